Background: an optimization exercise with open tools, aiming at small area. Do not read the settings as production practice. Only simulation tests tie the RTL to the original design; equivalence was not proved. The runs stand in the order in which they began. Some may have run side by side, so a run need not build on the results above it, and the first need not be the original design. Some runs may be left out. An edit can pass the tests and still lose a function that they never use.

--- flow/run.sh ---
#!/bin/bash
# synth_recipe.tcl (not shown) runs the flow's synth.tcl, then flattens the netlist and writes it again
# the make line also repeats each setting of config.mk as NAME=value (left out here)
make -C /OpenROAD-flow-scripts/flow DESIGN_CONFIG=/design/flow/config.mk WORK_HOME=/design/flow/orfs CLKGATE_MAP_FILE= SYNTH_SCRIPT=/design/flow/synth_recipe.tcl finish
--- flow/design.v ---
module nco (
    input  wire       Clock,
    input  wire       ClkEn,
    input  wire       Reset,
    input  wire [7:0] Theta,
    output reg  [9:0] Sine,
    output reg  [9:0] Cosine
);
  reg [9:0] sin_rom;
  reg [9:0] cos_rom;
  reg [9:0] sin_q;
  reg [9:0] cos_q;
  always @(*) begin
    case (Theta)
      8'd0: begin sin_rom = 10'h000; cos_rom = 10'h100; end
      8'd1: begin sin_rom = 10'h006; cos_rom = 10'h100; end
      8'd2: begin sin_rom = 10'h00d; cos_rom = 10'h100; end
      8'd3: begin sin_rom = 10'h013; cos_rom = 10'h0ff; end
      8'd4: begin sin_rom = 10'h019; cos_rom = 10'h0ff; end
      8'd5: begin sin_rom = 10'h01f; cos_rom = 10'h0fe; end
      8'd6: begin sin_rom = 10'h026; cos_rom = 10'h0fd; end
      8'd7: begin sin_rom = 10'h02c; cos_rom = 10'h0fc; end
      8'd8: begin sin_rom = 10'h032; cos_rom = 10'h0fb; end
      8'd9: begin sin_rom = 10'h038; cos_rom = 10'h0fa; end
      8'd10: begin sin_rom = 10'h03e; cos_rom = 10'h0f8; end
      8'd11: begin sin_rom = 10'h044; cos_rom = 10'h0f7; end
      8'd12: begin sin_rom = 10'h04a; cos_rom = 10'h0f5; end
      8'd13: begin sin_rom = 10'h050; cos_rom = 10'h0f3; end
      8'd14: begin sin_rom = 10'h056; cos_rom = 10'h0f1; end
      8'd15: begin sin_rom = 10'h05c; cos_rom = 10'h0ef; end
      8'd16: begin sin_rom = 10'h062; cos_rom = 10'h0ed; end
      8'd17: begin sin_rom = 10'h068; cos_rom = 10'h0ea; end
      8'd18: begin sin_rom = 10'h06d; cos_rom = 10'h0e7; end
      8'd19: begin sin_rom = 10'h073; cos_rom = 10'h0e5; end
      8'd20: begin sin_rom = 10'h079; cos_rom = 10'h0e2; end
      8'd21: begin sin_rom = 10'h07e; cos_rom = 10'h0df; end
      8'd22: begin sin_rom = 10'h084; cos_rom = 10'h0dc; end
      8'd23: begin sin_rom = 10'h089; cos_rom = 10'h0d8; end
      8'd24: begin sin_rom = 10'h08e; cos_rom = 10'h0d5; end
      8'd25: begin sin_rom = 10'h093; cos_rom = 10'h0d1; end
      8'd26: begin sin_rom = 10'h098; cos_rom = 10'h0ce; end
      8'd27: begin sin_rom = 10'h09d; cos_rom = 10'h0ca; end
      8'd28: begin sin_rom = 10'h0a2; cos_rom = 10'h0c6; end
      8'd29: begin sin_rom = 10'h0a7; cos_rom = 10'h0c2; end
      8'd30: begin sin_rom = 10'h0ac; cos_rom = 10'h0be; end
      8'd31: begin sin_rom = 10'h0b1; cos_rom = 10'h0b9; end
      8'd32: begin sin_rom = 10'h0b5; cos_rom = 10'h0b5; end
      8'd33: begin sin_rom = 10'h0b9; cos_rom = 10'h0b1; end
      8'd34: begin sin_rom = 10'h0be; cos_rom = 10'h0ac; end
      8'd35: begin sin_rom = 10'h0c2; cos_rom = 10'h0a7; end
      8'd36: begin sin_rom = 10'h0c6; cos_rom = 10'h0a2; end
      8'd37: begin sin_rom = 10'h0ca; cos_rom = 10'h09d; end
      8'd38: begin sin_rom = 10'h0ce; cos_rom = 10'h098; end
      8'd39: begin sin_rom = 10'h0d1; cos_rom = 10'h093; end
      8'd40: begin sin_rom = 10'h0d5; cos_rom = 10'h08e; end
      8'd41: begin sin_rom = 10'h0d8; cos_rom = 10'h089; end
      8'd42: begin sin_rom = 10'h0dc; cos_rom = 10'h084; end
      8'd43: begin sin_rom = 10'h0df; cos_rom = 10'h07e; end
      8'd44: begin sin_rom = 10'h0e2; cos_rom = 10'h079; end
      8'd45: begin sin_rom = 10'h0e5; cos_rom = 10'h073; end
      8'd46: begin sin_rom = 10'h0e7; cos_rom = 10'h06d; end
      8'd47: begin sin_rom = 10'h0ea; cos_rom = 10'h068; end
      8'd48: begin sin_rom = 10'h0ed; cos_rom = 10'h062; end
      8'd49: begin sin_rom = 10'h0ef; cos_rom = 10'h05c; end
      8'd50: begin sin_rom = 10'h0f1; cos_rom = 10'h056; end
      8'd51: begin sin_rom = 10'h0f3; cos_rom = 10'h050; end
      8'd52: begin sin_rom = 10'h0f5; cos_rom = 10'h04a; end
      8'd53: begin sin_rom = 10'h0f7; cos_rom = 10'h044; end
      8'd54: begin sin_rom = 10'h0f8; cos_rom = 10'h03e; end
      8'd55: begin sin_rom = 10'h0fa; cos_rom = 10'h038; end
      8'd56: begin sin_rom = 10'h0fb; cos_rom = 10'h032; end
      8'd57: begin sin_rom = 10'h0fc; cos_rom = 10'h02c; end
      8'd58: begin sin_rom = 10'h0fd; cos_rom = 10'h026; end
      8'd59: begin sin_rom = 10'h0fe; cos_rom = 10'h01f; end
      8'd60: begin sin_rom = 10'h0ff; cos_rom = 10'h019; end
      8'd61: begin sin_rom = 10'h0ff; cos_rom = 10'h013; end
      8'd62: begin sin_rom = 10'h100; cos_rom = 10'h00d; end
      8'd63: begin sin_rom = 10'h100; cos_rom = 10'h006; end
      8'd64: begin sin_rom = 10'h100; cos_rom = 10'h000; end
      8'd65: begin sin_rom = 10'h100; cos_rom = 10'h3fa; end
      8'd66: begin sin_rom = 10'h100; cos_rom = 10'h3f3; end
      8'd67: begin sin_rom = 10'h0ff; cos_rom = 10'h3ed; end
      8'd68: begin sin_rom = 10'h0ff; cos_rom = 10'h3e7; end
      8'd69: begin sin_rom = 10'h0fe; cos_rom = 10'h3e1; end
      8'd70: begin sin_rom = 10'h0fd; cos_rom = 10'h3da; end
      8'd71: begin sin_rom = 10'h0fc; cos_rom = 10'h3d4; end
      8'd72: begin sin_rom = 10'h0fb; cos_rom = 10'h3ce; end
      8'd73: begin sin_rom = 10'h0fa; cos_rom = 10'h3c8; end
      8'd74: begin sin_rom = 10'h0f8; cos_rom = 10'h3c2; end
      8'd75: begin sin_rom = 10'h0f7; cos_rom = 10'h3bc; end
      8'd76: begin sin_rom = 10'h0f5; cos_rom = 10'h3b6; end
      8'd77: begin sin_rom = 10'h0f3; cos_rom = 10'h3b0; end
      8'd78: begin sin_rom = 10'h0f1; cos_rom = 10'h3aa; end
      8'd79: begin sin_rom = 10'h0ef; cos_rom = 10'h3a4; end
      8'd80: begin sin_rom = 10'h0ed; cos_rom = 10'h39e; end
      8'd81: begin sin_rom = 10'h0ea; cos_rom = 10'h398; end
      8'd82: begin sin_rom = 10'h0e7; cos_rom = 10'h393; end
      8'd83: begin sin_rom = 10'h0e5; cos_rom = 10'h38d; end
      8'd84: begin sin_rom = 10'h0e2; cos_rom = 10'h387; end
      8'd85: begin sin_rom = 10'h0df; cos_rom = 10'h382; end
      8'd86: begin sin_rom = 10'h0dc; cos_rom = 10'h37c; end
      8'd87: begin sin_rom = 10'h0d8; cos_rom = 10'h377; end
      8'd88: begin sin_rom = 10'h0d5; cos_rom = 10'h372; end
      8'd89: begin sin_rom = 10'h0d1; cos_rom = 10'h36d; end
      8'd90: begin sin_rom = 10'h0ce; cos_rom = 10'h368; end
      8'd91: begin sin_rom = 10'h0ca; cos_rom = 10'h363; end
      8'd92: begin sin_rom = 10'h0c6; cos_rom = 10'h35e; end
      8'd93: begin sin_rom = 10'h0c2; cos_rom = 10'h359; end
      8'd94: begin sin_rom = 10'h0be; cos_rom = 10'h354; end
      8'd95: begin sin_rom = 10'h0b9; cos_rom = 10'h34f; end
      8'd96: begin sin_rom = 10'h0b5; cos_rom = 10'h34b; end
      8'd97: begin sin_rom = 10'h0b1; cos_rom = 10'h347; end
      8'd98: begin sin_rom = 10'h0ac; cos_rom = 10'h342; end
      8'd99: begin sin_rom = 10'h0a7; cos_rom = 10'h33e; end
      8'd100: begin sin_rom = 10'h0a2; cos_rom = 10'h33a; end
      8'd101: begin sin_rom = 10'h09d; cos_rom = 10'h336; end
      8'd102: begin sin_rom = 10'h098; cos_rom = 10'h332; end
      8'd103: begin sin_rom = 10'h093; cos_rom = 10'h32f; end
      8'd104: begin sin_rom = 10'h08e; cos_rom = 10'h32b; end
      8'd105: begin sin_rom = 10'h089; cos_rom = 10'h328; end
      8'd106: begin sin_rom = 10'h084; cos_rom = 10'h324; end
      8'd107: begin sin_rom = 10'h07e; cos_rom = 10'h321; end
      8'd108: begin sin_rom = 10'h079; cos_rom = 10'h31e; end
      8'd109: begin sin_rom = 10'h073; cos_rom = 10'h31b; end
      8'd110: begin sin_rom = 10'h06d; cos_rom = 10'h319; end
      8'd111: begin sin_rom = 10'h068; cos_rom = 10'h316; end
      8'd112: begin sin_rom = 10'h062; cos_rom = 10'h313; end
      8'd113: begin sin_rom = 10'h05c; cos_rom = 10'h311; end
      8'd114: begin sin_rom = 10'h056; cos_rom = 10'h30f; end
      8'd115: begin sin_rom = 10'h050; cos_rom = 10'h30d; end
      8'd116: begin sin_rom = 10'h04a; cos_rom = 10'h30b; end
      8'd117: begin sin_rom = 10'h044; cos_rom = 10'h309; end
      8'd118: begin sin_rom = 10'h03e; cos_rom = 10'h308; end
      8'd119: begin sin_rom = 10'h038; cos_rom = 10'h306; end
      8'd120: begin sin_rom = 10'h032; cos_rom = 10'h305; end
      8'd121: begin sin_rom = 10'h02c; cos_rom = 10'h304; end
      8'd122: begin sin_rom = 10'h026; cos_rom = 10'h303; end
      8'd123: begin sin_rom = 10'h01f; cos_rom = 10'h302; end
      8'd124: begin sin_rom = 10'h019; cos_rom = 10'h301; end
      8'd125: begin sin_rom = 10'h013; cos_rom = 10'h301; end
      8'd126: begin sin_rom = 10'h00d; cos_rom = 10'h300; end
      8'd127: begin sin_rom = 10'h006; cos_rom = 10'h300; end
      8'd128: begin sin_rom = 10'h000; cos_rom = 10'h300; end
      8'd129: begin sin_rom = 10'h3fa; cos_rom = 10'h300; end
      8'd130: begin sin_rom = 10'h3f3; cos_rom = 10'h300; end
      8'd131: begin sin_rom = 10'h3ed; cos_rom = 10'h301; end
      8'd132: begin sin_rom = 10'h3e7; cos_rom = 10'h301; end
      8'd133: begin sin_rom = 10'h3e1; cos_rom = 10'h302; end
      8'd134: begin sin_rom = 10'h3da; cos_rom = 10'h303; end
      8'd135: begin sin_rom = 10'h3d4; cos_rom = 10'h304; end
      8'd136: begin sin_rom = 10'h3ce; cos_rom = 10'h305; end
      8'd137: begin sin_rom = 10'h3c8; cos_rom = 10'h306; end
      8'd138: begin sin_rom = 10'h3c2; cos_rom = 10'h308; end
      8'd139: begin sin_rom = 10'h3bc; cos_rom = 10'h309; end
      8'd140: begin sin_rom = 10'h3b6; cos_rom = 10'h30b; end
      8'd141: begin sin_rom = 10'h3b0; cos_rom = 10'h30d; end
      8'd142: begin sin_rom = 10'h3aa; cos_rom = 10'h30f; end
      8'd143: begin sin_rom = 10'h3a4; cos_rom = 10'h311; end
      8'd144: begin sin_rom = 10'h39e; cos_rom = 10'h313; end
      8'd145: begin sin_rom = 10'h398; cos_rom = 10'h316; end
      8'd146: begin sin_rom = 10'h393; cos_rom = 10'h319; end
      8'd147: begin sin_rom = 10'h38d; cos_rom = 10'h31b; end
      8'd148: begin sin_rom = 10'h387; cos_rom = 10'h31e; end
      8'd149: begin sin_rom = 10'h382; cos_rom = 10'h321; end
      8'd150: begin sin_rom = 10'h37c; cos_rom = 10'h324; end
      8'd151: begin sin_rom = 10'h377; cos_rom = 10'h328; end
      8'd152: begin sin_rom = 10'h372; cos_rom = 10'h32b; end
      8'd153: begin sin_rom = 10'h36d; cos_rom = 10'h32f; end
      8'd154: begin sin_rom = 10'h368; cos_rom = 10'h332; end
      8'd155: begin sin_rom = 10'h363; cos_rom = 10'h336; end
      8'd156: begin sin_rom = 10'h35e; cos_rom = 10'h33a; end
      8'd157: begin sin_rom = 10'h359; cos_rom = 10'h33e; end
      8'd158: begin sin_rom = 10'h354; cos_rom = 10'h342; end
      8'd159: begin sin_rom = 10'h34f; cos_rom = 10'h347; end
      8'd160: begin sin_rom = 10'h34b; cos_rom = 10'h34b; end
      8'd161: begin sin_rom = 10'h347; cos_rom = 10'h34f; end
      8'd162: begin sin_rom = 10'h342; cos_rom = 10'h354; end
      8'd163: begin sin_rom = 10'h33e; cos_rom = 10'h359; end
      8'd164: begin sin_rom = 10'h33a; cos_rom = 10'h35e; end
      8'd165: begin sin_rom = 10'h336; cos_rom = 10'h363; end
      8'd166: begin sin_rom = 10'h332; cos_rom = 10'h368; end
      8'd167: begin sin_rom = 10'h32f; cos_rom = 10'h36d; end
      8'd168: begin sin_rom = 10'h32b; cos_rom = 10'h372; end
      8'd169: begin sin_rom = 10'h328; cos_rom = 10'h377; end
      8'd170: begin sin_rom = 10'h324; cos_rom = 10'h37c; end
      8'd171: begin sin_rom = 10'h321; cos_rom = 10'h382; end
      8'd172: begin sin_rom = 10'h31e; cos_rom = 10'h387; end
      8'd173: begin sin_rom = 10'h31b; cos_rom = 10'h38d; end
      8'd174: begin sin_rom = 10'h319; cos_rom = 10'h393; end
      8'd175: begin sin_rom = 10'h316; cos_rom = 10'h398; end
      8'd176: begin sin_rom = 10'h313; cos_rom = 10'h39e; end
      8'd177: begin sin_rom = 10'h311; cos_rom = 10'h3a4; end
      8'd178: begin sin_rom = 10'h30f; cos_rom = 10'h3aa; end
      8'd179: begin sin_rom = 10'h30d; cos_rom = 10'h3b0; end
      8'd180: begin sin_rom = 10'h30b; cos_rom = 10'h3b6; end
      8'd181: begin sin_rom = 10'h309; cos_rom = 10'h3bc; end
      8'd182: begin sin_rom = 10'h308; cos_rom = 10'h3c2; end
      8'd183: begin sin_rom = 10'h306; cos_rom = 10'h3c8; end
      8'd184: begin sin_rom = 10'h305; cos_rom = 10'h3ce; end
      8'd185: begin sin_rom = 10'h304; cos_rom = 10'h3d4; end
      8'd186: begin sin_rom = 10'h303; cos_rom = 10'h3da; end
      8'd187: begin sin_rom = 10'h302; cos_rom = 10'h3e1; end
      8'd188: begin sin_rom = 10'h301; cos_rom = 10'h3e7; end
      8'd189: begin sin_rom = 10'h301; cos_rom = 10'h3ed; end
      8'd190: begin sin_rom = 10'h300; cos_rom = 10'h3f3; end
      8'd191: begin sin_rom = 10'h300; cos_rom = 10'h3fa; end
      8'd192: begin sin_rom = 10'h300; cos_rom = 10'h000; end
      8'd193: begin sin_rom = 10'h300; cos_rom = 10'h006; end
      8'd194: begin sin_rom = 10'h300; cos_rom = 10'h00d; end
      8'd195: begin sin_rom = 10'h301; cos_rom = 10'h013; end
      8'd196: begin sin_rom = 10'h301; cos_rom = 10'h019; end
      8'd197: begin sin_rom = 10'h302; cos_rom = 10'h01f; end
      8'd198: begin sin_rom = 10'h303; cos_rom = 10'h026; end
      8'd199: begin sin_rom = 10'h304; cos_rom = 10'h02c; end
      8'd200: begin sin_rom = 10'h305; cos_rom = 10'h032; end
      8'd201: begin sin_rom = 10'h306; cos_rom = 10'h038; end
      8'd202: begin sin_rom = 10'h308; cos_rom = 10'h03e; end
      8'd203: begin sin_rom = 10'h309; cos_rom = 10'h044; end
      8'd204: begin sin_rom = 10'h30b; cos_rom = 10'h04a; end
      8'd205: begin sin_rom = 10'h30d; cos_rom = 10'h050; end
      8'd206: begin sin_rom = 10'h30f; cos_rom = 10'h056; end
      8'd207: begin sin_rom = 10'h311; cos_rom = 10'h05c; end
      8'd208: begin sin_rom = 10'h313; cos_rom = 10'h062; end
      8'd209: begin sin_rom = 10'h316; cos_rom = 10'h068; end
      8'd210: begin sin_rom = 10'h319; cos_rom = 10'h06d; end
      8'd211: begin sin_rom = 10'h31b; cos_rom = 10'h073; end
      8'd212: begin sin_rom = 10'h31e; cos_rom = 10'h079; end
      8'd213: begin sin_rom = 10'h321; cos_rom = 10'h07e; end
      8'd214: begin sin_rom = 10'h324; cos_rom = 10'h084; end
      8'd215: begin sin_rom = 10'h328; cos_rom = 10'h089; end
      8'd216: begin sin_rom = 10'h32b; cos_rom = 10'h08e; end
      8'd217: begin sin_rom = 10'h32f; cos_rom = 10'h093; end
      8'd218: begin sin_rom = 10'h332; cos_rom = 10'h098; end
      8'd219: begin sin_rom = 10'h336; cos_rom = 10'h09d; end
      8'd220: begin sin_rom = 10'h33a; cos_rom = 10'h0a2; end
      8'd221: begin sin_rom = 10'h33e; cos_rom = 10'h0a7; end
      8'd222: begin sin_rom = 10'h342; cos_rom = 10'h0ac; end
      8'd223: begin sin_rom = 10'h347; cos_rom = 10'h0b1; end
      8'd224: begin sin_rom = 10'h34b; cos_rom = 10'h0b5; end
      8'd225: begin sin_rom = 10'h34f; cos_rom = 10'h0b9; end
      8'd226: begin sin_rom = 10'h354; cos_rom = 10'h0be; end
      8'd227: begin sin_rom = 10'h359; cos_rom = 10'h0c2; end
      8'd228: begin sin_rom = 10'h35e; cos_rom = 10'h0c6; end
      8'd229: begin sin_rom = 10'h363; cos_rom = 10'h0ca; end
      8'd230: begin sin_rom = 10'h368; cos_rom = 10'h0ce; end
      8'd231: begin sin_rom = 10'h36d; cos_rom = 10'h0d1; end
      8'd232: begin sin_rom = 10'h372; cos_rom = 10'h0d5; end
      8'd233: begin sin_rom = 10'h377; cos_rom = 10'h0d8; end
      8'd234: begin sin_rom = 10'h37c; cos_rom = 10'h0dc; end
      8'd235: begin sin_rom = 10'h382; cos_rom = 10'h0df; end
      8'd236: begin sin_rom = 10'h387; cos_rom = 10'h0e2; end
      8'd237: begin sin_rom = 10'h38d; cos_rom = 10'h0e5; end
      8'd238: begin sin_rom = 10'h393; cos_rom = 10'h0e7; end
      8'd239: begin sin_rom = 10'h398; cos_rom = 10'h0ea; end
      8'd240: begin sin_rom = 10'h39e; cos_rom = 10'h0ed; end
      8'd241: begin sin_rom = 10'h3a4; cos_rom = 10'h0ef; end
      8'd242: begin sin_rom = 10'h3aa; cos_rom = 10'h0f1; end
      8'd243: begin sin_rom = 10'h3b0; cos_rom = 10'h0f3; end
      8'd244: begin sin_rom = 10'h3b6; cos_rom = 10'h0f5; end
      8'd245: begin sin_rom = 10'h3bc; cos_rom = 10'h0f7; end
      8'd246: begin sin_rom = 10'h3c2; cos_rom = 10'h0f8; end
      8'd247: begin sin_rom = 10'h3c8; cos_rom = 10'h0fa; end
      8'd248: begin sin_rom = 10'h3ce; cos_rom = 10'h0fb; end
      8'd249: begin sin_rom = 10'h3d4; cos_rom = 10'h0fc; end
      8'd250: begin sin_rom = 10'h3da; cos_rom = 10'h0fd; end
      8'd251: begin sin_rom = 10'h3e1; cos_rom = 10'h0fe; end
      8'd252: begin sin_rom = 10'h3e7; cos_rom = 10'h0ff; end
      8'd253: begin sin_rom = 10'h3ed; cos_rom = 10'h0ff; end
      8'd254: begin sin_rom = 10'h3f3; cos_rom = 10'h100; end
      8'd255: begin sin_rom = 10'h3fa; cos_rom = 10'h100; end
      default: begin sin_rom = 10'h000; cos_rom = 10'h000; end
    endcase
  end
  always @(posedge Clock) begin
    if (Reset) begin
      sin_q  <= 10'd0;
      cos_q  <= 10'd0;
      Sine   <= 10'd0;
      Cosine <= 10'd0;
    end else if (ClkEn) begin
      sin_q  <= sin_rom;
      cos_q  <= cos_rom;
      Sine   <= sin_q;
      Cosine <= cos_q;
    end
  end
endmodule
module multi (
    input  wire        Clock,
    input  wire        ClkEn,
    input  wire        Aclr,
    input  wire [9:0]  DataA,
    input  wire [9:0]  DataB,
    output reg  [19:0] Result
);
  reg [19:0] prod_q;
  wire signed [20:0] prod = $signed({1'b0, DataA}) * $signed(DataB);
  always @(posedge Clock) begin
    if (Aclr) begin
      prod_q <= 20'd0;
      Result <= 20'd0;
    end else if (ClkEn) begin
      prod_q <= prod[19:0];
      Result <= prod_q;
    end
  end
endmodule
module multi_12bit (
    input  wire        Clock,
    input  wire        ClkEn,
    input  wire        Aclr,
    input  wire [11:0] DataA,
    input  wire [11:0] DataB,
    output reg  [23:0] Result
);
  reg [23:0] prod_q;
  wire signed [23:0] prod = $signed(DataA) * $signed(DataB);
  always @(posedge Clock) begin
    if (Aclr) begin
      prod_q <= 24'd0;
      Result <= 24'd0;
    end else if (ClkEn) begin
      prod_q <= prod;
      Result <= prod_q;
    end
  end
endmodule
module CIC
  (input wire               clk,
   input wire               rst,
   input wire [7:0]		gain,
   input wire signed [11:0]  d_in,
   output reg signed [11:0]  d_out,
   output reg                d_valid);
  parameter width = 48;
  parameter decimation_ratio = 100;
  reg signed [width-1:0] d_tmp, d_d_tmp;
  reg signed [width-1:0] d1;
  reg signed [width-1:0] d2;
  reg signed [width-1:0] d3;
  reg signed [width-1:0] d4;
  reg signed [width-1:0] d6, d_d6;
  reg signed [width-1:0] d7, d_d7;
  reg signed [width-1:0] d8, d_d8;
  reg signed [width-1:0] d9;
  reg [15:0] count;
  reg v_comb;   
  always @(posedge clk)
    if (rst)
      begin
        d1 <= 'b0;
        d2 <= 'b0;
        d3 <= 'b0;
        d4 <= 'b0;
        count <= 16'b0;
        d_tmp <= 'b0;
        v_comb <= 1'b0;
      end
    else
    begin
      d1 <= d_in + d1;
      d2 <= d1 + d2;
      d3 <= d2 + d3;
      d4 <= d3 + d4;
      if (count == decimation_ratio - 1)
        begin
          count <= 16'b0;
          d_tmp <= d4;
          v_comb <= 1'b1;
        end else if (count == decimation_ratio >> 1)
          begin
            count <= count + 16'd1;
            v_comb <= 1'b0;
          end else
            begin
              count <= count + 16'd1;
              v_comb <= 1'b0;
            end
    end
  always @(posedge clk)   
    if (rst)
      begin
        d_valid <= 1'b0;
        d_d_tmp <= 'b0;
        d6 <= 'b0;
        d_d6 <= 'b0;
        d7 <= 'b0;
        d_d7 <= 'b0;
        d8 <= 'b0;
        d_d8 <= 'b0;
        d9 <= 'b0;
        d_out <= 12'b0;
      end
    else
    begin
      d_valid <= v_comb;
      if (v_comb)
        begin
          d_d_tmp <= d_tmp;
          d6 <= d_tmp - d_d_tmp;
          d_d6 <= d6;
          d7 <= d6 - d_d6;
          d_d7 <= d7;
          d8 <= d7 - d_d7;
          d_d8 <= d8;
          d9 <= d8 - d_d8;
		  d_out <= d9[35:24];
        end
    end
endmodule
module FM_demodule (
    input clk,
    input rst,
    input ce,
    input mult_ce,
    input signed [11:0] I_in,
    input signed [11:0] Q_in,
    output signed [11:0] Demod_out
);
reg signed [11:0] I_delay1;
reg signed [11:0] Q_delay1;
reg signed [11:0] I_delay2;
reg signed [11:0] Q_delay2;
always @(posedge clk) begin
    if (rst) begin
        I_delay1 <= 'b0;
        Q_delay1 <= 'b0;
        I_delay2 <= 'b0;
        Q_delay2 <= 'b0;
    end
    else if (ce) begin
        I_delay1 <= I_in;
        Q_delay1 <= Q_in;
        I_delay2 <= I_delay1;
        Q_delay2 <= Q_delay1;
    end
end
wire signed [23:0] I_times_Q_delay_full;
wire signed [23:0] Q_times_I_delay_full;
multi_12bit I_x_Q (.Clock(clk), .ClkEn(mult_ce), .Aclr(rst), .DataA(I_delay1), .DataB(Q_delay2),
    .Result(I_times_Q_delay_full));
multi_12bit Q_x_I (.Clock(clk), .ClkEn(mult_ce), .Aclr(rst), .DataA(Q_delay1), .DataB(I_delay2),
    .Result(Q_times_I_delay_full));
reg signed [31:0] out;
always @(posedge clk) begin
    if (rst)
        out <= 'b0;
    else if (ce)
        out <= Q_times_I_delay_full - I_times_Q_delay_full;
end
assign Demod_out = out[21:10];
endmodule
module fm_rx (
	input clk,
	input rst,
	input [9:0] adc_data,
	output [11:0] audio,
	output reg audio_valid
);
reg [7:0] t;
reg [3:0] t_cnt;
always @ (posedge clk) begin
	if (rst) begin
		t <= 0;
		t_cnt <= 0;
	end
	else if(t_cnt == 0) begin
		t <= 0;
		t_cnt <= t_cnt + 1'b1;
	end
	else if (t_cnt == 1) begin
		t <= 64;
		t_cnt <= t_cnt + 1'b1;
	end
	else if (t_cnt == 2) begin
		t<= 128;
		t_cnt <= t_cnt + 1'b1;
	end
	else if (t_cnt == 3) begin
		t <= 192;
		t_cnt <= 0;
	end
end
wire [9:0] sin;
wire [9:0] cos;
nco nco_inst (.Clock(clk), .ClkEn(1'b1), .Reset(rst), .Theta(t), .Sine(sin), .Cosine(cos));
wire signed [19:0] mix_I_FULL;
wire signed [19:0] mix_Q_FULL;
wire signed [11:0] mix_I;
wire signed [11:0] mix_Q;
assign mix_I = mix_I_FULL[19:8];
assign mix_Q = mix_Q_FULL[19:8];
multi multi_inst_I (.Clock(clk), .ClkEn(1'b1), .Aclr(rst), .DataA(adc_data), .DataB(cos), .Result(mix_I_FULL));
multi multi_inst_Q (.Clock(clk), .ClkEn(1'b1), .Aclr(rst), .DataA(adc_data), .DataB(sin), .Result(mix_Q_FULL));
wire signed [11:0] cic_out_data_I;
wire cic_out_valid_I;
CIC #(.width(36)) cic_I (
	.clk(clk),
	.rst(rst),
	.gain(8'd3),
	.d_in(mix_I),
	.d_out(cic_out_data_I),
	.d_valid(cic_out_valid_I)
);
wire signed [11:0] cic_out_data_Q;
wire cic_out_valid_Q;
CIC #(.width(36)) cic_Q (
	.clk(clk),
	.rst(rst),
	.gain(8'd3),
	.d_in(mix_Q),
	.d_out(cic_out_data_Q),
	.d_valid(cic_out_valid_Q)
);
reg demod_mult_ce;
always @ (posedge clk) begin
	if (rst) begin
		demod_mult_ce <= 1'b0;
		audio_valid <= 1'b0;
	end
	else begin
		demod_mult_ce <= cic_out_valid_I;
		audio_valid <= cic_out_valid_I;
	end
end
FM_demodule FM_inst (
    .clk(clk),
    .rst(rst),
    .ce(cic_out_valid_I),
    .mult_ce(demod_mult_ce),
    .I_in(cic_out_data_I),
    .Q_in(cic_out_data_Q),
    .Demod_out(audio)
);
endmodule
--- flow/constraint.sdc ---
create_clock -name core_clock -period 7.0 [get_ports {clk}]
set_input_delay 1.4000 -clock core_clock [delete_from_list [all_inputs] [get_ports {clk}]]
set_output_delay 1.4000 -clock core_clock [all_outputs]
set_load 0.01 [all_outputs]
--- flow/config.mk ---
export PLATFORM = sky130hd
export DESIGN_NAME = fm_rx
export DESIGN_NICKNAME = fm_rx
export VERILOG_FILES = /design/flow/design.v
export SDC_FILE = /design/flow/constraint.sdc
export NUM_CORES = 4
export LEC_CHECK = 0
export CAP_MARGIN = 20
export CORE_MARGIN = 2
export CORE_UTILIZATION = 40
export SLEW_MARGIN = 20
export SYNTH_MEMORY_MAX_BITS = 16384
==> summary.txt, run 1 <==
Setup path
  • CP startpoint kind: flop
  • Largest delay contributor family on the critical path: adder cells
  • RR Startpoint: FM_inst.Q_delay1[7]$_SDFFE_PP0P_
  • Cell repeated most along the worst path: fa_1
  • Cell depth of the worst setup path: 19
  • Critical path required time: 7660 ps
  • WP buf/inv: 2
  • Worst-case reg-to-reg path depth: 19
  • Setup CP Type: flop to flop
  • Critical-path top delay cell: dfxtp_1
  • Worst-path maximum fanout: 14
  • WP data arrival: 6570 ps
  • Setup crit start: FM_inst.Q_delay1[7]$_SDFFE_PP0P_
  • Crit-path max cell delay: 690 ps
  • Crit end category: flop
  • Crit-path cells: and2_1 -> fa_1 -> ha_1 -> fa_1 -> fa_1 -> inv_1 -> fa_1 -> inv_1 -> ha_1 -> nor2b_1 -> o21ai_0 -> a21boi_0 -> o21ai_0 -> a21oi_1 -> a211o_1 -> a21o_1 -> a31oi_1 -> or4b_2 -> o311ai_0

Logic synthesis
  • Post-Syn Instances: 8823
  • Number of synthesized flops with an enable pin: 0
  • Netlist Area Pre-Place: 76230 um2
  • Synth Warn #: 6
  • Avg Inst Size Synth: 8.640 um2
  • Library cells used by synthesis: 93
  • Post-synth top area share: 30.41%
  • Register area share after synthesis: 30.41%
  • Synth cell count leaders: dfxtp_1 (1158), nor2_1 (1130), inv_1 (799)
  • Main synth FF type: dfxtp_1
  • Largest family of logic cells by synthesized area: adder cells
  • Cell with the most instances after synthesis: dfxtp_1
  • Synth Register Bits: 1158
  • Mux contribution to synthesized area: 7.474%
  • Cell taking the most area after synthesis: dfxtp_1
  • Compound-Gate Fraction of Synth Area: 14.79%
  • Synth area leaders: dfxtp_1 (30%), ha_1 (13%), mux2i_1 (7.2%), fa_1 (7.1%), nor2_1 (5.6%)
  • Synth Area in Simple Gates: 16.70%
  • Synth Area in Adders: 19.83%
  • Synth async-reset ratio: 0%
  • Synth Net Count: 9881
  • Post-Synth XOR/XNOR Area: 5.227%

STA
  • Slew headroom: 25.60%
  • Clock Skew: 22.39 ps
  • Final setup viols: 0
  • RSZ-0062 raised after global routing: false
  • Worst slew pin tran: 1088 ps
  • Final hold violation count: 0
  • Setup ws final: 1084 ps
  • Final period util: 84.51%
  • Post-route minimum period: 5916 ps
  • Setup_tns: 0 ps
  • Max frequency: 169.0 MHz
  • Pins over their slew limit: 0

Global route
  • Vias in the first global route: 56000
  • Largest net degree at the start of global routing: 167
  • Initial antenna violation count: 0
  • Total Routing Usage GR: 16.40%
  • Global-route wire length before repair: 271.6 mm
  • Grt ovf: 0

Floorplanning
  • I/O pin cnt: 25
  • Die area: 194100 um2
  • CORE AREA: 189800 um2
  • Die Ht: 440.6 um
  • # rows: 160
  • Die width: 440.6 um
  • Initial Util: 40.17%

Route
  • Routed WL: 161.8 mm
  • DRT antenna net count: 0
  • Vias/cell: 5.116
  • Pre-antenna DRT Iters: 5
  • DRC: 0
  • First DRT Iteration DRCs: 2575
  • Vias: 57890
  • WL/cell: 14.30 um

Placed design
  • Port Buffers: 24
  • RePlAce Congestion: 0.8639
  • Setup slack at placement: 1059 ps
  • DPL Wire Length: 118.8 mm
  • Placed Cells: 11070

Clock network
  • Clk buf depth: 3
  • CTS Hold Buffers Added: 0
  • Htree depth: 4
  • Cts repair resizes: 0
  • CTS tree: yes
  • Clock transition at the registers of the reported paths: 60 ps
  • Clk latency of the worst-skew pair: 790 ps
  • Clock buffer count from CTS: 139
  • Setup bufs post-CTS: 0
  • CTS Sinks: 1158
  • Clock root cell: clkbuf_16

Job
  • Max Cap Viol: 0

Finish
  • Layout Nets: 9758
  • ANT cells: 0
  • Layout cell share with drive strength beyond 1: 4.020%
  • Syn-to-layout area delta: 9.606%
  • Fill cells: 18530
  • Post-Route Utilization: 44.03%
  • Finished Layout Cells: 11320

Worst hold path
  • Hold Path Cell Cnt: 1
  • Hold path start: multi_inst_Q.prod_q[13]$_SDFF_PP0_
  • Hold Path Class: flop to flop

Run status
  • Status: timing/DRC/antenna clean
[routing by layer]
layer	track usage [%]	up-vias	share of wire (%)
met1	21.11	26880	48
li1	-	30100	-
met3	2.389	230	2.8
met2	28.42	684	47
met4	4.558	0	2.3
met5	0	-	0
[area by class of cell]
| class | instances | area, um2 | area share, % |
|---|---|---|---|
| clock inverters | 54 | 794.5 | 0.9509 |
| repair buffers | 63 | 600.6 | 0.7188 |
| flip-flops and latches | 1158 | 23200 | 27.76 |
| inverters | 803 | 3018 | 3.612 |
| multi-input cells | 6535 | 48800 | 58.41 |
| well taps | 2511 | 3142 | 3.760 |
| clock buffers | 192 | 4001 | 4.789 |
[stage by stage]
stage               area, um2  hold WS (ps)
global route            83560         450.0
finish                  83560         432.1
global placement        78760         418.6
detailed placement      78760         422.0
floorplan               76230         413.8
CTS                     83560         433.7
[cell usage in the layout, fill, tap and decap left out, types with 23 or more instances in the layout]
| cell | count |
|---|---|
| o31ai_1 | 24 |
| fa_1 | 270 |
| clkbuf_16 | 142 |
| ha_1 | 776 |
| nor3b_1 | 23 |
| nor3_1 | 165 |
| o21ai_0 | 230 |
| nand4_1 | 43 |
| and2_1 | 149 |
| and4_1 | 25 |
| nor2b_1 | 153 |
| a31oi_1 | 64 |
| nor4_1 | 32 |
| a21oi_1 | 533 |
| mux2i_1 | 549 |
| nor2_1 | 1130 |
| nand2_1 | 614 |
| xor2_1 | 181 |
| clkbuf_1 | 24 |
| clkdlybuf4s50_1 | 23 |
| o22ai_1 | 29 |
| o21a_1 | 105 |
| a21boi_0 | 23 |
| xnor2_1 | 274 |
| a211oi_1 | 85 |
| o21bai_1 | 51 |
| or3_1 | 50 |
| a21o_1 | 248 |
| o211ai_1 | 33 |
| inv_1 | 797 |
| a311o_1 | 28 |
| nand2b_1 | 76 |
| buf_4 | 34 |
| or2_2 | 25 |
| dfxtp_1 | 1154 |
| clkbuf_8 | 26 |
| a211o_1 | 23 |
| nand3_1 | 125 |
| and3_1 | 80 |
[final timing paths]
kind | to | slack, ps
worst max-delay path | FM_inst.Q_x_I.prod_q[19]$_SDFFE_PP0P_ | 1080
worst min-delay path | multi_inst_Q.Result[13]$_SDFF_PP0_ | 430
worst max register to register | FM_inst.Q_x_I.prod_q[19]$_SDFFE_PP0P_ | 1080
worst min register to register | multi_inst_Q.Result[13]$_SDFF_PP0_ | 430
[logic make-up after synthesis]
group / count (synthesis)
fa+ha+maj: 1046
xor+xnor: 455
simple gates: 2755
mux: 567
compound gates: 1712
buf+inv: 1130
flops: 1158
Power of run 1 is not shown: the default activity estimate is doubtful for this run.
==> run 2: changes to the inputs <==
==> flow/design.v (replaced) <==
module fm_rx (
	input clk,
	input rst,
	input [9:0] adc_data,
	output [11:0] audio,
	output reg audio_valid
);
reg [6:0] cnt;        
reg       started;    
reg [2:0] pc;         
reg       rst_d;
wire first = ~started;
wire c99 = (cnt == 7'd99);
always @(posedge clk) begin
	if (rst) begin
		cnt <= 7'd0;
		started <= 1'b0;
		pc <= 3'd0;
		rst_d <= 1'b1;
	end else begin
		cnt <= c99 ? 7'd0 : cnt + 7'd1;
		started <= started | c99;
		if (c99 && pc != 3'd6) pc <= pc + 3'd1;
		rst_d <= 1'b0;
	end
end
wire clr = rst | rst_d;
reg [9:0] a1, a2, a3;
always @(posedge clk) begin
	if (rst) begin
		a1 <= 10'd0;
		a2 <= 10'd0;
		a3 <= 10'd0;
	end else begin
		a1 <= (first && cnt[6:1] == 6'd0) ? 10'd0 : adc_data;
		a2 <= a1;
		a3 <= a2;
	end
end
wire [1:0] p1 = cnt[1:0];
wire [1:0] p2 = cnt[1:0] - 2'd1;
wire [1:0] p3 = cnt[1:0] - 2'd2;
wire m1 = first && (cnt == 7'd3);
wire g1 = first && (cnt == 7'd4);
wire m2 = g1;
wire g2 = first && (cnt == 7'd5);
wire [10:0] v1 = {1'b0, a1} + (g1 ? {1'b0, a2} : 11'd0);
wire signed [11:0] s1op = m1 ? 12'sd0 : (p1[1] ? -$signed({1'b0, v1}) : $signed({1'b0, v1}));
wire [11:0] w2 = (p2[0] ? {2'b0, a2} : {1'b0, a2, 1'b0}) + (g2 ? {2'b0, a3} : 12'd0);
wire signed [12:0] inj2 = m2 ? 13'sd0 : (p2[1] ? $signed({1'b0, w2}) : -$signed({1'b0, w2}));
wire signed [11:0] inj3 = p3[0] ? 12'sd0 : (p3[1] ? -$signed({2'b0, a3}) : $signed({2'b0, a3}));
reg [32:0] A1, B1;
reg [33:0] A2, B2;
reg [35:0] A3, B3;
reg [35:0] A4, B4;
wire zfb = (cnt == 7'd98) || c99;
wire [32:0] A1n = B1 + {{21{s1op[11]}}, s1op};
wire [33:0] A2n = B2 + {A1, 1'b0} + {{21{inj2[12]}}, inj2};
wire [35:0] A3n = B3 + {A2, 2'b0} + {{24{inj3[11]}}, inj3};
wire [35:0] A4n = (zfb ? 36'd0 : B4) + A3;
always @(posedge clk) begin
	if (clr) begin
		A1 <= 33'd0;
		A2 <= 34'd0;
		A3 <= 36'd0;
		A4 <= 36'd0;
	end else begin
		A1 <= A1n;
		A2 <= A2n;
		A3 <= A3n;
		A4 <= A4n;
	end
	B1 <= A1;
	B2 <= A2;
	B3 <= A3;
	B4 <= A4;
end
wire ldQ  = (cnt == 7'd98);
wire ldI  = c99;
wire stepI = started && (cnt <= 7'd2);
wire stepQ = c99 || (started && (cnt <= 7'd1));
wire mul  = (cnt >= 7'd3) && (cnt <= 7'd14);
reg [35:0] accI, cI1, cI2, cI3;
reg [33:0] accQ, cQ1, cQ2, cQ3;
wire [35:0] subI = accI - cI1;
wire [33:0] subQ = accQ - cQ1;
always @(posedge clk) begin
	accI[23:0] <= ldI ? B4[23:0] : subI[23:0];
	accQ[21:0] <= ldQ ? B4[23:2] : subQ[21:0];
	if (ldI)       accI[35:24] <= B4[35:24];
	else if (stepI) accI[35:24] <= subI[35:24];
	else if (mul)  accI[35:24] <= {accI[24], accI[35:25]};
	if (ldQ)       accQ[33:22] <= B4[35:24];
	else if (stepQ) accQ[33:22] <= subQ[33:22];
	else if (mul)  accQ[33:22] <= {accQ[22], accQ[33:23]};
end
always @(posedge clk) begin
	if (rst) begin
		cI1 <= 36'd0; cI2 <= 36'd0; cI3 <= 36'd0;
		cQ1 <= 34'd0; cQ2 <= 34'd0; cQ3 <= 34'd0;
	end else begin
		if (stepI) begin
			cI1 <= cI2; cI2 <= cI3; cI3 <= accI;
		end
		if (stepQ) begin
			cQ1 <= cQ2; cQ2 <= cQ3; cQ3 <= accQ;
		end
	end
end
reg signed [11:0] Ip, Qp;
reg signed [14:0] R;
reg e10, e11;
wire qb = accQ[22];
wire ib = accI[24];
wire last = (cnt == 7'd14);
wire signed [12:0] ppa = (qb ? {Ip[11], Ip} : 13'sd0) - (ib ? {Qp[11], Qp} : 13'sd0);
wire signed [14:0] pp = last ? -{{2{ppa[12]}}, ppa} : {{2{ppa[12]}}, ppa};
wire signed [14:0] rsum = ((cnt == 7'd3) ? 15'sd0 : R) + pp;
always @(posedge clk) begin
	if (mul) begin
		R <= rsum >>> 1;
		if (cnt == 7'd13) e10 <= rsum[0];
		if (last) e11 <= rsum[0];
	end
end
always @(posedge clk) begin
	if (rst) begin
		Ip <= 12'sd0;
		Qp <= 12'sd0;
	end else if (started && cnt == 7'd15) begin
		Ip <= accI[35:24];
		Qp <= accQ[33:22];
	end
end
reg [11:0] F0, F1, F2, F3, F4, F5;
always @(posedge clk) begin
	if (cnt == 7'd1) begin
		F0 <= {R[9:0], e11, e10};
		F1 <= F0; F2 <= F1; F3 <= F2; F4 <= F3; F5 <= F4;
	end
end
always @(posedge clk) begin
	if (rst)
		audio_valid <= 1'b0;
	else
		audio_valid <= started && (cnt == 7'd1);
end
assign audio = (pc == 3'd6) ? F5 : 12'd0;
endmodule
==> summary.txt, run 2 <==
Run status
  • Status: timing/DRC/antenna clean

Placed design
  • DPL Wire Length: 55.86 mm
  • Placed Cells: 4999
  • Port Buffers: 24
  • Setup slack at placement: 79.76 ps
  • RePlAce Congestion: 0.8728

Floorplanning
  • I/O pin cnt: 25
  • Die Ht: 301.4 um
  • Die area: 90830 um2
  • Die width: 301.4 um
  • CORE AREA: 87970 um2
  • Initial Util: 40.21%
  • # rows: 109

Route
  • Met3 Wirelength: 3.373 mm
  • Pre-antenna DRT Iters: 5
  • Routed WL: 79.12 mm
  • First DRT Iteration DRCs: 1729
  • WL/cell: 15.35 um
  • Met2 WL: 33.76 mm
  • DRT met1 WL: 39.94 mm
  • Vias/cell: 5.149
  • Highest routed layer: met4
  • Vias: 26530
  • DRC: 0
  • DRT antenna net count: 0

Setup path
  • WP buf/inv: 1
  • RR Startpoint: cnt[5]$_SDFF_PP0_
  • Critical path required time: 7510 ps
  • Largest delay contributor family on the critical path: simple AND/OR/NAND/NOR gates
  • Setup CP Type: flop to flop
  • Crit-path max cell delay: 540 ps
  • Worst R2R Setup Slack: 300 ps
  • WP data arrival: 7210 ps
  • R2r endpoint: A2[33]$_SDFF_PP0_
  • Cell repeated most along the worst path: o21ai_2
  • Worst-case reg-to-reg path depth: 26
  • Critical-path top delay cell: or4b_4
  • Crit end category: flop
  • CP startpoint kind: flop
  • Worst-path maximum fanout: 8

Logic synthesis
  • Synth Warn #: 1
  • Cell with the most instances after synthesis: nand2_1
  • Post-Syn Instances: 3910
  • Library cells used by synthesis: 77
  • Synth area leaders: dfxtp_1 (34%), edfxtp_1 (9.5%), ha_1 (9.2%), nand2_1 (6.5%), a21oi_1 (6.4%)
  • Number of synthesized flops with an enable pin: 112
  • Synth async-reset ratio: 0%
  • Synth cell count leaders: nand2_1 (610), dfxtp_1 (601), a21oi_1 (451)
  • Netlist Area Pre-Place: 35370 um2
  • Cell taking the most area after synthesis: dfxtp_1
  • Synth Register Bits: 713
  • Post-synth top area share: 34.01%
  • Register area share after synthesis: 43.52%
  • Synth Net Count: 4257
  • Avg Inst Size Synth: 9.047 um2
  • Main synth FF type: dfxtp_1

Clock network
  • Clock root cell: clkbuf_16
  • Clock buffer count from CTS: 81
  • Clk latency of the worst-skew pair: 650 ps
  • CTS tree: yes
  • Clock transition at the registers of the reported paths: 60 ps
  • Htree depth: 3
  • Clk buf depth: 3
  • CTS Sinks: 713

Job
  • Max Cap Viol: 0

STA
  • Setup ws final: 301.4 ps
  • Hold slack: 312.4 ps
  • Max frequency: 149.3 MHz
  • Final period util: 95.69%
  • Pins over their slew limit: 0
  • Worst slew pin tran: 1017 ps
  • Post-route minimum period: 6699 ps
  • Final setup viols: 0
  • Clock Skew: 26.44 ps
  • Final hold violation count: 0
  • Slew headroom: 30.48%

Finish
  • Post-Route Utilization: 45.40%
  • ANT cells: 0
  • Highest-count cells in the layout ignoring fill and taps: nand2_1 (607), dfxtp_1 (600), a21oi_1 (448)
  • Layout cell share with drive strength beyond 1: 6.344%
  • Commonest non-fill, non-tap cell in the layout: nand2_1
  • Syn-to-layout area delta: 12.90%
  • Fill cells: 8513
  • Finished Layout Cells: 5153
  • Layout Nets: 4267

Global route
  • Grt ovf: 0
  • Total Routing Usage GR: 17.60%
  • Global-route wire length before repair: 131.1 mm
  • Initial antenna violation count: 1
  • Largest net degree at the start of global routing: 87
  • Vias in the first global route: 25340

Worst hold path
  • Hold-critical path endpoint: B4[12]$_DFF_P_
  • Hold Path Cell Cnt: 0
  • Hold path start: A4[12]$_SDFF_PP0_
  • Hold Path Class: flop to flop
-- run 2: changes by cell type after synthesis, sizes merged, moves of 96 or more --
cell and change:
nor2 -834, a21o -167, edfxtp +112, clkbuf -161, inv -643, fa -195, xnor2 -136, mux2i -546
nor3 -98, dfxtp -557, nor2b -96, ha -516
-- run 2: per-layer routing --
| metal | vias up | GRT usage (%) |
|---|---|---|
| li1 | 13560 | - |
| met5 | - | 0 |
| met3 | 124 | 2.637 |
| met1 | 12440 | 25.43 |
| met2 | 411 | 26.87 |
| met4 | 0 | 5.650 |
-- run 2: cell families (layout without fill, tap and decap cells) --
logic type / after synthesis / count (layout) / share of synthesized area (%)
buf+inv: 305 / 383 / 3.237
simple gates: 1364 / 1364 / 17.47
flops: 713 / 713 / 43.52
xor+xnor: 233 / 233 / 5.790
fa+ha+maj: 335 / 335 / 13.44
compound gates: 947 / 947 / 16.14
mux: 13 / 13 / 0.4032
-- run 2: worst register-to-register path: stages (launching register included) --
cell	delay (ps)
dfxtp_4	360
nor3_4	180
nor4bb_4	310
and3_1	230
ha_2	180
inv_1	50
fa_2	330
nor2b_1	130
o21a_2	160
o21ai_2	80
a221o_1	300
a31o_1	200
or4b_4	540
or3_4	390
o311a_4	440
fa_1	520
ha_4	290
nand4_1	150
or2_1	260
or4_4	510
a21oi_4	190
nor3b_2	80
o21ai_2	200
nor4_4	90
o41ai_4	210
xnor2_1	150
nor2_1	50
-- run 2: timing repair --
action,CTS,global route
endpoints found under the hold margin,0,0
setup buffers,0,4
setup endpoints to repair,0,18
hold buffers,0,0
gates resized for setup,0,31
-- run 2: stage by stage --
stage | TNS [ps] | cell area, um2
floorplan | -55.09 | 35410
global placement | 0 | 36960
detailed placement | 0 | 36960
CTS | 0 | 39760
global route | -12.77 | 39930
finish | 0 | 39930
-- run 2: worst max path at each step --
stage | startpoint | end | slack, ps | cells past startpoint
2_1_floorplan | cnt[4]$_SDFF_PP0_ | A2[33]$_SDFF_PP0_ | -60 | 29
3_3_place_gp | cnt[6]$_SDFF_PP0_ | A2[33]$_SDFF_PP0_ | 110 | 26
3_5_place_dp | cnt[6]$_SDFF_PP0_ | A2[33]$_SDFF_PP0_ | 80 | 26
4_1_cts | cnt[6]$_SDFF_PP0_ | A2[31]$_SDFF_PP0_ | 20 | 28
5_1_grt | cnt[5]$_SDFF_PP0_ | A2[33]$_SDFF_PP0_ | -10 | 26
6_report | cnt[5]$_SDFF_PP0_ | A2[33]$_SDFF_PP0_ | 300 | 26
-- run 2: layout make-up --
cell class	instances	area (um2)	area share, %
Multi-Input combinational cell	2892	19050	47.70
Sequential cell	713	15400	38.56
Clock buffer	110	2318	5.806
Tap cell	1165	1458	3.650
Timing Repair Buffer	75	638.1	1.598
Inverter	157	589.3	1.476
Clock inverter	41	481.7	1.206
Power of run 2 is not shown: the default activity estimate is doubtful for this run.
==> run 3: changes to the inputs <==
==> flow/design.v (replaced) <==
module CIC (
    input             clk,
    input             proc,     
    input             stst,     
    input             src,      
    input      [11:0] rd,       
    input             mask,     
    input             rot,      
    output     [11:0] y         
);
  reg [35:0] W0, W1, W2, W3;
  reg        cy;
  wire [11:0] ad = src ? rd : W0[11:0];
  wire [11:0] bd = mask ? 12'd0 : W1[11:0];
  wire [11:0] diff;
  wire        co;
  rca #(12) sub (.a(ad), .b(~bd), .ci(stst | cy), .s(diff), .co(co));
  always @(posedge clk) begin
    if (proc) begin
      W0 <= {diff, W0[35:12]};
      W1 <= {W2[11:0], W1[35:12]};
      W2 <= {W3[11:0], W2[35:12]};
      W3 <= {ad, W3[35:12]};
      cy <= co;
    end else if (rot) begin
      W0[35:24] <= {W0[24], W0[35:25]};
    end
  end
  assign y = W0[35:24];
endmodule
module rca #(parameter W = 12) (
    input  [W-1:0] a,
    input  [W-1:0] b,
    input          ci,
    output [W-1:0] s,
    output         co
);
  wire [W:0] c;
  assign c[0] = ci;
  genvar i;
  generate
    for (i = 0; i < W; i = i + 1) begin : bit_
      assign s[i]   = a[i] ^ b[i] ^ c[i];
      assign c[i+1] = (a[i] & b[i]) | (c[i] & (a[i] ^ b[i]));
    end
  endgenerate
  assign co = c[W];
endmodule
module csa_digit #(parameter W = 12) (
    input  [W-1:0] p,
    input  [W-1:0] q,
    input  [W-1:0] r,
    input          ki,
    input          ci,
    output [W-1:0] s,
    output         ko,
    output         co
);
  wire [W-1:0] x = p ^ q ^ r;
  wire [W-1:0] k = (p & q) | (p & r) | (q & r);
  rca #(W) add (.a(x), .b({k[W-2:0], ki}), .ci(ci), .s(s), .co(co));
  assign ko = k[W-1];
endmodule
module fm_rx (
	input clk,
	input rst,
	input [9:0] adc_data,
	output [11:0] audio,
	output reg audio_valid
);
reg [6:0] cnt;        
reg       started;    
reg [2:0] pc;         
reg       rst_d;
wire first = ~started;
wire c99 = (cnt == 7'd99);
always @(posedge clk) begin
	if (rst) begin
		cnt <= 7'd0;
		started <= 1'b0;
		pc <= 3'd0;
		rst_d <= 1'b1;
	end else begin
		cnt <= c99 ? 7'd0 : cnt + 7'd1;
		started <= started | c99;
		if (c99 && pc != 3'd6) pc <= pc + 3'd1;
		rst_d <= 1'b0;
	end
end
wire clr = rst | rst_d;
reg [10:0] a1;
reg [11:0] a2;
reg [9:0]  a3;
wire g0 = first && (cnt == 7'd3);
wire g1 = first && (cnt == 7'd4);
wire g2 = first && (cnt == 7'd5);
wire [11:0] a2_g = {a1, 1'b0} - a2;
wire [11:0] a3_g = a2 - {2'b0, a3};
always @(posedge clk) begin
	if (rst) begin
		a1 <= 11'd0;
		a2 <= 12'd0;
		a3 <= 10'd0;
	end else begin
		a1 <= (first && cnt[6:1] == 6'd0) ? 11'd0 : ({1'b0, adc_data} + (g0 ? a1 : 11'd0));
		a2 <= g1 ? a2_g : {1'b0, a1};
		a3 <= g2 ? a3_g[10:1] : a2[9:0];
	end
end
wire [1:0] p1 = cnt[1:0];
wire [1:0] p2 = cnt[1:0] - 2'd1;
wire [1:0] p3 = cnt[1:0] - 2'd2;
wire m1 = g0;         
wire m2 = g1;         
wire        neg1 = p1[1] & ~m1;
wire [11:0] op1  = m1 ? 12'd0 : ({1'b0, a1} ^ {12{neg1}});
wire        f2   = ~p2[0] & ~g2;                  
wire [12:0] v2   = f2 ? {a2, 1'b0} : {1'b0, a2};
wire        neg2 = ~p2[1] & ~m2;
wire [13:0] op2  = m2 ? 14'd0 : ({1'b0, v2} ^ {14{neg2}});
wire        isl3 = ~p3[0];
wire        neg3 = p3[1] & isl3;
wire [11:0] op3  = isl3 ? ({2'b0, a3} ^ {12{neg3}}) : 12'd0;
reg [32:0] X1, Y1;
reg [33:0] X2, Y2;
reg [35:0] X3, Y3, X4, Y4;
reg c01, c11, c02, k02, c12, k12, c03, k03, c13, k13, c04, c14;
reg [2:0] s1r;
reg       s1s;
reg [3:0] s2r;
reg       s2s;
reg       s3r, s3s;
wire z0 = (cnt == 7'd98) || c99;
wire z1 = c99 || (cnt == 7'd0);
wire z2 = (cnt == 7'd0) || (cnt == 7'd1);
wire [8:0]  n1d0;  wire n1c0;
wire [11:0] n1d1;  wire n1c1;
wire [11:0] n1d2;  wire n1c2;
rca #(9)  s1a (.a(Y1[8:0]),   .b(op1[8:0]),              .ci(neg1), .s(n1d0), .co(n1c0));
rca #(12) s1b (.a(X1[20:9]),  .b({{9{s1r[2]}}, s1r}),    .ci(c01),  .s(n1d1), .co(n1c1));
rca #(12) s1c (.a(Y1[32:21]), .b({12{s1s}}),             .ci(c11),  .s(n1d2), .co(n1c2));
wire [9:0]  n2d0;  wire n2k0, n2c0;
wire [11:0] n2d1;  wire n2k1, n2c1;
wire [11:0] n2d2;  wire n2k2, n2c2;
csa_digit #(10) s2a (.p(Y2[9:0]),   .q({X1[8:0], 1'b0}), .r(op2[9:0]),            .ki(neg2), .ci(1'b0), .s(n2d0), .ko(n2k0), .co(n2c0));
csa_digit #(12) s2b (.p(X2[21:10]), .q(Y1[20:9]),        .r({{8{s2r[3]}}, s2r}),  .ki(k02),  .ci(c02),  .s(n2d1), .ko(n2k1), .co(n2c1));
csa_digit #(12) s2c (.p(Y2[33:22]), .q(X1[32:21]),       .r({12{s2s}}),           .ki(k12),  .ci(c12),  .s(n2d2), .ko(n2k2), .co(n2c2));
wire [11:0] n3d0;  wire n3k0, n3c0;
wire [11:0] n3d1;  wire n3k1, n3c1;
wire [11:0] n3d2;  wire n3k2, n3c2;
csa_digit #(12) s3a (.p(Y3[11:0]),  .q({X2[9:0], 2'b00}), .r(op3),          .ki(neg3), .ci(1'b0), .s(n3d0), .ko(n3k0), .co(n3c0));
csa_digit #(12) s3b (.p(X3[23:12]), .q(Y2[21:10]),        .r({12{s3r}}),    .ki(k03),  .ci(c03),  .s(n3d1), .ko(n3k1), .co(n3c1));
csa_digit #(12) s3c (.p(Y3[35:24]), .q(X2[33:22]),        .r({12{s3s}}),    .ki(k13),  .ci(c13),  .s(n3d2), .ko(n3k2), .co(n3c2));
wire [11:0] n4d0;  wire n4c0;
wire [11:0] n4d1;  wire n4c1;
wire [11:0] n4d2;  wire n4c2;
rca #(12) s4a (.a(z0 ? 12'd0 : Y4[11:0]),  .b(X3[11:0]),  .ci(1'b0), .s(n4d0), .co(n4c0));
rca #(12) s4b (.a(z1 ? 12'd0 : X4[23:12]), .b(Y3[23:12]), .ci(c04),  .s(n4d1), .co(n4c1));
rca #(12) s4c (.a(z2 ? 12'd0 : Y4[35:24]), .b(X3[35:24]), .ci(c14),  .s(n4d2), .co(n4c2));
always @(posedge clk) begin
	if (clr) begin
		X1[8:0] <= 9'd0;    Y1[20:9] <= 12'd0;  X1[32:21] <= 12'd0;
		X2[9:0] <= 10'd0;   Y2[21:10] <= 12'd0; X2[33:22] <= 12'd0;
		X3[11:0] <= 12'd0;  Y3[23:12] <= 12'd0; X3[35:24] <= 12'd0;
		X4[11:0] <= 12'd0;  Y4[23:12] <= 12'd0; X4[35:24] <= 12'd0;
		{c01, c11, c02, k02, c12, k12, c03, k03, c13, k13, c04, c14} <= 12'd0;
		s1r <= 3'd0; s1s <= 1'b0; s2r <= 4'd0; s2s <= 1'b0; s3r <= 1'b0; s3s <= 1'b0;
	end else begin
		X1[8:0] <= n1d0;    Y1[20:9] <= n1d1;   X1[32:21] <= n1d2;
		X2[9:0] <= n2d0;    Y2[21:10] <= n2d1;  X2[33:22] <= n2d2;
		X3[11:0] <= n3d0;   Y3[23:12] <= n3d1;  X3[35:24] <= n3d2;
		X4[11:0] <= n4d0;   Y4[23:12] <= n4d1;  X4[35:24] <= n4d2;
		c01 <= n1c0;  c11 <= n1c1;
		c02 <= n2c0;  k02 <= n2k0;  c12 <= n2c1;  k12 <= n2k1;
		c03 <= n3c0;  k03 <= n3k0;  c13 <= n3c1;  k13 <= n3k1;
		c04 <= n4c0;  c14 <= n4c1;
		s1r <= op1[11:9];  s1s <= s1r[2];
		s2r <= op2[13:10]; s2s <= s2r[3];
		s3r <= op3[11];    s3s <= s3r;
	end
	X1[20:9] <= Y1[20:9];   Y1[8:0] <= X1[8:0];   Y1[32:21] <= X1[32:21];
	X2[21:10] <= Y2[21:10]; Y2[9:0] <= X2[9:0];   Y2[33:22] <= X2[33:22];
	X3[23:12] <= Y3[23:12]; Y3[11:0] <= X3[11:0]; Y3[35:24] <= X3[35:24];
	X4[23:12] <= Y4[23:12]; Y4[11:0] <= X4[11:0]; Y4[35:24] <= X4[35:24];
end
wire procI = c99 || (cnt <= 7'd7);
wire ststI = c99 || (cnt == 7'd2) || (cnt == 7'd5);
wire srcI  = c99 || (cnt <= 7'd1);
wire [11:0] rdI = c99 ? Y4[11:0] : (cnt == 7'd0) ? X4[23:12] : Y4[35:24];
wire procQ = (cnt >= 7'd98) || (cnt <= 7'd6);
wire ststQ = (cnt == 7'd98) || (cnt == 7'd1) || (cnt == 7'd4);
wire srcQ  = (cnt >= 7'd98) || (cnt == 7'd0);
wire [11:0] rdQ = (cnt == 7'd98) ? Y4[11:0] : c99 ? X4[23:12] : Y4[35:24];
wire cmask = (pc == 3'd0) || (pc == 3'd1 && cnt < 7'd50);
wire mul   = (cnt >= 7'd8) && (cnt <= 7'd19);
wire [11:0] Id, Qd;
CIC comb_I (.clk(clk), .proc(procI), .stst(ststI), .src(srcI), .rd(rdI),
            .mask(cmask), .rot(mul), .y(Id));
CIC comb_Q (.clk(clk), .proc(procQ), .stst(ststQ), .src(srcQ), .rd(rdQ),
            .mask(cmask), .rot(mul), .y(Qd));
reg signed [11:0] Ip, Qp;
reg signed [14:0] R;
reg e10, e11;
wire qb = Qd[0];
wire ib = Id[0];
wire last = (cnt == 7'd19);
wire signed [12:0] ppa = (qb ? {Ip[11], Ip} : 13'sd0) - (ib ? {Qp[11], Qp} : 13'sd0);
wire signed [14:0] pp = last ? -{{2{ppa[12]}}, ppa} : {{2{ppa[12]}}, ppa};
wire signed [14:0] rsum = ((cnt == 7'd8) ? 15'sd0 : R) + pp;
always @(posedge clk) begin
	if (mul) begin
		R <= rsum >>> 1;
		if (cnt == 7'd18) e10 <= rsum[0];
		if (last) e11 <= rsum[0];
	end
end
always @(posedge clk) begin
	if (rst) begin
		Ip <= 12'sd0;
		Qp <= 12'sd0;
	end else if (started && cnt == 7'd20) begin
		Ip <= Id;
		Qp <= Qd;
	end
end
reg [11:0] F0, F1, F2, F3, F4, F5;
always @(posedge clk) begin
	if (cnt == 7'd1) begin
		F0 <= {R[9:0], e11, e10};
		F1 <= F0; F2 <= F1; F3 <= F2; F4 <= F3; F5 <= F4;
	end
end
always @(posedge clk) begin
	if (rst)
		audio_valid <= 1'b0;
	else
		audio_valid <= started && (cnt == 7'd1);
end
assign audio = (pc == 3'd6) ? F5 : 12'd0;
endmodule
==> summary.txt, run 3 <==
Floorplanning
  • I/O pin cnt: 25
  • Initial Util: 40.25%
  • CORE AREA: 77210 um2
  • Die Ht: 282.8 um
  • Die area: 79950 um2
  • Die width: 282.8 um
  • # rows: 102

Clock network
  • CTS Sinks: 749
  • Clk latency of the worst-skew pair: 610 ps
  • Clk buf depth: 3
  • CTS tree: yes
  • CTS Hold Buffers Added: 0
  • Clock root cell: clkbuf_16
  • Clock buffer count from CTS: 77
  • Clock transition at the registers of the reported paths: 70 ps
  • Htree depth: 3

Logic synthesis
  • Synth Net Count: 2631
  • Post-synth top area share: 36.52%
  • Post-Syn Instances: 2323
  • Synth area leaders: edfxtp_1 (37%), dfxtp_1 (24%), fa_1 (15%), and2_1 (3.9%), ha_1 (2.8%)
  • Number of synthesized flops with an enable pin: 378
  • Synth async-reset ratio: 0%
  • Main synth FF type: edfxtp_1
  • Avg Inst Size Synth: 13.38 um2
  • Register area share after synthesis: 60.42%
  • Synth cell count leaders: edfxtp_1 (378), dfxtp_1 (371), fa_1 (226)
  • Synth Warn #: 2
  • Synth Register Bits: 749
  • Cell taking the most area after synthesis: edfxtp_1
  • Netlist Area Pre-Place: 31080 um2
  • Cell with the most instances after synthesis: edfxtp_1
  • Library cells used by synthesis: 69

Route
  • DRC: 0
  • Vias: 16460
  • Vias/cell: 4.711
  • Pre-antenna DRT Iters: 5
  • DRT antenna net count: 0
  • WL/cell: 16.28 um
  • First DRT Iteration DRCs: 999
  • Routed WL: 56.85 mm

Run status
  • Status: timing/DRC/antenna clean

Placed design
  • Placed Area: 32660 um2
  • Placed Cells: 3349
  • RePlAce Congestion: 0.8430
  • Port Buffers: 24
  • DPL Wire Length: 38.52 mm

Finish
  • Layout cell share with drive strength beyond 1: 8.442%
  • Fill cells: 6841
  • Final std cell area, no fill: 35270 um2
  • Commonest non-fill, non-tap cell in the layout: edfxtp_1
  • Highest-count cells in the layout ignoring fill and taps: edfxtp_1 (378), dfxtp_1 (370), fa_1 (221)
  • Layout Nets: 2700
  • Finished Layout Cells: 3493
  • Syn-to-layout area delta: 13.47%
  • Post-Route Utilization: 45.68%

Setup path
  • WP data arrival: 7110 ps
  • Worst R2R Setup Slack: 250 ps
  • CP startpoint kind: flop
  • Crit end category: flop
  • Setup CP Type: flop to flop
  • Critical path required time: 7360 ps
  • Worst-path maximum fanout: 3

STA
  • RSZ-0062 raised after global routing: false
  • Worst slew pin tran: 974.4 ps
  • Max frequency: 148.1 MHz
  • Setup_tns: 0 ps
  • Pins over their slew limit: 0
  • Final setup viols: 0
  • Clock Skew: 28.36 ps
  • Final period util: 96.44%
  • Slew headroom: 35.04%
  • Post-route minimum period: 6751 ps
  • Final hold violation count: 0

Worst hold path
  • Hold Path Class: flop to flop

Global route
  • Initial antenna violation count: 4
  • Total Routing Usage GR: 14.76%
  • Global-route wire length before repair: 92.05 mm
  • Vias in the first global route: 16920
  • Grt ovf: 0
  • Largest net degree at the start of global routing: 157

Job
  • Max Cap Viol: 0
[run 3: changes by cell type after synthesis, moves of 133 or more]
cell	change
ha_1	-190
fa_1	+151
a21oi_1	-346
edfxtp_1	+266
nand2_1	-415
and2_1	+133
nor2_1	-188
dfxtp_1	-230
[run 3: metal layers]
metal	up-vias	global-route usage (%)	share of wire, %
met2	252	23.18	46
met1	8216	20.89	48
li1	7898	-	-
met5	-	0	0
met3	91	2.791	3.8
met4	0	4.314	2.4
[run 3: critical path, cell delays in order, from the launching register on]
cell,delay [ps]
dfxtp_1,310
or3_4,410
buf_4,160
nor3_4,170
nand2_1,100
o21a_1,140
o21a_1,220
fa_1,410
fa_2,380
fa_2,400
fa_1,440
fa_1,440
fa_2,380
fa_2,370
fa_1,420
fa_1,420
fa_1,370
inv_1,90
fa_1,190
fa_1,420
mux2_2,270
[run 3: worst paths after layout]
kind | depth (start not counted) | end | from
setup / recovery | 20 | comb_Q.W0[35]$_DFFE_PP_ | cnt[3]$_SDFF_PP0_
hold / removal | 0 | X4[13]$_DFF_P_ | Y4[13]$_SDFF_PP0_
setup reg to reg | 20 | comb_Q.W0[35]$_DFFE_PP_ | cnt[3]$_SDFF_PP0_
hold reg to reg | 0 | X4[13]$_DFF_P_ | Y4[13]$_SDFF_PP0_
[run 3: area by class of cell]
| type | instances | area [um2] | share of cell area, % |
|---|---|---|---|
| antenna | 1 | 2.502 | 0.007095 |
| inverter | 176 | 660.6 | 1.873 |
| clock buffer | 101 | 2098 | 5.950 |
| sequential | 749 | 18780 | 53.25 |
| multi-input combinational | 1318 | 11380 | 32.28 |
| clock inverter | 38 | 437.9 | 1.242 |
| tap | 1040 | 1301 | 3.690 |
| timing repair buffer | 70 | 604.3 | 1.714 |
[run 3: through the flow]
step           hold slack (ps)  setup slack (ps)
4_1_cts                  318.5             7.527
5_1_grt                  325.8             35.72
3_5_place_dp             312.1             84.24
6_report                 318.5             249.1
3_3_place_gp             309.7             75.53
2_1_floorplan            309.6             22.05
[run 3: what timing repair did]
| item | in CTS | in global routing |
|---|---|---|
| resized for setup | 1 | 12 |
| setup endpoints to repair | 1 | 4 |
| buffers inserted | 0 | 4 |
| pin swaps | 0 | 1 |
[run 3: logic make-up (layout without fill, tap and decap cells)]
kind of cell / Yosys count / after routing / share of synthesized area (%)
flops: 749 / 749 / 60.42
simple gates: 667 / 667 / 10.88
fa+ha+maj: 296 / 296 / 17.37
buf+inv: 256 / 385 / 3.208
compound gates: 236 / 236 / 4.662
xor+xnor: 99 / 99 / 2.790
mux: 20 / 20 / 0.6682
other cells: 0 / 1 / 0
Power of run 3 is not shown: the default activity estimate is doubtful for this run.
==> run 4: changes to the inputs <==
==> flow/design.v (replaced) <==
module CIC (
    input             clk,
    input             proc,     
    input             stst,     
    input             src,      
    input      [8:0]  rd,       
    input             mask,     
    output     [11:0] y         
);
  reg [35:0] W0, W1, W2, W3;
  reg        cy;
  wire [8:0] ad = src ? rd : W0[8:0];
  wire [8:0] bd = mask ? 9'd0 : W1[8:0];
  wire [8:0] diff;
  wire       co;
  rca #(9) sub (.a(ad), .b(~bd), .ci(stst | cy), .s(diff), .co(co));
  always @(posedge clk) begin
    W0 <= {proc ? diff     : W0[8:0], W0[35:9]};
    W1 <= {proc ? W2[8:0]  : W1[8:0], W1[35:9]};
    W2 <= {proc ? W3[8:0]  : W2[8:0], W2[35:9]};
    W3 <= {proc ? ad       : W3[8:0], W3[35:9]};
    cy <= co;
  end
  assign y = W0[35:24];
endmodule
module rca #(parameter W = 12) (
    input  [W-1:0] a,
    input  [W-1:0] b,
    input          ci,
    output [W-1:0] s,
    output         co
);
  wire [W:0] c;
  assign c[0] = ci;
  genvar i;
  generate
    for (i = 0; i < W; i = i + 1) begin : bit_
      assign s[i]   = a[i] ^ b[i] ^ c[i];
      assign c[i+1] = (a[i] & b[i]) | (c[i] & (a[i] ^ b[i]));
    end
  endgenerate
  assign co = c[W];
endmodule
module csa_digit #(parameter W = 12) (
    input  [W-1:0] p,
    input  [W-1:0] q,
    input  [W-1:0] r,
    input          ki,
    input          ci,
    output [W-1:0] s,
    output         ko,
    output         co
);
  wire [W-1:0] x = p ^ q ^ r;
  wire [W-1:0] k = (p & q) | (p & r) | (q & r);
  rca #(W) add (.a(x), .b({k[W-2:0], ki}), .ci(ci), .s(s), .co(co));
  assign ko = k[W-1];
endmodule
module fm_rx (
	input clk,
	input rst,
	input [9:0] adc_data,
	output [11:0] audio,
	output reg audio_valid
);
reg [6:0] cnt;        
reg       started;    
reg [2:0] pc;         
reg       rst_d, rst_dd;
wire first = ~started;
wire c99 = (cnt == 7'd99);
always @(posedge clk) begin
	if (rst) begin
		cnt <= 7'd0;
		started <= 1'b0;
		pc <= 3'd0;
		rst_d <= 1'b1;
		rst_dd <= 1'b1;
	end else begin
		cnt <= c99 ? 7'd0 : cnt + 7'd1;
		started <= started | c99;
		if (c99 && pc != 3'd6) pc <= pc + 3'd1;
		rst_d <= 1'b0;
		rst_dd <= rst_d;
	end
end
wire clr = rst | rst_d | rst_dd;
reg [10:0] a1;
reg [11:0] a2;
reg [9:0]  a3;
wire g0 = first && (cnt == 7'd3);
wire g1 = first && (cnt == 7'd4);
wire g2 = first && (cnt == 7'd5);
wire [11:0] a2_g = {a1, 1'b0} - a2;
wire [11:0] a3_g = a2 - {2'b0, a3};
always @(posedge clk) begin
	if (rst) begin
		a1 <= 11'd0;
		a2 <= 12'd0;
		a3 <= 10'd0;
	end else begin
		a1 <= (first && cnt[6:1] == 6'd0) ? 11'd0 : ({1'b0, adc_data} + (g0 ? a1 : 11'd0));
		a2 <= g1 ? a2_g : {1'b0, a1};
		a3 <= g2 ? a3_g[10:1] : a2[9:0];
	end
end
wire [1:0] p1 = cnt[1:0];
wire [1:0] p2 = cnt[1:0] - 2'd1;
wire [1:0] p3 = cnt[1:0] - 2'd2;
wire m1 = g0;         
wire m2 = g1;         
wire        neg1 = p1[1] & ~m1;
wire [11:0] op1  = m1 ? 12'd0 : ({1'b0, a1} ^ {12{neg1}});
wire        f2   = ~p2[0] & ~g2;                  
wire [12:0] v2   = f2 ? {a2, 1'b0} : {1'b0, a2};
wire        neg2 = ~p2[1] & ~m2;
wire [13:0] op2  = m2 ? 14'd0 : ({1'b0, v2} ^ {14{neg2}});
wire        isl3 = ~p3[0];
wire        neg3 = p3[1] & isl3;
wire [11:0] op3  = isl3 ? ({2'b0, a3} ^ {12{neg3}}) : 12'd0;
reg [32:0] X1, Y1;
reg [33:0] X2, Y2;
reg [35:0] X3, Y3, X4, Y4;
reg [2:0] c1r, c4r;               
reg [2:0] c2r, k2r, c3r, k3r;     
reg [5:0] s1r;  reg s1b, s1c;     
reg [6:0] s2r;  reg s2b, s2c;
reg [2:0] s3r;  reg s3b, s3c;
wire z0 = clr || (cnt == 7'd98) || c99;
wire z1 = clr || c99 || (cnt == 7'd0);
wire z2 = clr || (cnt == 7'd0) || (cnt == 7'd1);
wire z3 = clr || (cnt == 7'd1) || (cnt == 7'd2);
wire [5:0] n1d0; wire [8:0] n1d1, n1d2, n1d3; wire [3:0] n1c;
rca #(6) s1a (.a(Y1[5:0]),   .b(op1[5:0]),               .ci(neg1),   .s(n1d0), .co(n1c[0]));
rca #(9) s1b_(.a(X1[14:6]),  .b({{3{s1r[5]}}, s1r}),     .ci(c1r[0]), .s(n1d1), .co(n1c[1]));
rca #(9) s1c_(.a(Y1[23:15]), .b({9{s1b}}),               .ci(c1r[1]), .s(n1d2), .co(n1c[2]));
rca #(9) s1d (.a(X1[32:24]), .b({9{s1c}}),               .ci(c1r[2]), .s(n1d3), .co(n1c[3]));
wire [6:0] n2d0; wire [8:0] n2d1, n2d2, n2d3; wire [3:0] n2c, n2k;
csa_digit #(7) s2a (.p(Y2[6:0]),   .q({X1[5:0], 1'b0}), .r(op2[6:0]),            .ki(neg2),   .ci(1'b0),   .s(n2d0), .ko(n2k[0]), .co(n2c[0]));
csa_digit #(9) s2b_(.p(X2[15:7]),  .q(Y1[14:6]),        .r({{2{s2r[6]}}, s2r}),  .ki(k2r[0]), .ci(c2r[0]), .s(n2d1), .ko(n2k[1]), .co(n2c[1]));
csa_digit #(9) s2c_(.p(Y2[24:16]), .q(X1[23:15]),       .r({9{s2b}}),            .ki(k2r[1]), .ci(c2r[1]), .s(n2d2), .ko(n2k[2]), .co(n2c[2]));
csa_digit #(9) s2d (.p(X2[33:25]), .q(Y1[32:24]),       .r({9{s2c}}),            .ki(k2r[2]), .ci(c2r[2]), .s(n2d3), .ko(n2k[3]), .co(n2c[3]));
wire [8:0] n3d0, n3d1, n3d2, n3d3; wire [3:0] n3c, n3k;
csa_digit #(9) s3a (.p(Y3[8:0]),   .q({X2[6:0], 2'b00}), .r(op3[8:0]),           .ki(neg3),   .ci(1'b0),   .s(n3d0), .ko(n3k[0]), .co(n3c[0]));
csa_digit #(9) s3b_(.p(X3[17:9]),  .q(Y2[15:7]),         .r({{6{s3r[2]}}, s3r}), .ki(k3r[0]), .ci(c3r[0]), .s(n3d1), .ko(n3k[1]), .co(n3c[1]));
csa_digit #(9) s3c_(.p(Y3[26:18]), .q(X2[24:16]),        .r({9{s3b}}),           .ki(k3r[1]), .ci(c3r[1]), .s(n3d2), .ko(n3k[2]), .co(n3c[2]));
csa_digit #(9) s3d (.p(X3[35:27]), .q(Y2[33:25]),        .r({9{s3c}}),           .ki(k3r[2]), .ci(c3r[2]), .s(n3d3), .ko(n3k[3]), .co(n3c[3]));
wire [8:0] n4d0, n4d1, n4d2, n4d3; wire [3:0] n4c;
rca #(9) s4a (.a(z0 ? 9'd0 : Y4[8:0]),   .b(X3[8:0]),   .ci(1'b0),   .s(n4d0), .co(n4c[0]));
rca #(9) s4b (.a(z1 ? 9'd0 : X4[17:9]),  .b(Y3[17:9]),  .ci(c4r[0]), .s(n4d1), .co(n4c[1]));
rca #(9) s4c (.a(z2 ? 9'd0 : Y4[26:18]), .b(X3[26:18]), .ci(c4r[1]), .s(n4d2), .co(n4c[2]));
rca #(9) s4d (.a(z3 ? 9'd0 : X4[35:27]), .b(Y3[35:27]), .ci(c4r[2]), .s(n4d3), .co(n4c[3]));
always @(posedge clk) begin
	if (clr) begin
		X1[5:0] <= 6'd0;  Y1[14:6] <= 9'd0;  X1[23:15] <= 9'd0;  Y1[32:24] <= 9'd0;
		X2[6:0] <= 7'd0;  Y2[15:7] <= 9'd0;  X2[24:16] <= 9'd0;  Y2[33:25] <= 9'd0;
		X3[8:0] <= 9'd0;  Y3[17:9] <= 9'd0;  X3[26:18] <= 9'd0;  Y3[35:27] <= 9'd0;
		c1r <= 3'd0; c2r <= 3'd0; k2r <= 3'd0; c3r <= 3'd0; k3r <= 3'd0; c4r <= 3'd0;
		s1r <= 6'd0; s1b <= 1'b0; s1c <= 1'b0;
		s2r <= 7'd0; s2b <= 1'b0; s2c <= 1'b0;
		s3r <= 3'd0; s3b <= 1'b0; s3c <= 1'b0;
	end else begin
		X1[5:0] <= n1d0;  Y1[14:6] <= n1d1;  X1[23:15] <= n1d2;  Y1[32:24] <= n1d3;
		X2[6:0] <= n2d0;  Y2[15:7] <= n2d1;  X2[24:16] <= n2d2;  Y2[33:25] <= n2d3;
		X3[8:0] <= n3d0;  Y3[17:9] <= n3d1;  X3[26:18] <= n3d2;  Y3[35:27] <= n3d3;
		c1r <= n1c[2:0];
		c2r <= n2c[2:0];  k2r <= n2k[2:0];
		c3r <= n3c[2:0];  k3r <= n3k[2:0];
		c4r <= n4c[2:0];
		s1r <= op1[11:6];  s1b <= s1r[5];  s1c <= s1b;
		s2r <= op2[13:7];  s2b <= s2r[6];  s2c <= s2b;
		s3r <= op3[11:9];  s3b <= s3r[2];  s3c <= s3b;
	end
	X4[8:0] <= n4d0;  Y4[17:9] <= n4d1;  X4[26:18] <= n4d2;  Y4[35:27] <= n4d3;
	Y1[5:0] <= X1[5:0];  X1[14:6] <= Y1[14:6];  Y1[23:15] <= X1[23:15];  X1[32:24] <= Y1[32:24];
	Y2[6:0] <= X2[6:0];  X2[15:7] <= Y2[15:7];  Y2[24:16] <= X2[24:16];  X2[33:25] <= Y2[33:25];
	Y3[8:0] <= X3[8:0];  X3[17:9] <= Y3[17:9];  Y3[26:18] <= X3[26:18];  X3[35:27] <= Y3[35:27];
	Y4[8:0] <= X4[8:0];  X4[17:9] <= Y4[17:9];  Y4[26:18] <= X4[26:18];  X4[35:27] <= Y4[35:27];
end
wire proc = (cnt >= 7'd98) || (cnt <= 7'd9);
wire stst = (cnt == 7'd98) || (cnt == 7'd2) || (cnt == 7'd6);
wire src  = (cnt >= 7'd98) || (cnt <= 7'd1);
wire [1:0] dsel = cnt[1:0];    
wire [8:0] rdI = (dsel == 2'd2) ? X4[8:0] : (dsel == 2'd3) ? Y4[17:9] : (dsel == 2'd0) ? X4[26:18] : Y4[35:27];
wire [8:0] rdQ = (dsel == 2'd2) ? Y4[8:0] : (dsel == 2'd3) ? X4[17:9] : (dsel == 2'd0) ? Y4[26:18] : X4[35:27];
wire cmask = (pc == 3'd0) || (pc == 3'd1 && cnt < 7'd50);
wire [11:0] Id, Qd;
CIC comb_I (.clk(clk), .proc(proc), .stst(stst), .src(src), .rd(rdI), .mask(cmask), .y(Id));
CIC comb_Q (.clk(clk), .proc(proc), .stst(stst), .src(src), .rd(rdQ), .mask(cmask), .y(Qd));
reg signed [11:0] Ip, Qp;
reg signed [14:0] R;
reg e10, e11;
wire mstep = (cnt[1:0] == 2'd2) && (cnt >= 7'd10) && (cnt <= 7'd54);
wire last = (cnt == 7'd54);
wire signed [12:0] ppa = (Ip[0] ? {Qd[11], Qd} : 13'sd0) - (Qp[0] ? {Id[11], Id} : 13'sd0);
wire signed [14:0] pp = last ? -{{2{ppa[12]}}, ppa} : {{2{ppa[12]}}, ppa};
wire signed [14:0] rsum = ((cnt == 7'd10) ? 15'sd0 : R) + pp;
always @(posedge clk) begin
	if (mstep) begin
		R <= rsum >>> 1;
		if (cnt == 7'd50) e10 <= rsum[0];
		if (last) e11 <= rsum[0];
	end
end
always @(posedge clk) begin
	if (rst) begin
		Ip <= 12'sd0;
		Qp <= 12'sd0;
	end else if (mstep) begin
		Ip <= {Ip[0], Ip[11:1]};
		Qp <= {Qp[0], Qp[11:1]};
	end else if (started && cnt == 7'd58) begin
		Ip <= Id;
		Qp <= Qd;
	end
end
reg [11:0] F0, F1, F2, F3, F4, F5;
always @(posedge clk) begin
	if (cnt == 7'd1) begin
		F0 <= {R[9:0], e11, e10};
		F1 <= F0; F2 <= F1; F3 <= F2; F4 <= F3; F5 <= F4;
	end
end
always @(posedge clk) begin
	if (rst)
		audio_valid <= 1'b0;
	else
		audio_valid <= started && (cnt == 7'd1);
end
assign audio = (pc == 3'd6) ? F5 : 12'd0;
endmodule
==> summary.txt, run 4 <==
Run status
  • Status: timing/DRC/antenna clean

Placed design
  • DPL Wire Length: 38.59 mm
  • RePlAce Congestion: 0.8480
  • Placed Area: 30200 um2
  • Port Buffers: 24

Clock network
  • Cts repair resizes: 0
  • Clk buf depth: 3
  • Clk latency of the worst-skew pair: 620 ps
  • Setup bufs post-CTS: 0
  • Htree depth: 3
  • CTS tree: yes
  • CTS Hold Buffers Added: 0
  • CTS Sinks: 766
  • Clock transition at the registers of the reported paths: 60 ps
  • Clock root cell: clkbuf_16
  • Clock buffer count from CTS: 78

Route
  • DRT antenna net count: 0
  • WL/cell: 15.76 um
  • Vias/cell: 4.646
  • Pre-antenna DRT Iters: 5
  • Routed WL: 55.28 mm
  • First DRT Iteration DRCs: 932
  • Vias: 16300
  • DRC: 0

STA
  • Worst slew pin tran: 918.5 ps
  • Setup_tns: 0 ps
  • Final setup viols: 0
  • Max frequency: 163.9 MHz
  • RSZ-0062 raised after global routing: false
  • Pins over their slew limit: 0
  • Slew headroom: 37.90%
  • Final hold violation count: 0
  • Final period util: 87.17%
  • Post-route minimum period: 6102 ps
  • Clock Skew: 21.12 ps

Job
  • Max Cap Viol: 0

Setup path
  • Setup CP Type: flop to flop
  • Crit-path max cell delay: 520 ps
  • Cell depth of the worst setup path: 20
  • Crit-path cells: inv_1 -> nor3_1 -> nor3b_1 -> a21oi_1 -> nor2_1 -> nor2_1 -> fa_1 -> fa_1 -> fa_1 -> fa_1 -> fa_1 -> inv_1 -> fa_1 -> inv_1 -> fa_1 -> fa_1 -> inv_1 -> fa_1 -> nand2_1 -> nand2_1
  • Worst-path maximum fanout: 10
  • Cell repeated most along the worst path: fa_1
  • Critical path required time: 7510 ps
  • CP startpoint kind: flop
  • WP data arrival: 6610 ps
  • Crit end category: flop
  • Worst R2R Setup Slack: 900 ps
  • WP buf/inv: 4
  • Worst-case reg-to-reg path depth: 20
  • Critical-path top delay cell: dfxtp_1
  • Largest delay contributor family on the critical path: adder cells

Logic synthesis
  • Synth Warn #: 2
  • Post-Syn Instances: 2459
  • Cell taking the most area after synthesis: dfxtp_1
  • Library cells used by synthesis: 70
  • Synth area leaders: dfxtp_1 (47%), fa_1 (15%), edfxtp_1 (9.1%), nand2_1 (3.5%), and2_1 (3.4%)
  • Cell with the most instances after synthesis: dfxtp_1
  • Post-synth top area share: 46.90%
  • Register area share after synthesis: 56.03%
  • Synth Register Bits: 766
  • Synth async-reset ratio: 0%
  • Number of synthesized flops with an enable pin: 88
  • Netlist Area Pre-Place: 28940 um2
  • Avg Inst Size Synth: 11.77 um2
  • Synth Net Count: 2761
  • Synth cell count leaders: dfxtp_1 (678), nand2_1 (272), fa_1 (220)
  • Main synth FF type: dfxtp_1

Finish
  • Fill cells: 6496
  • Highest-count cells in the layout ignoring fill and taps: dfxtp_1 (678), nand2_1 (272), fa_1 (220)
  • Syn-to-layout area delta: 13.18%
  • Commonest non-fill, non-tap cell in the layout: dfxtp_1
  • Layout Nets: 2797
  • Sequential cell area: 16220 um2
  • Post-Route Utilization: 45.74%
  • Layout cell share with drive strength beyond 1: 6.453%
  • Final std cell area, no fill: 32760 um2
  • Area of the multi-input gates: 11860 um2

Global route
  • Total Routing Usage GR: 15.51%
  • Initial antenna violation count: 1
  • Largest net degree at the start of global routing: 85
  • Vias in the first global route: 17160
  • Global-route wire length before repair: 92.33 mm
  • Grt ovf: 0

Floorplanning
  • I/O pin cnt: 25
  • CORE AREA: 71610 um2
  • # rows: 98
  • Initial Util: 40.42%
  • Die area: 74520 um2
  • Die Ht: 273.0 um
  • Die width: 273.0 um

Worst hold path
  • Hold Path Cell Cnt: 0
  • Hold Path Class: flop to flop
## run 4: cell types whose count changed in the layout (fill, tap and decap cells not counted), sizes merged, moves of 22 or more
cell,delta
a211oi,+22
and2,-34
buf,-28
dfxtp,+307
edfxtp,-290
inv,-23
mux2i,+31
nand2,+75
nand3,-23
nor2,+79
## run 4: worst paths after layout
kind,endpoint,start
setup reg to reg,comb_I.W0[35]$_DFF_P_,cnt[1]$_SDFF_PP0_
hold reg to reg,comb_Q.W3[5]$_DFF_P_,comb_Q.W3[14]$_DFF_P_
hold / removal,comb_Q.W3[5]$_DFF_P_,comb_Q.W3[14]$_DFF_P_
setup / recovery,comb_I.W0[35]$_DFF_P_,cnt[1]$_SDFF_PP0_
## run 4: per-layer routing
layer | track usage, % | part of all wire (%) | wire length (um) | up-vias
met4 | 5.824 | 2.7 | 1506 | 0
met5 | 0 | 0 | 0 | -
met2 | 24.82 | 46 | 25640 | 295
li1 | - | - | - | 8030
met3 | 2.531 | 4.1 | 2283 | 90
met1 | 21.21 | 47 | 25850 | 7884
## run 4: layout make-up
cell class                      instances  share of cell area, %
Sequential cell                       766                  49.50
Inverter                              150                  1.719
Multi-Input combinational cell       1457                  36.21
Clock buffer                          111                  6.833
Clock inverter                         31                 0.9626
Timing Repair Buffer                   42                  1.131
Antenna cell                            1               0.007639
Tap cell                              950                  3.629
## run 4: worst register-to-register path: stages (launching register included)
cell and delay (ps):
dfxtp_1 520, inv_1 210, nor3_1 490, nor3b_1 260
a21oi_1 60, nor2_1 190, nor2_1 90, fa_1 490
fa_1 480, fa_1 470, fa_1 460, fa_1 420
inv_1 90, fa_1 170, inv_1 60, fa_1 460
fa_1 440, inv_1 90, fa_1 430, nand2_1 80
nand2_1 60
## run 4: cells by family (layout without fill, tap and decap cells)
kind of cell	after synthesis	after routing	share of synthesized area, %
fa+ha+maj	290	290	18.24
compound gates	261	261	5.559
simple gates	762	762	12.55
mux	45	45	1.556
buf+inv	236	334	3.065
other cells	0	1	0
xor+xnor	99	99	2.996
flops	766	766	56.03
## run 4: metrics by stage
step / hold WS [ps] / instances / worst slack [ps]
global route: 313.2 / 3507 / 605.1
CTS: 309.1 / 3507 / 960.6
detailed placement: 312.1 / 3365 / 1004
finish: 312.8 / 3508 / 898.0
global placement: 309.5 / 3365 / 1113
floorplan: 309.6 / 2459 / 648.4
Power of run 4 is not shown: the default activity estimate is doubtful for this run.
==> run 5: changes to the inputs <==
--- a/flow/config.mk
+++ b/flow/config.mk
@@ -8,5 +8,6 @@
 export CAP_MARGIN = 20
 export CORE_MARGIN = 2
 export CORE_UTILIZATION = 40
+export CTS_BUF_LIST = sky130_fd_sc_hd__clkbuf_4
 export SLEW_MARGIN = 20
 export SYNTH_MEMORY_MAX_BITS = 16384
==> summary.txt, run 5 <==
Run status
  • Status: timing/DRC/antenna clean

Logic synthesis
  • Register area share after synthesis: 56.03%
  • Post-Syn Instances: 2459
  • Cell taking the most area after synthesis: dfxtp_1
  • Synth Net Count: 2761
  • Synth Warn #: 2
  • Netlist Area Pre-Place: 28940 um2
  • Synth async-reset ratio: 0%
  • Post-synth top area share: 46.90%
  • Synth cell count leaders: dfxtp_1 (678), nand2_1 (272), fa_1 (220)
  • Number of synthesized flops with an enable pin: 88
  • Synth area leaders: dfxtp_1 (47%), fa_1 (15%), edfxtp_1 (9.1%), nand2_1 (3.5%), and2_1 (3.4%)
  • Main synth FF type: dfxtp_1
  • Avg Inst Size Synth: 11.77 um2
  • Synth Register Bits: 766
  • Cell with the most instances after synthesis: dfxtp_1
  • Library cells used by synthesis: 70

STA
  • Setup ws final: 911.7 ps
  • Final hold violation count: 0
  • Final period util: 86.98%
  • Final setup viols: 0
  • RSZ-0062 raised after global routing: false
  • Hold slack: 290.7 ps
  • Slew headroom: 37.41%
  • Pins over their slew limit: 0
  • Setup_tns: 0 ps
  • Post-route minimum period: 6088 ps
  • Max frequency: 164.2 MHz
  • Worst slew pin tran: 929.0 ps
  • Clock Skew: 55.45 ps

Clock network
  • Cts repair resizes: 0
  • Clock root cell: clkbuf_4
  • Setup bufs post-CTS: 0
  • Htree depth: 4
  • CTS Sinks: 766
  • Clock transition at the registers of the reported paths: 70 ps
  • Clk buf depth: 3
  • Clk latency of the worst-skew pair: 980 ps
  • Clock buffer count from CTS: 188
  • CTS Hold Buffers Added: 0
  • CTS tree: yes

Route
  • Vias: 17030
  • DRC: 0
  • Vias/cell: 4.605
  • First DRT Iteration DRCs: 737
  • Routed WL: 56.21 mm
  • DRT antenna net count: 0
  • Pre-antenna DRT Iters: 5
  • Met3 Wirelength: 2.728 mm
  • WL/cell: 15.20 um
  • Met2 WL: 26.38 mm
  • Highest routed layer: met4
  • DRT met1 WL: 25.79 mm

Setup path
  • WP data arrival: 6960 ps
  • CP startpoint kind: flop
  • R2r endpoint: comb_I.W0[35]$_DFF_P_
  • Worst-path maximum fanout: 10
  • RR Startpoint: cnt[1]$_SDFF_PP0_
  • Critical path required time: 7870 ps
  • Worst-case reg-to-reg path depth: 20
  • Setup CP Type: flop to flop
  • Crit end category: flop
  • Worst R2R Setup Slack: 910 ps

Placed design
  • DPL Wire Length: 38.59 mm
  • Setup slack at placement: 1004 ps
  • Port Buffers: 24
  • RePlAce Congestion: 0.8480

Floorplanning
  • # rows: 98
  • Die width: 273.0 um
  • Die area: 74520 um2
  • CORE AREA: 71610 um2
  • I/O pin cnt: 25
  • Initial Util: 40.42%
  • Die Ht: 273.0 um

Finish
  • Syn-to-layout area delta: 12.91%
  • Highest-count cells in the layout ignoring fill and taps: dfxtp_1 (678), clkbuf_4 (276), nand2_1 (272)
  • Layout Nets: 2907
  • Fill cells: 6625
  • Commonest non-fill, non-tap cell in the layout: dfxtp_1
  • Layout cell share with drive strength beyond 1: 12.52%

Global route
  • Grt ovf: 0
  • Largest net degree at the start of global routing: 85
  • Total Routing Usage GR: 15.94%
  • Initial antenna violation count: 2
  • Global-route wire length before repair: 94.41 mm
  • Vias in the first global route: 18160

Worst hold path
  • Hold Path Class: flop to flop
  • Hold-critical path endpoint: comb_Q.W3[11]$_DFF_P_
  • Hold path start: comb_Q.W3[20]$_DFF_P_
  • Hold Path Cell Cnt: 0

Job
  • Max Cap Viol: 0
-- run 5: final cells by class --
class / count / area [um2] / area share (%)
diodes: 1 / 2.502 / 0.007658
clock buffers: 276 / 2072 / 6.340
clock inverters: 57 / 404.1 / 1.237
inverters: 150 / 563.0 / 1.723
multi-input cells: 1457 / 11860 / 36.30
flip-flops and latches: 766 / 16220 / 49.62
well taps: 950 / 1189 / 3.637
repair buffers: 42 / 370.4 / 1.133
-- run 5: logic make-up after synthesis --
family                     synth area share [%]
buffers and inverters                     3.065
muxes                                     1.556
adders and majority gates                 18.24
DFF                                       56.03
xor gates and xnor gates                  2.996
AOI/OAI and AO/OA                         5.559
and+or+nand+nor                           12.55
-- run 5: worst max path at each step --
stage                            from               endpoint  cells after the start
floorplan           cnt[0]$_SDFF_PP0_  comb_I.W0[35]$_DFF_P_                     25
global placement    cnt[0]$_SDFF_PP0_  comb_I.W0[35]$_DFF_P_                     21
detailed placement  cnt[1]$_SDFF_PP0_  comb_I.W0[35]$_DFF_P_                     20
CTS                 cnt[1]$_SDFF_PP0_  comb_I.W0[35]$_DFF_P_                     20
global route        cnt[1]$_SDFF_PP0_  comb_I.W0[35]$_DFF_P_                     20
finish              cnt[1]$_SDFF_PP0_  comb_I.W0[35]$_DFF_P_                     20
-- run 5: per-layer routing --
layer | GRT usage (%) | vias to the layer above
li1 | - | 8381
met2 | 25.25 | 325
met4 | 6.212 | 0
met3 | 4.481 | 97
met5 | 0 | -
met1 | 20.70 | 8231
-- run 5: worst max-delay path: stages, from the launching register on --
cell and delay (ps):
dfxtp_1 520, inv_1 210, nor3_1 480, nor3b_1 250, a21oi_1 60, nor2_1 190, nor2_1 90, fa_1 480
fa_1 480, fa_1 470, fa_1 460, fa_1 420, inv_1 90, fa_1 170, inv_1 60, fa_1 450
fa_1 430, inv_1 90, fa_1 430, nand2_1 80, nand2_1 60
-- run 5: through the flow --
stage               instances  instance area (um2)  utilization [%]
finish                   3699                32680            45.64
global route             3699                32680            45.64
CTS                      3698                32680            45.63
detailed placement       3365                30200            42.17
global placement         3365                30200            42.17
floorplan                2459                28940                -
Power of run 5 is not shown: the default activity estimate is doubtful for this run.
==> run 6: changes to the inputs <==
--- a/flow/design.v
+++ b/flow/design.v
@@ -91,15 +91,19 @@
 wire g0 = first && (cnt == 7'd3);
 wire g1 = first && (cnt == 7'd4);
 wire g2 = first && (cnt == 7'd5);
-wire [11:0] a2_g = {a1, 1'b0} - a2;
-wire [11:0] a3_g = a2 - {2'b0, a3};
+wire [10:0] a1_n;
+wire [11:0] a2_g, a3_g;
+wire        a1_c, a2_c, a3_c;
+rca #(11) add_a1 (.a({1'b0, adc_data}), .b(g0 ? a1 : 11'd0), .ci(1'b0), .s(a1_n), .co(a1_c));
+rca #(12) sub_a2 (.a({a1, 1'b0}), .b(~a2), .ci(1'b1), .s(a2_g), .co(a2_c));
+rca #(12) sub_a3 (.a(a2), .b(~{2'b0, a3}), .ci(1'b1), .s(a3_g), .co(a3_c));
 always @(posedge clk) begin
 	if (rst) begin
 		a1 <= 11'd0;
 		a2 <= 12'd0;
 		a3 <= 10'd0;
 	end else begin
-		a1 <= (first && cnt[6:1] == 6'd0) ? 11'd0 : ({1'b0, adc_data} + (g0 ? a1 : 11'd0));
+		a1 <= (first && cnt[6:1] == 6'd0) ? 11'd0 : a1_n;
 		a2 <= g1 ? a2_g : {1'b0, a1};
 		a3 <= g2 ? a3_g[10:1] : a2[9:0];
 	end
@@ -215,11 +219,16 @@
 	end
 end
 reg [11:0] F0, F1, F2, F3, F4, F5;
-always @(posedge clk) begin
-	if (cnt == 7'd1) begin
-		F0 <= {R[9:0], e11, e10};
-		F1 <= F0; F2 <= F1; F3 <= F2; F4 <= F3; F5 <= F4;
-	end
+wire [11:0] Xn = {R[9:0], e11, e10};
+wire fsh = (cnt >= 7'd98) || (cnt <= 7'd1);
+wire [2:0] xd = (dsel == 2'd2) ? Xn[2:0] : (dsel == 2'd3) ? Xn[5:3] : (dsel == 2'd0) ? Xn[8:6] : Xn[11:9];
+always @(posedge clk) begin
+	F0 <= {fsh ? xd      : F0[2:0], F0[11:3]};
+	F1 <= {fsh ? F0[2:0] : F1[2:0], F1[11:3]};
+	F2 <= {fsh ? F1[2:0] : F2[2:0], F2[11:3]};
+	F3 <= {fsh ? F2[2:0] : F3[2:0], F3[11:3]};
+	F4 <= {fsh ? F3[2:0] : F4[2:0], F4[11:3]};
+	F5 <= {fsh ? F4[2:0] : F5[2:0], F5[11:3]};
 end
 always @(posedge clk) begin
 	if (rst)
--- a/flow/config.mk
+++ b/flow/config.mk
@@ -8,6 +8,5 @@
 export CAP_MARGIN = 20
 export CORE_MARGIN = 2
 export CORE_UTILIZATION = 40
-export CTS_BUF_LIST = sky130_fd_sc_hd__clkbuf_4
 export SLEW_MARGIN = 20
 export SYNTH_MEMORY_MAX_BITS = 16384
==> summary.txt, run 6 <==
Run status
  • Status: timing/DRC/antenna clean

Route
  • Routed WL: 51.53 mm
  • Vias/cell: 4.575
  • DRT antenna net count: 0
  • First DRT Iteration DRCs: 857
  • DRC: 0
  • Pre-antenna DRT Iters: 5
  • WL/cell: 15.34 um
  • Vias: 15370

Global route
  • Largest net degree at the start of global routing: 74
  • GRT Max-Usage Layer: met2
  • GR Layer Usage met2: 23.80%
  • Met3 usage: 2.978%
  • Global-route wire length before repair: 87.00 mm
  • Met1 usage: 21.30%
  • Grt ovf: 0
  • Total Routing Usage GR: 15.24%
  • Initial antenna violation count: 0
  • Vias in the first global route: 16330

Logic synthesis
  • Synth Net Count: 2641
  • Synth Register Bits: 766
  • Cell taking the most area after synthesis: dfxtp_1
  • Synth area leaders: dfxtp_1 (54%), fa_1 (18%), and2_1 (3.8%), nand2_1 (3.2%), nor2_1 (2.6%)
  • Synth cell count leaders: dfxtp_1 (750), fa_1 (245), nand2_1 (241)
  • Avg Inst Size Synth: 11.90 um2
  • Register area share after synthesis: 55.60%
  • Netlist Area Pre-Place: 27870 um2
  • Post-Syn Instances: 2342
  • Synth Warn #: 2
  • Cell with the most instances after synthesis: dfxtp_1
  • Main synth FF type: dfxtp_1
  • Number of synthesized flops with an enable pin: 16
  • Post-synth top area share: 53.88%
  • Synth async-reset ratio: 0%
  • Library cells used by synthesis: 58

STA
  • Post-route minimum period: 6273 ps
  • Worst slew pin tran: 1018 ps
  • Max frequency: 159.4 MHz
  • Setup_tns: 0 ps
  • Pins over their slew limit: 0
  • Final setup viols: 0
  • Final period util: 89.61%
  • Slew headroom: 31.75%
  • RSZ-0062 raised after global routing: false
  • Final hold violation count: 0
  • Clock Skew: 30.38 ps

Clock network
  • CTS tree: yes
  • Clock buffer count from CTS: 76
  • Clk buf depth: 3
  • Setup bufs post-CTS: 0
  • CTS Hold Buffers Added: 0
  • Htree depth: 3
  • CTS Sinks: 766
  • Clk latency of the worst-skew pair: 640 ps
  • Clock transition at the registers of the reported paths: 60 ps
  • Clock root cell: clkbuf_16
  • Cts repair resizes: 0

Finish
  • Syn-to-layout area delta: 13.63%
  • Highest-count cells in the layout ignoring fill and taps: dfxtp_1 (750), fa_1 (245), nand2_1 (241)
  • Layout cell share with drive strength beyond 1: 7.208%
  • Layout Nets: 2669
  • ANT cells: 0
  • Commonest non-fill, non-tap cell in the layout: dfxtp_1

Setup path
  • Worst R2R Setup Slack: 730 ps
  • WP data arrival: 6780 ps
  • Setup crit start: cnt[4]$_SDFF_PP0_
  • Setup CP Type: flop to flop
  • R2r endpoint: comb_I.W0[35]$_DFF_P_
  • Worst-case reg-to-reg path depth: 18
  • RR Startpoint: cnt[4]$_SDFF_PP0_
  • Cell repeated most along the worst path: fa_1
  • Critical path required time: 7510 ps
  • Worst setup path endpoint: comb_I.W0[35]$_DFF_P_
  • Worst-path maximum fanout: 55
  • Crit end category: flop
  • Crit-path max cell delay: 510 ps
  • CP startpoint kind: flop
  • Crit-path cells: nor3_2 -> nor3b_1 -> a221o_2 -> buf_4 -> o21ai_0 -> fa_1 -> fa_1 -> fa_1 -> fa_1 -> inv_1 -> fa_1 -> inv_1 -> fa_1 -> fa_1 -> inv_1 -> fa_1 -> nand2_1 -> nand2_1
  • Critical-path top delay cell: nor3b_1

Floorplanning
  • Die width: 268.0 um
  • I/O pin cnt: 25
  • Die area: 71800 um2
  • Initial Util: 40.49%
  • # rows: 96
  • Die Ht: 268.0 um
  • CORE AREA: 68830 um2

Job
  • Max Cap Viol: 0

Placed design
  • Port Buffers: 24
  • RePlAce Congestion: 0.8588
  • DPL Wire Length: 36.15 mm

Worst hold path
  • Hold Path Class: flop to flop
run 6: cell count changes after synthesis, sizes merged, moves of 15 or more:
cell	delta
fa	+25
inv	-15
ha	-28
dfxtp	+72
mux2	+15
o21ai	-23
a211oi	+19
a21oi	-31
nand2	-31
edfxtp	-72
run 6: worst min-delay path by stage:
stage,startpoint,to,slack [ps],cells past startpoint
after floorplan,F0[3]$_DFF_P_,F0[0]$_DFF_P_,310,0
after global placement,F3[3]$_DFF_P_,F3[0]$_DFF_P_,310,0
after detailed placement,F2[6]$_DFF_P_,F2[3]$_DFF_P_,310,0
after CTS,comb_I.W3[16]$_DFF_P_,comb_I.W3[7]$_DFF_P_,320,0
after global routing,comb_I.W3[16]$_DFF_P_,comb_I.W3[7]$_DFF_P_,320,0
final,comb_I.W3[16]$_DFF_P_,comb_I.W3[7]$_DFF_P_,320,0
run 6: worst max-delay path: cells and delay by family (launching register included):
family	cells	cell delay, ps
flops	1	420
fa+ha+maj	8	3330
buf+inv	4	750
simple gates	4	1090
compound gates	2	530
run 6: logic make-up after synthesis:
kind of cell / share of synthesized area, %
multiplexers: 2.618
buffers and inverters: 3.093
AND/OR/NAND/NOR: 11.95
XOR/XNOR: 2.882
adder cells (fa/ha/maj): 19.49
AO/OA/AOI/OAI: 4.373
flip-flops: 55.60
run 6: metrics by stage:
| step | instances | area, um2 | hold slack [ps] | setup WS [ps] | utilization, % |
|---|---|---|---|---|---|
| 6_report | 3359 | 31670 | 317.9 | 727.1 | 46.01 |
| 5_1_grt | 3359 | 31670 | 323.2 | 357.6 | 46.01 |
| 4_1_cts | 3359 | 31670 | 316.3 | 749.3 | 46.01 |
| 3_5_place_dp | 3223 | 29120 | 312.1 | 828.0 | 42.31 |
| 3_3_place_gp | 3222 | 29090 | 309.9 | 910.8 | 42.27 |
| 2_1_floorplan | 2342 | 27870 | 309.6 | 723.3 | - |
run 6: per-layer routing:
metal / share of wire [%] / routed length, um
met1: 48 / 24720
met2: 45 / 23330
met3: 3.9 / 2011
met4: 2.8 / 1459
met5: 0 / 0
run 6: final cells by class:
type | instances | area [um2]
fill | 6190 | 37160
tap | 931 | 1165
clock buffer | 105 | 2142
multi-input combinational | 1349 | 11560
timing repair buffer | 42 | 390.4
sequential | 766 | 15490
clock inverter | 31 | 405.4
inverter | 135 | 506.7
Power of run 6 is not shown: the default activity estimate is doubtful for this run.
==> run 7: changes to the inputs <==
--- a/flow/config.mk
+++ b/flow/config.mk
@@ -8,5 +8,8 @@
 export CAP_MARGIN = 20
 export CORE_MARGIN = 2
 export CORE_UTILIZATION = 40
+export CTS_BUF_LIST = sky130_fd_sc_hd__clkbuf_16
+export CTS_CLUSTER_DIAMETER = 150
+export CTS_CLUSTER_SIZE = 30
 export SLEW_MARGIN = 20
 export SYNTH_MEMORY_MAX_BITS = 16384
==> summary.txt, run 7 <==
Run status
  • Status: timing/DRC/antenna clean

STA
  • Setup_tns: 0 ps
  • Final setup viols: 0
  • Clock Skew: 17.13 ps
  • Max frequency: 160.3 MHz
  • Worst slew pin tran: 1044 ps
  • Hold slack: 320.4 ps
  • Slew headroom: 29.98%
  • Final period util: 89.10%
  • Post-route minimum period: 6237 ps
  • Pins over their slew limit: 0
  • RSZ-0062 raised after global routing: false
  • Final hold violation count: 0

Logic synthesis
  • Cell with the most instances after synthesis: dfxtp_1
  • Synth Net Count: 2641
  • Library cells used by synthesis: 58
  • Number of synthesized flops with an enable pin: 16
  • Post-Syn Instances: 2342
  • Main synth FF type: dfxtp_1
  • Synth cell count leaders: dfxtp_1 (750), fa_1 (245), nand2_1 (241)
  • Cell taking the most area after synthesis: dfxtp_1
  • Post-synth top area share: 53.88%
  • Synth area leaders: dfxtp_1 (54%), fa_1 (18%), and2_1 (3.8%), nand2_1 (3.2%), nor2_1 (2.6%)
  • Synth Register Bits: 766
  • Synth Warn #: 2
  • Register area share after synthesis: 55.60%
  • Avg Inst Size Synth: 11.90 um2
  • Netlist Area Pre-Place: 27870 um2
  • Synth async-reset ratio: 0%

Route
  • First DRT Iteration DRCs: 817
  • Vias: 14940
  • DRT antenna net count: 0
  • Vias/cell: 4.586
  • Routed WL: 49.56 mm
  • DRC: 0
  • Pre-antenna DRT Iters: 5
  • WL/cell: 15.22 um

Finish
  • Layout cell share with drive strength beyond 1: 3.740%
  • Fill cells: 6354
  • Finished Layout Cells: 3257
  • Highest-count cells in the layout ignoring fill and taps: dfxtp_1 (750), fa_1 (245), nand2_1 (241)
  • Post-Route Utilization: 43.41%
  • Layout Nets: 2622
  • Commonest non-fill, non-tap cell in the layout: dfxtp_1
  • ANT cells: 0
  • Syn-to-layout area delta: 7.219%

Placed design
  • Port Buffers: 24
  • RePlAce Congestion: 0.8588
  • Placed Cells: 3223
  • DPL Wire Length: 36.15 mm

Global route
  • Global-route wire length before repair: 83.90 mm
  • Initial antenna violation count: 0
  • Total Routing Usage GR: 14.46%
  • Grt ovf: 0
  • Largest net degree at the start of global routing: 74
  • Vias in the first global route: 15740

Setup path
  • Worst-path maximum fanout: 55
  • WP data arrival: 6740 ps
  • Critical-path top delay cell: buf_4
  • Worst R2R Setup Slack: 760 ps
  • Largest delay contributor family on the critical path: adder cells
  • RR Startpoint: cnt[4]$_SDFF_PP0_
  • Crit-path max cell delay: 520 ps
  • WP buf/inv: 4
  • Setup CP Type: flop to flop
  • CP startpoint kind: flop
  • R2r endpoint: comb_I.W0[35]$_DFF_P_
  • Crit end category: flop
  • Critical path required time: 7500 ps
  • Cell repeated most along the worst path: fa_1
  • Crit-path cells: nor3_2 -> nor3b_1 -> a221o_2 -> buf_4 -> o21ai_0 -> fa_1 -> fa_1 -> fa_1 -> fa_1 -> inv_1 -> fa_1 -> inv_1 -> fa_1 -> fa_1 -> inv_1 -> fa_1 -> nand2_1 -> nand2_1
  • Worst-case reg-to-reg path depth: 18

Clock network
  • Cts repair resizes: 0
  • Clk latency of the worst-skew pair: 610 ps
  • Htree depth: 1
  • Clk buf depth: 3
  • CTS Hold Buffers Added: 0
  • Setup bufs post-CTS: 0
  • CTS Sinks: 766
  • Clock buffer count from CTS: 29
  • Clock root cell: clkbuf_16
  • Clock transition at the registers of the reported paths: 120 ps
  • CTS tree: yes

Floorplanning
  • Die width: 268.0 um
  • Initial Util: 40.49%
  • # rows: 96
  • Die area: 71800 um2
  • I/O pin cnt: 25
  • CORE AREA: 68830 um2
  • Die Ht: 268.0 um

Worst hold path
  • Hold Path Cell Cnt: 0
  • Hold path start: F0[11]$_DFF_P_
  • Hold Path Class: flop to flop
  • Hold-critical path endpoint: F0[8]$_DFF_P_

Job
  • Max Cap Viol: 0
## run 7: cell types whose count changed in the layout (fill, tap and decap cells not counted), sizes merged
cell and delta:
bufinv -4, clkbuf -76, clkinv -21, clkinvlp -3, inv +2
## run 7: per-layer routing
layer  GRT usage, %  wire (um)
met5              0          0
met1          21.09      24420
met2          23.34      22730
met4          3.020        975
met3          1.530       1436
## run 7: cell families after synthesis
group / count (synthesis) / share of synthesized area, %
simple gates: 707 / 11.95
mux: 71 / 2.618
buf+inv: 227 / 3.093
flops: 766 / 55.60
compound gates: 194 / 4.373
xor+xnor: 90 / 2.882
fa+ha+maj: 287 / 19.49
## run 7: stage by stage
step	instance area [um2]	setup slack, ps
floorplan	27870	723.3
global placement	29090	910.8
detailed placement	29120	828.0
CTS	29880	769.1
global route	29880	364.1
finish	29880	762.7
## run 7: layout make-up
| class | instances | area (um2) | area share, % |
|---|---|---|---|
| Timing Repair Buffer | 42 | 390.4 | 1.306 |
| Inverter | 135 | 506.7 | 1.696 |
| Tap cell | 931 | 1165 | 3.899 |
| Sequential cell | 766 | 15490 | 51.86 |
| Multi-Input combinational cell | 1349 | 11560 | 38.69 |
| Clock buffer | 29 | 725.7 | 2.429 |
| Clock inverter | 5 | 36.28 | 0.1214 |
## run 7: worst max path at each step
stage | to | from | depth (start not counted) | slack (ps)
finish | comb_I.W0[35]$_DFF_P_ | cnt[4]$_SDFF_PP0_ | 18 | 760
global route | comb_Q.W0[35]$_DFF_P_ | cnt[4]$_SDFF_PP0_ | 20 | 360
CTS | comb_I.W0[35]$_DFF_P_ | cnt[4]$_SDFF_PP0_ | 18 | 770
detailed placement | comb_I.W0[35]$_DFF_P_ | cnt[4]$_SDFF_PP0_ | 18 | 830
global placement | a1[10]$_SDFF_PP0_ | adc_data[0] | 15 | 910
floorplan | comb_I.W0[35]$_DFF_P_ | cnt[0]$_SDFF_PP0_ | 25 | 720
## run 7: worst register-to-register path, cell delays in order (launching register included)
cell and delay [ps]:
dfxtp_1 430, nor3_2 450, nor3b_1 490, a221o_2 280, buf_4 520, o21ai_0 250
fa_1 480, fa_1 500, fa_1 500, fa_1 450, inv_1 100, fa_1 170
inv_1 60, fa_1 440, fa_1 420, inv_1 80, fa_1 380, nand2_1 70
nand2_1 60
Power of run 7 is not shown: the default activity estimate is doubtful for this run.
==> run 8: changes to the inputs <==
--- a/flow/design.v
+++ b/flow/design.v
@@ -98,15 +98,9 @@
 rca #(12) sub_a2 (.a({a1, 1'b0}), .b(~a2), .ci(1'b1), .s(a2_g), .co(a2_c));
 rca #(12) sub_a3 (.a(a2), .b(~{2'b0, a3}), .ci(1'b1), .s(a3_g), .co(a3_c));
 always @(posedge clk) begin
-	if (rst) begin
-		a1 <= 11'd0;
-		a2 <= 12'd0;
-		a3 <= 10'd0;
-	end else begin
-		a1 <= (first && cnt[6:1] == 6'd0) ? 11'd0 : a1_n;
-		a2 <= g1 ? a2_g : {1'b0, a1};
-		a3 <= g2 ? a3_g[10:1] : a2[9:0];
-	end
+	a1 <= (rst || (first && cnt[6:1] == 6'd0)) ? 11'd0 : a1_n;
+	a2 <= g1 ? a2_g : {1'b0, a1};
+	a3 <= g2 ? a3_g[10:1] : a2[9:0];
 end
 wire [1:0] p1 = cnt[1:0];
 wire [1:0] p2 = cnt[1:0] - 2'd1;
@@ -192,16 +186,16 @@
 CIC comb_I (.clk(clk), .proc(proc), .stst(stst), .src(src), .rd(rdI), .mask(cmask), .y(Id));
 CIC comb_Q (.clk(clk), .proc(proc), .stst(stst), .src(src), .rd(rdQ), .mask(cmask), .y(Qd));
 reg signed [11:0] Ip, Qp;
-reg signed [14:0] R;
+reg [14:0] R;
 reg e10, e11;
 wire mstep = (cnt[1:0] == 2'd2) && (cnt >= 7'd10) && (cnt <= 7'd54);
 wire last = (cnt == 7'd54);
-wire signed [12:0] ppa = (Ip[0] ? {Qd[11], Qd} : 13'sd0) - (Qp[0] ? {Id[11], Id} : 13'sd0);
-wire signed [14:0] pp = last ? -{{2{ppa[12]}}, ppa} : {{2{ppa[12]}}, ppa};
-wire signed [14:0] rsum = ((cnt == 7'd10) ? 15'sd0 : R) + pp;
+wire [14:0] u = {{3{Qd[11]}}, Qd} & {15{Ip[0]}};
+wire [14:0] v = {{3{Id[11]}}, Id} & {15{Qp[0]}};
+wire [14:0] rsum = ((cnt == 7'd10) ? 15'd0 : R) + (u ^ {15{last}}) + (v ^ {15{~last}}) + 15'd1;
 always @(posedge clk) begin
 	if (mstep) begin
-		R <= rsum >>> 1;
+		R <= {rsum[14], rsum[14:1]};
 		if (cnt == 7'd50) e10 <= rsum[0];
 		if (last) e11 <= rsum[0];
 	end
--- a/flow/config.mk
+++ b/flow/config.mk
@@ -9,7 +9,7 @@
 export CORE_MARGIN = 2
 export CORE_UTILIZATION = 40
 export CTS_BUF_LIST = sky130_fd_sc_hd__clkbuf_16
-export CTS_CLUSTER_DIAMETER = 150
-export CTS_CLUSTER_SIZE = 30
+export CTS_CLUSTER_DIAMETER = 100
+export CTS_CLUSTER_SIZE = 22
 export SLEW_MARGIN = 20
 export SYNTH_MEMORY_MAX_BITS = 16384
==> summary.txt, run 8 <==
Finish
  • Final std cell area, no fill: 29970 um2
  • Finished Layout Cells: 3197
  • Highest-count cells in the layout ignoring fill and taps: dfxtp_1 (749), nand2_1 (279), fa_1 (257)
  • Layout Nets: 2556
  • Fill cells: 6261
  • Layout cell share with drive strength beyond 1: 5.033%
  • Commonest non-fill, non-tap cell in the layout: dfxtp_1
  • Syn-to-layout area delta: 8.293%

Setup path
  • Critical path required time: 7540 ps
  • WP buf/inv: 5
  • Setup CP Type: flop to flop
  • Crit end category: flop
  • Cell repeated most along the worst path: fa_1
  • CP startpoint kind: flop
  • Worst-path maximum fanout: 53
  • Crit-path max cell delay: 600 ps
  • Largest delay contributor family on the critical path: adder cells
  • WP data arrival: 6800 ps
  • Crit-path cells: inv_1 -> ha_1 -> o21ba_2 -> o32ai_4 -> buf_4 -> nand2_1 -> o21ai_0 -> fa_1 -> fa_1 -> fa_1 -> inv_1 -> fa_1 -> fa_1 -> inv_1 -> fa_1 -> inv_1 -> fa_1 -> fa_1 -> fa_1 -> nand2_1 -> nand2_1
  • Critical-path top delay cell: buf_4

STA
  • Max frequency: 159.6 MHz
  • Pins over their slew limit: 0
  • Final setup viols: 0
  • Setup_tns: 0 ps
  • Slew headroom: 35.74%
  • Clock Skew: 16.46 ps
  • RSZ-0062 raised after global routing: false
  • Worst slew pin tran: 963.9 ps
  • Post-route minimum period: 6264 ps
  • Final hold violation count: 0
  • Final period util: 89.49%

Floorplanning
  • Initial Util: 40.34%
  • # rows: 96
  • I/O pin cnt: 25
  • CORE AREA: 68590 um2
  • Die width: 267.0 um
  • Die Ht: 267.0 um
  • Die area: 71290 um2

Logic synthesis
  • Cell with the most instances after synthesis: dfxtp_1
  • Synth area leaders: dfxtp_1 (54%), fa_1 (19%), and2_1 (3.9%), nand2_1 (3.8%), mux2i_1 (1.9%)
  • Synth cell count leaders: dfxtp_1 (749), nand2_1 (279), fa_1 (257)
  • Post-Syn Instances: 2256
  • Netlist Area Pre-Place: 27670 um2
  • Synth Register Bits: 766
  • Synth Net Count: 2555
  • Number of synthesized flops with an enable pin: 17
  • Cell taking the most area after synthesis: dfxtp_1
  • Post-synth top area share: 54.19%
  • Avg Inst Size Synth: 12.27 um2
  • Main synth FF type: dfxtp_1
  • Register area share after synthesis: 56.03%
  • Synth Warn #: 2
  • Library cells used by synthesis: 60
  • Synth async-reset ratio: 0%

Clock network
  • Clock transition at the registers of the reported paths: 90 ps
  • Clock root cell: clkbuf_16
  • CTS Sinks: 766
  • Clk buf depth: 3
  • Clock buffer count from CTS: 41
  • CTS Hold Buffers Added: 0
  • Htree depth: 2
  • Cts repair resizes: 0
  • Setup bufs post-CTS: 0
  • CTS tree: yes
  • Clk latency of the worst-skew pair: 590 ps

Route
  • Vias/cell: 4.502
  • DRC: 0
  • Routed WL: 47.72 mm
  • DRT antenna net count: 0
  • First DRT Iteration DRCs: 733
  • Vias: 14390
  • Pre-antenna DRT Iters: 5
  • WL/cell: 14.93 um

Placed design
  • Placed Cells: 3145
  • Placed Area: 28840 um2
  • DPL Wire Length: 34.03 mm
  • RePlAce Congestion: 0.8373
  • Port Buffers: 24

Global route
  • Total Routing Usage GR: 14.21%
  • Largest net degree at the start of global routing: 108
  • Grt ovf: 0
  • Vias in the first global route: 15380
  • Global-route wire length before repair: 80.54 mm
  • Initial antenna violation count: 1

Run status
  • Status: timing/DRC/antenna clean

Job
  • Max Cap Viol: 0

Worst hold path
  • Hold Path Class: flop to flop
run 8: cell count changes after synthesis, moves of 11 or more:
cell and change:
nand2_1 +38, clkbuf_1 -35, nor2_1 -71, and3_1 -17, a22oi_1 +24, o21ai_0 +29
ha_1 -12, a211oi_1 -44, fa_1 +12, nand3_1 -11, buf_2 +24, a21oi_1 -19
run 8: cell type report:
cell class / count / area [um2] / area share, %
Tap cell: 931 / 1165 / 3.887
Sequential cell: 766 / 15500 / 51.74
Clock inverter: 9 / 71.32 / 0.2380
Timing Repair Buffer: 45 / 397.9 / 1.328
Inverter: 134 / 503.0 / 1.679
Multi-Input combinational cell: 1269 / 11270 / 37.61
Clock buffer: 42 / 1051 / 3.507
Antenna cell: 1 / 2.502 / 0.008351
run 8: worst paths after layout:
check | startpoint | endpoint | slack (ps) | cells after the start
worst max-delay path | cnt[1]$_SDFF_PP0_ | comb_Q.W0[35]$_DFF_P_ | 740 | 21
worst min-delay path | comb_Q.W1[35]$_DFF_P_ | comb_Q.W1[26]$_DFF_P_ | 320 | 0
worst max register to register | cnt[1]$_SDFF_PP0_ | comb_Q.W0[35]$_DFF_P_ | 740 | 21
worst min register to register | comb_Q.W1[35]$_DFF_P_ | comb_Q.W1[26]$_DFF_P_ | 320 | 0
run 8: logic make-up (layout without fill, tap and decap cells):
family | Yosys count | after routing | share of synthesized area [%]
fa+ha+maj | 287 | 287 | 19.95
mux | 76 | 76 | 2.853
buf+inv | 221 | 230 | 3.333
simple gates | 628 | 628 | 10.67
xor+xnor | 92 | 92 | 2.912
flops | 766 | 766 | 56.03
compound gates | 186 | 186 | 4.246
other cells | 0 | 1 | 0
run 8: routing by layer:
layer	up-vias	wire length, um	track usage (%)
met1	7071	22940	20.10
met2	199	21530	22.18
met3	91	1685	2.140
li1	7032	-	-
met5	-	0	0
met4	0	1564	5.087
run 8: through the flow:
| step | utilization [%] | hold WS (ps) | setup WS (ps) |
|---|---|---|---|
| detailed placement | 42.05 | 312.1 | 557.9 |
| floorplan | - | 309.6 | 1089 |
| finish | 43.69 | 319.7 | 735.9 |
| global placement | 42.05 | 309.5 | 625.9 |
| global route | 43.69 | 328.0 | 282.8 |
| CTS | 43.69 | 317.0 | 744.2 |
Power of run 8 is not shown: the default activity estimate is doubtful for this run.
==> run 9: changes to the inputs <==
--- a/flow/config.mk
+++ b/flow/config.mk
@@ -9,7 +9,7 @@
 export CORE_MARGIN = 2
 export CORE_UTILIZATION = 40
 export CTS_BUF_LIST = sky130_fd_sc_hd__clkbuf_16
-export CTS_CLUSTER_DIAMETER = 100
-export CTS_CLUSTER_SIZE = 22
+export CTS_CLUSTER_DIAMETER = 130
+export CTS_CLUSTER_SIZE = 28
 export SLEW_MARGIN = 20
 export SYNTH_MEMORY_MAX_BITS = 16384
==> summary.txt, run 9 <==
Setup path
  • Worst setup path endpoint: comb_Q.W0[35]$_DFF_P_
  • Critical path required time: 7550 ps
  • Worst-case reg-to-reg path depth: 21
  • Setup CP Type: flop to flop
  • Crit end category: flop
  • WP data arrival: 6840 ps
  • Worst-path maximum fanout: 53
  • CP startpoint kind: flop
  • Setup crit start: cnt[1]$_SDFF_PP0_
  • RR Startpoint: cnt[1]$_SDFF_PP0_
  • Worst R2R Setup Slack: 720 ps
  • R2r endpoint: comb_Q.W0[35]$_DFF_P_

Logic synthesis
  • Avg Inst Size Synth: 12.27 um2
  • Post-Syn Instances: 2256
  • Library cells used by synthesis: 60
  • Number of synthesized flops with an enable pin: 17
  • Synth Warn #: 2
  • Mux contribution to synthesized area: 2.853%
  • Synth Area in Adders: 19.95%
  • Largest family of logic cells by synthesized area: adder cells
  • Cell taking the most area after synthesis: dfxtp_1
  • Synth Net Count: 2555
  • Register area share after synthesis: 56.03%
  • Synth cell count leaders: dfxtp_1 (749), nand2_1 (279), fa_1 (257)
  • Cell with the most instances after synthesis: dfxtp_1
  • Synth area leaders: dfxtp_1 (54%), fa_1 (19%), and2_1 (3.9%), nand2_1 (3.8%), mux2i_1 (1.9%)
  • Synth Area in Simple Gates: 10.67%
  • Compound-Gate Fraction of Synth Area: 4.246%
  • Post-synth top area share: 54.19%
  • Post-Synth XOR/XNOR Area: 2.912%
  • Main synth FF type: dfxtp_1
  • Synth Register Bits: 766
  • Synth async-reset ratio: 0%
  • Netlist Area Pre-Place: 27670 um2

Finish
  • Layout Nets: 2546
  • Final std cell area, no fill: 29660 um2
  • Layout cell share with drive strength beyond 1: 4.531%
  • Finished Layout Cells: 3183
  • Syn-to-layout area delta: 7.181%
  • Highest-count cells in the layout ignoring fill and taps: dfxtp_1 (749), nand2_1 (279), fa_1 (257)
  • Commonest non-fill, non-tap cell in the layout: dfxtp_1

Floorplanning
  • Die area: 71290 um2
  • Die width: 267.0 um
  • Initial Util: 40.34%
  • I/O pin cnt: 25
  • CORE AREA: 68590 um2
  • Die Ht: 267.0 um
  • # rows: 96

Clock network
  • Clock transition at the registers of the reported paths: 110 ps
  • Clock root cell: clkbuf_16
  • Htree depth: 1
  • Cts repair resizes: 0
  • CTS tree: yes
  • Clock buffer count from CTS: 31
  • Clk latency of the worst-skew pair: 630 ps
  • CTS Hold Buffers Added: 0
  • CTS Sinks: 766
  • Clk buf depth: 3
  • Setup bufs post-CTS: 0

Route
  • Met3 Wirelength: 1.567 mm
  • DRC: 0
  • DRT met1 WL: 22.83 mm
  • Vias/cell: 4.501
  • Routed WL: 47.21 mm
  • Highest routed layer: met4
  • WL/cell: 14.83 um
  • Pre-antenna DRT Iters: 5
  • Met2 WL: 21.44 mm
  • DRT antenna net count: 0
  • First DRT Iteration DRCs: 754
  • Vias: 14330

STA
  • Post-route minimum period: 6282 ps
  • Final period util: 89.74%
  • Worst slew pin tran: 969.8 ps
  • RSZ-0062 raised after global routing: false
  • Pins over their slew limit: 0
  • Slew headroom: 35.35%
  • Final setup viols: 0
  • Hold slack: 314.9 ps
  • Clock Skew: 44.48 ps
  • Setup_tns: 0 ps
  • Max frequency: 159.2 MHz
  • Final hold violation count: 0

Placed design
  • DPL Wire Length: 34.03 mm
  • RePlAce Congestion: 0.8373
  • Placed Cells: 3145
  • Port Buffers: 24
  • Placed Area: 28840 um2

Job
  • Max Cap Viol: 0

Global route
  • Total Routing Usage GR: 14.01%
  • Largest net degree at the start of global routing: 108
  • Global-route wire length before repair: 80.03 mm
  • Grt ovf: 0
  • Vias in the first global route: 15240
  • Initial antenna violation count: 1

Worst hold path
  • Hold Path Class: flop to flop

Run status
  • Status: timing/DRC/antenna clean
[run 9: cell counts after synthesis]
Identical to the previous run, type by type.
[run 9: routing by layer]
layer,vias to the layer above,GRT usage (%)
li1,7004,-
met5,-,0
met2,196,22.23
met3,77,1.836
met1,7049,20.09
met4,0,4.024
[run 9: logic make-up (layout without fill, tap and decap cells)]
group	after synthesis	after routing
and+or+nand+nor	628	628
muxes	76	76
buffers and inverters	221	216
AOI/OAI and AO/OA	186	186
adders and majority gates	287	287
DFF	766	766
xor gates and xnor gates	92	92
other	0	1
[run 9: stage by stage]
stage | utilization [%] | setup WS [ps]
3_3_place_gp | 42.05 | 625.9
5_1_grt | 43.24 | 223.1
3_5_place_dp | 42.05 | 557.9
6_report | 43.24 | 718.2
4_1_cts | 43.24 | 695.5
2_1_floorplan | - | 1089
[run 9: layout make-up]
type / count / area [um2]
inverters: 134 / 503.0
clock inverters: 6 / 38.79
repair buffers: 45 / 397.9
clock buffers: 31 / 775.7
fillers: 6291 / 38930
multi-input cells: 1269 / 11270
diodes: 1 / 2.502
well taps: 931 / 1165
flip-flops and latches: 766 / 15500
[run 9: worst min path at each step]
stage	endpoint	depth (start not counted)	from
detailed placement	F1[3]$_DFF_P_	0	F1[6]$_DFF_P_
CTS	comb_I.W1[18]$_DFF_P_	0	comb_I.W1[27]$_DFF_P_
finish	comb_I.W1[18]$_DFF_P_	0	comb_I.W1[27]$_DFF_P_
global placement	comb_Q.W0[13]$_DFF_P_	0	comb_Q.W0[22]$_DFF_P_
global route	comb_Q.W2[15]$_DFF_P_	0	comb_Q.W2[24]$_DFF_P_
floorplan	F0[0]$_DFF_P_	0	F0[3]$_DFF_P_
[run 9: worst max-delay path: stages, from the launching register on]
cell,delay [ps]
dfxtp_1,450
inv_1,240
ha_1,330
o21ba_2,220
o32ai_4,540
buf_4,590
nand2_1,150
o21ai_0,150
fa_1,290
fa_1,240
fa_1,180
inv_1,60
fa_1,440
fa_1,430
inv_1,90
fa_1,170
inv_1,60
fa_1,450
fa_1,460
fa_1,540
nand2_1,40
nand2_1,90
Power of run 9 is not shown: the default activity estimate is doubtful for this run.
==> run 10: changes to the inputs <==
--- a/flow/config.mk
+++ b/flow/config.mk
@@ -7,7 +7,7 @@
 export LEC_CHECK = 0
 export CAP_MARGIN = 20
 export CORE_MARGIN = 2
-export CORE_UTILIZATION = 40
+export CORE_UTILIZATION = 55
 export CTS_BUF_LIST = sky130_fd_sc_hd__clkbuf_16
 export CTS_CLUSTER_DIAMETER = 130
 export CTS_CLUSTER_SIZE = 28
==> summary.txt, run 10 <==
Setup path
  • Worst-case reg-to-reg path depth: 21
  • Critical path required time: 7530 ps
  • Setup CP Type: flop to flop
  • Worst-path maximum fanout: 12
  • Setup crit start: cnt[0]$_SDFF_PP0_
  • Crit end category: flop
  • WP data arrival: 6780 ps
  • RR Startpoint: cnt[0]$_SDFF_PP0_
  • CP startpoint kind: flop

Route
  • DRT antenna net count: 0
  • Vias: 14320
  • Pre-antenna DRT Iters: 5
  • Routed WL: 47.80 mm
  • WL/cell: 16.32 um
  • First DRT Iteration DRCs: 779
  • DRC: 0
  • Vias/cell: 4.890

STA
  • Final period util: 89.35%
  • RSZ-0062 raised after global routing: false
  • Setup_tns: 0 ps
  • Pins over their slew limit: 0
  • Final setup viols: 0
  • Setup ws final: 745.8 ps
  • Max frequency: 159.9 MHz
  • Worst slew pin tran: 891.5 ps
  • Slew headroom: 40.11%
  • Final hold violation count: 0
  • Clock Skew: 22.60 ps
  • Post-route minimum period: 6254 ps

Clock network
  • CTS Sinks: 766
  • CTS Hold Buffers Added: 0
  • Clk buf depth: 3
  • Clock buffer count from CTS: 31
  • Clk latency of the worst-skew pair: 640 ps
  • Setup bufs post-CTS: 0
  • Cts repair resizes: 0
  • Clock root cell: clkbuf_16
  • CTS tree: yes
  • Clock transition at the registers of the reported paths: 110 ps
  • Htree depth: 1

Logic synthesis
  • Cell taking the most area after synthesis: dfxtp_1
  • Cell with the most instances after synthesis: dfxtp_1
  • Synth area leaders: dfxtp_1 (54%), fa_1 (19%), and2_1 (3.9%), nand2_1 (3.8%), mux2i_1 (1.9%)
  • Synth cell count leaders: dfxtp_1 (749), nand2_1 (279), fa_1 (257)
  • Synth Register Bits: 766
  • Post-synth top area share: 54.19%
  • Main synth FF type: dfxtp_1
  • Library cells used by synthesis: 60
  • Synth Net Count: 2555
  • Post-Syn Instances: 2256
  • Synth Warn #: 2
  • Number of synthesized flops with an enable pin: 17
  • Netlist Area Pre-Place: 27670 um2
  • Register area share after synthesis: 56.03%
  • Avg Inst Size Synth: 12.27 um2
  • Synth async-reset ratio: 0%

Global route
  • Vias in the first global route: 14720
  • Initial antenna violation count: 0
  • Total Routing Usage GR: 19.26%
  • Global-route wire length before repair: 80.32 mm
  • Grt ovf: 0
  • Largest net degree at the start of global routing: 73

Placed design
  • Port Buffers: 24
  • Setup slack at placement: 533.1 ps
  • RePlAce Congestion: 0.8151
  • DPL Wire Length: 34.17 mm

Floorplanning
  • Die area: 52120 um2
  • # rows: 82
  • Initial Util: 55.49%
  • I/O pin cnt: 25
  • CORE AREA: 49860 um2
  • Die width: 228.3 um
  • Die Ht: 228.3 um

Finish
  • Highest-count cells in the layout ignoring fill and taps: dfxtp_1 (749), nand2_1 (279), fa_1 (257)
  • Commonest non-fill, non-tap cell in the layout: dfxtp_1
  • Fill cells: 4200
  • Post-Route Utilization: 58.92%
  • Layout Nets: 2550
  • Layout cell share with drive strength beyond 1: 4.741%
  • ANT cells: 0
  • Syn-to-layout area delta: 6.168%

Worst hold path
  • Hold path start: comb_I.W1[27]$_DFF_P_
  • Hold Path Cell Cnt: 0
  • Hold Path Class: flop to flop

Run status
  • Status: timing/DRC/antenna clean

Job
  • Max Cap Viol: 0
[run 10: cell counts after synthesis]
No cell type changed its count.
[run 10: layout make-up]
type                    count  area, um2  area share, %
clock buffers              31      775.7          2.641
clock inverters             8      51.30         0.1746
inverters                 134      503.0          1.712
multi-input cells        1269      11270          38.37
flip-flops and latches    766      15500          52.78
well taps                 672      840.8          2.862
repair buffers             49      427.9          1.457
[run 10: kinds of logic (layout without fill, tap and decap cells)]
group                    count (synthesis)  in the layout  share of synthesized area [%]
XOR/XNOR                                92             92                          2.912
flip-flops                             766            766                          56.03
buffers and inverters                  221            222                          3.333
adder cells (fa/ha/maj)                287            287                          19.95
AO/OA/AOI/OAI                          186            186                          4.246
multiplexers                            76             76                          2.853
AND/OR/NAND/NOR                        628            628                          10.67
[run 10: worst paths after layout]
path | endpoint | slack [ps]
min | comb_I.W1[18]$_DFF_P_ | 330
max | comb_I.W0[35]$_DFF_P_ | 750
max reg2reg | comb_I.W0[35]$_DFF_P_ | 750
min reg2reg | comb_I.W1[18]$_DFF_P_ | 330
[run 10: layer usage]
metal	vias to the layer above	wire (um)	part of all wire [%]	global-route usage, %
met5	-	0	0	0
met2	167	22680	47	31.72
met1	7083	22770	48	27.86
met3	60	1400	2.9	2.171
li1	7014	-	-	-
met4	0	954	2.0	3.881
[run 10: critical path, cell delays in order, from the launching register on]
cell       delay, ps
dfxtp_1          460
inv_1            430
ha_1             250
buf_4            240
nand2b_1         140
a2bb2oi_1        150
nor3_1           250
nor2_1           110
fa_1             480
fa_1             480
fa_1             490
fa_1             470
fa_1             430
inv_1             90
fa_1             170
inv_1             60
fa_1             440
fa_1             420
inv_1             90
fa_1             390
nand2_1           70
nand2_1           50
[run 10: stage by stage]
step           std cells  hold WS [ps]  instance area (um2)
6_report            2929         326.6                29380
5_1_grt             2929         336.3                29380
4_1_cts             2929         323.1                29370
3_5_place_dp        2890         312.1                28550
3_3_place_gp        2890         310.1                28550
2_1_floorplan       2256         309.6                27670
Power of run 10 is not shown: the default activity estimate is doubtful for this run.
==> run 11: changes to the inputs <==
--- a/flow/design.v
+++ b/flow/design.v
@@ -85,32 +85,28 @@
 	end
 end
 wire clr = rst | rst_d | rst_dd;
-reg [10:0] a1;
-reg [11:0] a2;
-reg [9:0]  a3;
-wire g0 = first && (cnt == 7'd3);
+reg [9:0] a1, a2, a3;
+reg [2:0] gsp;
 wire g1 = first && (cnt == 7'd4);
 wire g2 = first && (cnt == 7'd5);
-wire [10:0] a1_n;
-wire [11:0] a2_g, a3_g;
-wire        a1_c, a2_c, a3_c;
-rca #(11) add_a1 (.a({1'b0, adc_data}), .b(g0 ? a1 : 11'd0), .ci(1'b0), .s(a1_n), .co(a1_c));
-rca #(12) sub_a2 (.a({a1, 1'b0}), .b(~a2), .ci(1'b1), .s(a2_g), .co(a2_c));
-rca #(12) sub_a3 (.a(a2), .b(~{2'b0, a3}), .ci(1'b1), .s(a3_g), .co(a3_c));
-always @(posedge clk) begin
-	a1 <= (rst || (first && cnt[6:1] == 6'd0)) ? 11'd0 : a1_n;
-	a2 <= g1 ? a2_g : {1'b0, a1};
-	a3 <= g2 ? a3_g[10:1] : a2[9:0];
+wire g3 = first && (cnt == 7'd6);
+wire g4 = first && (cnt == 7'd7);
+wire g5 = first && (cnt == 7'd8);
+always @(posedge clk) begin
+	a1 <= (rst || (first && cnt[6:1] == 6'd0)) ? 10'd0 : adc_data;
+	a2 <= a1;
+	a3 <= a2;
+	gsp <= a3[9:7];
 end
 wire [1:0] p1 = cnt[1:0];
 wire [1:0] p2 = cnt[1:0] - 2'd1;
 wire [1:0] p3 = cnt[1:0] - 2'd2;
-wire m1 = g0;         
-wire m2 = g1;         
+wire m1 = first && (cnt == 7'd3);    
+wire m2 = g1;                        
 wire        neg1 = p1[1] & ~m1;
-wire [11:0] op1  = m1 ? 12'd0 : ({1'b0, a1} ^ {12{neg1}});
-wire        f2   = ~p2[0] & ~g2;                  
-wire [12:0] v2   = f2 ? {a2, 1'b0} : {1'b0, a2};
+wire [11:0] op1  = m1 ? 12'd0 : ({2'b0, a1} ^ {12{neg1}});
+wire        f2   = ~p2[0];                        
+wire [12:0] v2   = f2 ? {2'b0, a2, 1'b0} : {3'b0, a2};
 wire        neg2 = ~p2[1] & ~m2;
 wire [13:0] op2  = m2 ? 14'd0 : ({1'b0, v2} ^ {14{neg2}});
 wire        isl3 = ~p3[0];
@@ -129,15 +125,15 @@
 wire z2 = clr || (cnt == 7'd0) || (cnt == 7'd1);
 wire z3 = clr || (cnt == 7'd1) || (cnt == 7'd2);
 wire [5:0] n1d0; wire [8:0] n1d1, n1d2, n1d3; wire [3:0] n1c;
-rca #(6) s1a (.a(Y1[5:0]),   .b(op1[5:0]),               .ci(neg1),   .s(n1d0), .co(n1c[0]));
-rca #(9) s1b_(.a(X1[14:6]),  .b({{3{s1r[5]}}, s1r}),     .ci(c1r[0]), .s(n1d1), .co(n1c[1]));
+rca #(6) s1a (.a(g1 ? a2[5:0] : Y1[5:0]),   .b(op1[5:0]),               .ci(neg1),   .s(n1d0), .co(n1c[0]));
+rca #(9) s1b_(.a(g2 ? {5'd0, a3[9:6]} : X1[14:6]), .b({{3{s1r[5]}}, s1r}),     .ci(c1r[0]), .s(n1d1), .co(n1c[1]));
 rca #(9) s1c_(.a(Y1[23:15]), .b({9{s1b}}),               .ci(c1r[1]), .s(n1d2), .co(n1c[2]));
 rca #(9) s1d (.a(X1[32:24]), .b({9{s1c}}),               .ci(c1r[2]), .s(n1d3), .co(n1c[3]));
 wire [6:0] n2d0; wire [8:0] n2d1, n2d2, n2d3; wire [3:0] n2c, n2k;
-csa_digit #(7) s2a (.p(Y2[6:0]),   .q({X1[5:0], 1'b0}), .r(op2[6:0]),            .ki(neg2),   .ci(1'b0),   .s(n2d0), .ko(n2k[0]), .co(n2c[0]));
-csa_digit #(9) s2b_(.p(X2[15:7]),  .q(Y1[14:6]),        .r({{2{s2r[6]}}, s2r}),  .ki(k2r[0]), .ci(c2r[0]), .s(n2d1), .ko(n2k[1]), .co(n2c[1]));
-csa_digit #(9) s2c_(.p(Y2[24:16]), .q(X1[23:15]),       .r({9{s2b}}),            .ki(k2r[1]), .ci(c2r[1]), .s(n2d2), .ko(n2k[2]), .co(n2c[2]));
-csa_digit #(9) s2d (.p(X2[33:25]), .q(Y1[32:24]),       .r({9{s2c}}),            .ki(k2r[2]), .ci(c2r[2]), .s(n2d3), .ko(n2k[3]), .co(n2c[3]));
+csa_digit #(7) s2a (.p(g2 ? ~a3[6:0] : Y2[6:0]),   .q({X1[5:0], 1'b0}), .r(op2[6:0]),            .ki(neg2),   .ci(g2),     .s(n2d0), .ko(n2k[0]), .co(n2c[0]));
+csa_digit #(9) s2b_(.p(g3 ? {6'h3f, ~gsp} : X2[15:7]), .q(Y1[14:6]),        .r({{2{s2r[6]}}, s2r}),  .ki(k2r[0]), .ci(c2r[0]), .s(n2d1), .ko(n2k[1]), .co(n2c[1]));
+csa_digit #(9) s2c_(.p(Y2[24:16] | {9{g4}}), .q(X1[23:15]),       .r({9{s2b}}),            .ki(k2r[1]), .ci(c2r[1]), .s(n2d2), .ko(n2k[2]), .co(n2c[2]));
+csa_digit #(9) s2d (.p(X2[33:25] | {9{g5}}), .q(Y1[32:24]),       .r({9{s2c}}),            .ki(k2r[2]), .ci(c2r[2]), .s(n2d3), .ko(n2k[3]), .co(n2c[3]));
 wire [8:0] n3d0, n3d1, n3d2, n3d3; wire [3:0] n3c, n3k;
 csa_digit #(9) s3a (.p(Y3[8:0]),   .q({X2[6:0], 2'b00}), .r(op3[8:0]),           .ki(neg3),   .ci(1'b0),   .s(n3d0), .ko(n3k[0]), .co(n3c[0]));
 csa_digit #(9) s3b_(.p(X3[17:9]),  .q(Y2[15:7]),         .r({{6{s3r[2]}}, s3r}), .ki(k3r[0]), .ci(c3r[0]), .s(n3d1), .ko(n3k[1]), .co(n3c[1]));
--- a/flow/config.mk
+++ b/flow/config.mk
@@ -7,7 +7,7 @@
 export LEC_CHECK = 0
 export CAP_MARGIN = 20
 export CORE_MARGIN = 2
-export CORE_UTILIZATION = 55
+export CORE_UTILIZATION = 40
 export CTS_BUF_LIST = sky130_fd_sc_hd__clkbuf_16
 export CTS_CLUSTER_DIAMETER = 130
 export CTS_CLUSTER_SIZE = 28
==> summary.txt, run 11 <==
Clock network
  • CTS Sinks: 763
  • Clock transition at the registers of the reported paths: 110 ps
  • Setup bufs post-CTS: 0
  • Clock buffer count from CTS: 31
  • Clk latency of the worst-skew pair: 640 ps
  • Cts repair resizes: 0
  • CTS tree: yes
  • Clock root cell: clkbuf_16
  • CTS Hold Buffers Added: 0
  • Htree depth: 1
  • Clk buf depth: 3

Floorplanning
  • Die Ht: 264.2 um
  • Die width: 264.2 um
  • Initial Util: 40.34%
  • CORE AREA: 67160 um2
  • Die area: 69820 um2
  • # rows: 95
  • I/O pin cnt: 25

Route
  • Met2 WL: 21.09 mm
  • Routed WL: 46.89 mm
  • DRT met1 WL: 23.75 mm
  • WL/cell: 15.17 um
  • Pre-antenna DRT Iters: 5
  • Highest routed layer: met4
  • Vias/cell: 4.423
  • Vias: 13670
  • First DRT Iteration DRCs: 734
  • Met3 Wirelength: 967 um
  • DRC: 0
  • DRT antenna net count: 0

Logic synthesis
  • Post-Syn Instances: 2214
  • Netlist Area Pre-Place: 27090 um2
  • Synth cell count leaders: dfxtp_1 (747), nand2_1 (240), fa_1 (230)
  • Register area share after synthesis: 56.98%
  • Library cells used by synthesis: 52
  • Synth async-reset ratio: 0%
  • Cell with the most instances after synthesis: dfxtp_1
  • Synth Net Count: 2484
  • Cell taking the most area after synthesis: dfxtp_1
  • Post-synth top area share: 55.20%
  • Synth area leaders: dfxtp_1 (55%), fa_1 (17%), and2_1 (3.6%), nand2_1 (3.3%), mux2i_1 (2.8%)
  • Number of synthesized flops with an enable pin: 16
  • Avg Inst Size Synth: 12.24 um2
  • Synth Warn #: 2
  • Main synth FF type: dfxtp_1
  • Synth Register Bits: 763

Global route
  • Grt ovf: 0
  • Vias in the first global route: 14460
  • Initial antenna violation count: 0
  • Largest net degree at the start of global routing: 101
  • Global-route wire length before repair: 78.14 mm
  • Total Routing Usage GR: 13.87%

Finish
  • Finished Layout Cells: 3091
  • Layout cell share with drive strength beyond 1: 5.458%
  • Layout Nets: 2481
  • Fill cells: 6155
  • Commonest non-fill, non-tap cell in the layout: dfxtp_1
  • Highest-count cells in the layout ignoring fill and taps: dfxtp_1 (747), nand2_1 (240), fa_1 (230)
  • Syn-to-layout area delta: 7.358%

Setup path
  • CP startpoint kind: flop
  • WP data arrival: 7100 ps
  • Critical path required time: 7560 ps
  • Worst-path maximum fanout: 10
  • Worst R2R Setup Slack: 460 ps
  • Setup CP Type: flop to flop
  • Crit end category: flop

STA
  • Final period util: 93.40%
  • Max frequency: 153.0 MHz
  • Final hold violation count: 0
  • Pins over their slew limit: 0
  • Slew headroom: 40.61%
  • Setup_tns: 0 ps
  • Worst slew pin tran: 890.8 ps
  • Clock Skew: 24.19 ps
  • Final setup viols: 0
  • RSZ-0062 raised after global routing: false
  • Post-route minimum period: 6538 ps

Placed design
  • RePlAce Congestion: 0.8064
  • Port Buffers: 24
  • Placed Cells: 3051
  • DPL Wire Length: 33.77 mm

Job
  • Max Cap Viol: 0

Run status
  • Status: timing/DRC/antenna clean

Worst hold path
  • Hold Path Class: flop to flop
[run 11: cell types whose count changed after synthesis, sizes merged, moves of 22 or more]
cell    delta
mux2i     +22
a21oi     -26
nand2     -39
inv       +37
a211oi    +23
fa        -27
a22oi     -24
mux2      +28
[run 11: critical path: stages (launching register included)]
cell and delay (ps):
dfxtp_1 390, or3_4 440, nor2_1 130, and3_1 450, nor2_1 110, fa_1 500, inv_1 60, fa_1 400
fa_1 460, fa_1 460, fa_1 460, fa_1 480, fa_1 470, fa_1 460, fa_1 440, xor2_1 160
xnor2_1 150, or3_1 310, a21oi_1 130
[run 11: layer usage]
| layer | GRT usage (%) | vias up |
|---|---|---|
| met5 | 0 | - |
| met4 | 3.163 | 0 |
| met3 | 1.454 | 51 |
| met2 | 22.20 | 113 |
| met1 | 20.27 | 6668 |
| li1 | - | 6840 |
[run 11: path summary, 6_finish.rpt]
check                                          start              endpoint  cells after the start
worst max-delay path               cnt[6]$_SDFF_PP0_     Y2[33]$_SDFF_PP0_                     18
worst min-delay path            comb_I.W3[9]$_DFF_P_  comb_I.W3[0]$_DFF_P_                      0
worst max register to register     cnt[6]$_SDFF_PP0_     Y2[33]$_SDFF_PP0_                     18
worst min register to register  comb_I.W3[9]$_DFF_P_  comb_I.W3[0]$_DFF_P_                      0
[run 11: layout make-up]
cell class	instances	area [um2]	area share [%]
clock inverter	8	51.30	0.1764
timing repair buffer	42	375.4	1.291
multi-input combinational	1201	10710	36.81
sequential	763	15430	53.07
tap	873	1092	3.756
antenna	1	2.502	0.008604
clock buffer	31	775.7	2.667
inverter	172	645.6	2.220
[run 11: cells by family (layout without fill, tap and decap cells)]
| kind of cell | after synthesis | after routing | synth area share [%] |
|---|---|---|---|
| AO/OA/AOI/OAI | 130 | 130 | 2.836 |
| XOR/XNOR | 86 | 86 | 2.780 |
| adder cells (fa/ha/maj) | 258 | 258 | 18.29 |
| buffers and inverters | 250 | 253 | 3.672 |
| flip-flops | 763 | 763 | 56.98 |
| multiplexers | 126 | 126 | 4.961 |
| other | 0 | 1 | 0 |
| AND/OR/NAND/NOR | 601 | 601 | 10.48 |
[run 11: through the flow]
stage          utilization, %  area (um2)  setup slack [ps]  hold WS, ps
6_report                43.31       29080             462.2        324.1
5_1_grt                 43.30       29080             135.2        327.3
4_1_cts                 43.30       29080             375.2        328.2
3_5_place_dp            42.07       28250             413.5        312.1
3_3_place_gp            42.07       28250             573.8        310.1
2_1_floorplan               -       27090             630.1        309.6
Power of run 11 is not shown: the default activity estimate is doubtful for this run.
==> run 12: changes to the inputs <==
--- a/flow/config.mk
+++ b/flow/config.mk
@@ -9,7 +9,7 @@
 export CORE_MARGIN = 2
 export CORE_UTILIZATION = 40
 export CTS_BUF_LIST = sky130_fd_sc_hd__clkbuf_16
-export CTS_CLUSTER_DIAMETER = 130
-export CTS_CLUSTER_SIZE = 28
+export CTS_CLUSTER_DIAMETER = 110
+export CTS_CLUSTER_SIZE = 32
 export SLEW_MARGIN = 20
 export SYNTH_MEMORY_MAX_BITS = 16384
==> summary.txt, run 12 <==
Global route
  • Met1 usage: 20.28%
  • Initial antenna violation count: 0
  • Met3 usage: 1.408%
  • GR Layer Usage met2: 22.01%
  • Grt ovf: 0
  • Largest net degree at the start of global routing: 101
  • Total Routing Usage GR: 13.78%
  • GRT Max-Usage Layer: met2
  • Vias in the first global route: 14370
  • Global-route wire length before repair: 77.80 mm

Logic synthesis
  • Register area share after synthesis: 56.98%
  • Synth area leaders: dfxtp_1 (55%), fa_1 (17%), and2_1 (3.6%), nand2_1 (3.3%), mux2i_1 (2.8%)
  • Number of synthesized flops with an enable pin: 16
  • Library cells used by synthesis: 52
  • Post-synth top area share: 55.20%
  • Synth cell count leaders: dfxtp_1 (747), nand2_1 (240), fa_1 (230)
  • Synth async-reset ratio: 0%
  • Avg Inst Size Synth: 12.24 um2
  • Main synth FF type: dfxtp_1
  • Post-Syn Instances: 2214
  • Netlist Area Pre-Place: 27090 um2
  • Cell with the most instances after synthesis: dfxtp_1
  • Synth Net Count: 2484
  • Cell taking the most area after synthesis: dfxtp_1
  • Synth Register Bits: 763
  • Synth Warn #: 2

Clock network
  • CTS Hold Buffers Added: 0
  • Setup bufs post-CTS: 0
  • CTS Sinks: 763
  • Clk latency of the worst-skew pair: 620 ps
  • Clock transition at the registers of the reported paths: 120 ps
  • Clk buf depth: 3
  • Htree depth: 1
  • Cts repair resizes: 0
  • Clock buffer count from CTS: 29
  • CTS tree: yes
  • Clock root cell: clkbuf_16

Placed design
  • DPL Wire Length: 33.77 mm
  • RePlAce Congestion: 0.8064
  • Port Buffers: 24
  • Setup slack at placement: 413.5 ps

STA
  • Max frequency: 152.7 MHz
  • Final setup viols: 0
  • Slew headroom: 40.30%
  • RSZ-0062 raised after global routing: false
  • Worst slew pin tran: 895.6 ps
  • Post-route minimum period: 6550 ps
  • Pins over their slew limit: 0
  • Final hold violation count: 0
  • Setup ws final: 450.3 ps
  • Setup_tns: 0 ps
  • Clock Skew: 24.57 ps
  • Final period util: 93.57%

Floorplanning
  • Initial Util: 40.34%
  • Die width: 264.2 um
  • Die area: 69820 um2
  • Die Ht: 264.2 um
  • CORE AREA: 67160 um2
  • I/O pin cnt: 25
  • # rows: 95

Setup path
  • WP data arrival: 7100 ps
  • Crit end category: flop
  • R2r endpoint: Y2[33]$_SDFF_PP0_
  • Critical path required time: 7550 ps
  • Worst-path maximum fanout: 10
  • CP startpoint kind: flop
  • Worst-case reg-to-reg path depth: 18
  • RR Startpoint: cnt[6]$_SDFF_PP0_
  • Setup CP Type: flop to flop
  • Worst R2R Setup Slack: 450 ps

Job
  • Max Cap Viol: 0

Route
  • Vias/cell: 4.421
  • DRT antenna net count: 0
  • Pre-antenna DRT Iters: 5
  • DRC: 0
  • Routed WL: 46.68 mm
  • WL/cell: 15.11 um
  • Vias: 13660
  • First DRT Iteration DRCs: 706

Finish
  • Commonest non-fill, non-tap cell in the layout: dfxtp_1
  • Syn-to-layout area delta: 7.385%
  • ANT cells: 0
  • Layout cell share with drive strength beyond 1: 5.415%
  • Highest-count cells in the layout ignoring fill and taps: dfxtp_1 (747), nand2_1 (240), fa_1 (230)
  • Layout Nets: 2479

Worst hold path
  • Hold Path Cell Cnt: 0
  • Hold Path Class: flop to flop
  • Hold-critical path endpoint: F1[8]$_DFF_P_
  • Hold path start: F1[11]$_DFF_P_

Run status
  • Status: timing/DRC/antenna clean
-- run 12: kinds of logic after synthesis --
logic type	after synthesis	synth area share, %
buf+inv	250	3.672
simple gates	601	10.48
mux	126	4.961
fa+ha+maj	258	18.29
compound gates	130	2.836
flops	763	56.98
xor+xnor	86	2.780
-- run 12: metal layers --
metal  vias to the layer above  wire [um]
met4                         0       1011
met5                         -          0
met3                        51        962
li1                       6832          -
met2                       130      20860
met1                      6642      23850
-- run 12: cell type report --
type / instances / area [um2]
clock buffer: 29 / 725.7
timing repair buffer: 42 / 375.4
clock inverter: 9 / 111.4
multi-input combinational: 1201 / 10710
inverter: 172 / 645.6
fill: 6149 / 38070
sequential: 763 / 15430
tap: 873 / 1092
-- run 12: stage by stage --
stage | hold slack [ps] | instance area, um2 | utilization (%) | std cells
detailed placement | 312.1 | 28250 | 42.07 | 3051
floorplan | 309.6 | 27090 | - | 2214
global placement | 310.1 | 28250 | 42.07 | 3051
CTS | 322.3 | 29090 | 43.32 | 3089
finish | 318.2 | 29090 | 43.32 | 3089
global route | 320.8 | 29090 | 43.32 | 3089
-- run 12: how the worst max path moves through the flow --
stage	startpoint	end	slack (ps)	depth (start not counted)
after CTS	cnt[6]$_SDFF_PP0_	Y2[33]$_SDFF_PP0_	380	18
after floorplan	cnt[0]$_SDFF_PP0_	Y2[33]$_SDFF_PP0_	630	21
after global routing	cnt[6]$_SDFF_PP0_	Y2[33]$_SDFF_PP0_	150	18
final	cnt[6]$_SDFF_PP0_	Y2[33]$_SDFF_PP0_	450	18
after detailed placement	cnt[6]$_SDFF_PP0_	Y2[33]$_SDFF_PP0_	410	18
after global placement	cnt[6]$_SDFF_PP0_	Y2[33]$_SDFF_PP0_	570	18
-- run 12: critical path: stages (launching register included) --
cell and delay (ps):
dfxtp_1 400, or3_4 450, nor2_1 130, and3_1 460, nor2_1 110, fa_1 500, inv_1 60, fa_1 400
fa_1 460, fa_1 460, fa_1 460, fa_1 470, fa_1 470, fa_1 460, fa_1 440, xor2_1 160
xnor2_1 140, or3_1 310, a21oi_1 130
Power of run 12 is not shown: the default activity estimate is doubtful for this run.
==> run 13: changes to the inputs <==
--- a/flow/config.mk
+++ b/flow/config.mk
@@ -9,7 +9,7 @@
 export CORE_MARGIN = 2
 export CORE_UTILIZATION = 40
 export CTS_BUF_LIST = sky130_fd_sc_hd__clkbuf_16
-export CTS_CLUSTER_DIAMETER = 110
-export CTS_CLUSTER_SIZE = 32
+export CTS_CLUSTER_DIAMETER = 200
+export CTS_CLUSTER_SIZE = 26
 export SLEW_MARGIN = 20
 export SYNTH_MEMORY_MAX_BITS = 16384
==> summary.txt, run 13 <==
Clock network
  • Setup bufs post-CTS: 0
  • CTS tree: yes
  • CTS Sinks: 763
  • Clock buffer count from CTS: 35
  • Cts repair resizes: 0
  • Clock root cell: clkbuf_16
  • CTS Hold Buffers Added: 0
  • Clock transition at the registers of the reported paths: 100 ps
  • Clk latency of the worst-skew pair: 580 ps
  • Clk buf depth: 3
  • Htree depth: 2

Logic synthesis
  • Main synth FF type: dfxtp_1
  • Avg Inst Size Synth: 12.24 um2
  • Cell with the most instances after synthesis: dfxtp_1
  • Synth async-reset ratio: 0%
  • Cell taking the most area after synthesis: dfxtp_1
  • Synth Warn #: 2
  • Synth area leaders: dfxtp_1 (55%), fa_1 (17%), and2_1 (3.6%), nand2_1 (3.3%), mux2i_1 (2.8%)
  • Number of synthesized flops with an enable pin: 16
  • Synth cell count leaders: dfxtp_1 (747), nand2_1 (240), fa_1 (230)
  • Post-Syn Instances: 2214
  • Synth Net Count: 2484
  • Register area share after synthesis: 56.98%
  • Library cells used by synthesis: 52
  • Synth Register Bits: 763
  • Post-synth top area share: 55.20%
  • Netlist Area Pre-Place: 27090 um2

Route
  • WL/cell: 15.12 um
  • Pre-antenna DRT Iters: 5
  • DRT antenna net count: 0
  • Vias/cell: 4.421
  • Vias: 13670
  • Routed WL: 46.76 mm
  • DRC: 0
  • First DRT Iteration DRCs: 680

Finish
  • Highest-count cells in the layout ignoring fill and taps: dfxtp_1 (747), nand2_1 (240), fa_1 (230)
  • Fill cells: 6138
  • Syn-to-layout area delta: 7.778%
  • Layout Nets: 2485
  • Final std cell area, no fill: 29200 um2
  • Sequential cell area: 15430 um2
  • Layout cell share with drive strength beyond 1: 5.586%
  • ANT cells: 0
  • Area of the multi-input gates: 10710 um2
  • Commonest non-fill, non-tap cell in the layout: dfxtp_1

Setup path
  • Critical path required time: 7520 ps
  • CP startpoint kind: flop
  • Crit end category: flop
  • Crit-path cells: or3_4 -> nor2_1 -> and3_1 -> nor2_1 -> fa_1 -> inv_1 -> fa_1 -> fa_1 -> fa_1 -> fa_1 -> fa_1 -> fa_1 -> fa_1 -> fa_1 -> xor2_1 -> xnor2_1 -> or3_1 -> a21oi_1
  • WP data arrival: 7060 ps
  • Crit-path max cell delay: 500 ps
  • Cell repeated most along the worst path: fa_1
  • Critical-path top delay cell: fa_1
  • Setup CP Type: flop to flop
  • Worst-case reg-to-reg path depth: 18
  • Worst-path maximum fanout: 10

Run status
  • Status: timing/DRC/antenna clean

STA
  • Setup_tns: 0 ps
  • Worst slew pin tran: 891.9 ps
  • Final hold violation count: 0
  • Max frequency: 153.0 MHz
  • Clock Skew: 22.60 ps
  • Hold slack: 319.4 ps
  • Slew headroom: 40.54%
  • Pins over their slew limit: 0
  • Post-route minimum period: 6537 ps
  • Final setup viols: 0
  • Final period util: 93.39%
  • RSZ-0062 raised after global routing: false

Global route
  • Largest net degree at the start of global routing: 101
  • Global-route wire length before repair: 78.23 mm
  • Initial antenna violation count: 0
  • Grt ovf: 0
  • Vias in the first global route: 14560
  • Total Routing Usage GR: 13.96%

Placed design
  • DPL Wire Length: 33.77 mm
  • Placed Area: 28250 um2
  • RePlAce Congestion: 0.8064
  • Port Buffers: 24

Floorplanning
  • Die width: 264.2 um
  • Die Ht: 264.2 um
  • CORE AREA: 67160 um2
  • I/O pin cnt: 25
  • Die area: 69820 um2
  • Initial Util: 40.34%
  • # rows: 95

Job
  • Max Cap Viol: 0

Worst hold path
  • Hold Path Class: flop to flop
  • Hold Path Cell Cnt: 0
[run 13: critical path, delay by kind of cell (launching register included)]
family                     cells  cell delay (ps)
xor gates and xnor gates       2              310
buffers and inverters          1               60
AOI/OAI and AO/OA              1              130
adders and majority gates      9             4130
DFF                            1              390
and+or+nand+nor                5             1450
[run 13: path summary, 6_finish.rpt]
check	from	end	slack (ps)
worst max-delay path	cnt[6]$_SDFF_PP0_	Y2[33]$_SDFF_PP0_	460
worst min-delay path	comb_I.W3[9]$_DFF_P_	comb_I.W3[0]$_DFF_P_	320
worst max register to register	cnt[6]$_SDFF_PP0_	Y2[33]$_SDFF_PP0_	460
worst min register to register	comb_I.W3[9]$_DFF_P_	comb_I.W3[0]$_DFF_P_	320
[run 13: kinds of logic after synthesis]
logic type / Yosys count / share of synthesized area [%]
fa+ha+maj: 258 / 18.29
buf+inv: 250 / 3.672
flops: 763 / 56.98
xor+xnor: 86 / 2.780
simple gates: 601 / 10.48
compound gates: 130 / 2.836
mux: 126 / 4.961
[run 13: through the flow]
step | utilization (%) | worst slack (ps) | cells
2_1_floorplan | - | 630.1 | 2214
3_3_place_gp | 42.07 | 573.8 | 3051
3_5_place_dp | 42.07 | 413.5 | 3051
4_1_cts | 43.47 | 398.7 | 3093
5_1_grt | 43.47 | 160.7 | 3093
6_report | 43.47 | 462.8 | 3093
[run 13: metal layers]
layer / vias up / part of all wire [%] / wire (um) / track usage (%)
met5: - / 0 / 0 / 0
met4: 0 / 2.1 / 960 / 3.701
met3: 52 / 2.4 / 1109 / 1.687
met2: 151 / 45 / 21240 / 22.30
met1: 6621 / 50 / 23450 / 20.12
li1: 6850 / - / - / -
[run 13: cell type report]
class,instances,share of cell area [%]
Clock buffer,35,3.000
Timing Repair Buffer,42,1.286
Inverter,172,2.211
Tap cell,873,3.741
Clock inverter,7,0.2314
Sequential cell,763,52.86
Multi-Input combinational cell,1201,36.67
Power of run 13 is not shown: the default activity estimate is doubtful for this run.
==> run 14: changes to the inputs <==
--- a/flow/design.v
+++ b/flow/design.v
@@ -64,27 +64,20 @@
 	output reg audio_valid
 );
 reg [6:0] cnt;        
-reg       started;    
-reg [2:0] pc;         
-reg       rst_d, rst_dd;
+reg [1:0] pc;         
+wire started = (pc != 2'd0);    
 wire first = ~started;
 wire c99 = (cnt == 7'd99);
 always @(posedge clk) begin
 	if (rst) begin
 		cnt <= 7'd0;
-		started <= 1'b0;
-		pc <= 3'd0;
-		rst_d <= 1'b1;
-		rst_dd <= 1'b1;
+		pc <= 2'd0;
 	end else begin
 		cnt <= c99 ? 7'd0 : cnt + 7'd1;
-		started <= started | c99;
-		if (c99 && pc != 3'd6) pc <= pc + 3'd1;
-		rst_d <= 1'b0;
-		rst_dd <= rst_d;
-	end
-end
-wire clr = rst | rst_d | rst_dd;
+		if (c99 && !pc[1]) pc <= pc + 2'd1;
+	end
+end
+wire clr = rst | (first && cnt < 7'd2);    
 reg [9:0] a1, a2, a3;
 reg [2:0] gsp;
 wire g1 = first && (cnt == 7'd4);
@@ -177,7 +170,7 @@
 wire [1:0] dsel = cnt[1:0];    
 wire [8:0] rdI = (dsel == 2'd2) ? X4[8:0] : (dsel == 2'd3) ? Y4[17:9] : (dsel == 2'd0) ? X4[26:18] : Y4[35:27];
 wire [8:0] rdQ = (dsel == 2'd2) ? Y4[8:0] : (dsel == 2'd3) ? X4[17:9] : (dsel == 2'd0) ? Y4[26:18] : X4[35:27];
-wire cmask = (pc == 3'd0) || (pc == 3'd1 && cnt < 7'd50);
+wire cmask = (pc == 2'd0) || (pc == 2'd1 && cnt < 7'd50);
 wire [11:0] Id, Qd;
 CIC comb_I (.clk(clk), .proc(proc), .stst(stst), .src(src), .rd(rdI), .mask(cmask), .y(Id));
 CIC comb_Q (.clk(clk), .proc(proc), .stst(stst), .src(src), .rd(rdQ), .mask(cmask), .y(Qd));
@@ -186,8 +179,9 @@
 reg e10, e11;
 wire mstep = (cnt[1:0] == 2'd2) && (cnt >= 7'd10) && (cnt <= 7'd54);
 wire last = (cnt == 7'd54);
-wire [14:0] u = {{3{Qd[11]}}, Qd} & {15{Ip[0]}};
-wire [14:0] v = {{3{Id[11]}}, Id} & {15{Qp[0]}};
+wire pm = ~pc[1];
+wire [14:0] u = {{3{Qd[11]}}, Qd} & {15{Ip[0] & ~pm}};
+wire [14:0] v = {{3{Id[11]}}, Id} & {15{Qp[0] & ~pm}};
 wire [14:0] rsum = ((cnt == 7'd10) ? 15'd0 : R) + (u ^ {15{last}}) + (v ^ {15{~last}}) + 15'd1;
 always @(posedge clk) begin
 	if (mstep) begin
@@ -197,21 +191,18 @@
 	end
 end
 always @(posedge clk) begin
-	if (rst) begin
-		Ip <= 12'sd0;
-		Qp <= 12'sd0;
-	end else if (mstep) begin
+	if (mstep) begin
 		Ip <= {Ip[0], Ip[11:1]};
 		Qp <= {Qp[0], Qp[11:1]};
-	end else if (started && cnt == 7'd58) begin
+	end else if (cnt == 7'd58) begin
 		Ip <= Id;
 		Qp <= Qd;
 	end
 end
 reg [11:0] F0, F1, F2, F3, F4, F5;
 wire [11:0] Xn = {R[9:0], e11, e10};
-wire fsh = (cnt >= 7'd98) || (cnt <= 7'd1);
-wire [2:0] xd = (dsel == 2'd2) ? Xn[2:0] : (dsel == 2'd3) ? Xn[5:3] : (dsel == 2'd0) ? Xn[8:6] : Xn[11:9];
+wire fsh = (cnt >= 7'd98) || (cnt <= 7'd1) || first;
+wire [2:0] xd = first ? 3'd0 : (dsel == 2'd2) ? Xn[2:0] : (dsel == 2'd3) ? Xn[5:3] : (dsel == 2'd0) ? Xn[8:6] : Xn[11:9];
 always @(posedge clk) begin
 	F0 <= {fsh ? xd      : F0[2:0], F0[11:3]};
 	F1 <= {fsh ? F0[2:0] : F1[2:0], F1[11:3]};
@@ -226,5 +217,5 @@
 	else
 		audio_valid <= started && (cnt == 7'd1);
 end
-assign audio = (pc == 3'd6) ? F5 : 12'd0;
-endmodule
+assign audio = F5;
+endmodule
--- a/flow/config.mk
+++ b/flow/config.mk
@@ -9,7 +9,7 @@
 export CORE_MARGIN = 2
 export CORE_UTILIZATION = 40
 export CTS_BUF_LIST = sky130_fd_sc_hd__clkbuf_16
-export CTS_CLUSTER_DIAMETER = 200
-export CTS_CLUSTER_SIZE = 26
+export CTS_CLUSTER_DIAMETER = 130
+export CTS_CLUSTER_SIZE = 28
 export SLEW_MARGIN = 20
 export SYNTH_MEMORY_MAX_BITS = 16384
==> summary.txt, run 14 <==
Worst hold path
  • Hold Path Class: flop to flop
  • Hold path start: F3[8]$_DFF_P_
  • Hold-critical path endpoint: F3[5]$_DFF_P_
  • Hold Path Cell Cnt: 0

Setup path
  • CP startpoint kind: flop
  • Worst R2R Setup Slack: 720 ps
  • Crit-path max cell delay: 480 ps
  • Crit-path cells: or3_1 -> nor2_1 -> and3_1 -> nor2_1 -> fa_1 -> inv_1 -> fa_1 -> fa_1 -> fa_1 -> fa_1 -> fa_1 -> fa_1 -> fa_1 -> fa_1 -> xor2_1 -> xnor2_1 -> or3_1 -> a21oi_1
  • WP data arrival: 6820 ps
  • Critical-path top delay cell: fa_1
  • Worst-path maximum fanout: 9
  • Setup CP Type: flop to flop
  • Critical path required time: 7540 ps
  • Crit end category: flop
  • WP buf/inv: 1
  • Worst-case reg-to-reg path depth: 18
  • R2r endpoint: Y2[33]$_SDFF_PP0_
  • Largest delay contributor family on the critical path: adder cells
  • Cell repeated most along the worst path: fa_1
  • RR Startpoint: cnt[5]$_SDFF_PP0_

Clock network
  • Clk buf depth: 3
  • CTS Hold Buffers Added: 0
  • Clock root cell: clkbuf_16
  • Clock transition at the registers of the reported paths: 110 ps
  • CTS Sinks: 759
  • Htree depth: 1
  • Clock buffer count from CTS: 31
  • Cts repair resizes: 0
  • Setup bufs post-CTS: 0
  • CTS tree: yes
  • Clk latency of the worst-skew pair: 630 ps

Placed design
  • RePlAce Congestion: 0.9032
  • DPL Wire Length: 33.11 mm
  • Port Buffers: 24

Global route
  • Grt ovf: 0
  • Largest net degree at the start of global routing: 75
  • Initial antenna violation count: 1
  • Vias in the first global route: 14480
  • Total Routing Usage GR: 13.64%
  • Global-route wire length before repair: 76.95 mm

Logic synthesis
  • Number of synthesized flops with an enable pin: 40
  • Post-Syn Instances: 2157
  • Library cells used by synthesis: 50
  • Register area share after synthesis: 57.75%
  • Synth async-reset ratio: 0%
  • Synth Net Count: 2425
  • Synth cell count leaders: dfxtp_1 (719), nand2_1 (237), fa_1 (230)
  • Avg Inst Size Synth: 12.52 um2
  • Cell with the most instances after synthesis: dfxtp_1
  • Post-synth top area share: 53.30%
  • Synth Register Bits: 759
  • Main synth FF type: dfxtp_1
  • Synth area leaders: dfxtp_1 (53%), fa_1 (17%), edfxtp_1 (4.4%), and2_1 (3.8%), nand2_1 (3.3%)
  • Cell taking the most area after synthesis: dfxtp_1
  • Synth Warn #: 2
  • Netlist Area Pre-Place: 27000 um2

STA
  • Pins over their slew limit: 0
  • RSZ-0062 raised after global routing: false
  • Clock Skew: 24.88 ps
  • Max frequency: 159.3 MHz
  • Slew headroom: 35.29%
  • Worst slew pin tran: 969.6 ps
  • Final period util: 89.69%
  • Post-route minimum period: 6278 ps
  • Final setup viols: 0
  • Final hold violation count: 0
  • Setup_tns: 0 ps

Finish
  • Highest-count cells in the layout ignoring fill and taps: dfxtp_1 (719), nand2_1 (237), fa_1 (230)
  • Area of the multi-input gates: 10360 um2
  • Syn-to-layout area delta: 7.344%
  • Fill cells: 6290
  • ANT cells: 0
  • Layout Nets: 2428
  • Commonest non-fill, non-tap cell in the layout: dfxtp_1
  • Layout cell share with drive strength beyond 1: 6.784%
  • Sequential cell area: 15600 um2

Floorplanning
  • Initial Util: 40.28%
  • # rows: 95
  • Die area: 69610 um2
  • Die width: 263.8 um
  • I/O pin cnt: 25
  • CORE AREA: 67040 um2
  • Die Ht: 263.8 um

Route
  • Routed WL: 45.79 mm
  • DRC: 0
  • First DRT Iteration DRCs: 728
  • Vias/cell: 4.458
  • Pre-antenna DRT Iters: 5
  • Vias: 13550
  • DRT antenna net count: 0
  • WL/cell: 15.06 um

Job
  • Max Cap Viol: 0

Run status
  • Status: timing/DRC/antenna clean
==> run 14: final cells by class <==
type,instances,area share (%)
Clock buffer,31,2.676
Timing Repair Buffer,44,1.347
Inverter,186,2.408
Multi-Input combinational cell,1138,35.76
Tap cell,873,3.768
Sequential cell,759,53.80
Clock inverter,9,0.2460
==> run 14: worst max-delay path by stage <==
stage | start | to | slack (ps) | depth (start not counted)
6_report | cnt[5]$_SDFF_PP0_ | Y2[33]$_SDFF_PP0_ | 720 | 18
5_1_grt | cnt[5]$_SDFF_PP0_ | Y2[33]$_SDFF_PP0_ | 400 | 18
4_1_cts | cnt[5]$_SDFF_PP0_ | Y2[33]$_SDFF_PP0_ | 700 | 18
3_5_place_dp | cnt[5]$_SDFF_PP0_ | Y2[33]$_SDFF_PP0_ | 750 | 18
3_3_place_gp | cnt[5]$_SDFF_PP0_ | Y2[33]$_SDFF_PP0_ | 720 | 18
2_1_floorplan | cnt[0]$_SDFF_PP0_ | Y2[33]$_SDFF_PP0_ | 180 | 23
==> run 14: metrics by stage <==
stage	util, %	hold slack, ps	std cells	cell area [um2]	setup WS (ps)
global placement	41.98	309.5	3000	28140	715.9
floorplan	-	309.6	2157	27000	179.8
finish	43.24	325.0	3040	28990	721.6
detailed placement	41.98	312.1	3000	28140	747.2
CTS	43.24	320.9	3040	28990	696.0
global route	43.24	330.1	3040	28990	401.7
==> run 14: cells by family (layout without fill, tap and decap cells) <==
logic type                 count (synthesis)  after routing  share of synthesized area (%)
AOI/OAI and AO/OA                        109            109                          2.368
xor gates and xnor gates                  86             86                          2.789
adders and majority gates                256            256                          18.26
buffers and inverters                    260            270                          3.980
DFF                                      759            759                          57.75
muxes                                    126            126                          5.069
and+or+nand+nor                          561            561                          9.790
==> run 14: routing by layer <==
metal  GRT usage, %  share of wire (%)
met1          19.43                 48
met2          22.37                 46
met3          1.482                3.5
met4          3.271                2.0
met5              0                  0
==> run 14: worst register-to-register path, delay by kind of cell, from the launching register on <==
kind / cells / cell delay (ps)
adder cells (fa/ha/maj): 9 / 4070
AND/OR/NAND/NOR: 5 / 1250
flip-flops: 1 / 430
XOR/XNOR: 2 / 300
AO/OA/AOI/OAI: 1 / 140
buffers and inverters: 1 / 50
Power of run 14 is not shown: the default activity estimate is doubtful for this run.
==> run 15: changes to the inputs <==
--- a/flow/design.v
+++ b/flow/design.v
@@ -199,23 +199,17 @@
 		Qp <= Qd;
 	end
 end
-reg [11:0] F0, F1, F2, F3, F4, F5;
+reg [71:0] FR;
 wire [11:0] Xn = {R[9:0], e11, e10};
 wire fsh = (cnt >= 7'd98) || (cnt <= 7'd1) || first;
 wire [2:0] xd = first ? 3'd0 : (dsel == 2'd2) ? Xn[2:0] : (dsel == 2'd3) ? Xn[5:3] : (dsel == 2'd0) ? Xn[8:6] : Xn[11:9];
-always @(posedge clk) begin
-	F0 <= {fsh ? xd      : F0[2:0], F0[11:3]};
-	F1 <= {fsh ? F0[2:0] : F1[2:0], F1[11:3]};
-	F2 <= {fsh ? F1[2:0] : F2[2:0], F2[11:3]};
-	F3 <= {fsh ? F2[2:0] : F3[2:0], F3[11:3]};
-	F4 <= {fsh ? F3[2:0] : F4[2:0], F4[11:3]};
-	F5 <= {fsh ? F4[2:0] : F5[2:0], F5[11:3]};
-end
+always @(posedge clk)
+	FR <= {fsh ? xd : FR[2:0], FR[71:3]};
 always @(posedge clk) begin
 	if (rst)
 		audio_valid <= 1'b0;
 	else
 		audio_valid <= started && (cnt == 7'd1);
 end
-assign audio = F5;
-endmodule
+assign audio = FR[11:0];
+endmodule
==> summary.txt, run 15 <==
Finish
  • Max reg flops: 72
  • Layout cell share with drive strength beyond 1: 6.040%
  • ANT cells: 0
  • Highest-count cells in the layout ignoring fill and taps: dfxtp_1 (719), nand2_1 (243), fa_1 (230)
  • Commonest non-fill, non-tap cell in the layout: dfxtp_1
  • Syn-to-layout area delta: 7.114%
  • Fill cells: 6210
  • Layout Nets: 2429
  • Biggest register: FR

Worst hold path
  • Hold Path Class: flop to flop

Setup path
  • Cell repeated most along the worst path: fa_1
  • Critical path required time: 7550 ps
  • CP startpoint kind: flop
  • Critical-path top delay cell: dfxtp_1
  • Worst-path maximum fanout: 13
  • Crit-path cells: nor2b_1 -> and4_1 -> nor2_1 -> fa_1 -> inv_1 -> fa_1 -> fa_1 -> fa_1 -> fa_1 -> fa_1 -> fa_1 -> fa_1 -> fa_1 -> xor2_1 -> xnor2_1 -> or3_1 -> a21oi_1
  • Setup CP Type: flop to flop
  • WP data arrival: 7140 ps
  • Crit end category: flop
  • Crit-path max cell delay: 640 ps

Clock network
  • CTS tree: yes
  • Clock buffer count from CTS: 31
  • Clk latency of the worst-skew pair: 630 ps
  • Clk buf depth: 3
  • Clock root cell: clkbuf_16
  • Setup bufs post-CTS: 0
  • CTS Hold Buffers Added: 0
  • Clock transition at the registers of the reported paths: 110 ps
  • Htree depth: 1
  • Cts repair resizes: 0
  • CTS Sinks: 759

Route
  • Vias/cell: 4.439
  • Vias: 13500
  • First DRT Iteration DRCs: 736
  • DRC: 0
  • Routed WL: 45.53 mm
  • DRT antenna net count: 0
  • WL/cell: 14.97 um
  • Pre-antenna DRT Iters: 4

Floorplanning
  • Die area: 69460 um2
  • CORE AREA: 66920 um2
  • Initial Util: 40.27%
  • I/O pin cnt: 25
  • # rows: 95
  • Die Ht: 263.5 um
  • Die width: 263.5 um

STA
  • Final hold violation count: 0
  • Slew headroom: 27.52%
  • Setup ws final: 403.4 ps
  • Final setup viols: 0
  • Pins over their slew limit: 0
  • RSZ-0062 raised after global routing: false
  • Setup_tns: 0 ps
  • Clock Skew: 38.35 ps
  • Max frequency: 151.6 MHz
  • Post-route minimum period: 6597 ps
  • Final period util: 94.24%
  • Worst slew pin tran: 1087 ps

Logic synthesis
  • Main synth FF type: dfxtp_1
  • Synth cell count leaders: dfxtp_1 (719), nand2_1 (243), fa_1 (230)
  • Cell with the most instances after synthesis: dfxtp_1
  • Synth Warn #: 2
  • Register area share after synthesis: 57.88%
  • Number of synthesized flops with an enable pin: 40
  • Library cells used by synthesis: 55
  • Synth async-reset ratio: 0%
  • Avg Inst Size Synth: 12.42 um2
  • Cell taking the most area after synthesis: dfxtp_1
  • Synth Net Count: 2437
  • Netlist Area Pre-Place: 26950 um2
  • Post-synth top area share: 53.42%
  • Post-Syn Instances: 2169
  • Synth area leaders: dfxtp_1 (53%), fa_1 (17%), edfxtp_1 (4.5%), and2_1 (3.8%), nand2_1 (3.4%)
  • Synth Register Bits: 759

Global route
  • Grt ovf: 0
  • Total Routing Usage GR: 13.73%
  • Initial antenna violation count: 0
  • Largest net degree at the start of global routing: 80
  • Vias in the first global route: 14540
  • Global-route wire length before repair: 77.33 mm

Placed design
  • RePlAce Congestion: 0.8454
  • DPL Wire Length: 32.96 mm
  • Port Buffers: 24
  • Setup slack at placement: 384.9 ps

Run status
  • Status: timing/DRC/antenna clean

Job
  • Max Cap Viol: 0
-- run 15: kinds of logic after synthesis --
logic type               synth area share [%]
flip-flops                              57.88
AND/OR/NAND/NOR                         9.965
buffers and inverters                   4.295
adder cells (fa/ha/maj)                 18.29
AO/OA/AOI/OAI                           2.456
multiplexers                            4.448
XOR/XNOR                                2.665
-- run 15: through the flow --
step / instance area [um2] / hold slack (ps) / util (%) / cells
after CTS: 28860 / 318.3 / 43.13 / 3042
after floorplan: 26950 / 309.6 / - / 2169
final: 28860 / 321.3 / 43.13 / 3042
after global routing: 28860 / 330.9 / 43.13 / 3042
after detailed placement: 28020 / 312.1 / 41.87 / 3001
after global placement: 28020 / 309.8 / 41.87 / 3001
-- run 15: final timing paths --
check / start / endpoint / slack (ps) / depth (start not counted)
max: cnt[3]$_SDFF_PP0_ / Y2[33]$_SDFF_PP0_ / 400 / 17
min reg2reg: comb_Q.W1[16]$_DFF_P_ / comb_Q.W1[7]$_DFF_P_ / 320 / 0
min: comb_Q.W1[16]$_DFF_P_ / comb_Q.W1[7]$_DFF_P_ / 320 / 0
max reg2reg: cnt[3]$_SDFF_PP0_ / Y2[33]$_SDFF_PP0_ / 400 / 17
-- run 15: worst max-delay path: cells and delay by family (launching register included) --
kind,cells,cell delay (ps)
compound gates,1,140
xor+xnor,2,310
fa+ha+maj,9,4150
buf+inv,1,50
flops,1,640
simple gates,4,1240
-- run 15: cell type report --
type / instances / area (um2) / share of cell area, %
Clock buffer: 31 / 775.7 / 2.688
Clock inverter: 10 / 68.82 / 0.2384
Inverter: 189 / 709.4 / 2.458
Multi-Input combinational cell: 1136 / 10230 / 35.45
Sequential cell: 759 / 15600 / 54.03
Tap cell: 873 / 1092 / 3.784
Timing Repair Buffer: 44 / 390.4 / 1.353
-- run 15: routing by layer --
layer / global-route usage [%] / part of all wire (%)
met2: 22.94 / 47
met5: 0 / 0
met3: 1.599 / 2.7
met1: 19.25 / 48
met4: 2.842 / 1.8
Power of run 15 is not shown: the default activity estimate is doubtful for this run.
==> run 16: changes to the inputs <==
--- a/flow/config.mk
+++ b/flow/config.mk
@@ -8,7 +8,7 @@
 export CAP_MARGIN = 20
 export CORE_MARGIN = 2
 export CORE_UTILIZATION = 40
-export CTS_BUF_LIST = sky130_fd_sc_hd__clkbuf_16
+export CTS_BUF_LIST = sky130_fd_sc_hd__clkbuf_8 sky130_fd_sc_hd__clkbuf_16
 export CTS_CLUSTER_DIAMETER = 130
 export CTS_CLUSTER_SIZE = 28
 export SLEW_MARGIN = 20
==> summary.txt, run 16 <==
STA
  • Setup_tns: 0 ps
  • Worst slew pin tran: 1087 ps
  • RSZ-0062 raised after global routing: false
  • Clock Skew: 38.58 ps
  • Max frequency: 151.6 MHz
  • Slew headroom: 27.52%
  • Pins over their slew limit: 0
  • Final hold violation count: 0
  • Post-route minimum period: 6595 ps
  • Final period util: 94.21%
  • Final setup viols: 0

Setup path
  • Setup CP Type: flop to flop
  • Crit end category: flop
  • Largest delay contributor family on the critical path: adder cells
  • CP startpoint kind: flop
  • Cell repeated most along the worst path: fa_1
  • Critical path required time: 7550 ps
  • Worst-path maximum fanout: 13
  • WP buf/inv: 1
  • Critical-path top delay cell: dfxtp_1
  • Crit-path cells: nor2b_1 -> and4_1 -> nor2_1 -> fa_1 -> inv_1 -> fa_1 -> fa_1 -> fa_1 -> fa_1 -> fa_1 -> fa_1 -> fa_1 -> fa_1 -> xor2_1 -> xnor2_1 -> or3_1 -> a21oi_1
  • Crit-path max cell delay: 640 ps
  • WP data arrival: 7140 ps

Logic synthesis
  • Synth Warn #: 2
  • Post-synth top area share: 53.42%
  • Register area share after synthesis: 57.88%
  • Cell with the most instances after synthesis: dfxtp_1
  • Netlist Area Pre-Place: 26950 um2
  • Avg Inst Size Synth: 12.42 um2
  • Main synth FF type: dfxtp_1
  • Number of synthesized flops with an enable pin: 40
  • Synth async-reset ratio: 0%
  • Synth cell count leaders: dfxtp_1 (719), nand2_1 (243), fa_1 (230)
  • Synth Net Count: 2437
  • Post-Syn Instances: 2169
  • Synth Register Bits: 759
  • Synth area leaders: dfxtp_1 (53%), fa_1 (17%), edfxtp_1 (4.5%), and2_1 (3.8%), nand2_1 (3.4%)
  • Cell taking the most area after synthesis: dfxtp_1
  • Library cells used by synthesis: 55

Worst hold path
  • Hold Path Class: flop to flop

Finish
  • Fill cells: 6205
  • Commonest non-fill, non-tap cell in the layout: dfxtp_1
  • Highest-count cells in the layout ignoring fill and taps: dfxtp_1 (719), nand2_1 (243), fa_1 (230)
  • Syn-to-layout area delta: 7.151%
  • Max reg flops: 72
  • Final std cell area, no fill: 28870 um2
  • ANT cells: 0
  • Biggest register: FR
  • Layout Nets: 2429
  • Layout cell share with drive strength beyond 1: 6.086%

Global route
  • Vias in the first global route: 14530
  • Largest net degree at the start of global routing: 80
  • Global-route wire length before repair: 77.33 mm
  • Grt ovf: 0
  • Total Routing Usage GR: 13.73%
  • Initial antenna violation count: 0

Clock network
  • CTS tree: yes
  • Clk latency of the worst-skew pair: 630 ps
  • Setup bufs post-CTS: 0
  • CTS Hold Buffers Added: 0
  • Clock root cell: clkbuf_16
  • CTS Sinks: 759
  • Clock buffer count from CTS: 31
  • Clk buf depth: 3
  • Cts repair resizes: 0
  • Htree depth: 1
  • Clock transition at the registers of the reported paths: 110 ps

Placed design
  • RePlAce Congestion: 0.8454
  • Placed Area: 28020 um2
  • DPL Wire Length: 32.96 mm
  • Port Buffers: 24

Route
  • DRC: 0
  • WL/cell: 14.97 um
  • Pre-antenna DRT Iters: 4
  • First DRT Iteration DRCs: 737
  • Vias/cell: 4.441
  • DRT antenna net count: 0
  • Vias: 13510
  • Routed WL: 45.54 mm

Floorplanning
  • Die Ht: 263.5 um
  • Die area: 69460 um2
  • Die width: 263.5 um
  • # rows: 95
  • Initial Util: 40.27%
  • CORE AREA: 66920 um2
  • I/O pin cnt: 25

Job
  • Max Cap Viol: 0

Run status
  • Status: timing/DRC/antenna clean
run 16: cell counts after synthesis:
No cell type changed its count.
run 16: final timing paths:
path              cells past startpoint                    to  slack, ps                   from
hold reg to reg                       0  comb_Q.W1[7]$_DFF_P_        320  comb_Q.W1[16]$_DFF_P_
setup reg to reg                     17     Y2[33]$_SDFF_PP0_        410      cnt[3]$_SDFF_PP0_
setup / recovery                     17     Y2[33]$_SDFF_PP0_        410      cnt[3]$_SDFF_PP0_
hold / removal                        0  comb_Q.W1[7]$_DFF_P_        320  comb_Q.W1[16]$_DFF_P_
run 16: kinds of logic (layout without fill, tap and decap cells):
logic type,count (synthesis),after routing,share of synthesized area [%]
compound gates,115,115,2.456
xor+xnor,82,82,2.665
mux,112,112,4.448
flops,759,759,57.88
buf+inv,274,274,4.295
fa+ha+maj,256,256,18.29
simple gates,571,571,9.965
run 16: per-layer routing:
layer,routed length [um],share of wire [%],GRT usage [%]
met2,21480,47,22.94
met1,22020,48,19.25
met3,1213,2.7,1.599
met5,0,0,0
met4,820,1.8,2.842
run 16: final cells by class:
class	instances	area (um2)	area share (%)
clock buffer	32	789.5	2.734
clock inverter	9	65.06	0.2253
inverter	189	709.4	2.457
multi-input combinational	1136	10230	35.44
sequential	759	15600	54.01
tap	873	1092	3.783
timing repair buffer	44	390.4	1.352
run 16: stage by stage:
stage	std cells	hold slack [ps]	setup slack [ps]	utilization, %
floorplan	2169	309.6	46.09	-
global placement	3001	309.8	539.2	41.87
detailed placement	3001	312.1	384.9	41.87
CTS	3042	318.3	345.7	43.14
global route	3042	330.9	101.5	43.14
finish	3042	321.1	405.3	43.14
Power of run 16 is not shown: the default activity estimate is doubtful for this run.
==> run 17: changes to the inputs <==
--- a/flow/design.v
+++ b/flow/design.v
@@ -79,7 +79,6 @@
 end
 wire clr = rst | (first && cnt < 7'd2);    
 reg [9:0] a1, a2, a3;
-reg [2:0] gsp;
 wire g1 = first && (cnt == 7'd4);
 wire g2 = first && (cnt == 7'd5);
 wire g3 = first && (cnt == 7'd6);
@@ -89,7 +88,6 @@
 	a1 <= (rst || (first && cnt[6:1] == 6'd0)) ? 10'd0 : adc_data;
 	a2 <= a1;
 	a3 <= a2;
-	gsp <= a3[9:7];
 end
 wire [1:0] p1 = cnt[1:0];
 wire [1:0] p2 = cnt[1:0] - 2'd1;
@@ -110,59 +108,59 @@
 reg [35:0] X3, Y3, X4, Y4;
 reg [2:0] c1r, c4r;               
 reg [2:0] c2r, k2r, c3r, k3r;     
-reg [5:0] s1r;  reg s1b, s1c;     
-reg [6:0] s2r;  reg s2b, s2c;
-reg [2:0] s3r;  reg s3b, s3c;
+reg       s1a, s1b, s1c;          
+reg [1:0] s2r;  reg s2b, s2c;     
+reg       s3a, s3b, s3c;
 wire z0 = clr || (cnt == 7'd98) || c99;
 wire z1 = clr || c99 || (cnt == 7'd0);
 wire z2 = clr || (cnt == 7'd0) || (cnt == 7'd1);
 wire z3 = clr || (cnt == 7'd1) || (cnt == 7'd2);
-wire [5:0] n1d0; wire [8:0] n1d1, n1d2, n1d3; wire [3:0] n1c;
-rca #(6) s1a (.a(g1 ? a2[5:0] : Y1[5:0]),   .b(op1[5:0]),               .ci(neg1),   .s(n1d0), .co(n1c[0]));
-rca #(9) s1b_(.a(g2 ? {5'd0, a3[9:6]} : X1[14:6]), .b({{3{s1r[5]}}, s1r}),     .ci(c1r[0]), .s(n1d1), .co(n1c[1]));
-rca #(9) s1c_(.a(Y1[23:15]), .b({9{s1b}}),               .ci(c1r[1]), .s(n1d2), .co(n1c[2]));
-rca #(9) s1d (.a(X1[32:24]), .b({9{s1c}}),               .ci(c1r[2]), .s(n1d3), .co(n1c[3]));
-wire [6:0] n2d0; wire [8:0] n2d1, n2d2, n2d3; wire [3:0] n2c, n2k;
-csa_digit #(7) s2a (.p(g2 ? ~a3[6:0] : Y2[6:0]),   .q({X1[5:0], 1'b0}), .r(op2[6:0]),            .ki(neg2),   .ci(g2),     .s(n2d0), .ko(n2k[0]), .co(n2c[0]));
-csa_digit #(9) s2b_(.p(g3 ? {6'h3f, ~gsp} : X2[15:7]), .q(Y1[14:6]),        .r({{2{s2r[6]}}, s2r}),  .ki(k2r[0]), .ci(c2r[0]), .s(n2d1), .ko(n2k[1]), .co(n2c[1]));
-csa_digit #(9) s2c_(.p(Y2[24:16] | {9{g4}}), .q(X1[23:15]),       .r({9{s2b}}),            .ki(k2r[1]), .ci(c2r[1]), .s(n2d2), .ko(n2k[2]), .co(n2c[2]));
-csa_digit #(9) s2d (.p(X2[33:25] | {9{g5}}), .q(Y1[32:24]),       .r({9{s2c}}),            .ki(k2r[2]), .ci(c2r[2]), .s(n2d3), .ko(n2k[3]), .co(n2c[3]));
-wire [8:0] n3d0, n3d1, n3d2, n3d3; wire [3:0] n3c, n3k;
-csa_digit #(9) s3a (.p(Y3[8:0]),   .q({X2[6:0], 2'b00}), .r(op3[8:0]),           .ki(neg3),   .ci(1'b0),   .s(n3d0), .ko(n3k[0]), .co(n3c[0]));
-csa_digit #(9) s3b_(.p(X3[17:9]),  .q(Y2[15:7]),         .r({{6{s3r[2]}}, s3r}), .ki(k3r[0]), .ci(c3r[0]), .s(n3d1), .ko(n3k[1]), .co(n3c[1]));
-csa_digit #(9) s3c_(.p(Y3[26:18]), .q(X2[24:16]),        .r({9{s3b}}),           .ki(k3r[1]), .ci(c3r[1]), .s(n3d2), .ko(n3k[2]), .co(n3c[2]));
-csa_digit #(9) s3d (.p(X3[35:27]), .q(Y2[33:25]),        .r({9{s3c}}),           .ki(k3r[2]), .ci(c3r[2]), .s(n3d3), .ko(n3k[3]), .co(n3c[3]));
+wire [11:0] n1d0; wire [5:0] n1d1; wire [6:0] n1d2; wire [7:0] n1d3; wire [3:0] n1c;
+rca #(12) s1_0 (.a(g1 ? {2'b0, a2} : Y1[11:0]), .b(op1),        .ci(neg1),   .s(n1d0), .co(n1c[0]));
+rca #(6)  s1_1 (.a(X1[17:12]),                  .b({6{s1a}}),   .ci(c1r[0]), .s(n1d1), .co(n1c[1]));
+rca #(7)  s1_2 (.a(Y1[24:18]),                  .b({7{s1b}}),   .ci(c1r[1]), .s(n1d2), .co(n1c[2]));
+rca #(8)  s1_3 (.a(X1[32:25]),                  .b({8{s1c}}),   .ci(c1r[2]), .s(n1d3), .co(n1c[3]));
+wire [11:0] n2d0; wire [5:0] n2d1; wire [6:0] n2d2; wire [8:0] n2d3; wire [3:0] n2c, n2k;
+csa_digit #(12) s2_0 (.p(g2 ? ~{2'b0, a3} : Y2[11:0]), .q({X1[10:0], 1'b0}), .r(op2[11:0]),         .ki(neg2),   .ci(g2),     .s(n2d0), .ko(n2k[0]), .co(n2c[0]));
+csa_digit #(6)  s2_1 (.p(X2[17:12] | {6{g3}}),         .q(Y1[16:11]),        .r({{4{s2r[1]}}, s2r}), .ki(k2r[0]), .ci(c2r[0]), .s(n2d1), .ko(n2k[1]), .co(n2c[1]));
+csa_digit #(7)  s2_2 (.p(Y2[24:18] | {7{g4}}),         .q(X1[23:17]),        .r({7{s2b}}),           .ki(k2r[1]), .ci(c2r[1]), .s(n2d2), .ko(n2k[2]), .co(n2c[2]));
+csa_digit #(9)  s2_3 (.p(X2[33:25] | {9{g5}}),         .q(Y1[32:24]),        .r({9{s2c}}),           .ki(k2r[2]), .ci(c2r[2]), .s(n2d3), .ko(n2k[3]), .co(n2c[3]));
+wire [11:0] n3d0; wire [5:0] n3d1; wire [8:0] n3d2, n3d3; wire [3:0] n3c, n3k;
+csa_digit #(12) s3_0 (.p(Y3[11:0]),  .q({X2[9:0], 2'b00}), .r(op3),        .ki(neg3),   .ci(1'b0),   .s(n3d0), .ko(n3k[0]), .co(n3c[0]));
+csa_digit #(6)  s3_1 (.p(X3[17:12]), .q(Y2[15:10]),        .r({6{s3a}}),   .ki(k3r[0]), .ci(c3r[0]), .s(n3d1), .ko(n3k[1]), .co(n3c[1]));
+csa_digit #(9)  s3_2 (.p(Y3[26:18]), .q(X2[24:16]),        .r({9{s3b}}),   .ki(k3r[1]), .ci(c3r[1]), .s(n3d2), .ko(n3k[2]), .co(n3c[2]));
+csa_digit #(9)  s3_3 (.p(X3[35:27]), .q(Y2[33:25]),        .r({9{s3c}}),   .ki(k3r[2]), .ci(c3r[2]), .s(n3d3), .ko(n3k[3]), .co(n3c[3]));
 wire [8:0] n4d0, n4d1, n4d2, n4d3; wire [3:0] n4c;
-rca #(9) s4a (.a(z0 ? 9'd0 : Y4[8:0]),   .b(X3[8:0]),   .ci(1'b0),   .s(n4d0), .co(n4c[0]));
-rca #(9) s4b (.a(z1 ? 9'd0 : X4[17:9]),  .b(Y3[17:9]),  .ci(c4r[0]), .s(n4d1), .co(n4c[1]));
-rca #(9) s4c (.a(z2 ? 9'd0 : Y4[26:18]), .b(X3[26:18]), .ci(c4r[1]), .s(n4d2), .co(n4c[2]));
-rca #(9) s4d (.a(z3 ? 9'd0 : X4[35:27]), .b(Y3[35:27]), .ci(c4r[2]), .s(n4d3), .co(n4c[3]));
+rca #(9) s4_0 (.a(z0 ? 9'd0 : Y4[8:0]),   .b(X3[8:0]),   .ci(1'b0),   .s(n4d0), .co(n4c[0]));
+rca #(9) s4_1 (.a(z1 ? 9'd0 : X4[17:9]),  .b(Y3[17:9]),  .ci(c4r[0]), .s(n4d1), .co(n4c[1]));
+rca #(9) s4_2 (.a(z2 ? 9'd0 : Y4[26:18]), .b(X3[26:18]), .ci(c4r[1]), .s(n4d2), .co(n4c[2]));
+rca #(9) s4_3 (.a(z3 ? 9'd0 : X4[35:27]), .b(Y3[35:27]), .ci(c4r[2]), .s(n4d3), .co(n4c[3]));
 always @(posedge clk) begin
 	if (clr) begin
-		X1[5:0] <= 6'd0;  Y1[14:6] <= 9'd0;  X1[23:15] <= 9'd0;  Y1[32:24] <= 9'd0;
-		X2[6:0] <= 7'd0;  Y2[15:7] <= 9'd0;  X2[24:16] <= 9'd0;  Y2[33:25] <= 9'd0;
-		X3[8:0] <= 9'd0;  Y3[17:9] <= 9'd0;  X3[26:18] <= 9'd0;  Y3[35:27] <= 9'd0;
+		X1[11:0] <= 12'd0;  Y1[17:12] <= 6'd0;  X1[24:18] <= 7'd0;  Y1[32:25] <= 8'd0;
+		X2[11:0] <= 12'd0;  Y2[17:12] <= 6'd0;  X2[24:18] <= 7'd0;  Y2[33:25] <= 9'd0;
+		X3[11:0] <= 12'd0;  Y3[17:12] <= 6'd0;  X3[26:18] <= 9'd0;  Y3[35:27] <= 9'd0;
 		c1r <= 3'd0; c2r <= 3'd0; k2r <= 3'd0; c3r <= 3'd0; k3r <= 3'd0; c4r <= 3'd0;
-		s1r <= 6'd0; s1b <= 1'b0; s1c <= 1'b0;
-		s2r <= 7'd0; s2b <= 1'b0; s2c <= 1'b0;
-		s3r <= 3'd0; s3b <= 1'b0; s3c <= 1'b0;
+		s1a <= 1'b0; s1b <= 1'b0; s1c <= 1'b0;
+		s2r <= 2'd0; s2b <= 1'b0; s2c <= 1'b0;
+		s3a <= 1'b0; s3b <= 1'b0; s3c <= 1'b0;
 	end else begin
-		X1[5:0] <= n1d0;  Y1[14:6] <= n1d1;  X1[23:15] <= n1d2;  Y1[32:24] <= n1d3;
-		X2[6:0] <= n2d0;  Y2[15:7] <= n2d1;  X2[24:16] <= n2d2;  Y2[33:25] <= n2d3;
-		X3[8:0] <= n3d0;  Y3[17:9] <= n3d1;  X3[26:18] <= n3d2;  Y3[35:27] <= n3d3;
+		X1[11:0] <= n1d0;  Y1[17:12] <= n1d1;  X1[24:18] <= n1d2;  Y1[32:25] <= n1d3;
+		X2[11:0] <= n2d0;  Y2[17:12] <= n2d1;  X2[24:18] <= n2d2;  Y2[33:25] <= n2d3;
+		X3[11:0] <= n3d0;  Y3[17:12] <= n3d1;  X3[26:18] <= n3d2;  Y3[35:27] <= n3d3;
 		c1r <= n1c[2:0];
 		c2r <= n2c[2:0];  k2r <= n2k[2:0];
 		c3r <= n3c[2:0];  k3r <= n3k[2:0];
 		c4r <= n4c[2:0];
-		s1r <= op1[11:6];  s1b <= s1r[5];  s1c <= s1b;
-		s2r <= op2[13:7];  s2b <= s2r[6];  s2c <= s2b;
-		s3r <= op3[11:9];  s3b <= s3r[2];  s3c <= s3b;
+		s1a <= op1[11];    s1b <= s1a;     s1c <= s1b;
+		s2r <= op2[13:12]; s2b <= s2r[1];  s2c <= s2b;
+		s3a <= op3[11];    s3b <= s3a;     s3c <= s3b;
 	end
 	X4[8:0] <= n4d0;  Y4[17:9] <= n4d1;  X4[26:18] <= n4d2;  Y4[35:27] <= n4d3;
-	Y1[5:0] <= X1[5:0];  X1[14:6] <= Y1[14:6];  Y1[23:15] <= X1[23:15];  X1[32:24] <= Y1[32:24];
-	Y2[6:0] <= X2[6:0];  X2[15:7] <= Y2[15:7];  Y2[24:16] <= X2[24:16];  X2[33:25] <= Y2[33:25];
-	Y3[8:0] <= X3[8:0];  X3[17:9] <= Y3[17:9];  Y3[26:18] <= X3[26:18];  X3[35:27] <= Y3[35:27];
-	Y4[8:0] <= X4[8:0];  X4[17:9] <= Y4[17:9];  Y4[26:18] <= X4[26:18];  X4[35:27] <= Y4[35:27];
+	Y1[11:0] <= X1[11:0];  X1[17:12] <= Y1[17:12];  Y1[24:18] <= X1[24:18];  X1[32:25] <= Y1[32:25];
+	Y2[11:0] <= X2[11:0];  X2[17:12] <= Y2[17:12];  Y2[24:18] <= X2[24:18];  X2[33:25] <= Y2[33:25];
+	Y3[11:0] <= X3[11:0];  X3[17:12] <= Y3[17:12];  Y3[26:18] <= X3[26:18];  X3[35:27] <= Y3[35:27];
+	Y4[8:0] <= X4[8:0];    X4[17:9] <= Y4[17:9];    Y4[26:18] <= X4[26:18];  X4[35:27] <= Y4[35:27];
 end
 wire proc = (cnt >= 7'd98) || (cnt <= 7'd9);
 wire stst = (cnt == 7'd98) || (cnt == 7'd2) || (cnt == 7'd6);
--- a/flow/config.mk
+++ b/flow/config.mk
@@ -8,7 +8,7 @@
 export CAP_MARGIN = 20
 export CORE_MARGIN = 2
 export CORE_UTILIZATION = 40
-export CTS_BUF_LIST = sky130_fd_sc_hd__clkbuf_8 sky130_fd_sc_hd__clkbuf_16
+export CTS_BUF_LIST = sky130_fd_sc_hd__clkbuf_16
 export CTS_CLUSTER_DIAMETER = 130
 export CTS_CLUSTER_SIZE = 28
 export SLEW_MARGIN = 20
==> summary.txt, run 17 <==
Logic synthesis
  • Synth cell count leaders: dfxtp_1 (707), nand2_1 (268), fa_1 (230)
  • Post-synth top area share: 52.64%
  • Netlist Area Pre-Place: 26890 um2
  • Synth Warn #: 2
  • Main synth FF type: dfxtp_1
  • Synth area leaders: dfxtp_1 (53%), fa_1 (17%), edfxtp_1 (4.5%), and2_1 (4.1%), nand2_1 (3.7%)
  • Post-Syn Instances: 2133
  • Synth async-reset ratio: 0%
  • Library cells used by synthesis: 65
  • Register area share after synthesis: 57.11%
  • Cell taking the most area after synthesis: dfxtp_1
  • Cell with the most instances after synthesis: dfxtp_1
  • Synth Net Count: 2402
  • Avg Inst Size Synth: 12.61 um2
  • Synth Register Bits: 747
  • Number of synthesized flops with an enable pin: 40

Finish
  • Layout Nets: 2405
  • Post-Route Utilization: 43.20%
  • Biggest register: FR
  • Commonest non-fill, non-tap cell in the layout: dfxtp_1
  • Finished Layout Cells: 3018
  • Highest-count cells in the layout ignoring fill and taps: dfxtp_1 (706), nand2_1 (268), fa_1 (222)
  • Syn-to-layout area delta: 7.315%
  • ANT cells: 0
  • Layout cell share with drive strength beyond 1: 8.205%
  • Max reg flops: 72

Route
  • First DRT Iteration DRCs: 664
  • Vias: 13320
  • Routed WL: 44.88 mm
  • Pre-antenna DRT Iters: 5
  • WL/cell: 14.87 um
  • DRC: 0
  • DRT antenna net count: 0
  • Vias/cell: 4.415

Floorplanning
  • CORE AREA: 66800 um2
  • # rows: 95
  • Die area: 69310 um2
  • Initial Util: 40.25%
  • Die Ht: 263.3 um
  • I/O pin cnt: 25
  • Die width: 263.3 um

Setup path
  • Setup CP Type: flop to flop
  • Critical path required time: 7580 ps
  • Worst-path maximum fanout: 5
  • R2r endpoint: X1[11]$_SDFF_PP0_
  • CP startpoint kind: flop
  • WP data arrival: 7240 ps
  • Worst setup path endpoint: X1[11]$_SDFF_PP0_
  • Worst R2R Setup Slack: 350 ps
  • Worst-case reg-to-reg path depth: 21
  • Setup crit start: cnt[2]$_SDFF_PP0_
  • Crit end category: flop
  • RR Startpoint: cnt[2]$_SDFF_PP0_

Clock network
  • Clock buffer count from CTS: 31
  • Clk buf depth: 3
  • Clock root cell: clkbuf_16
  • Clock transition at the registers of the reported paths: 110 ps
  • CTS Sinks: 747
  • Clk latency of the worst-skew pair: 650 ps
  • Htree depth: 1
  • CTS tree: yes
  • CTS Hold Buffers Added: 0

STA
  • Pins over their slew limit: 0
  • Final period util: 95.04%
  • Final setup viols: 0
  • Hold slack: 306.4 ps
  • Final hold violation count: 0
  • Worst slew pin tran: 1007 ps
  • Post-route minimum period: 6653 ps
  • Max frequency: 150.3 MHz
  • Slew headroom: 32.72%
  • Clock Skew: 42.47 ps
  • RSZ-0062 raised after global routing: false
  • Setup ws final: 347.0 ps

Global route
  • GR Layer Usage met2: 21.99%
  • Total Routing Usage GR: 13.55%
  • GRT Max-Usage Layer: met2
  • Global-route wire length before repair: 76.76 mm
  • Initial antenna violation count: 0
  • Met3 usage: 1.497%
  • Met1 usage: 19.48%
  • Largest net degree at the start of global routing: 73
  • Vias in the first global route: 14360
  • Grt ovf: 0

Run status
  • Status: timing/DRC/antenna clean

Placed design
  • DPL Wire Length: 32.68 mm
  • Port Buffers: 24
  • RePlAce Congestion: 0.7665
  • Setup slack at placement: 130.6 ps
  • Placed Cells: 2973

Worst hold path
  • Hold Path Class: flop to flop

Job
  • Max Cap Viol: 0
[run 17: how the worst min path moves through the flow]
stage                                 end             startpoint  cells past startpoint  slack (ps)
detailed placement   comb_I.W1[2]$_DFF_P_  comb_I.W1[11]$_DFF_P_                      0         310
global placement     comb_Q.W3[5]$_DFF_P_  comb_Q.W3[14]$_DFF_P_                      0         310
global route        comb_Q.W2[25]$_DFF_P_  comb_Q.W2[34]$_DFF_P_                      0         310
CTS                 comb_Q.W2[25]$_DFF_P_  comb_Q.W2[34]$_DFF_P_                      0         290
finish                     FR[68]$_DFF_P_         FR[71]$_DFF_P_                      0         310
floorplan                  FR[10]$_DFF_P_         FR[13]$_DFF_P_                      0         310
[run 17: per-layer routing]
layer	vias up	share of wire, %
li1	6557	-
met1	6588	50
met2	118	46
met3	61	2.4
met4	0	2.1
met5	-	0
[run 17: layout make-up]
cell class | count | area [um2]
fillers | 6164 | 37950
well taps | 873 | 1092
clock buffers | 31 | 775.7
flip-flops and latches | 747 | 15360
repair buffers | 54 | 465.4
multi-input cells | 1150 | 10500
clock inverters | 11 | 90.09
inverters | 152 | 575.6
[run 17: critical path, cell delays in order (launching register included)]
cell,delay [ps]
dfxtp_1,330
or3_1,430
nor2_4,150
nand3_1,170
nand2_1,130
inv_1,120
fa_1,470
fa_1,460
fa_1,460
fa_1,460
fa_1,470
fa_2,410
fa_2,400
fa_2,400
fa_1,430
inv_1,90
fa_1,170
inv_1,50
fa_1,400
inv_1,90
fa_1,410
nor2_1,110
[run 17: timing repair]
action                                  in CTS  in global routing
buffers inserted                             0                  3
endpoints found under the setup margin       0                  3
hold endpoints to repair                     0                  0
resized for setup                            0                  3
[run 17: logic make-up (layout without fill, tap and decap cells)]
kind of cell	after synthesis	after routing	share of synthesized area, %
buffers and inverters	236	248	4.067
adder cells (fa/ha/maj)	257	257	18.38
XOR/XNOR	82	82	2.950
AO/OA/AOI/OAI	109	109	2.634
multiplexers	104	104	4.300
flip-flops	747	747	57.11
AND/OR/NAND/NOR	598	598	10.56
[run 17: through the flow]
step | cell area (um2) | setup TNS (ps)
after floorplan | 26940 | -2.754
after global placement | 27960 | 0
after detailed placement | 27960 | 0
after CTS | 28820 | 0
after global routing | 28860 | 0
final | 28860 | 0
Power of run 17 is not shown: the default activity estimate is doubtful for this run.
==> run 18: changes to the inputs <==
--- a/flow/design.v
+++ b/flow/design.v
@@ -109,7 +109,7 @@
 reg [2:0] c1r, c4r;               
 reg [2:0] c2r, k2r, c3r, k3r;     
 reg       s1a, s1b, s1c;          
-reg [1:0] s2r;  reg s2b, s2c;     
+reg [3:0] s2r;  reg s2b, s2c;     
 reg       s3a, s3b, s3c;
 wire z0 = clr || (cnt == 7'd98) || c99;
 wire z1 = clr || c99 || (cnt == 7'd0);
@@ -120,14 +120,14 @@
 rca #(6)  s1_1 (.a(X1[17:12]),                  .b({6{s1a}}),   .ci(c1r[0]), .s(n1d1), .co(n1c[1]));
 rca #(7)  s1_2 (.a(Y1[24:18]),                  .b({7{s1b}}),   .ci(c1r[1]), .s(n1d2), .co(n1c[2]));
 rca #(8)  s1_3 (.a(X1[32:25]),                  .b({8{s1c}}),   .ci(c1r[2]), .s(n1d3), .co(n1c[3]));
-wire [11:0] n2d0; wire [5:0] n2d1; wire [6:0] n2d2; wire [8:0] n2d3; wire [3:0] n2c, n2k;
-csa_digit #(12) s2_0 (.p(g2 ? ~{2'b0, a3} : Y2[11:0]), .q({X1[10:0], 1'b0}), .r(op2[11:0]),         .ki(neg2),   .ci(g2),     .s(n2d0), .ko(n2k[0]), .co(n2c[0]));
-csa_digit #(6)  s2_1 (.p(X2[17:12] | {6{g3}}),         .q(Y1[16:11]),        .r({{4{s2r[1]}}, s2r}), .ki(k2r[0]), .ci(c2r[0]), .s(n2d1), .ko(n2k[1]), .co(n2c[1]));
+wire [9:0] n2d0; wire [7:0] n2d1; wire [6:0] n2d2; wire [8:0] n2d3; wire [3:0] n2c, n2k;
+csa_digit #(10) s2_0 (.p(g2 ? ~a3 : Y2[9:0]),         .q({X1[8:0], 1'b0}),  .r(op2[9:0]),         .ki(neg2),   .ci(g2),     .s(n2d0), .ko(n2k[0]), .co(n2c[0]));
+csa_digit #(8)  s2_1 (.p(X2[17:10] | {8{g3}}),         .q(Y1[16:9]),         .r({{4{s2r[3]}}, s2r}), .ki(k2r[0]), .ci(c2r[0]), .s(n2d1), .ko(n2k[1]), .co(n2c[1]));
 csa_digit #(7)  s2_2 (.p(Y2[24:18] | {7{g4}}),         .q(X1[23:17]),        .r({7{s2b}}),           .ki(k2r[1]), .ci(c2r[1]), .s(n2d2), .ko(n2k[2]), .co(n2c[2]));
 csa_digit #(9)  s2_3 (.p(X2[33:25] | {9{g5}}),         .q(Y1[32:24]),        .r({9{s2c}}),           .ki(k2r[2]), .ci(c2r[2]), .s(n2d3), .ko(n2k[3]), .co(n2c[3]));
-wire [11:0] n3d0; wire [5:0] n3d1; wire [8:0] n3d2, n3d3; wire [3:0] n3c, n3k;
-csa_digit #(12) s3_0 (.p(Y3[11:0]),  .q({X2[9:0], 2'b00}), .r(op3),        .ki(neg3),   .ci(1'b0),   .s(n3d0), .ko(n3k[0]), .co(n3c[0]));
-csa_digit #(6)  s3_1 (.p(X3[17:12]), .q(Y2[15:10]),        .r({6{s3a}}),   .ki(k3r[0]), .ci(c3r[0]), .s(n3d1), .ko(n3k[1]), .co(n3c[1]));
+wire [9:0] n3d0; wire [7:0] n3d1; wire [8:0] n3d2, n3d3; wire [3:0] n3c, n3k;
+csa_digit #(10) s3_0 (.p(Y3[9:0]),   .q({X2[7:0], 2'b00}), .r(op3[9:0]),        .ki(neg3),   .ci(1'b0),   .s(n3d0), .ko(n3k[0]), .co(n3c[0]));
+csa_digit #(8)  s3_1 (.p(X3[17:10]), .q(Y2[15:8]),         .r({8{s3a}}),   .ki(k3r[0]), .ci(c3r[0]), .s(n3d1), .ko(n3k[1]), .co(n3c[1]));
 csa_digit #(9)  s3_2 (.p(Y3[26:18]), .q(X2[24:16]),        .r({9{s3b}}),   .ki(k3r[1]), .ci(c3r[1]), .s(n3d2), .ko(n3k[2]), .co(n3c[2]));
 csa_digit #(9)  s3_3 (.p(X3[35:27]), .q(Y2[33:25]),        .r({9{s3c}}),   .ki(k3r[2]), .ci(c3r[2]), .s(n3d3), .ko(n3k[3]), .co(n3c[3]));
 wire [8:0] n4d0, n4d1, n4d2, n4d3; wire [3:0] n4c;
@@ -138,28 +138,28 @@
 always @(posedge clk) begin
 	if (clr) begin
 		X1[11:0] <= 12'd0;  Y1[17:12] <= 6'd0;  X1[24:18] <= 7'd0;  Y1[32:25] <= 8'd0;
-		X2[11:0] <= 12'd0;  Y2[17:12] <= 6'd0;  X2[24:18] <= 7'd0;  Y2[33:25] <= 9'd0;
-		X3[11:0] <= 12'd0;  Y3[17:12] <= 6'd0;  X3[26:18] <= 9'd0;  Y3[35:27] <= 9'd0;
+		X2[9:0] <= 10'd0;   Y2[17:10] <= 8'd0;  X2[24:18] <= 7'd0;  Y2[33:25] <= 9'd0;
+		X3[9:0] <= 10'd0;   Y3[17:10] <= 8'd0;  X3[26:18] <= 9'd0;  Y3[35:27] <= 9'd0;
 		c1r <= 3'd0; c2r <= 3'd0; k2r <= 3'd0; c3r <= 3'd0; k3r <= 3'd0; c4r <= 3'd0;
 		s1a <= 1'b0; s1b <= 1'b0; s1c <= 1'b0;
-		s2r <= 2'd0; s2b <= 1'b0; s2c <= 1'b0;
+		s2r <= 4'd0; s2b <= 1'b0; s2c <= 1'b0;
 		s3a <= 1'b0; s3b <= 1'b0; s3c <= 1'b0;
 	end else begin
 		X1[11:0] <= n1d0;  Y1[17:12] <= n1d1;  X1[24:18] <= n1d2;  Y1[32:25] <= n1d3;
-		X2[11:0] <= n2d0;  Y2[17:12] <= n2d1;  X2[24:18] <= n2d2;  Y2[33:25] <= n2d3;
-		X3[11:0] <= n3d0;  Y3[17:12] <= n3d1;  X3[26:18] <= n3d2;  Y3[35:27] <= n3d3;
+		X2[9:0] <= n2d0;   Y2[17:10] <= n2d1;  X2[24:18] <= n2d2;  Y2[33:25] <= n2d3;
+		X3[9:0] <= n3d0;   Y3[17:10] <= n3d1;  X3[26:18] <= n3d2;  Y3[35:27] <= n3d3;
 		c1r <= n1c[2:0];
 		c2r <= n2c[2:0];  k2r <= n2k[2:0];
 		c3r <= n3c[2:0];  k3r <= n3k[2:0];
 		c4r <= n4c[2:0];
 		s1a <= op1[11];    s1b <= s1a;     s1c <= s1b;
-		s2r <= op2[13:12]; s2b <= s2r[1];  s2c <= s2b;
+		s2r <= op2[13:10]; s2b <= s2r[3];  s2c <= s2b;
 		s3a <= op3[11];    s3b <= s3a;     s3c <= s3b;
 	end
 	X4[8:0] <= n4d0;  Y4[17:9] <= n4d1;  X4[26:18] <= n4d2;  Y4[35:27] <= n4d3;
 	Y1[11:0] <= X1[11:0];  X1[17:12] <= Y1[17:12];  Y1[24:18] <= X1[24:18];  X1[32:25] <= Y1[32:25];
-	Y2[11:0] <= X2[11:0];  X2[17:12] <= Y2[17:12];  Y2[24:18] <= X2[24:18];  X2[33:25] <= Y2[33:25];
-	Y3[11:0] <= X3[11:0];  X3[17:12] <= Y3[17:12];  Y3[26:18] <= X3[26:18];  X3[35:27] <= Y3[35:27];
+	Y2[9:0] <= X2[9:0];    X2[17:10] <= Y2[17:10];  Y2[24:18] <= X2[24:18];  X2[33:25] <= Y2[33:25];
+	Y3[9:0] <= X3[9:0];    X3[17:10] <= Y3[17:10];  Y3[26:18] <= X3[26:18];  X3[35:27] <= Y3[35:27];
 	Y4[8:0] <= X4[8:0];    X4[17:9] <= Y4[17:9];    Y4[26:18] <= X4[26:18];  X4[35:27] <= Y4[35:27];
 end
 wire proc = (cnt >= 7'd98) || (cnt <= 7'd9);
==> summary.txt, run 18 <==
Route
  • Vias: 13290
  • WL/cell: 15.16 um
  • First DRT Iteration DRCs: 604
  • Pre-antenna DRT Iters: 5
  • Routed WL: 45.65 mm
  • DRT antenna net count: 0
  • DRC: 0
  • Vias/cell: 4.414

Worst hold path
  • Hold Path Cell Cnt: 0
  • Hold Path Class: flop to flop
  • Hold-critical path endpoint: FR[32]$_DFF_P_
  • Hold path start: FR[35]$_DFF_P_

Finish
  • Fill cells: 6110
  • Commonest non-fill, non-tap cell in the layout: dfxtp_1
  • Highest-count cells in the layout ignoring fill and taps: dfxtp_1 (708), nand2_1 (261), fa_1 (229)
  • Layout Nets: 2409
  • Finished Layout Cells: 3011
  • Post-Route Utilization: 43.26%
  • Layout cell share with drive strength beyond 1: 5.869%
  • Biggest register: FR
  • Max reg flops: 72
  • Syn-to-layout area delta: 6.783%
  • ANT cells: 0

Placed design
  • DPL Wire Length: 33.03 mm
  • Placed Cells: 2972
  • Port Buffers: 24
  • RePlAce Congestion: 0.8178

Setup path
  • Crit end category: flop
  • Critical-path top delay cell: fa_1
  • Worst-path maximum fanout: 3
  • Critical path required time: 7570 ps
  • WP buf/inv: 4
  • Largest delay contributor family on the critical path: adder cells
  • WP data arrival: 7190 ps
  • CP startpoint kind: flop
  • RR Startpoint: cnt[3]$_SDFF_PP0_
  • Crit-path max cell delay: 470 ps
  • R2r endpoint: X1[11]$_SDFF_PP0_
  • Crit-path cells: nor4_4 -> nand2_2 -> o21ai_2 -> inv_1 -> fa_1 -> fa_2 -> fa_1 -> fa_1 -> fa_1 -> fa_1 -> fa_1 -> fa_1 -> fa_1 -> inv_1 -> fa_1 -> inv_1 -> fa_1 -> inv_1 -> fa_1 -> nor2_1
  • Worst-case reg-to-reg path depth: 20
  • Cell repeated most along the worst path: fa_1
  • Setup CP Type: flop to flop
  • Worst R2R Setup Slack: 370 ps

Logic synthesis
  • Synth area leaders: dfxtp_1 (53%), fa_1 (17%), edfxtp_1 (4.5%), nand2_1 (3.7%), and2_1 (3.7%)
  • Synth async-reset ratio: 0%
  • Avg Inst Size Synth: 12.48 um2
  • Main synth FF type: dfxtp_1
  • Cell taking the most area after synthesis: dfxtp_1
  • Synth Warn #: 2
  • Post-Syn Instances: 2141
  • Register area share after synthesis: 57.52%
  • Cell with the most instances after synthesis: dfxtp_1
  • Synth cell count leaders: dfxtp_1 (708), nand2_1 (262), fa_1 (230)
  • Post-synth top area share: 53.03%
  • Library cells used by synthesis: 58
  • Synth Net Count: 2409
  • Synth Register Bits: 748
  • Number of synthesized flops with an enable pin: 40
  • Netlist Area Pre-Place: 26730 um2

Clock network
  • Clock transition at the registers of the reported paths: 110 ps
  • CTS Hold Buffers Added: 0
  • Clk latency of the worst-skew pair: 620 ps
  • CTS Sinks: 748
  • Clock root cell: clkbuf_16
  • CTS tree: yes
  • Htree depth: 1
  • Clk buf depth: 3
  • Clock buffer count from CTS: 30

Floorplanning
  • Die Ht: 262.5 um
  • Die area: 68900 um2
  • # rows: 94
  • Die width: 262.5 um
  • I/O pin cnt: 25
  • Initial Util: 40.51%
  • CORE AREA: 65980 um2

STA
  • Pins over their slew limit: 0
  • Final hold violation count: 0
  • Max frequency: 150.9 MHz
  • Worst slew pin tran: 885.3 ps
  • RSZ-0062 raised after global routing: false
  • Final setup viols: 0
  • Final period util: 94.66%
  • Setup_tns: 0 ps
  • Post-route minimum period: 6626 ps
  • Clock Skew: 22.08 ps
  • Slew headroom: 40.35%

Run status
  • Status: timing/DRC/antenna clean

Global route
  • Grt ovf: 0
  • Largest net degree at the start of global routing: 76
  • Vias in the first global route: 13800
  • Initial antenna violation count: 0
  • Global-route wire length before repair: 74.81 mm
  • Total Routing Usage GR: 13.41%

Job
  • Max Cap Viol: 0
run 18: cell types whose count changed in the layout (fill, tap and decap cells not counted), moves of 8 or more:
| cell | previous run | this run |
|---|---|---|
| o21ai_1 | 1 | 9 |
| a21oi_1 | 21 | 47 |
| mux2_2 | 52 | 21 |
| nor2_1 | 110 | 128 |
| xnor2_2 | 10 | 0 |
| and3_1 | 5 | 23 |
| and2_1 | 175 | 157 |
| xnor2_1 | 42 | 55 |
run 18: worst max path at each step:
stage	to	cells past startpoint	start	slack [ps]
2_1_floorplan	X1[11]$_SDFF_PP0_	26	cnt[0]$_SDFF_PP0_	2
3_3_place_gp	X1[11]$_SDFF_PP0_	20	cnt[5]$_SDFF_PP0_	320
3_5_place_dp	X1[11]$_SDFF_PP0_	20	cnt[5]$_SDFF_PP0_	220
4_1_cts	X1[11]$_SDFF_PP0_	20	cnt[5]$_SDFF_PP0_	150
5_1_grt	X1[11]$_SDFF_PP0_	21	cnt[3]$_SDFF_PP0_	50
6_report	X1[11]$_SDFF_PP0_	20	cnt[3]$_SDFF_PP0_	370
run 18: timing repair:
action / CTS / global route
endpoints found under the setup margin: 0 / 1
setup buffers: 0 / 1
endpoints found under the hold margin: 0 / 0
gates resized for setup: 0 / 4
run 18: stage by stage:
| step | hold WS [ps] | setup slack [ps] | cell area [um2] |
|---|---|---|---|
| 4_1_cts | 325.0 | 152.1 | 28520 |
| 3_3_place_gp | 310.2 | 321.4 | 27720 |
| 6_report | 320.8 | 373.9 | 28540 |
| 2_1_floorplan | 309.6 | 2.183 | 26730 |
| 5_1_grt | 333.4 | 52.18 | 28540 |
| 3_5_place_dp | 312.1 | 215.4 | 27720 |
run 18: cells by family after synthesis:
kind of cell | Yosys count | share of synthesized area, %
adders and majority gates | 256 | 18.44
DFF | 748 | 57.52
xor gates and xnor gates | 85 | 2.785
muxes | 83 | 3.539
and+or+nand+nor | 602 | 10.56
AOI/OAI and AO/OA | 124 | 2.753
buffers and inverters | 243 | 4.400
run 18: layout make-up:
cell class / instances / area (um2) / share of cell area (%)
clock buffers: 31 / 775.7 / 2.718
clock inverters: 7 / 31.28 / 0.1096
inverters: 153 / 576.8 / 2.021
multi-input cells: 1150 / 10210 / 35.76
flip-flops and latches: 748 / 15370 / 53.87
well taps: 864 / 1081 / 3.788
repair buffers: 58 / 495.5 / 1.736
run 18: layer usage:
layer	routed length (um)	GRT usage, %	vias to the layer above
li1	-	-	6576
met1	22250	19.03	6533
met2	21120	21.88	124
met3	1199	1.734	57
met4	1091	3.215	0
met5	0	0	-
Power of run 18 is not shown: the default activity estimate is doubtful for this run.
==> run 19: changes to the inputs <==
--- a/flow/config.mk
+++ b/flow/config.mk
@@ -11,5 +11,6 @@
 export CTS_BUF_LIST = sky130_fd_sc_hd__clkbuf_16
 export CTS_CLUSTER_DIAMETER = 130
 export CTS_CLUSTER_SIZE = 28
+export GPL_TIMING_DRIVEN = 0
 export SLEW_MARGIN = 20
 export SYNTH_MEMORY_MAX_BITS = 16384
==> summary.txt, run 19 <==
Run status
  • Status: timing/DRC/antenna clean

Finish
  • Layout Nets: 2465
  • Area of the multi-input gates: 10260 um2
  • Sequential cell area: 15380 um2
  • Commonest non-fill, non-tap cell in the layout: dfxtp_1
  • Highest-count cells in the layout ignoring fill and taps: dfxtp_1 (706), nand2_1 (261), fa_1 (223)
  • Biggest register: FR
  • Max reg flops: 72
  • Layout cell share with drive strength beyond 1: 7.574%
  • Fill cells: 6079
  • ANT cells: 0
  • Syn-to-layout area delta: 8.501%

Logic synthesis
  • Avg Inst Size Synth: 12.48 um2
  • Cell taking the most area after synthesis: dfxtp_1
  • Number of synthesized flops with an enable pin: 40
  • Synth async-reset ratio: 0%
  • Compound-Gate Fraction of Synth Area: 2.753%
  • Synth Area in Adders: 18.44%
  • Mux contribution to synthesized area: 3.539%
  • Main synth FF type: dfxtp_1
  • Synth Area in Simple Gates: 10.56%
  • Register area share after synthesis: 57.52%
  • Post-Synth XOR/XNOR Area: 2.785%
  • Cell with the most instances after synthesis: dfxtp_1
  • Library cells used by synthesis: 58
  • Synth Register Bits: 748
  • Post-Syn Instances: 2141
  • Post-synth top area share: 53.03%
  • Largest family of logic cells by synthesized area: adder cells
  • Synth area leaders: dfxtp_1 (53%), fa_1 (17%), edfxtp_1 (4.5%), nand2_1 (3.7%), and2_1 (3.7%)
  • Synth Net Count: 2409
  • Netlist Area Pre-Place: 26730 um2
  • Synth cell count leaders: dfxtp_1 (708), nand2_1 (262), fa_1 (230)
  • Synth Warn #: 2

Clock network
  • Clk buf depth: 3
  • Clock root cell: clkbuf_16
  • CTS Hold Buffers Added: 0
  • Clk latency of the worst-skew pair: 630 ps
  • CTS Sinks: 748
  • CTS tree: yes
  • Clock transition at the registers of the reported paths: 110 ps
  • Htree depth: 1
  • Clock buffer count from CTS: 30

Floorplanning
  • Die area: 68900 um2
  • Die width: 262.5 um
  • I/O pin cnt: 25
  • # rows: 94
  • Die Ht: 262.5 um
  • Initial Util: 40.51%
  • CORE AREA: 65980 um2

Setup path
  • Largest delay contributor family on the critical path: adder cells
  • Crit end category: flop
  • Crit-path max cell delay: 480 ps
  • Setup CP Type: flop to flop
  • Worst-path maximum fanout: 10
  • Crit-path cells: buf_6 -> nor4_4 -> and2_1 -> buf_4 -> and3_2 -> buf_4 -> nor2_1 -> ha_1 -> fa_1 -> inv_1 -> fa_1 -> inv_1 -> fa_1 -> fa_1 -> fa_1 -> fa_1 -> fa_1 -> fa_1 -> fa_1 -> fa_1 -> and2_1
  • WP data arrival: 7270 ps
  • Cell repeated most along the worst path: fa_1
  • Critical-path top delay cell: fa_1
  • Critical path required time: 7530 ps
  • WP buf/inv: 5
  • CP startpoint kind: flop

Route
  • Highest routed layer: met5
  • WL/cell: 15.60 um
  • First DRT Iteration DRCs: 804
  • Vias/cell: 4.409
  • Routed WL: 47.87 mm
  • Pre-antenna DRT Iters: 5
  • Met3 Wirelength: 1.817 mm
  • DRT met1 WL: 22.96 mm
  • DRC: 0
  • Vias: 13530
  • DRT antenna net count: 0
  • Met2 WL: 21.84 mm

STA
  • Final hold violation count: 0
  • RSZ-0062 raised after global routing: false
  • Slew headroom: 30.49%
  • Final setup viols: 0
  • Worst slew pin tran: 1043 ps
  • Setup ws final: 260.0 ps
  • Clock Skew: 20.43 ps
  • Post-route minimum period: 6740 ps
  • Max frequency: 148.4 MHz
  • Final period util: 96.29%
  • Pins over their slew limit: 0

Worst hold path
  • Hold Path Class: flop to flop

Global route
  • Vias in the first global route: 14110
  • Initial antenna violation count: 3
  • Grt ovf: 0
  • Largest net degree at the start of global routing: 30
  • Global-route wire length before repair: 77.85 mm
  • Total Routing Usage GR: 14.13%

Placed design
  • RePlAce Congestion: 0.8340
  • DPL Wire Length: 36.55 mm
  • Port Buffers: 23
  • Setup slack at placement: -913.7 ps

Job
  • Max Cap Viol: 0
-- run 19: cell families (layout without fill, tap and decap cells) --
group / Yosys count / count (layout)
compound gates: 124 / 124
flops: 748 / 748
mux: 83 / 83
fa+ha+maj: 256 / 256
xor+xnor: 85 / 85
simple gates: 602 / 602
buf+inv: 243 / 307
-- run 19: metrics by stage --
stage	cells	TNS, ps	hold WS (ps)	instance area [um2]	utilization [%]
final	3069	0	329.5	29000	43.95
after detailed placement	3028	-4411	312.1	28050	42.51
after CTS	3067	0	329.6	28930	43.84
after floorplan	2141	0	309.6	26730	-
after global placement	3028	-3944	309.6	28050	42.51
after global routing	3069	0	337.4	29000	43.95
-- run 19: repair_timing --
item                                    CTS  global route
endpoints found under the setup margin   14             6
buffers inserted                          1             2
gates resized for setup                  25            22
pin swaps                                 1             1
-- run 19: worst register-to-register path, stage by stage, from the launching register on --
cell,delay (ps)
dfxtp_1,320
buf_6,130
nor4_4,370
and2_1,190
buf_4,190
and3_2,270
buf_4,200
nor2_1,80
ha_1,310
fa_1,400
inv_1,100
fa_1,180
inv_1,60
fa_1,440
fa_1,470
fa_1,460
fa_1,460
fa_1,460
fa_1,460
fa_1,470
fa_1,480
and2_1,140
-- run 19: path summary, 6_finish.rpt --
path	from	to	slack (ps)	cells past startpoint
min	comb_Q.W1[22]$_DFF_P_	comb_Q.W1[13]$_DFF_P_	330	0
min reg2reg	comb_Q.W1[22]$_DFF_P_	comb_Q.W1[13]$_DFF_P_	330	0
max	cnt[5]$_SDFF_PP0_	X2[9]$_SDFF_PP0_	260	21
max reg2reg	cnt[5]$_SDFF_PP0_	X2[9]$_SDFF_PP0_	260	21
-- run 19: per-layer routing --
layer  GRT usage, %  up-vias
met5              0        -
met1          19.89     6587
met3          2.043       74
li1               -     6702
met4          3.510        2
met2          22.99      165
-- run 19: final cells by class --
class | count | share of cell area [%]
clock buffer | 30 | 2.589
tap | 864 | 3.728
multi-input combinational | 1150 | 35.37
timing repair buffer | 26 | 0.8715
sequential | 748 | 53.02
buffer | 88 | 2.218
clock inverter | 10 | 0.1898
inverter | 153 | 2.006
Power of run 19 is not shown: the default activity estimate is doubtful for this run.
==> run 20: changes to the inputs <==
--- a/flow/config.mk
+++ b/flow/config.mk
@@ -10,7 +10,6 @@
 export CORE_UTILIZATION = 40
 export CTS_BUF_LIST = sky130_fd_sc_hd__clkbuf_16
 export CTS_CLUSTER_DIAMETER = 130
-export CTS_CLUSTER_SIZE = 28
-export GPL_TIMING_DRIVEN = 0
+export CTS_CLUSTER_SIZE = 30
 export SLEW_MARGIN = 20
 export SYNTH_MEMORY_MAX_BITS = 16384
==> summary.txt, run 20 <==
Run status
  • Status: timing/DRC/antenna clean

Floorplanning
  • Initial Util: 40.51%
  • I/O pin cnt: 25
  • Die width: 262.5 um
  • Die area: 68900 um2
  • CORE AREA: 65980 um2
  • Die Ht: 262.5 um
  • # rows: 94

Worst hold path
  • Hold Path Class: flop to flop

STA
  • Slew headroom: 38.97%
  • Post-route minimum period: 6629 ps
  • Max frequency: 150.9 MHz
  • Final period util: 94.70%
  • Final hold violation count: 0
  • Worst slew pin tran: 905.8 ps
  • Final setup viols: 0
  • RSZ-0062 raised after global routing: false
  • Pins over their slew limit: 0
  • Setup_tns: 0 ps
  • Clock Skew: 19.68 ps

Placed design
  • DPL Wire Length: 33.03 mm
  • RePlAce Congestion: 0.8178
  • Port Buffers: 24

Setup path
  • WP buf/inv: 4
  • Largest delay contributor family on the critical path: adder cells
  • Critical path required time: 7550 ps
  • Cell repeated most along the worst path: fa_1
  • CP startpoint kind: flop
  • Setup CP Type: flop to flop
  • Crit end category: flop
  • WP data arrival: 7180 ps
  • Critical-path top delay cell: fa_1
  • Worst-path maximum fanout: 3
  • Crit-path cells: nor4_4 -> nand2_2 -> o21ai_2 -> inv_1 -> fa_1 -> fa_2 -> fa_1 -> fa_1 -> fa_1 -> fa_1 -> fa_1 -> fa_1 -> fa_1 -> inv_1 -> fa_1 -> inv_1 -> fa_1 -> inv_1 -> fa_1 -> nor2_1
  • Crit-path max cell delay: 470 ps

Logic synthesis
  • Cell taking the most area after synthesis: dfxtp_1
  • Synth cell count leaders: dfxtp_1 (708), nand2_1 (262), fa_1 (230)
  • Netlist Area Pre-Place: 26730 um2
  • Main synth FF type: dfxtp_1
  • Synth Register Bits: 748
  • Library cells used by synthesis: 58
  • Post-Syn Instances: 2141
  • Synth area leaders: dfxtp_1 (53%), fa_1 (17%), edfxtp_1 (4.5%), nand2_1 (3.7%), and2_1 (3.7%)
  • Synth Net Count: 2409
  • Avg Inst Size Synth: 12.48 um2
  • Number of synthesized flops with an enable pin: 40
  • Post-synth top area share: 53.03%
  • Synth Warn #: 2
  • Register area share after synthesis: 57.52%
  • Synth async-reset ratio: 0%
  • Cell with the most instances after synthesis: dfxtp_1

Clock network
  • CTS Sinks: 748
  • CTS tree: yes
  • Clock root cell: clkbuf_16
  • CTS Hold Buffers Added: 0
  • Clock buffer count from CTS: 28
  • Htree depth: 1
  • Clk latency of the worst-skew pair: 620 ps
  • Clock transition at the registers of the reported paths: 110 ps
  • Clk buf depth: 3

Global route
  • Largest net degree at the start of global routing: 76
  • Initial antenna violation count: 0
  • Vias in the first global route: 13800
  • Global-route wire length before repair: 74.69 mm
  • Total Routing Usage GR: 13.40%
  • Grt ovf: 0

Finish
  • Max reg flops: 72
  • Commonest non-fill, non-tap cell in the layout: dfxtp_1
  • ANT cells: 0
  • Biggest register: FR
  • Highest-count cells in the layout ignoring fill and taps: dfxtp_1 (708), nand2_1 (261), fa_1 (229)
  • Layout Nets: 2407
  • Syn-to-layout area delta: 6.591%
  • Layout cell share with drive strength beyond 1: 5.732%
  • Fill cells: 6111

Route
  • Pre-antenna DRT Iters: 5
  • Vias: 13320
  • WL/cell: 15.16 um
  • Routed WL: 45.62 mm
  • First DRT Iteration DRCs: 621
  • DRT antenna net count: 0
  • DRC: 0
  • Vias/cell: 4.426

Job
  • Max Cap Viol: 0
==> run 20: cell counts after synthesis <==
Identical to the previous run, type by type.
==> run 20: through the flow <==
stage | cells | setup slack [ps] | util, % | cell area, um2 | hold WS (ps)
after floorplan | 2141 | 2.183 | - | 26730 | 309.6
after global placement | 2972 | 321.4 | 42.01 | 27720 | 310.2
after detailed placement | 2972 | 215.4 | 42.01 | 27720 | 312.1
after CTS | 3009 | 154.0 | 43.15 | 28470 | 332.2
after global routing | 3010 | 42.71 | 43.18 | 28490 | 340.6
final | 3010 | 371.2 | 43.18 | 28490 | 328.8
==> run 20: area by class of cell <==
cell class / count / area, um2 / share of cell area (%)
clock buffer: 29 / 725.7 / 2.547
sequential: 748 / 15370 / 53.97
tap: 864 / 1081 / 3.794
multi-input combinational: 1150 / 10210 / 35.82
timing repair buffer: 58 / 495.5 / 1.739
clock inverter: 8 / 30.03 / 0.1054
inverter: 153 / 576.8 / 2.025
==> run 20: repair_timing <==
item | 4_1_cts | 5_1_grt
buffers inserted | 0 | 1
setup endpoints to repair | 0 | 1
resized for setup | 0 | 4
==> run 20: path summary, 6_finish.rpt <==
path | startpoint | endpoint | slack, ps | depth (start not counted)
worst max-delay path | cnt[3]$_SDFF_PP0_ | X1[11]$_SDFF_PP0_ | 370 | 20
worst min-delay path | FR[35]$_DFF_P_ | FR[32]$_DFF_P_ | 330 | 0
worst max register to register | cnt[3]$_SDFF_PP0_ | X1[11]$_SDFF_PP0_ | 370 | 20
worst min register to register | FR[35]$_DFF_P_ | FR[32]$_DFF_P_ | 330 | 0
==> run 20: kinds of logic after synthesis <==
family | synth area share (%)
simple gates | 10.56
buf+inv | 4.400
compound gates | 2.753
mux | 3.539
fa+ha+maj | 18.44
flops | 57.52
xor+xnor | 2.785
==> run 20: per-layer routing <==
layer | global-route usage, % | vias to the layer above | routed length [um]
met5 | 0 | - | 0
li1 | - | 6571 | -
met3 | 1.790 | 52 | 1346
met4 | 2.765 | 0 | 862
met1 | 18.96 | 6554 | 22160
met2 | 22.06 | 145 | 21250
Power of run 20 is not shown: the default activity estimate is doubtful for this run.

## re-timing with driven ports
How much do the figures lean on ideal ports? The routed layouts below were timed once more, with nothing changed but the port constraints.
Step 1 (the two cells are an assumption about what drives the block):
set clk [get_ports {clk}]
set_driving_cell -lib_cell sky130_fd_sc_hd__clkbuf_16 $clk
set_driving_cell -lib_cell sky130_fd_sc_hd__buf_2 [delete_from_list [all_inputs] $clk]
Step 2 adds t to the input delays and takes it off the output delays; t is the mean of the earliest and latest rising clock arrival at the registers after step 1. Input paths then give back, and output paths get back, about the clock's delay inside the block.
Three values: no drivers, after step 1, after step 2; two values: the first two.
run	t (ns)	setup slack, ns	hold slack, ns	worst setup path after step 2	slew at the worst register clock pin (ns)
run 1	0.861	1.084 / 1.084 / 1.084	0.432 / 0.432 / 0.432	register to register	0.06 / 0.06
run 2	0.695	0.301 / 0.301 / 0.301	0.312 / 0.312 / 0.312	register to register	0.07 / 0.07
run 3	0.663	0.249 / 0.249 / 0.249	0.318 / 0.318 / 0.318	register to register	0.07 / 0.07
run 4	0.666	0.898 / 0.898 / 0.898	0.313 / 0.313 / 0.313	register to register	0.06 / 0.06
run 5	1.021	0.912 / 0.912 / 0.912	0.291 / 0.291 / 0.291	register to register	0.08 / 0.08
run 6	0.688	0.727 / 0.727 / 0.727	0.318 / 0.318 / 0.318	register to register	0.07 / 0.07
run 7	0.667	0.763 / 0.763 / 0.763	0.320 / 0.320 / 0.320	register to register	0.12 / 0.12
run 8	0.637	0.736 / 0.736 / 0.520	0.320 / 0.320 / 0.320	input to register	0.09 / 0.09
run 9	0.669	0.718 / 0.718 / 0.540	0.315 / 0.315 / 0.315	input to register	0.12 / 0.12
run 10	0.689	0.746 / 0.746 / 0.531	0.327 / 0.327 / 0.327	input to register	0.11 / 0.11
run 11	0.690	0.462 / 0.462 / 0.418	0.324 / 0.324 / 0.324	input to register	0.12 / 0.12
run 12	0.676	0.450 / 0.450 / 0.442	0.318 / 0.318 / 0.318	input to register	0.12 / 0.12
run 13	0.629	0.463 / 0.463 / 0.431	0.319 / 0.319 / 0.319	input to register	0.11 / 0.11
run 14	0.679	0.722 / 0.722 / 0.722	0.325 / 0.325 / 0.325	register to register	0.12 / 0.12
run 15	0.669	0.403 / 0.403 / 0.403	0.321 / 0.321 / 0.321	register to register	0.12 / 0.12
run 16	0.668	0.405 / 0.405 / 0.405	0.321 / 0.321 / 0.321	register to register	0.12 / 0.12
run 17	0.684	0.347 / 0.347 / 0.347	0.306 / 0.306 / 0.306	register to register	0.11 / 0.11
run 18	0.673	0.374 / 0.374 / 0.374	0.321 / 0.321 / 0.321	register to register	0.12 / 0.12
run 19	0.681	0.260 / 0.260 / 0.260	0.329 / 0.329 / 0.329	register to register	0.11 / 0.11
run 20	0.670	0.371 / 0.371 / 0.371	0.329 / 0.329 / 0.329	register to register	0.12 / 0.12
After both steps every run listed still meets setup and hold. The setup slack of run 8, which loses most, moves by 0.000 ns with the drivers and by -0.216 ns with both steps.
